This design comes from an exercise in tuning for small area and a short achievable clock period on the open sky130 flow, not from production work. RTL that was checked went through simulation tests only; none was proved equivalent to the original. Order is by start time. A run may have started before the one above it ended, and the first run may already hold edits. The series may have gaps, and a smaller design here may also do less where the tests do not look. Function not checked in runs 3, 4 and 8: the RTL went through the layout flow alone. No activity file was given, so power comes from the tool's default toggle rates.

File: flow/design.v
`timescale 1ns / 1ps
module gen_clk #(
  parameter CNT_100HZ_MAX = 1_000_000,
  parameter CNT_1KHZ_MAX  = 100_000,
  parameter CNT_1US_MAX   = 100
) (
  input  iClk,
  input  iRst,
  output reg oClk100hz,
  output reg oClk1khz,
  output reg oTick1us
);
  reg [31:0] rCnt100hz;
  always @(posedge iClk or posedge iRst) begin
    if (iRst) begin
      rCnt100hz <= 0;
      oClk100hz <= 0;
    end
    else begin
      if (rCnt100hz >= CNT_100HZ_MAX - 1) begin
        rCnt100hz <= 0;
        oClk100hz <= 1'b1;
      end
      else begin
        rCnt100hz <= rCnt100hz + 1;
        oClk100hz <= 1'b0;
      end
    end
  end
  reg [31:0] rCnt1khz;
  always @(posedge iClk or posedge iRst) begin
    if (iRst) begin
      rCnt1khz <= 0;
      oClk1khz <= 0;
    end
    else begin
      if (rCnt1khz >= CNT_1KHZ_MAX - 1) begin
        rCnt1khz <= 0;
        oClk1khz <= 1'b1;
      end
      else begin
        rCnt1khz <= rCnt1khz + 1;
        oClk1khz <= 1'b0;
      end
    end
  end
  reg [31:0] rCnt1us;
  always @(posedge iClk or posedge iRst) begin
    if (iRst) begin
      rCnt1us <= 0;
      oTick1us <= 0;
    end
    else begin
      if (rCnt1us >= CNT_1US_MAX - 1) begin
        rCnt1us <= 0;
        oTick1us <= 1'b1;
      end
      else begin
        rCnt1us <= rCnt1us + 1;
        oTick1us <= 1'b0;
      end
    end
  end
endmodule
`timescale 1ns / 1ps
module baud_rate_gen #(
  parameter CLK_FREQ = 100_000_000,
  parameter BAUD_RATE = 9600
)(
  input  wire iClk,
  input  wire iRst,
  output wire oTick16x
);
  localparam CNT_MAX = CLK_FREQ / (BAUD_RATE * 16);
  localparam CNT_WIDTH = ($clog2(CNT_MAX) > 0) ? $clog2(CNT_MAX) : 1;
  reg [CNT_WIDTH-1:0] rCnt;
  reg rTick16x;
  always @(posedge iClk or posedge iRst) begin
    if (iRst) begin
      rCnt <= 0;
      rTick16x <= 0;
    end else begin
      if (rCnt >= (CNT_MAX - 1)) begin
        rCnt <= 0;
        rTick16x <= 1;
      end else begin
        rCnt <= rCnt + 1;
        rTick16x <= 0;
      end
    end
  end
  assign oTick16x = rTick16x;
endmodule
`timescale 1ns / 1ps
module uart_rx (
  input  wire       iClk,
  input  wire       iRst,  
  input  wire       iTick16x,  
  input  wire       iRx,
  output wire [7:0] oData,
  output wire       oValid
);
  localparam [1:0] IDLE  = 2'b00;
  localparam [1:0] START = 2'b01;
  localparam [1:0] DATA  = 2'b10;
  localparam [1:0] STOP  = 2'b11;
  reg [1:0] rCurState, rNxtState;
  reg [7:0] rData;
  reg [2:0] rBitCnt;
  reg [3:0] rTickCnt;
  reg       rValid;
  reg  rRxSync1, rRxSync2;
  wire wRxSynced;
  always @(posedge iClk or posedge iRst) begin
    if (iRst) begin
      rRxSync1 <= 1'b1;
      rRxSync2 <= 1'b1;
    end else begin
      rRxSync1 <= iRx;
      rRxSync2 <= rRxSync1;
    end
  end
  always @(posedge iClk or posedge iRst) begin
    if (iRst)   rCurState <= IDLE;
    else        rCurState <= rNxtState;
  end
  always @(*) begin
    rNxtState = rCurState;  
    case (rCurState)
      IDLE: begin
        if (wRxSynced == 1'b0) begin 
          rNxtState = START;
        end
      end
      START: begin
        if (iTick16x) begin
          if (rTickCnt == 7) begin
            if (wRxSynced == 1'b0) rNxtState = DATA;
            else                   rNxtState = IDLE;  
          end
        end
      end
      DATA: begin
        if (iTick16x && (rTickCnt == 15)) begin
          if (rBitCnt == 7) rNxtState = STOP;
        end
      end
      STOP: begin
        if (iTick16x && (rTickCnt == 15)) begin
          rNxtState = IDLE;
        end
      end
      default: rNxtState = IDLE;
    endcase
  end
  always @(posedge iClk or posedge iRst) begin
    if (iRst) begin
      rData    <= 0;
      rBitCnt  <= 0;
      rTickCnt <= 0;
      rValid   <= 1'b0;
    end 
    else begin
      rValid <= 1'b0; 
      case (rCurState)
        IDLE: begin
          rTickCnt <= 0;
          rBitCnt  <= 0;
        end
        START: begin
          if (iTick16x) begin
            if (rTickCnt == 7) begin
              rTickCnt <= 0;  
            end else begin
              rTickCnt <= rTickCnt + 1;
            end
          end
        end
        DATA: begin
          if (iTick16x) begin
            if (rTickCnt == 15) begin
              rTickCnt <= 0;
              rData    <= {wRxSynced, rData[7:1]};  
              if (rBitCnt != 7) begin
                rBitCnt <= rBitCnt + 1;
              end
            end else begin
              rTickCnt <= rTickCnt + 1;
            end
          end
        end
        STOP: begin
          if (iTick16x) begin
            if (rTickCnt == 15) begin
              rTickCnt <= 0;
              if (wRxSynced == 1'b1) begin
                rValid <= 1'b1;  
              end
            end else begin
              rTickCnt <= rTickCnt + 1;
            end
          end
        end
      endcase
    end
  end
  assign oData     = rData;
  assign oValid    = rValid;
  assign wRxSynced = rRxSync2;
endmodule
`timescale 1ns / 1ps
module uart_tx (
  input  wire       iClk,
  input  wire       iRst,  
  input  wire       iTick16x,  
  input  wire [7:0] iData,
  input  wire       iValid,
  output wire       oTx,
  output wire       oBusy
);
  localparam [1:0] IDLE  = 2'b00;
  localparam [1:0] START = 2'b01;
  localparam [1:0] DATA  = 2'b10;
  localparam [1:0] STOP  = 2'b11;
  reg [1:0] rCurState, rNxtState;
  reg [7:0] rShiftReg;  
  reg [2:0] rBitCnt;
  reg [3:0] rTickCnt;
  reg       rTx;
  always @(posedge iClk or posedge iRst) begin
    if (iRst)   rCurState <= IDLE;
    else        rCurState <= rNxtState;
  end
  always @(*) begin
    rNxtState = rCurState;  
    case (rCurState)
      IDLE: begin
        if (iValid) rNxtState = START;
      end
      START: begin
        if (iTick16x && (rTickCnt == 15)) begin
          rNxtState = DATA;
        end
      end
      DATA: begin
        if (iTick16x && (rTickCnt == 15)) begin
          if (rBitCnt == 7) rNxtState = STOP;
        end
      end
      STOP: begin
        if (iTick16x && (rTickCnt == 15)) begin
          rNxtState = IDLE;
        end
      end
      default: rNxtState = IDLE;
    endcase
  end
  always @(posedge iClk or posedge iRst) begin
    if (iRst) begin
      rShiftReg <= 0;
      rBitCnt   <= 0;
      rTickCnt  <= 0;
      rTx       <= 1'b1;  
    end else begin
      if (iTick16x) rTickCnt <= rTickCnt + 1;
      case (rCurState)
        IDLE: begin
          rTx <= 1'b1;
          rTickCnt <= 0;
          rBitCnt  <= 0;
          if (iValid) begin
            rShiftReg <= iData;  
          end
        end
        START: begin
          rTx <= 1'b0;  
          if (iTick16x && (rTickCnt == 15)) begin
             rTickCnt <= 0;  
          end
        end
        DATA: begin
          rTx <= rShiftReg[0]; 
          if (iTick16x && (rTickCnt == 15)) begin
            rTickCnt <= 0;
            rShiftReg <= {1'b0, rShiftReg[7:1]};
            if (rBitCnt != 7) begin
              rBitCnt <= rBitCnt + 1;
            end
          end
        end
        STOP: begin
          rTx <= 1'b1;  
          if (iTick16x && (rTickCnt == 15)) begin
             rTickCnt <= 0;
          end
        end
      endcase
    end
  end
  assign oTx   = rTx;
  assign oBusy = (rCurState != IDLE);
endmodule
`timescale 1ns / 1ps
module Fifo #(
  parameter integer P_DATA_WIDTH = 8,
  parameter integer P_FIFO_DEPTH = 16
)(
  input  wire                    iClk,
  input  wire                    iRst,
  input  wire                    iPush,
  input  wire [P_DATA_WIDTH-1:0] iPushData,
  output wire                    oFull,
  input  wire                    iPop,
  output wire [P_DATA_WIDTH-1:0] oPopData,
  output wire                    oEmpty
);
  localparam integer LP_ADDR_WIDTH = (P_FIFO_DEPTH <= 2) ? 1 : $clog2(P_FIFO_DEPTH);
  localparam integer LP_CNT_WIDTH  = $clog2(P_FIFO_DEPTH + 1);
  localparam [1:0] IDLE     = 2'd0;
  localparam [1:0] PUSH_ONLY = 2'd1;
  localparam [1:0] POP_ONLY  = 2'd2;
  localparam [1:0] PUSH_POP  = 2'd3;
  reg [1:0] rCurState;
  reg [1:0] rNxtState;
  reg [P_DATA_WIDTH-1:0] rMem [0:P_FIFO_DEPTH-1];
  reg [LP_ADDR_WIDTH-1:0] rWrPtr;
  reg [LP_ADDR_WIDTH-1:0] rRdPtr;
  reg [LP_CNT_WIDTH-1:0]  rCount;
  wire wPushReq;
  wire wPopReq;
  function [LP_ADDR_WIDTH-1:0] f_inc_ptr;
    input [LP_ADDR_WIDTH-1:0] ptr;
    begin
      if (ptr == (P_FIFO_DEPTH - 1)) f_inc_ptr = {LP_ADDR_WIDTH{1'b0}};
      else                           f_inc_ptr = ptr + 1'b1;
    end
  endfunction
  assign oEmpty   = (rCount == {LP_CNT_WIDTH{1'b0}});
  assign oFull    = (rCount == P_FIFO_DEPTH[LP_CNT_WIDTH-1:0]);
  assign wPushReq = iPush && !oFull;
  assign wPopReq  = iPop && !oEmpty;
  assign oPopData = rMem[rRdPtr];
  always @(*) begin
    rNxtState = IDLE;
    case (rCurState)
      IDLE, PUSH_ONLY, POP_ONLY, PUSH_POP: begin
        case ({wPushReq, wPopReq})
          2'b10: rNxtState = PUSH_ONLY;
          2'b01: rNxtState = POP_ONLY;
          2'b11: rNxtState = PUSH_POP;
          default: rNxtState = IDLE;
        endcase
      end
      default: rNxtState = IDLE;
    endcase
  end
  always @(posedge iClk or posedge iRst) begin
    if (iRst) begin
      rCurState <= IDLE;
      rWrPtr    <= {LP_ADDR_WIDTH{1'b0}};
      rRdPtr    <= {LP_ADDR_WIDTH{1'b0}};
      rCount    <= {LP_CNT_WIDTH{1'b0}};
    end else begin
      rCurState <= rNxtState;
      case (rNxtState)
        PUSH_ONLY: begin
          rMem[rWrPtr] <= iPushData;
          rWrPtr       <= f_inc_ptr(rWrPtr);
          rCount       <= rCount + 1'b1;
        end
        POP_ONLY: begin
          rRdPtr <= f_inc_ptr(rRdPtr);
          rCount <= rCount - 1'b1;
        end
        PUSH_POP: begin
          rMem[rWrPtr] <= iPushData;
          rWrPtr       <= f_inc_ptr(rWrPtr);
          rRdPtr       <= f_inc_ptr(rRdPtr);
        end
        default: begin
        end
      endcase
    end
  end
endmodule
`timescale 1ns / 1ps
module button_sync #(
  parameter P_BUTTON_WIDTH = 5
) (
  input wire                      iClk,
  input wire                      iRst,
  input wire [P_BUTTON_WIDTH-1:0] iButtonRaw,
  output wire [P_BUTTON_WIDTH-1:0] oButtonEdge
);
  reg [P_BUTTON_WIDTH-1:0] rSync1;
  reg [P_BUTTON_WIDTH-1:0] rSync2;
  reg [P_BUTTON_WIDTH-1:0] rPrev;
  always @(posedge iClk or posedge iRst) begin
    if (iRst) begin
      rSync1 <= {P_BUTTON_WIDTH{1'b0}};
      rSync2 <= {P_BUTTON_WIDTH{1'b0}};
      rPrev  <= {P_BUTTON_WIDTH{1'b0}};
    end else begin
      rSync1 <= iButtonRaw;
      rSync2 <= rSync1;
      rPrev  <= rSync2;
    end
  end
  assign oButtonEdge = rSync2 & ~rPrev;
endmodule
`timescale 1ns / 1ps
module uart_ascii_decoder (
  input  wire       iClk,
  input  wire       iRst,
  input  wire [7:0] iRxData,    
  input  wire       iRxValid,   
  output reg        oBtnC,      
  output reg        oBtnU,      
  output reg        oBtnD,      
  output reg        oBtnL,      
  output reg        oBtnR,      
  output reg        oTglSw0,    
  output reg        oTglSw1,    
  output reg        oTglSw2,    
  output reg        oTglSw3,    
  output reg        oClrSwTgl,  
  output reg        oReqWatchRpt,   
  output reg        oReqSr04Rpt,    
  output reg        oReqTempRpt,    
  output reg        oReqHumRpt,     
  output reg [7:0]  oLoopData,              
  output reg        oLoopValid              
);
  always @(posedge iClk or posedge iRst) begin
    if (iRst) begin
      oBtnC <= 1'b0;
      oBtnU <= 1'b0;
      oBtnD <= 1'b0;
      oBtnL <= 1'b0;
      oBtnR <= 1'b0;
      oTglSw0     <= 1'b0;
      oTglSw1     <= 1'b0;
      oTglSw2     <= 1'b0;
      oTglSw3     <= 1'b0;
      oClrSwTgl   <= 1'b0;
      oReqWatchRpt <= 1'b0;
      oReqSr04Rpt  <= 1'b0;
      oReqTempRpt  <= 1'b0;
      oReqHumRpt   <= 1'b0;
      oLoopData  <= 8'd0;
      oLoopValid <= 1'b0;
    end else begin
      oBtnC <= 1'b0;
      oBtnU <= 1'b0;
      oBtnD <= 1'b0;
      oBtnL <= 1'b0;
      oBtnR <= 1'b0;
      oTglSw0 <= 1'b0;
      oTglSw1 <= 1'b0;
      oTglSw2 <= 1'b0;
      oTglSw3 <= 1'b0;
      oClrSwTgl <= 1'b0;
      oReqWatchRpt <= 1'b0;
      oReqSr04Rpt  <= 1'b0;
      oReqTempRpt  <= 1'b0;
      oReqHumRpt   <= 1'b0;
      oLoopValid <= 1'b0;
      if (iRxValid) begin
        oLoopData  <= iRxData;
        oLoopValid <= 1'b1;
        case (iRxData)
          "c", "C": oBtnC <= 1'b1;
          "u", "U": oBtnU <= 1'b1;
          "d", "D": oBtnD <= 1'b1;
          "l", "L": oBtnL <= 1'b1;
          "r", "R": oBtnR <= 1'b1;
          "0", "1": oTglSw0 <= 1'b1;
          "2", "3": oTglSw1 <= 1'b1;
          "4", "5": oTglSw2 <= 1'b1;
          "6":      oTglSw3 <= 1'b1;
          "x", "X": oClrSwTgl <= 1'b1;
          "w", "W": oReqWatchRpt <= 1'b1;
          "s", "S": oReqSr04Rpt  <= 1'b1;
          "t", "T": oReqTempRpt  <= 1'b1;
          "h", "H": oReqHumRpt   <= 1'b1;
          default: ;
        endcase
      end
    end
  end
endmodule
`timescale 1ns / 1ps
module control_unit (
  input  wire      iClk,
  input  wire      iRst,
  input  wire      iSw0,
  input  wire      iSw1,
  input  wire      iSw2,
  input  wire      iSw3,
  input  wire      iPhysBtnC,
  input  wire      iPhysBtnU,
  input  wire      iPhysBtnD,
  input  wire      iPhysBtnL,
  input  wire      iPhysBtnR,
  input  wire      iDecBtnC,
  input  wire      iDecBtnU,
  input  wire      iDecBtnD,
  input  wire      iDecBtnL,
  input  wire      iDecBtnR,
  input  wire      iDecTglSw0,    
  input  wire      iDecTglSw1,    
  input  wire      iDecTglSw2,    
  input  wire      iDecTglSw3,    
  input  wire      iDecClrSwTgl,  
  input  wire      iDecReqWatchRpt,   
  input  wire      iDecReqSr04Rpt,    
  input  wire      iDecReqTempRpt,    
  input  wire      iDecReqHumRpt,     
  output wire      oWatchMode,                 
  output wire      oWatchDisplay,              
  output wire [1:0] oDisplaySelect,            
  output wire      oBtnC,
  output wire      oBtnU,
  output wire      oBtnD,
  output wire      oBtnL,
  output wire      oBtnR,
  output wire      oReqWatchRpt,               
  output wire      oReqSr04Rpt,                
  output wire      oReqTempRpt,                
  output wire      oReqHumRpt,                 
  output wire      oSr04Start,                 
  output wire      oDht11Start                 
);
  reg  [3:0] rSwTgl;
  wire [3:0] wSwEff;
  wire      wSw2Eff;
  wire      wSw3Eff;
  always @(posedge iClk or posedge iRst) begin
    if (iRst) begin
      rSwTgl <= 4'b0000;
    end else begin
      if (iDecClrSwTgl) rSwTgl <= 4'b0000;
      else begin
        if (iDecTglSw0) rSwTgl[0] <= ~rSwTgl[0];
        if (iDecTglSw1) rSwTgl[1] <= ~rSwTgl[1];
        if (iDecTglSw2) rSwTgl[2] <= ~rSwTgl[2];
        if (iDecTglSw3) rSwTgl[3] <= ~rSwTgl[3];
      end
    end
  end
  assign wSwEff = {iSw3, iSw2, iSw1, iSw0} ^ rSwTgl;
  assign oWatchMode    = wSwEff[0];
  assign oWatchDisplay = wSwEff[1];
  assign wSw2Eff       = wSwEff[2];
  assign wSw3Eff       = wSwEff[3];
  assign oDisplaySelect = (!wSw2Eff) ? 2'b00 :
                          (!wSw3Eff) ? 2'b01 : 2'b10;
  assign oBtnC = iPhysBtnC | iDecBtnC;
  assign oBtnU = iPhysBtnU | iDecBtnU;
  assign oBtnD = iPhysBtnD | iDecBtnD;
  assign oBtnL = iPhysBtnL | iDecBtnL;
  assign oBtnR = iPhysBtnR | iDecBtnR;
  assign oReqWatchRpt = iDecReqWatchRpt;
  assign oReqSr04Rpt  = iDecReqSr04Rpt;
  assign oReqTempRpt  = iDecReqTempRpt;
  assign oReqHumRpt   = iDecReqHumRpt;
  assign oSr04Start  = (iPhysBtnC | iDecBtnC) && (oDisplaySelect == 2'b01);
  assign oDht11Start = (iPhysBtnC | iDecBtnC) && (oDisplaySelect == 2'b10);
endmodule
`timescale 1ns / 1ps
module clock_core (
  input iClk,         
  input iRst,         
  input iTick,        
  input iBtnRunStop,  
  input iBtnInc,      
  input iBtnDec,      
  input iBtnLeft,     
  input iBtnRight,    
  output reg [6:0] oSec,
  output reg [6:0] oMin,
  output reg [6:0] oHour,
  output reg [6:0] oCentisec,
  output reg [1:0] oEditState  
);
  localparam RUN       = 2'd0;
  localparam EDIT_SEC  = 2'd1;
  localparam EDIT_MIN  = 2'd2;
  localparam EDIT_HOUR = 2'd3;
  always @(posedge iClk or posedge iRst) begin
    if (iRst) begin
      oCentisec  <= 0;
      oSec       <= 0;
      oMin       <= 0;
      oHour      <= 12;  
      oEditState <= RUN;
    end
    else begin
      if (iBtnRunStop) begin
        if (oEditState == RUN)
          oEditState <= EDIT_SEC;  
        else
          oEditState <= RUN;       
      end
      if (oEditState == RUN) begin
        if (iTick) begin
          if (oCentisec >= 99) begin
            oCentisec <= 0;
            if (oSec >= 59) begin
              oSec <= 0;
              if (oMin >= 59) begin
                oMin <= 0;
                if (oHour >= 12) oHour <= 1;
                else oHour <= oHour + 1;
              end
              else oMin <= oMin + 1;
            end
            else oSec <= oSec + 1;
          end
          else oCentisec <= oCentisec + 1;
        end
      end
      else begin
        if (iBtnLeft) begin
          case (oEditState)
            EDIT_SEC:  oEditState <= EDIT_MIN;
            EDIT_MIN:  oEditState <= EDIT_HOUR;
            EDIT_HOUR: oEditState <= EDIT_SEC;  
          endcase
        end
        else if (iBtnRight) begin
          case (oEditState)
            EDIT_SEC:  oEditState <= EDIT_HOUR;  
            EDIT_MIN:  oEditState <= EDIT_SEC;
            EDIT_HOUR: oEditState <= EDIT_MIN;
          endcase
        end
        if (iBtnInc) begin
          case (oEditState)
            EDIT_SEC: begin
              oCentisec <= 0;  
              if (oSec >= 59) oSec <= 0; else oSec <= oSec + 1;
            end
            EDIT_MIN: begin
              if (oMin >= 59) oMin <= 0; else oMin <= oMin + 1;
            end
            EDIT_HOUR: begin
              if (oHour >= 12) oHour <= 1; else oHour <= oHour + 1;
            end
          endcase
        end
        else if (iBtnDec) begin
          case (oEditState)
            EDIT_SEC: begin
              oCentisec <= 0;
              if (oSec == 0) oSec <= 59; else oSec <= oSec - 1;
            end
            EDIT_MIN: begin
              if (oMin == 0) oMin <= 59; else oMin <= oMin - 1;
            end
            EDIT_HOUR: begin
              if (oHour == 1) oHour <= 12; else oHour <= oHour - 1;
            end
          endcase
        end
      end
    end
  end
endmodule
`timescale 1ns / 1ps
module stopwatch (
  input        iClk,
  input        iClk100HzEn,
  input        iRst,
  input        iRunStop,
  input        iClear,
  input        iRecordNext,
  input        iRecordPrev,
  output reg [6:0] oHour,
  output reg [6:0] oMin,
  output reg [6:0] oSec,
  output reg [6:0] oCentisec,
  output            oMemWE,
  output [4:0]      oMemAddr,
  output [27:0]     oMemWData,
  input  [27:0]     iMemRData,
  output            oMemEn
);
  localparam [1:0] IDLE  = 2'b00;
  localparam [1:0] RUN   = 2'b01;
  localparam [1:0] STOP  = 2'b10;
  localparam [1:0] CLEAR = 2'b11;
  localparam integer LP_MEM_DEPTH = 30;
  reg [1:0] rCurState;
  reg [1:0] rNxtState;
  reg [6:0] rHour;
  reg [6:0] rMin;
  reg [6:0] rSec;
  reg [6:0] rCentisec;
  reg [27:0] rMemWData;
  reg        rMemWE;
  reg [4:0]  rMemAddr;
  reg [4:0] rRecordWrAddr;
  reg [4:0] rRecordRdAddr;
  reg [5:0] rRecordCount;  
  reg       rViewingRecord;
  reg [5:0] rClearCnt;
  always @(posedge iClk or posedge iRst) begin
    if (iRst) rCurState <= IDLE;
    else      rCurState <= rNxtState;
  end
  always @(*) begin
    case (rCurState)
      IDLE: begin
        if (iClear)         rNxtState = CLEAR;
        else if (iRunStop)  rNxtState = RUN;
        else                rNxtState = IDLE;
      end
      RUN: begin
        if (iClear)         rNxtState = CLEAR;
        else if (iRunStop)  rNxtState = STOP;
        else                rNxtState = RUN;
      end
      STOP: begin
        if (iClear)         rNxtState = CLEAR;
        else if (iRunStop)  rNxtState = RUN;
        else                rNxtState = STOP;
      end
      CLEAR: begin
        if (rClearCnt >= LP_MEM_DEPTH) rNxtState = IDLE;
        else                           rNxtState = CLEAR;
      end
      default: rNxtState = IDLE;
    endcase
  end
  always @(posedge iClk or posedge iRst) begin
    if (iRst) begin
      rHour     <= 7'd0;
      rMin      <= 7'd0;
      rSec      <= 7'd0;
      rCentisec <= 7'd0;
    end else if (iClk100HzEn) begin
      case (rCurState)
        IDLE: begin
          rHour     <= 7'd0;
          rMin      <= 7'd0;
          rSec      <= 7'd0;
          rCentisec <= 7'd0;
        end
        RUN: begin
          if (rCentisec >= 99) begin
            rCentisec <= 0;
            if (rSec >= 59) begin
              rSec <= 0;
              if (rMin >= 59) begin
                rMin <= 0;
                if (rHour >= 99) rHour <= 0;
                else             rHour <= rHour + 1'b1;
              end else begin
                rMin <= rMin + 1'b1;
              end
            end else begin
              rSec <= rSec + 1'b1;
            end
          end else begin
            rCentisec <= rCentisec + 1'b1;
          end
        end
        CLEAR: begin
          rHour     <= 7'd0;
          rMin      <= 7'd0;
          rSec      <= 7'd0;
          rCentisec <= 7'd0;
        end
        default: begin
          rHour     <= rHour;
          rMin      <= rMin;
          rSec      <= rSec;
          rCentisec <= rCentisec;
        end
      endcase
    end
  end
  always @(*) begin
    rMemWE    = 1'b0;
    rMemAddr  = rRecordRdAddr;
    rMemWData = 28'd0;
    if ((rCurState == RUN) && (rNxtState == STOP) && (rRecordCount < LP_MEM_DEPTH)) begin
      rMemWE    = 1'b1;
      rMemAddr  = rRecordWrAddr;
      rMemWData = {rHour, rMin, rSec, rCentisec};
    end
    else if ((rCurState == CLEAR) && (rClearCnt < LP_MEM_DEPTH)) begin
      rMemWE    = 1'b1;
      rMemAddr  = rClearCnt[4:0];
      rMemWData = 28'd0;
    end
  end
  always @(posedge iClk or posedge iRst) begin
    if (iRst) begin
      rRecordWrAddr <= 5'd0;
      rRecordCount  <= 6'd0;
    end else if ((rCurState == CLEAR) || iClear) begin
      rRecordWrAddr <= 5'd0;
      rRecordCount  <= 6'd0;
    end else if ((rCurState == RUN) && (rNxtState == STOP) && (rRecordCount < LP_MEM_DEPTH)) begin
      if (rRecordWrAddr < LP_MEM_DEPTH - 1) rRecordWrAddr <= rRecordWrAddr + 1'b1;
      else                                  rRecordWrAddr <= rRecordWrAddr;
      rRecordCount <= rRecordCount + 1'b1;
    end
  end
  always @(posedge iClk or posedge iRst) begin
    if (iRst) begin
      rRecordRdAddr  <= 5'd0;
      rViewingRecord <= 1'b0;
    end else if (rCurState == CLEAR) begin
      rRecordRdAddr  <= 5'd0;
      rViewingRecord <= 1'b0;
    end else if ((rCurState == RUN) || iRunStop) begin
      rViewingRecord <= 1'b0;
    end else if (rCurState == STOP) begin
      if (iRecordNext) begin
        if (!rViewingRecord && (rRecordCount > 0)) begin
          rRecordRdAddr  <= 5'd0;
          rViewingRecord <= 1'b1;
        end else if (rViewingRecord && (rRecordRdAddr + 1 < rRecordCount)) begin
          rRecordRdAddr <= rRecordRdAddr + 1'b1;
        end
      end else if (iRecordPrev && rViewingRecord) begin
        if (rRecordRdAddr > 0) rRecordRdAddr <= rRecordRdAddr - 1'b1;
        else                   rViewingRecord <= 1'b0;
      end
    end
  end
  always @(posedge iClk or posedge iRst) begin
    if (iRst) begin
      rClearCnt <= 6'd0;
    end else if (rCurState == CLEAR) begin
      if (rClearCnt < LP_MEM_DEPTH) rClearCnt <= rClearCnt + 1'b1;
      else                          rClearCnt <= rClearCnt;
    end else begin
      rClearCnt <= 6'd0;
    end
  end
  wire [27:0] wRecordData = iMemRData;
  always @(*) begin
    if (rCurState == CLEAR) begin
      oHour     = 7'd99;
      oMin      = 7'd99;
      oSec      = 7'd99;
      oCentisec = 7'd99;
    end else if (rViewingRecord && (rRecordCount > 0)) begin
      oHour     = wRecordData[27:21];
      oMin      = wRecordData[20:14];
      oSec      = wRecordData[13:7];
      oCentisec = wRecordData[6:0];
    end else begin
      oHour     = rHour;
      oMin      = rMin;
      oSec      = rSec;
      oCentisec = rCentisec;
    end
  end
  assign oMemWE    = rMemWE;
  assign oMemAddr  = rMemAddr;
  assign oMemWData = rMemWData;
  assign oMemEn    = (rCurState == RUN) || (rCurState == STOP) || (rCurState == CLEAR);
endmodule
`timescale 1ns / 1ps
module stopwatch_mem (
  input  wire        iClk,
  input  wire        iWE,       
  input  wire [4:0]  iAddr,     
  input  wire [27:0] iWData,    
  output wire [27:0] oRData
);
  reg [27:0] rMem [0:29];
  always @(posedge iClk) begin
    if (iWE) begin
      if (iAddr < 30) begin
        rMem[iAddr] <= iWData;
      end
    end
  end
  assign oRData = (iAddr < 30) ? rMem[iAddr] : 28'd0;
endmodule
`timescale 1ns / 1ps
module watch_top #(
  parameter integer BLINK_BIT = 25
) (
  input        iClk,
  input        iRst,
  input        iTick100Hz,
  input        iSw0,  
  input        iSw1,  
  input        iBtnCEdge,
  input        iBtnREdge,
  input        iBtnLEdge,
  input        iBtnUEdge,
  input        iBtnDEdge,
  output [13:0] oDispData,
  output [3:0]  oBlinkMask,
  output [6:0] oCurrentHour,
  output [6:0] oCurrentMin,
  output [6:0] oCurrentSec,
  output [6:0] oCurrentCenti
);
  wire [6:0] wClockHour;
  wire [6:0] wClockMin;
  wire [6:0] wClockSec;
  wire [6:0] wClockCenti;
  wire [6:0] wStopHour;
  wire [6:0] wStopMin;
  wire [6:0] wStopSec;
  wire [6:0] wStopCenti;
  wire [6:0] wDispHour;
  wire [6:0] wDispMin;
  wire [6:0] wDispSec;
  wire [6:0] wDispCenti;
  wire [1:0] wEditState;
  clock_core u_clock_core (
    .iClk(iClk),
    .iRst(iRst),
    .iTick(iTick100Hz),
    .iBtnRunStop(iSw0 ? iBtnCEdge : 1'b0),
    .iBtnInc(iSw0 ? iBtnUEdge : 1'b0),
    .iBtnDec(iSw0 ? iBtnDEdge : 1'b0),
    .iBtnLeft(iSw0 ? iBtnLEdge : 1'b0),
    .iBtnRight(iSw0 ? iBtnREdge : 1'b0),
    .oHour(wClockHour),
    .oMin(wClockMin),
    .oSec(wClockSec),
    .oCentisec(wClockCenti),
    .oEditState(wEditState)
  );
  wire        wMemWE;
  wire [4:0]  wMemAddr;
  wire [27:0] wMemWData;
  wire [27:0] wMemRData;
  wire        wStopwatchMemEn;
  stopwatch u_stopwatch (
    .iClk(iClk),
    .iClk100HzEn(iTick100Hz),
    .iRst(iRst),
    .iRunStop(!iSw0 ? iBtnCEdge : 1'b0),
    .iClear(!iSw0 ? iBtnUEdge : 1'b0),
    .iRecordNext(!iSw0 ? iBtnREdge : 1'b0),
    .iRecordPrev(!iSw0 ? iBtnLEdge : 1'b0),
    .oHour(wStopHour),
    .oMin(wStopMin),
    .oSec(wStopSec),
    .oCentisec(wStopCenti),
    .oMemWE(wMemWE),
    .oMemAddr(wMemAddr),
    .oMemWData(wMemWData),
    .iMemRData(wMemRData),
    .oMemEn(wStopwatchMemEn)
  );
  stopwatch_mem u_stopwatch_mem (
    .iClk(iClk),
    .iWE(wMemWE & wStopwatchMemEn),
    .iAddr(wMemAddr),
    .iWData(wMemWData),
    .oRData(wMemRData)
  );
  assign wDispHour  = iSw0 ? wClockHour  : wStopHour;
  assign wDispMin   = iSw0 ? wClockMin   : wStopMin;
  assign wDispSec   = iSw0 ? wClockSec   : wStopSec;
  assign wDispCenti = iSw0 ? wClockCenti : wStopCenti;
  assign oDispData = iSw1 ? {wDispHour, wDispMin} : {wDispSec, wDispCenti};
  reg [25:0] rBlinkCnt;
  wire wBlinkState = rBlinkCnt[BLINK_BIT];
  always @(posedge iClk or posedge iRst) begin
    if (iRst) rBlinkCnt <= 26'd0;
    else      rBlinkCnt <= rBlinkCnt + 1'b1;
  end
  reg [3:0] rBlinkMask;
  always @(*) begin
    rBlinkMask = 4'b0000;
    if (iSw0 && wBlinkState) begin
      case (wEditState)
        2'd1: if (!iSw1) rBlinkMask = 4'b1100;  
        2'd2: if ( iSw1) rBlinkMask = 4'b0011;  
        2'd3: if ( iSw1) rBlinkMask = 4'b1100;  
        default: rBlinkMask = 4'b0000;
      endcase
    end
  end
  assign oBlinkMask = rBlinkMask;
  assign oCurrentHour  = iSw0 ? wClockHour  : wStopHour;
  assign oCurrentMin   = iSw0 ? wClockMin   : wStopMin;
  assign oCurrentSec   = iSw0 ? wClockSec   : wStopSec;
  assign oCurrentCenti = iSw0 ? wClockCenti : wStopCenti;
endmodule
`timescale 1ns / 1ps
module sr04_controller #(
  parameter integer TRIG_US               = 10,
  parameter integer WAIT_ECHO_TIMEOUT_US  = 30_000, 
  parameter integer MEASURE_TIMEOUT_US    = 30_000
) (
  input  wire       iClk,
  input  wire       iRst,
  input  wire       iTickUs,
  input  wire       iEcho,
  input  wire       iStart,
  output reg        oTrig,
  output reg [9:0]  oDistanceCm,
  output reg        oDistanceValid
);
  localparam US_PER_CM       = 58;  
  localparam [2:0] IDLE      = 3'd0;
  localparam [2:0] START     = 3'd1;
  localparam [2:0] WAIT_ECHO = 3'd2;
  localparam [2:0] MEASURE   = 3'd3;
  localparam [2:0] DONE      = 3'd4;
  reg [2:0]  rCurState;
  reg [2:0]  rNxtState;
  reg [31:0] rTrigCnt;
  reg [31:0] rStepUsCnt;
  reg [31:0] rEchoUsCnt;
  reg [5:0]  rCnt58us;
  reg [9:0]  rDist;
  reg rEchoSync1;
  reg rEchoSync2;
  always @(posedge iClk or posedge iRst) begin
    if (iRst) begin
      rEchoSync1 <= 1'b0;
      rEchoSync2 <= 1'b0;
    end else begin
      rEchoSync1 <= iEcho;
      rEchoSync2 <= rEchoSync1;
    end
  end
  always @(*) begin
    rNxtState = rCurState;
    case (rCurState)
      IDLE: begin
        if (iStart) rNxtState = START;
        else        rNxtState = IDLE;
      end
      START: begin
        if (rTrigCnt > TRIG_US ) rNxtState = WAIT_ECHO;  
        else                           rNxtState = START;
      end
      WAIT_ECHO: begin
        if (rEchoSync2)                             rNxtState = MEASURE;
        else if (rStepUsCnt >= WAIT_ECHO_TIMEOUT_US) rNxtState = IDLE;  
        else                                        rNxtState = WAIT_ECHO;
      end
      MEASURE: begin
        if (!rEchoSync2)                          rNxtState = DONE;
        else if (rStepUsCnt >= MEASURE_TIMEOUT_US) rNxtState = IDLE;
        else                                      rNxtState = MEASURE;
      end
      DONE: rNxtState = IDLE;
      default: rNxtState = IDLE;
    endcase
  end
  always @(posedge iClk or posedge iRst) begin
    if (iRst) rCurState <= IDLE;
    else      rCurState <= rNxtState;
  end
  always @(posedge iClk or posedge iRst) begin
    if (iRst) begin
      rTrigCnt <= 32'd0;
      rStepUsCnt <= 32'd0;
      rEchoUsCnt <= 32'd0;
      rCnt58us <= 6'd0;
      rDist <= 10'd0;
      oTrig          <= 1'b0;
      oDistanceCm    <= 10'd0;
      oDistanceValid <= 1'b0;
    end else begin
      case (rCurState)
        IDLE: begin
          oTrig <= 1'b0;
          rStepUsCnt <= 32'd0;
          if (rNxtState == START) begin
            rTrigCnt <= 32'd0;
            oDistanceValid <= 1'b0;
          end
        end
        START: begin
          oTrig <= 1'b1;
          rStepUsCnt <= 32'd0;
          if (rNxtState == WAIT_ECHO) begin
            oTrig          <= 1'b0;
            rStepUsCnt <= 32'd0;
            rEchoUsCnt <= 32'd0;
            rCnt58us <= 6'd0;
            rDist <= 10'd0;
            rTrigCnt<=1'b0;
          end 
          else if (iTickUs) begin
            rTrigCnt <= rTrigCnt + 1'b1;
          end
        end
        WAIT_ECHO: begin
          oTrig <= 1'b0;
          if (rNxtState == MEASURE) begin
            rStepUsCnt <= 32'd0;
            rEchoUsCnt <= 32'd0;
            rCnt58us <= 6'd0;
            rDist <= 10'd0;
          end else if (rNxtState == WAIT_ECHO && iTickUs) begin
            rStepUsCnt <= rStepUsCnt + 1'b1;
          end
        end
        MEASURE: begin
          oTrig <= 1'b0;
          if ((rNxtState == MEASURE) && rEchoSync2 && iTickUs) begin
            rStepUsCnt <= rStepUsCnt + 1'b1;
            rEchoUsCnt <= rEchoUsCnt + 1'b1;
            if (rCnt58us == (US_PER_CM - 1)) begin
              rCnt58us <= 6'd0;
              rDist <= rDist + 1'b1;
            end 
            else begin
              rCnt58us <= rCnt58us + 1'b1;
            end
          end
        end
        DONE: begin
          oTrig <= 1'b0;
          if (rEchoUsCnt > 0) begin
            oDistanceCm    <= rDist;
            oDistanceValid <= 1'b1;
          end
        end
        default: begin
          oTrig <= 1'b0;
        end
      endcase
    end
  end
endmodule
`timescale 1ns / 1ps
module dht11_controller #(
  parameter integer START_LOW_MS      = 19,
  parameter integer START_RELEASE_US  = 30,
  parameter integer RESP_TIMEOUT_US   = 200,
  parameter integer BIT_TIMEOUT_US    = 120,
  parameter integer BIT_LOW_US        = 50,
  parameter integer BIT_HIGH_THRESHOLD_US = 40
)(
  input  wire      iClk,
  input  wire      iRst,
  input  wire      iTickUs,
  input  wire      iStart,
  input  wire      iData,
  output wire      oDataLow,
  output reg [7:0] oHumInt,
  output reg [7:0] oTempInt,
  output reg       oDataValid
);
  localparam integer START_LOW_US         = START_LOW_MS * 1000;
  localparam [3:0] IDLE       = 4'd0;
  localparam [3:0] START_LOW  = 4'd1;
  localparam [3:0] START_HIGH = 4'd2;
  localparam [3:0] WAIT_LOW   = 4'd3;
  localparam [3:0] WAIT_HIGH  = 4'd4;
  localparam [3:0] LOW_BIT    = 4'd5;
  localparam [3:0] HIGH_BIT   = 4'd6;
  localparam [3:0] DONE       = 4'd7;
  reg [3:0]  rCurState;       
  reg [3:0]  rNxtState;       
  reg [31:0] rStepUsCnt;      
  reg [31:0] rHighUsCnt;      
  reg [5:0]  rBitIdx;         
  reg [39:0] rDataShift;      
  reg        rHighSeen;       
  reg        rRespHighSeen;   
  reg rDataSync1;             
  reg rDataSync2;             
  wire wDataIn;               
  wire [7:0] wHumIntField;    
  wire [7:0] wHumDecField;    
  wire [7:0] wTempIntField;   
  wire [7:0] wTempDecField;   
  wire [7:0] wChecksumField;  
  wire [7:0] wChecksumCalc;   
  wire       wBitValue;       
  assign oDataLow = (rCurState == START_LOW);
  assign wDataIn = iData;
  assign wHumIntField   = rDataShift[39:32];
  assign wHumDecField   = rDataShift[31:24];
  assign wTempIntField  = rDataShift[23:16];
  assign wTempDecField  = rDataShift[15:8];
  assign wChecksumField = rDataShift[7:0];
  assign wChecksumCalc  = wHumIntField + wHumDecField + wTempIntField + wTempDecField;
  assign wBitValue = (rHighUsCnt >= BIT_HIGH_THRESHOLD_US);
  always @(posedge iClk or posedge iRst) begin
    if (iRst) begin
      rDataSync1 <= 1'b1;
      rDataSync2 <= 1'b1;
    end else begin
      rDataSync1 <= wDataIn;
      rDataSync2 <= rDataSync1;
    end
  end
  always @(*) begin
    rNxtState = rCurState;
    case (rCurState)
      IDLE: begin  
        if (iStart) rNxtState = START_LOW;
        else        rNxtState = IDLE;
      end
      START_LOW: begin  
        if (rStepUsCnt >= START_LOW_US) rNxtState = START_HIGH;
        else                            rNxtState = START_LOW;
      end
      START_HIGH: begin  
        if (rStepUsCnt >= START_RELEASE_US) rNxtState = WAIT_LOW;
        else                                rNxtState = START_HIGH;
      end
      WAIT_LOW: begin  
        if (!rDataSync2)                    rNxtState = WAIT_HIGH;
        else if (rStepUsCnt >= RESP_TIMEOUT_US) rNxtState = IDLE;
        else                                rNxtState = WAIT_LOW;
      end
      WAIT_HIGH: begin  
        if (!rRespHighSeen) begin
          if (rDataSync2)                      rNxtState = WAIT_HIGH;
          else if (rStepUsCnt >= RESP_TIMEOUT_US) rNxtState = IDLE;
          else                                 rNxtState = WAIT_HIGH;
        end else begin
          if (!rDataSync2)                     rNxtState = LOW_BIT;
          else if (rStepUsCnt >= RESP_TIMEOUT_US) rNxtState = IDLE;
          else                                 rNxtState = WAIT_HIGH;
        end
      end
      LOW_BIT: begin  
        if (rStepUsCnt >= BIT_LOW_US)       rNxtState = HIGH_BIT;
        else                                rNxtState = LOW_BIT;
      end
      HIGH_BIT: begin  
        if (rHighSeen && !rDataSync2) begin
          if (rBitIdx >= 39) rNxtState = DONE;
          else               rNxtState = LOW_BIT;
        end else if (rStepUsCnt >= BIT_TIMEOUT_US) begin
          rNxtState = IDLE;
        end else begin
          rNxtState = HIGH_BIT;
        end
      end
      DONE: rNxtState = IDLE;
      default: rNxtState = IDLE;
    endcase
  end
  always @(posedge iClk or posedge iRst) begin
    if (iRst) rCurState <= IDLE;
    else      rCurState <= rNxtState;
  end
  always @(posedge iClk or posedge iRst) begin
    if (iRst) begin
      rStepUsCnt   <= 32'd0;
      rHighUsCnt   <= 32'd0;
      rBitIdx      <= 6'd0;
      rDataShift   <= 40'd0;
      rHighSeen    <= 1'b0;
      rRespHighSeen <= 1'b0;
      oHumInt      <= 8'd0;
      oTempInt     <= 8'd0;
      oDataValid   <= 1'b0;
    end 
    else begin
      if (rNxtState != rCurState) rStepUsCnt <= 32'd0; 
      else if (iTickUs)           rStepUsCnt <= rStepUsCnt + 1'b1;
      if ((rCurState == WAIT_HIGH) && (rNxtState == LOW_BIT)) begin
        rBitIdx       <= 6'd0;
        rDataShift    <= 40'd0;
        rRespHighSeen <= 1'b0;
      end
      if ((rCurState == WAIT_LOW) && (rNxtState == WAIT_HIGH)) begin
        rRespHighSeen <= 1'b0;
      end
      if ((rCurState == WAIT_HIGH) && (rNxtState == WAIT_HIGH) && rDataSync2) begin
        rRespHighSeen <= 1'b1;
      end
      if ((rCurState == LOW_BIT) && (rNxtState == HIGH_BIT)) begin
        rHighUsCnt <= 32'd0;
        rHighSeen  <= 1'b0;
      end
      if ((rCurState == HIGH_BIT) && (rNxtState == HIGH_BIT)) begin
        if (rDataSync2) rHighSeen <= 1'b1;
        if (iTickUs && rDataSync2) rHighUsCnt <= rHighUsCnt + 1'b1;
      end
      if ((rCurState == HIGH_BIT) && ((rNxtState == LOW_BIT) || (rNxtState == DONE))) begin
        rDataShift <= {rDataShift[38:0], wBitValue};
      end
      if ((rCurState == HIGH_BIT) && (rNxtState == LOW_BIT)) begin
        rBitIdx <= rBitIdx + 1'b1;
      end
      if (rCurState == DONE) begin
        if (wChecksumCalc == wChecksumField) begin
          oHumInt    <= wHumIntField;
          oTempInt   <= wTempIntField;
          oDataValid <= 1'b1;
        end
      end
    end
  end
endmodule
`timescale 1ns / 1ps
module uart_ascii_sender (
  input  wire       iClk,
  input  wire       iRst,
  input  wire       iTxFifoFull,  
  output reg  [7:0] oTxData,
  output reg        oTxPushValid,
  input  wire [7:0] iLoopData,
  input  wire       iLoopValid,
  input  wire       iReqWatchReport,
  input  wire       iReqSr04Report,
  input  wire       iReqTempReport,
  input  wire       iReqHumReport,
  input  wire [6:0] iWatchHour,
  input  wire [6:0] iWatchMin,
  input  wire [6:0] iWatchSec,
  input  wire [9:0] iSr04DistanceCm,
  input  wire       iSr04DistanceValid,
  input  wire [7:0] iDhtHumInt,
  input  wire [7:0] iDhtTempInt,
  input  wire       iDhtDataValid
);
  localparam [2:0] ST_IDLE      = 3'd0;
  localparam [2:0] ST_LOAD_DATA = 3'd1;
  localparam [2:0] ST_ASSERT    = 3'd2;
  localparam [2:0] SRC_LOOP  = 3'd0;
  localparam [2:0] SRC_WATCH = 3'd1;
  localparam [2:0] SRC_SR04  = 3'd2;
  localparam [2:0] SRC_TEMP  = 3'd3;
  localparam [2:0] SRC_HUM   = 3'd4;
  reg [2:0] rCurState;
  reg [2:0] rNxtState;
  reg [2:0] rActiveSrc;
  reg [5:0] rCharIdx;
  reg [5:0] rLastIdx;
  reg       rLoopPending;
  reg [7:0] rLoopBuf;
  reg       rWatchPending;
  reg       rSr04Pending;
  reg       rTempPending;
  reg       rHumPending;
  reg [6:0] rSnapHour;
  reg [6:0] rSnapMin;
  reg [6:0] rSnapSec;
  reg [9:0] rSnapSr04Cm;
  reg       rSnapSr04Valid;
  reg [7:0] rSnapDhtHum;
  reg [7:0] rSnapDhtTemp;
  reg       rSnapDhtValid;
  function [7:0] f_ascii_digit; 
    input [3:0] val;
    begin
      f_ascii_digit = 8'h30 + val;
    end
  endfunction
  function [7:0] f_watch_char;
    input [5:0] idx;
    input [6:0] hh;
    input [6:0] mm;
    input [6:0] ss;
    begin
      case (idx)
        0:  f_watch_char = 8'h0D;
        1:  f_watch_char = 8'h0A;
        2:  f_watch_char = "W";
        3:  f_watch_char = "A";
        4:  f_watch_char = "T";
        5:  f_watch_char = "C";
        6:  f_watch_char = "H";
        7:  f_watch_char = " ";
        8:  f_watch_char = f_ascii_digit((hh / 10) % 10);
        9:  f_watch_char = f_ascii_digit(hh % 10);
        10: f_watch_char = ":";
        11: f_watch_char = f_ascii_digit((mm / 10) % 10);
        12: f_watch_char = f_ascii_digit(mm % 10);
        13: f_watch_char = ":";
        14: f_watch_char = f_ascii_digit((ss / 10) % 10);
        15: f_watch_char = f_ascii_digit(ss % 10);
        16: f_watch_char = 8'h0D;
        17: f_watch_char = 8'h0A;
        default: f_watch_char = " ";
      endcase
    end
  endfunction
  function [7:0] f_sr04_char;
    input [5:0] idx;
    input [9:0] cm;
    input       valid;
    reg [3:0] h;
    reg [3:0] t;
    reg [3:0] o;
    begin
      h = (cm / 100) % 10;
      t = (cm / 10) % 10;
      o = cm % 10;
      case (idx)
        0:  f_sr04_char = 8'h0D;
        1:  f_sr04_char = 8'h0A;
        2:  f_sr04_char = "S";
        3:  f_sr04_char = "R";
        4:  f_sr04_char = "0";
        5:  f_sr04_char = "4";
        6:  f_sr04_char = " ";
        7:  f_sr04_char = valid ? f_ascii_digit(h) : "-";
        8:  f_sr04_char = valid ? f_ascii_digit(t) : "-";
        9:  f_sr04_char = valid ? f_ascii_digit(o) : "-";
        10: f_sr04_char = "c";
        11: f_sr04_char = "m";
        12: f_sr04_char = 8'h0D;
        13: f_sr04_char = 8'h0A;
        default: f_sr04_char = " ";
      endcase
    end
  endfunction
  function [7:0] f_temp_char;
    input [5:0] idx;
    input [7:0] temp;
    input       valid;
    reg [3:0] t;
    reg [3:0] o;
    begin
      t = (temp / 10) % 10;
      o = temp % 10;
      case (idx)
        0:  f_temp_char = 8'h0D;
        1:  f_temp_char = 8'h0A;
        2:  f_temp_char = "T";
        3:  f_temp_char = "E";
        4:  f_temp_char = "M";
        5:  f_temp_char = "P";
        6:  f_temp_char = " ";
        7:  f_temp_char = valid ? f_ascii_digit(t) : "-";
        8:  f_temp_char = valid ? f_ascii_digit(o) : "-";
        9:  f_temp_char = "C";
        10: f_temp_char = 8'h0D;
        11: f_temp_char = 8'h0A;
        default: f_temp_char = " ";
      endcase
    end
  endfunction
  function [7:0] f_hum_char;
    input [5:0] idx;
    input [7:0] hum;
    input       valid;
    reg [3:0] t;
    reg [3:0] o;
    begin
      t = (hum / 10) % 10;
      o = hum % 10;
      case (idx)
        0:  f_hum_char = 8'h0D;
        1:  f_hum_char = 8'h0A;
        2:  f_hum_char = "H";
        3:  f_hum_char = "U";
        4:  f_hum_char = "M";
        5:  f_hum_char = " ";
        6:  f_hum_char = valid ? f_ascii_digit(t) : "-";
        7:  f_hum_char = valid ? f_ascii_digit(o) : "-";
        8:  f_hum_char = "%";
        9:  f_hum_char = 8'h0D;
        10: f_hum_char = 8'h0A;
        default: f_hum_char = " ";
      endcase
    end
  endfunction
  always @(*) begin
    rNxtState = rCurState;
    case (rCurState)
      ST_IDLE: begin
        if (rLoopPending || rWatchPending || rSr04Pending || rTempPending || rHumPending) rNxtState = ST_LOAD_DATA;
        else                                                                                rNxtState = ST_IDLE;
      end
      ST_LOAD_DATA: rNxtState = ST_ASSERT;
      ST_ASSERT: begin
        if (!iTxFifoFull) begin
          if (rCharIdx < rLastIdx) rNxtState = ST_LOAD_DATA;
          else                     rNxtState = ST_IDLE;
        end else begin
          rNxtState = ST_ASSERT;
        end
      end
      default: rNxtState = ST_IDLE;
    endcase
  end
  always @(posedge iClk or posedge iRst) begin
    if (iRst) rCurState <= ST_IDLE;
    else      rCurState <= rNxtState;
  end
  always @(posedge iClk or posedge iRst) begin
    if (iRst) begin
      rActiveSrc     <= SRC_LOOP;
      rCharIdx       <= 6'd0;
      rLastIdx       <= 6'd0;
      rLoopPending   <= 1'b0;
      rLoopBuf       <= 8'd0;
      rWatchPending  <= 1'b0;
      rSr04Pending   <= 1'b0;
      rTempPending   <= 1'b0;
      rHumPending    <= 1'b0;
      rSnapHour      <= 7'd0;
      rSnapMin       <= 7'd0;
      rSnapSec       <= 7'd0;
      rSnapSr04Cm    <= 10'd0;
      rSnapSr04Valid <= 1'b0;
      rSnapDhtHum    <= 8'd0;
      rSnapDhtTemp   <= 8'd0;
      rSnapDhtValid  <= 1'b0;
      oTxData        <= 8'd0;
      oTxPushValid   <= 1'b0;
    end else begin
      oTxPushValid <= 1'b0;
      if (iLoopValid) begin
        rLoopPending <= 1'b1;
        rLoopBuf     <= iLoopData;
      end
      if (iReqWatchReport) rWatchPending <= 1'b1;
      if (iReqSr04Report)  rSr04Pending  <= 1'b1;
      if (iReqTempReport)  rTempPending  <= 1'b1;
      if (iReqHumReport)   rHumPending   <= 1'b1;
      case (rCurState)
        ST_IDLE: begin
          if (rLoopPending) begin
            rActiveSrc   <= SRC_LOOP;
            rCharIdx     <= 6'd0;
            rLastIdx     <= 6'd0;
            rLoopPending <= 1'b0;
          end else if (rWatchPending) begin
            rActiveSrc    <= SRC_WATCH;
            rCharIdx      <= 6'd0;
            rLastIdx      <= 6'd17;
            rWatchPending <= 1'b0;
            rSnapHour     <= iWatchHour;
            rSnapMin      <= iWatchMin;
            rSnapSec      <= iWatchSec;
          end else if (rSr04Pending) begin
            rActiveSrc     <= SRC_SR04;
            rCharIdx       <= 6'd0;
            rLastIdx       <= 6'd13;
            rSr04Pending   <= 1'b0;
            rSnapSr04Cm    <= iSr04DistanceCm;
            rSnapSr04Valid <= iSr04DistanceValid;
          end else if (rTempPending) begin
            rActiveSrc    <= SRC_TEMP;
            rCharIdx      <= 6'd0;
            rLastIdx      <= 6'd11;
            rTempPending  <= 1'b0;
            rSnapDhtTemp  <= iDhtTempInt;
            rSnapDhtValid <= iDhtDataValid;
          end else if (rHumPending) begin
            rActiveSrc    <= SRC_HUM;
            rCharIdx      <= 6'd0;
            rLastIdx      <= 6'd10;
            rHumPending   <= 1'b0;
            rSnapDhtHum   <= iDhtHumInt;
            rSnapDhtValid <= iDhtDataValid;
          end
        end
        ST_LOAD_DATA: begin
          case (rActiveSrc)
            SRC_LOOP:  oTxData <= rLoopBuf;
            SRC_WATCH: oTxData <= f_watch_char(rCharIdx, rSnapHour, rSnapMin, rSnapSec);
            SRC_SR04:  oTxData <= f_sr04_char(rCharIdx, rSnapSr04Cm, rSnapSr04Valid);
            SRC_TEMP:  oTxData <= f_temp_char(rCharIdx, rSnapDhtTemp, rSnapDhtValid);
            default:   oTxData <= f_hum_char(rCharIdx, rSnapDhtHum, rSnapDhtValid);
          endcase
        end
        ST_ASSERT: begin
          if (!iTxFifoFull) begin
            oTxPushValid <= 1'b1;
          end
          if (!iTxFifoFull && (rCharIdx < rLastIdx)) begin
            rCharIdx <= rCharIdx + 1'b1;
          end
        end
        default: ;
      endcase
    end
  end
endmodule
`timescale 1ns / 1ps
module fnd_controller (
  input        iClk,
  input        iRst,
  input        iScanTick,
  input  [13:0] iDigit,
  output [ 7:0] oFndFont,
  output [ 3:0] oFndCom
);
reg  [1:0] rFndSel;
wire [3:0] wDigit1, wDigit10, wDigit100, wDigit1000;
wire [3:0] wSelectedDigit;
reg  [3:0] rFndCom;
reg  [3:0] rMuxOut;
reg  [7:0] rFndFont;
always @(posedge iClk, posedge iRst) begin
  if (iRst) begin
    rFndSel <= 2'b00;
  end
  else if (iScanTick) begin
    rFndSel <= rFndSel + 1;
  end
end
assign wDigit1    = iDigit[6:0] % 10;
assign wDigit10   = iDigit[6:0] / 10;
assign wDigit100  = iDigit[13:7] % 10;
assign wDigit1000 = iDigit[13:7] / 10;
always @(rFndSel) begin
  case (rFndSel)
    2'b00:
      rFndCom = 4'b1110;
    2'b01:
      rFndCom = 4'b1101;
    2'b10:
      rFndCom = 4'b1011;
    2'b11:
      rFndCom = 4'b0111;
    default:
      rFndCom = 4'b1111;
  endcase
end
always @(*) begin
  case (rFndSel)
    2'b00:
      rMuxOut <= wDigit1;
    2'b01:
      rMuxOut <= wDigit10;
    2'b10:
      rMuxOut <= wDigit100;
    2'b11:
      rMuxOut <= wDigit1000;
    default:
      rMuxOut <= wDigit1;
  endcase
end
assign wSelectedDigit = rMuxOut;
always @(wSelectedDigit) begin
  case (wSelectedDigit)
    4'd0:
      rFndFont = 8'hC0;
    4'd1:
      rFndFont = 8'hf9;
    4'd2:
      rFndFont = 8'ha4;
    4'd3:
      rFndFont = 8'hB0;
    4'd4:
      rFndFont = 8'h99;
    4'd5:
      rFndFont = 8'h92;
    4'd6:
      rFndFont = 8'h82;
    4'd7:
      rFndFont = 8'hf8;
    4'd8:
      rFndFont = 8'h80;
    4'd9:
      rFndFont = 8'h90;
    default:
      rFndFont = 8'hFF;
  endcase
end
assign oFndCom  = rFndCom;
assign oFndFont = (rFndSel == 2'b10) ? (rFndFont & 8'h7F) : rFndFont;
endmodule
`timescale 1ns / 1ps
module Top (
  input        iClk,
  input        iRst,
  input        iRx,
  output       oTx,
  input        iSw0,
  input        iSw1,
  input        iSw2,
  input        iSw3,
  input        iBtnC,
  input        iBtnU,
  input        iBtnD,
  input        iBtnL,
  input        iBtnR,
  input        iSr04Echo,
  output       oSr04Trig,
  input        iDht11Data,
  output       oDht11DataLow,
  output [3:0] oFndCom,
  output [7:0] oFndFont
);
  wire wTick100Hz;   
  wire wTick1kHz;    
  wire wTick1us;     
  wire wTick16x;     
  gen_clk #(
    .CNT_100HZ_MAX(10),
    .CNT_1KHZ_MAX(32),
    .CNT_1US_MAX(2)
  ) u_gen_clk (
    .iClk(iClk),
    .iRst(iRst),
    .oClk100hz(wTick100Hz),
    .oClk1khz(wTick1kHz),
    .oTick1us(wTick1us)
  );
  baud_rate_gen #(
    .CLK_FREQ(100_000_000),
    .BAUD_RATE(1_562_500)
  ) u_baud_gen (
    .iClk(iClk),
    .iRst(iRst),
    .oTick16x(wTick16x)
  );
  wire [7:0] wRxData;       
  wire       wRxValid;      
  wire [7:0] wRxFifoData;   
  wire       wRxFifoPop;    
  wire       wRxFifoEmpty;  
  wire       wRxFifoFull;   
  wire [7:0] wTxData;       
  wire       wTxPushValid;  
  wire       wTxBusy;       
  wire       wTxPathBusy;   
  wire [7:0] wTxFifoData;   
  wire       wTxFifoPop;    
  wire       wTxFifoEmpty;  
  wire       wTxFifoFull;   
  uart_rx u_uart_rx (
    .iClk(iClk),
    .iRst(iRst),
    .iTick16x(wTick16x),
    .iRx(iRx),
    .oData(wRxData),
    .oValid(wRxValid)
  );
  Fifo #(
    .P_DATA_WIDTH(8),
    .P_FIFO_DEPTH(16)
  ) u_uart_rx_fifo (
    .iClk(iClk),
    .iRst(iRst),
    .iPush(wRxValid && !wRxFifoFull),
    .iPushData(wRxData),
    .oFull(wRxFifoFull),
    .iPop(wRxFifoPop),
    .oPopData(wRxFifoData),
    .oEmpty(wRxFifoEmpty)
  );
  assign wRxFifoPop = !wRxFifoEmpty;
  Fifo #(
    .P_DATA_WIDTH(8),
    .P_FIFO_DEPTH(16)
  ) u_uart_tx_fifo (
    .iClk(iClk),
    .iRst(iRst),
    .iPush(wTxPushValid && !wTxFifoFull),
    .iPushData(wTxData),
    .oFull(wTxFifoFull),
    .iPop(wTxFifoPop),
    .oPopData(wTxFifoData),
    .oEmpty(wTxFifoEmpty)
  );
  assign wTxFifoPop = (!wTxFifoEmpty) && (!wTxBusy);
  uart_tx u_uart_tx (
    .iClk(iClk),
    .iRst(iRst),
    .iTick16x(wTick16x),
    .iData(wTxFifoData),
    .iValid(wTxFifoPop),
    .oTx(oTx),
    .oBusy(wTxBusy)
  );
  wire wPhysBtnC;  
  wire wPhysBtnU;  
  wire wPhysBtnD;  
  wire wPhysBtnL;  
  wire wPhysBtnR;  
  button_sync #(
    .P_BUTTON_WIDTH(5)
  ) u_button_sync (
    .iClk(iClk),
    .iRst(iRst),
    .iButtonRaw({iBtnC, iBtnU, iBtnD, iBtnL, iBtnR}),
    .oButtonEdge({wPhysBtnC, wPhysBtnU, wPhysBtnD, wPhysBtnL, wPhysBtnR})
  );
  wire wDecBtnC;                
  wire wDecBtnU;                
  wire wDecBtnD;                
  wire wDecBtnL;                
  wire wDecBtnR;                
  wire wDecTglSw0;              
  wire wDecTglSw1;              
  wire wDecTglSw2;              
  wire wDecTglSw3;              
  wire wDecClrSwTgl;            
  wire wDecReqWatchRpt;         
  wire wDecReqSr04Rpt;          
  wire wDecReqTempRpt;          
  wire wDecReqHumRpt;           
  wire [7:0] wDecLoopData;      
  wire wDecLoopValid;           
  uart_ascii_decoder u_uart_ascii_decoder (
    .iClk(iClk),
    .iRst(iRst),
    .iRxData(wRxFifoData),
    .iRxValid(wRxFifoPop),
    .oBtnC(wDecBtnC),
    .oBtnU(wDecBtnU),
    .oBtnD(wDecBtnD),
    .oBtnL(wDecBtnL),
    .oBtnR(wDecBtnR),
    .oTglSw0(wDecTglSw0),
    .oTglSw1(wDecTglSw1),
    .oTglSw2(wDecTglSw2),
    .oTglSw3(wDecTglSw3),
    .oClrSwTgl(wDecClrSwTgl),
    .oReqWatchRpt(wDecReqWatchRpt),
    .oReqSr04Rpt(wDecReqSr04Rpt),
    .oReqTempRpt(wDecReqTempRpt),
    .oReqHumRpt(wDecReqHumRpt),
    .oLoopData(wDecLoopData),
    .oLoopValid(wDecLoopValid)
  );
  wire wBtnC;                 
  wire wBtnU;                 
  wire wBtnD;                 
  wire wBtnL;                 
  wire wBtnR;                 
  wire wWatchMode;            
  wire wWatchDisplay;         
  wire [1:0] wDisplaySelect;  
  wire wReqWatchRpt;          
  wire wReqSr04Rpt;           
  wire wReqTempRpt;           
  wire wReqHumRpt;            
  wire wSr04Start;            
  wire wDht11Start;           
  control_unit u_control_unit (
    .iClk(iClk),
    .iRst(iRst),
    .iSw0(iSw0),
    .iSw1(iSw1),
    .iSw2(iSw2),
    .iSw3(iSw3),
    .iPhysBtnC(wPhysBtnC),
    .iPhysBtnU(wPhysBtnU),
    .iPhysBtnD(wPhysBtnD),
    .iPhysBtnL(wPhysBtnL),
    .iPhysBtnR(wPhysBtnR),
    .iDecBtnC(wDecBtnC),
    .iDecBtnU(wDecBtnU),
    .iDecBtnD(wDecBtnD),
    .iDecBtnL(wDecBtnL),
    .iDecBtnR(wDecBtnR),
    .iDecTglSw0(wDecTglSw0),
    .iDecTglSw1(wDecTglSw1),
    .iDecTglSw2(wDecTglSw2),
    .iDecTglSw3(wDecTglSw3),
    .iDecClrSwTgl(wDecClrSwTgl),
    .iDecReqWatchRpt(wDecReqWatchRpt),
    .iDecReqSr04Rpt(wDecReqSr04Rpt),
    .iDecReqTempRpt(wDecReqTempRpt),
    .iDecReqHumRpt(wDecReqHumRpt),
    .oWatchMode(wWatchMode),
    .oWatchDisplay(wWatchDisplay),
    .oDisplaySelect(wDisplaySelect),
    .oBtnC(wBtnC),
    .oBtnU(wBtnU),
    .oBtnD(wBtnD),
    .oBtnL(wBtnL),
    .oBtnR(wBtnR),
    .oReqWatchRpt(wReqWatchRpt),
    .oReqSr04Rpt(wReqSr04Rpt),
    .oReqTempRpt(wReqTempRpt),
    .oReqHumRpt(wReqHumRpt),
    .oSr04Start(wSr04Start),
    .oDht11Start(wDht11Start)
  );
  wire [13:0] wWatchDispData;    
  wire [3:0]  wWatchBlinkMask;   
  wire [6:0]  wWatchCurHour;     
  wire [6:0]  wWatchCurMin;      
  wire [6:0]  wWatchCurSec;      
  wire [6:0]  wWatchCurCenti;    
  watch_top #(
    .BLINK_BIT(9)
  ) u_watch_top (
    .iClk(iClk),
    .iRst(iRst),
    .iTick100Hz(wTick100Hz),
    .iSw0(wWatchMode),
    .iSw1(wWatchDisplay),
    .iBtnCEdge(wBtnC),
    .iBtnREdge(wBtnR),
    .iBtnLEdge(wBtnL),
    .iBtnUEdge(wBtnU),
    .iBtnDEdge(wBtnD),
    .oDispData(wWatchDispData),  
    .oBlinkMask(wWatchBlinkMask), 
    .oCurrentHour(wWatchCurHour),
    .oCurrentMin(wWatchCurMin),
    .oCurrentSec(wWatchCurSec),
    .oCurrentCenti(wWatchCurCenti)
  );
  wire [9:0] wSr04DistanceCm;    
  wire       wSr04DistanceValid; 
  sr04_controller u_sr04_controller (
    .iClk(iClk),
    .iRst(iRst),
    .iTickUs(wTick1us),
    .iEcho(iSr04Echo),
    .iStart(wSr04Start),
    .oTrig(oSr04Trig),
    .oDistanceCm(wSr04DistanceCm),
    .oDistanceValid(wSr04DistanceValid)
  );
  wire [7:0] wDhtHumInt;       
  wire [7:0] wDhtTempInt;      
  wire       wDhtDataValid;    
  dht11_controller #(
    .START_LOW_MS(1)
  ) u_dht11_controller (
    .iClk(iClk),
    .iRst(iRst),
    .iTickUs(wTick1us),
    .iStart(wDht11Start),
    .iData(iDht11Data),
    .oDataLow(oDht11DataLow),
    .oHumInt(wDhtHumInt),
    .oTempInt(wDhtTempInt),
    .oDataValid(wDhtDataValid)
  );
  assign wTxPathBusy = wTxFifoFull;
  uart_ascii_sender u_uart_ascii_sender (
    .iClk(iClk),
    .iRst(iRst),
    .iTxFifoFull(wTxPathBusy),
    .oTxData(wTxData),
    .oTxPushValid(wTxPushValid),
    .iLoopData(wDecLoopData),
    .iLoopValid(wDecLoopValid),
    .iReqWatchReport(wReqWatchRpt),
    .iReqSr04Report(wReqSr04Rpt),
    .iReqTempReport(wReqTempRpt),
    .iReqHumReport(wReqHumRpt),
    .iWatchHour(wWatchCurHour),
    .iWatchMin(wWatchCurMin),
    .iWatchSec(wWatchCurSec),
    .iSr04DistanceCm(wSr04DistanceCm),
    .iSr04DistanceValid(wSr04DistanceValid),
    .iDhtHumInt(wDhtHumInt),
    .iDhtTempInt(wDhtTempInt),
    .iDhtDataValid(wDhtDataValid)
  );
  wire [6:0] wSr04High = wSr04DistanceCm / 100; 
  wire [6:0] wSr04Low  = wSr04DistanceCm % 100; 
  wire [13:0] wSr04DispData = wSr04DistanceValid ? {wSr04High, wSr04Low} : 14'd0;
  wire [13:0] wDht11DispData = wDhtDataValid ? {wDhtTempInt[6:0], wDhtHumInt[6:0]} : 14'd0;
  reg [13:0] rSelectedDispData;  
  reg [3:0]  rSelectedBlinkMask;   
  always @(*) begin
    case (wDisplaySelect)
      2'b00: begin
        rSelectedDispData = wWatchDispData;
        rSelectedBlinkMask  = wWatchBlinkMask;
      end
      2'b01: begin
        rSelectedDispData = wSr04DispData;
        rSelectedBlinkMask  = 4'b0000;
      end
      2'b10: begin
        rSelectedDispData = wDht11DispData;
        rSelectedBlinkMask  = 4'b0000;
      end
      default: begin
        rSelectedDispData = 14'd0;
        rSelectedBlinkMask  = 4'b1111;
      end
    endcase
  end
  wire [3:0] wFndCom;   
  wire [7:0] wFndFont;  
  fnd_controller u_fnd_controller (
    .iClk(iClk),
    .iRst(iRst),
    .iScanTick(wTick1kHz),
    .iDigit(rSelectedDispData),
    .oFndFont(wFndFont),
    .oFndCom(wFndCom)
  );
  assign oFndCom  = wFndCom | rSelectedBlinkMask;
  assign oFndFont = wFndFont;
endmodule
File: flow/run.sh
#!/bin/bash
# synth_recipe.tcl (not shown) runs the flow's synth.tcl, then flattens the netlist and writes it again
# the make line also repeats each setting of config.mk as NAME=value (left out here)
make -C /OpenROAD-flow-scripts/flow DESIGN_CONFIG=/design/flow/config.mk WORK_HOME=/design/flow/orfs CLKGATE_MAP_FILE= SYNTH_SCRIPT=/design/flow/synth_recipe.tcl finish
File: flow/config.mk
export PLATFORM = sky130hd
export DESIGN_NAME = Top
export DESIGN_NICKNAME = Top
export VERILOG_FILES = /design/flow/design.v
export SDC_FILE = /design/flow/constraint.sdc
export NUM_CORES = 4
export LEC_CHECK = 0
export CAP_MARGIN = 20
export CORE_MARGIN = 2
export CORE_UTILIZATION = 40
export SLEW_MARGIN = 20
File: flow/constraint.sdc
create_clock -name core_clock -period 70.0 [get_ports {iClk}]
set_input_delay 14.0000 -clock core_clock [delete_from_list [all_inputs] [get_ports {iClk}]]
set_output_delay 14.0000 -clock core_clock [all_outputs]
set_load 0.01 [all_outputs]
==> results of run 1 <==
[cells in the final DEF (no fill, tap or decap), drive strengths merged, types with 124 or more instances in the layout]
master  Yosys  routed
ha        154     154
mux2i     167     167
clkbuf    248     241
nor2      538     538
and3      212     212
inv       191     197
nand3     240     240
nand2     761     761
o21ai     413     413
buf       128     146
a21oi     260     260
dfrtp     646     646
edfxtp   1096    1096
a31oi     124     124
[worst reg2reg max path: cells and delay by family (launching register included)]
family	cells	cell delay, ns
compound gates	17	5.13
simple gates	6	1.55
flops	1	0.84
fa+ha+maj	2	0.58
mux	1	0.38
buf+inv	2	0.28
[worst min-delay path by stage]
stage | slack, ns | to | depth (start not counted)
global route | 0.36 | u_button_sync.rSync2[2] | 0
detailed placement | 0.34 | u_button_sync.rSync2[1] | 0
floorplan | 0.33 | u_button_sync.rSync2[0] | 0
global placement | 0.34 | u_button_sync.rSync2[1] | 0
finish | 0.34 | u_button_sync.rSync2[1] | 0
CTS | 0.34 | u_button_sync.rSync2[1] | 0
[kinds of logic after synthesis]
kind of cell,count (synthesis),share of synthesized area (%)
simple gates,2343,13.7
flops,1749,60.3
compound gates,1682,14.2
buf+inv,570,2.92
mux,286,3.76
xor+xnor,199,2.14
fa+ha+maj,179,2.87
other cells,1,0.00459
[registers in the layout, summed over array words and instances (netlist names), 10 cells and up, named ones only]
name	cells
u_dht11_controller.rDataShift	40
u_dht11_controller.rHighUsCnt	32
u_dht11_controller.rStepUsCnt	32
u_gen_clk.rCnt100hz	32
u_gen_clk.rCnt1khz	32
u_gen_clk.rCnt1us	32
u_sr04_controller.oDistanceCm	10
u_sr04_controller.rDist	10
u_sr04_controller.rEchoUsCnt	32
u_sr04_controller.rStepUsCnt	32
u_sr04_controller.rTrigCnt	32
u_uart_ascii_sender.rSnapSr04Cm	10
u_uart_rx_fifo.rMem	128
u_uart_tx_fifo.rMem	128
u_watch_top.rBlinkCnt	10
u_watch_top.u_stopwatch_mem.rMem	840
[where the power goes]
group,internal (W),switching [W]
combinational,0.000172,0.000406
clock,0.000554,0.000425
sequential,0.00111,0.0000324
total,0.00184,0.000863
[metal layers]
layer / share of wire, % / vias up / track usage (%)
met4: 3.9 / 6 / 8.70
met2: 47 / 2372 / 35.9
met3: 7.7 / 486 / 4.02
met1: 42 / 29361 / 30.1
met5: 0.015 / - / 0
li1: - / 26517 / -
[final cells by class]
type | count | area share (%)
Timing Repair Buffer | 174 | 1.50
Multi-Input combinational cell | 4772 | 33.6
Clock inverter | 99 | 1.12
Antenna cell | 4 | 0.0109
Clock buffer | 241 | 5.50
Tap cell | 2672 | 3.65
Inverter | 194 | 0.804
Sequential cell | 1749 | 53.8
[through the flow]
step                      instance area, um2  worst slack [ns]  util [%]
after floorplan                        82000             36.11         -
after CTS                              91500             31.56      45.2
final                                  91500             31.47      45.2
after global routing                   91500             30.84      45.2
after detailed placement               85400             31.58      42.2
after global placement                 85400             31.79      42.2
==> impl_metrics.tcl, run 1 <==
set metrics [dict create \
    synth_seq_area_share_pct 60.3 \
    via_per_inst 5.93 \
    worst_pin_slew_ns 1.21 \
    grt_pass1_wl_um 358000 \
    io_buffers 28 \
    drive_gt1_share_pct 9.46 \
    period_share_pct 55.0 \
    fin_nets 7259 \
    ff2ff_setup_slack_ns 61.21 \
    yosys.area.top_type "edfxtp_1" \
    drv_cap 0 \
    cp_num_buf_inv 6 \
    reg2reg_to "u_uart_ascii_sender.oTxData[2]" \
    slowest_stage "mux2i_1" \
    clk_latency_ns 0.87 \
    cp-start-kind "primary input" \
    die-area_um2 208000 \
    hp-class "flip-flop to flip-flop" \
    worstHoldStart "u_button_sync.rSync1[1]" \
    hold_viol 0 \
    multi_input_area_um2 30700 \
    crit_arrival_ns 24.53 \
    drt_iter0_drc 6755 \
    cts_buffer_depth 3 \
    cts.sinks 1749 \
    setup.worst_path.end_class "primary output" \
    rsz0062_at_grt "false" \
    cts.reportedPaths.clkPinSlew_ns 0.06 \
    ir_worst_vdd_v 0.0000292 \
    cts_tree "built" \
    synth_top_cell_area_share_pct 40.3 \
    fillers 18320 \
    wirelength_um 238000 \
    routabilityCongestion 0.908 \
    drc 0 \
    power.density_nw_per_um2 29.5 \
    clock-root-buffer "clkbuf_16" \
    dp_cells 9561 \
    power.total_w 0.00270 \
    area_growth_pct 12.1 \
    synth.area.top_cells "edfxtp_1 40%, dfrtp_1 20%, nand2_1 3.5%" \
    cp-endpoint "oFndFont[5]" \
    design.core.area_um2 203000 \
    crit_start "iSw0" \
    grt_pass1_vias 55922 \
    postSynthAreaPerCell_um2 11.6 \
    antenna_found_initial 10 \
    period_needed_ns 38.53 \
    r2r-start "u_uart_ascii_sender.rSnapSr04Cm[8]" \
    holdWs_ns 0.342 \
    yosysMostFrequentCell "edfxtp_1" \
    syn_inst 7009 \
    numCtsBuffers 184 \
    yosysUniqueCellTypes 120 \
    initial_core_util_pct 40.3 \
    dr.pass1.iters 8 \
    finalNonFillerCells 9905 \
    yosys-top-cells-count "1096 x edfxtp_1, 760 x nand2_1, 646 x dfrtp_1, 533 x nor2_1, 386 x o21ai_0" \
    critPathMaxFanout 65 \
    leakagePower_nw 35.6 \
    yosys_warnings 18 \
    path_common_cell "buf_4" \
    htree_levels 4 \
    syn-cell-area_um2 81600 \
    synth_edf_count 1096 \
    grt_max_degree 132 \
    cts_hold_buf 0 \
    worst-path-stages 29 \
    die_w_um 456 \
    ant_nets 0 \
    post_cts_buffers 0 \
    fmax_ghz 0.0260 \
    rr_worst_depth 28 \
    outcome "timing/DRC/antenna clean" \
    slew_violations 0 \
    dominantRegCellSynth "edfxtp_1" \
    fin_skew_ns 0.0505 \
    path_class "primary input to primary output" \
    vias 58742 \
    worst_ep_required_time_ns 56.00 \
    rows 165 \
    grt_overflow 0 \
    synth-seq-cells 1749 \
    ctsResizeCount 0 \
    setup_viol 0 \
    fin_tns_setup_ns 0 \
    async_flop_share_pct 37.3 \
    seqCellArea_um2 49300 \
    place_hpwl_um 148000 \
    max_stage_delay_ns 0.91 \
    post_drt_wl_per_cell_um 24.0 \
    crit_family "buffers and inverters" \
    slew-limit-headroom_pct 18.7 \
    grt.total_usage_pct 22.4 \
    ios 29 \
    die_h_um 456 \
]
==> run 2, diff against run 1 <==
==> flow/design.v (replaced) <==
`timescale 1ns / 1ps
module gen_clk (
  input        iClk,
  input        iRst,
  output       oTick100Hz,
  output       oTick1us,
  output       oTick16x,
  output [1:0] oPhase,      
  output [1:0] oFndSel,     
  output       oBlink       
);
  reg [9:0] rCnt;       
  reg       rStarted;   
  reg [3:0] rCnt10;     
  wire wTick10 = rCnt10[3] & rCnt10[1];
  always @(posedge iClk or posedge iRst) begin
    if (iRst) begin
      rCnt     <= 10'd0;
      rStarted <= 1'b0;
      rCnt10   <= 4'd0;
    end else begin
      rCnt     <= rCnt + 1'b1;
      rStarted <= 1'b1;
      rCnt10   <= wTick10 ? 4'd1 : rCnt10 + 1'b1;
    end
  end
  assign oTick100Hz = wTick10;
  assign oTick1us   = rStarted & ~rCnt[0];
  assign oTick16x   = rStarted & (rCnt[1:0] == 2'd0);
  assign oPhase     = rCnt[1:0];
  assign oFndSel    = rStarted ? (rCnt[6:5] - {1'b0, (rCnt[4:0] == 5'd0)}) : 2'd0;
  assign oBlink     = rCnt[9];
endmodule
`timescale 1ns / 1ps
module baud_rate_gen (
  input  wire iClk,
  input  wire iRst,
  output wire oTick16x
);
  assign oTick16x = 1'b0;
endmodule
`timescale 1ns / 1ps
module uart_rx (
  input  wire       iClk,
  input  wire       iRst,
  input  wire       iTick16x,
  input  wire [1:0] iPhase,    
  input  wire       iRx,
  output wire [7:0] oData,
  output wire       oValid
);
  localparam [1:0] IDLE  = 2'b00;
  localparam [1:0] START = 2'b01;
  localparam [1:0] DATA  = 2'b10;
  localparam [1:0] STOP  = 2'b11;
  reg [1:0] rState;
  reg [7:0] rData;
  reg [6:0] rCnt;      
  reg       rPend;     
  reg       rRxSync1, rRxSync2;
  wire wRx = rRxSync2;
  always @(posedge iClk or posedge iRst) begin
    if (iRst) begin
      rRxSync1 <= 1'b1;
      rRxSync2 <= 1'b1;
    end else begin
      rRxSync1 <= iRx;
      rRxSync2 <= rRxSync1;
    end
  end
  always @(posedge iClk or posedge iRst) begin
    if (iRst) begin
      rState <= IDLE;
      rData  <= 8'd0;
      rCnt   <= 7'd0;
      rPend  <= 1'b0;
    end else begin
      if (iPhase == 2'd3) rPend <= 1'b0;
      case (rState)
        IDLE: begin
          rCnt <= 7'd0;
          if (!wRx) rState <= START;
        end
        START: begin
          if (iTick16x) begin
            if (rCnt[2:0] == 3'd7) begin
              rCnt   <= 7'd0;
              rState <= wRx ? IDLE : DATA;
            end else begin
              rCnt <= rCnt + 1'b1;
            end
          end
        end
        DATA: begin
          if (iTick16x) begin
            rCnt <= rCnt + 1'b1;
            if (rCnt[3:0] == 4'd15) begin
              rData <= {wRx, rData[7:1]};
              if (rCnt[6:4] == 3'd7) rState <= STOP;
            end
          end
        end
        STOP: begin
          if (iTick16x) begin
            rCnt <= rCnt + 1'b1;
            if (rCnt[3:0] == 4'd15) begin
              rState <= IDLE;
              if (wRx) rPend <= 1'b1;
            end
          end
        end
      endcase
    end
  end
  assign oData  = rData;
  assign oValid = rPend & (iPhase == 2'd3);
endmodule
`timescale 1ns / 1ps
module uart_tx (
  input  wire       iClk,
  input  wire       iRst,
  input  wire       iTick16x,
  input  wire [7:0] iData,
  input  wire       iValid,
  output wire       oTx,
  output wire       oBusy
);
  localparam [1:0] IDLE  = 2'b00;
  localparam [1:0] START = 2'b01;
  localparam [1:0] DATA  = 2'b10;
  localparam [1:0] STOP  = 2'b11;
  reg [1:0] rState;
  reg [7:0] rShift;
  reg [6:0] rCnt;    
  reg       rTx;
  wire wBitEnd = iTick16x & (rCnt[3:0] == 4'd15);
  always @(posedge iClk or posedge iRst) begin
    if (iRst) begin
      rState <= IDLE;
      rShift <= 8'd0;
      rCnt   <= 7'd0;
      rTx    <= 1'b1;
    end else begin
      if (iTick16x) rCnt <= rCnt + 1'b1;
      case (rState)
        IDLE: begin
          rTx  <= 1'b1;
          rCnt <= 7'd0;
          if (iValid) begin
            rShift <= iData;
            rState <= START;
          end
        end
        START: begin
          rTx <= 1'b0;
          if (wBitEnd) begin
            rCnt   <= 7'd0;
            rState <= DATA;
          end
        end
        DATA: begin
          rTx <= rShift[0];
          if (wBitEnd) begin
            rShift <= {1'b0, rShift[7:1]};
            if (rCnt[6:4] == 3'd7) rState <= STOP;
          end
        end
        STOP: begin
          rTx <= 1'b1;
          if (wBitEnd) rState <= IDLE;
        end
      endcase
    end
  end
  assign oTx   = rTx;
  assign oBusy = (rState != IDLE);
endmodule
`timescale 1ns / 1ps
module Fifo (
  input  wire       iClk,
  input  wire       iRst,
  input  wire       iPush,
  input  wire [7:0] iPushData,
  output wire       oFull,
  input  wire       iPop,
  output wire [7:0] oPopData,
  output wire       oEmpty
);
  reg [7:0] rMem [0:15];
  reg [4:0] rWrPtr;
  reg [4:0] rRdPtr;
  assign oEmpty   = (rWrPtr == rRdPtr);
  assign oFull    = (rWrPtr == {~rRdPtr[4], rRdPtr[3:0]});
  assign oPopData = rMem[rRdPtr[3:0]];
  wire wPush = iPush & ~oFull;
  wire wPop  = iPop & ~oEmpty;
  always @(posedge iClk) begin
    if (wPush) rMem[rWrPtr[3:0]] <= iPushData;
  end
  always @(posedge iClk or posedge iRst) begin
    if (iRst) begin
      rWrPtr <= 5'd0;
      rRdPtr <= 5'd0;
    end else begin
      if (wPush) rWrPtr <= rWrPtr + 1'b1;
      if (wPop)  rRdPtr <= rRdPtr + 1'b1;
    end
  end
endmodule
`timescale 1ns / 1ps
module button_sync #(
  parameter P_BUTTON_WIDTH = 5
) (
  input wire                       iClk,
  input wire                       iRst,
  input wire  [P_BUTTON_WIDTH-1:0] iButtonRaw,
  output wire [P_BUTTON_WIDTH-1:0] oButtonEdge
);
  reg [P_BUTTON_WIDTH-1:0] rSync1;
  reg [P_BUTTON_WIDTH-1:0] rSync2;
  reg [P_BUTTON_WIDTH-1:0] rPrev;
  always @(posedge iClk or posedge iRst) begin
    if (iRst) begin
      rSync1 <= {P_BUTTON_WIDTH{1'b0}};
      rSync2 <= {P_BUTTON_WIDTH{1'b0}};
      rPrev  <= {P_BUTTON_WIDTH{1'b0}};
    end else begin
      rSync1 <= iButtonRaw;
      rSync2 <= rSync1;
      rPrev  <= rSync2;
    end
  end
  assign oButtonEdge = rSync2 & ~rPrev;
endmodule
`timescale 1ns / 1ps
module uart_ascii_decoder (
  input  wire [7:0] iRxData,
  input  wire       iRxValid,
  output wire       oBtnC,
  output wire       oBtnU,
  output wire       oBtnD,
  output wire       oBtnL,
  output wire       oBtnR,
  output wire       oTglSw0,
  output wire       oTglSw1,
  output wire       oTglSw2,
  output wire       oTglSw3,
  output wire       oClrSwTgl,
  output wire       oReqWatchRpt,
  output wire       oReqSr04Rpt,
  output wire       oReqTempRpt,
  output wire       oReqHumRpt
);
  wire       wLetter = iRxValid & (iRxData[7:6] == 2'b01);
  wire [4:0] wL      = iRxData[4:0];
  wire       wDigit  = iRxValid & (iRxData[7:3] == 5'b00110);  
  wire [2:0] wD      = iRxData[2:0];
  assign oBtnC        = wLetter & (wL == 5'h03);   
  assign oBtnU        = wLetter & (wL == 5'h15);   
  assign oBtnD        = wLetter & (wL == 5'h04);   
  assign oBtnL        = wLetter & (wL == 5'h0C);   
  assign oBtnR        = wLetter & (wL == 5'h12);   
  assign oClrSwTgl    = wLetter & (wL == 5'h18);   
  assign oReqWatchRpt = wLetter & (wL == 5'h17);   
  assign oReqSr04Rpt  = wLetter & (wL == 5'h13);   
  assign oReqTempRpt  = wLetter & (wL == 5'h14);   
  assign oReqHumRpt   = wLetter & (wL == 5'h08);   
  assign oTglSw0 = wDigit & (wD[2:1] == 2'd0);     
  assign oTglSw1 = wDigit & (wD[2:1] == 2'd1);     
  assign oTglSw2 = wDigit & (wD[2:1] == 2'd2);     
  assign oTglSw3 = wDigit & (wD == 3'd6);          
endmodule
`timescale 1ns / 1ps
module control_unit (
  input  wire       iClk,
  input  wire       iRst,
  input  wire [3:0] iSw,           
  input  wire [4:0] iPhysBtn,      
  input  wire [4:0] iDecBtn,       
  input  wire [3:0] iDecTglSw,
  input  wire       iDecClrSwTgl,
  output wire [3:0] oSwTgl,        
  output wire [3:0] oSwEff,        
  output wire [4:0] oBtn           
);
  reg [3:0] rSwTgl;
  always @(posedge iClk or posedge iRst) begin
    if (iRst)              rSwTgl <= 4'b0000;
    else if (iDecClrSwTgl) rSwTgl <= 4'b0000;
    else                   rSwTgl <= rSwTgl ^ iDecTglSw;
  end
  assign oSwTgl = rSwTgl;
  assign oSwEff = iSw ^ rSwTgl;
  assign oBtn   = iPhysBtn | iDecBtn;
endmodule
`timescale 1ns / 1ps
module clock_core (
  input            iClk,
  input            iRst,
  input            iTick,
  input            iBtnRunStop,
  input            iBtnInc,
  input            iBtnDec,
  input            iBtnLeft,
  input            iBtnRight,
  output reg       oHourT,      
  output reg [3:0] oHourO,      
  output reg [2:0] oMinT,
  output reg [3:0] oMinO,
  output reg [2:0] oSecT,
  output reg [3:0] oSecO,
  output reg [3:0] oCentiT,
  output reg [3:0] oCentiO,
  output reg [1:0] oEditState   
);
  localparam RUN       = 2'd0;
  localparam EDIT_SEC  = 2'd1;
  localparam EDIT_MIN  = 2'd2;
  localparam EDIT_HOUR = 2'd3;
  wire wCentiMax = (oCentiT == 4'd9) & (oCentiO == 4'd9);
  wire wSecMax   = (oSecT == 3'd5) & (oSecO == 4'd9);
  wire wMinMax   = (oMinT == 3'd5) & (oMinO == 4'd9);
  wire wSecZero  = (oSecT == 3'd0) & (oSecO == 4'd0);
  wire wMinZero  = (oMinT == 3'd0) & (oMinO == 4'd0);
  wire wHour12   = oHourT & (oHourO == 4'd2);
  wire wHour1    = ~oHourT & (oHourO == 4'd1);
  always @(posedge iClk or posedge iRst) begin
    if (iRst) begin
      oCentiT    <= 4'd0;
      oCentiO    <= 4'd0;
      oSecT      <= 3'd0;
      oSecO      <= 4'd0;
      oMinT      <= 3'd0;
      oMinO      <= 4'd0;
      oHourT     <= 1'b1;    
      oHourO     <= 4'd2;
      oEditState <= RUN;
    end else begin
      if (iBtnRunStop) oEditState <= (oEditState == RUN) ? EDIT_SEC : RUN;
      if (oEditState == RUN) begin
        if (iTick) begin
          if (oCentiO == 4'd9) begin
            oCentiO <= 4'd0;
            oCentiT <= (oCentiT == 4'd9) ? 4'd0 : oCentiT + 1'b1;
          end else begin
            oCentiO <= oCentiO + 1'b1;
          end
          if (wCentiMax) begin
            if (oSecO == 4'd9) begin
              oSecO <= 4'd0;
              oSecT <= (oSecT == 3'd5) ? 3'd0 : oSecT + 1'b1;
            end else begin
              oSecO <= oSecO + 1'b1;
            end
            if (wSecMax) begin
              if (oMinO == 4'd9) begin
                oMinO <= 4'd0;
                oMinT <= (oMinT == 3'd5) ? 3'd0 : oMinT + 1'b1;
              end else begin
                oMinO <= oMinO + 1'b1;
              end
              if (wMinMax) begin
                if (wHour12)                begin oHourT <= 1'b0; oHourO <= 4'd1; end
                else if (oHourO == 4'd9)    begin oHourT <= 1'b1; oHourO <= 4'd0; end
                else                        oHourO <= oHourO + 1'b1;
              end
            end
          end
        end
      end else begin
        if (iBtnLeft) begin
          case (oEditState)
            EDIT_SEC:  oEditState <= EDIT_MIN;
            EDIT_MIN:  oEditState <= EDIT_HOUR;
            default:   oEditState <= EDIT_SEC;
          endcase
        end else if (iBtnRight) begin
          case (oEditState)
            EDIT_SEC:  oEditState <= EDIT_HOUR;
            EDIT_MIN:  oEditState <= EDIT_SEC;
            default:   oEditState <= EDIT_MIN;
          endcase
        end
        if (iBtnInc) begin
          case (oEditState)
            EDIT_SEC: begin
              oCentiT <= 4'd0;
              oCentiO <= 4'd0;
              if (oSecO == 4'd9) begin
                oSecO <= 4'd0;
                oSecT <= (oSecT == 3'd5) ? 3'd0 : oSecT + 1'b1;
              end else begin
                oSecO <= oSecO + 1'b1;
              end
            end
            EDIT_MIN: begin
              if (oMinO == 4'd9) begin
                oMinO <= 4'd0;
                oMinT <= (oMinT == 3'd5) ? 3'd0 : oMinT + 1'b1;
              end else begin
                oMinO <= oMinO + 1'b1;
              end
            end
            default: begin
              if (wHour12)             begin oHourT <= 1'b0; oHourO <= 4'd1; end
              else if (oHourO == 4'd9) begin oHourT <= 1'b1; oHourO <= 4'd0; end
              else                     oHourO <= oHourO + 1'b1;
            end
          endcase
        end else if (iBtnDec) begin
          case (oEditState)
            EDIT_SEC: begin
              oCentiT <= 4'd0;
              oCentiO <= 4'd0;
              if (wSecZero) begin
                oSecT <= 3'd5;
                oSecO <= 4'd9;
              end else if (oSecO == 4'd0) begin
                oSecT <= oSecT - 1'b1;
                oSecO <= 4'd9;
              end else begin
                oSecO <= oSecO - 1'b1;
              end
            end
            EDIT_MIN: begin
              if (wMinZero) begin
                oMinT <= 3'd5;
                oMinO <= 4'd9;
              end else if (oMinO == 4'd0) begin
                oMinT <= oMinT - 1'b1;
                oMinO <= 4'd9;
              end else begin
                oMinO <= oMinO - 1'b1;
              end
            end
            default: begin
              if (wHour1)              begin oHourT <= 1'b1; oHourO <= 4'd2; end
              else if (oHourO == 4'd0) begin oHourT <= 1'b0; oHourO <= 4'd9; end
              else                     oHourO <= oHourO - 1'b1;
            end
          endcase
        end
      end
    end
  end
endmodule
`timescale 1ns / 1ps
module stopwatch (
  input            iClk,
  input            iRst,
  input            iTick,
  input            iRunStop,
  input            iClear,
  input            iRecordNext,
  input            iRecordPrev,
  output reg [6:0] oHour,
  output reg [6:0] oMin,
  output reg [6:0] oSec,
  output reg [6:0] oCentisec
);
  localparam [1:0] IDLE  = 2'b00;
  localparam [1:0] RUN   = 2'b01;
  localparam [1:0] STOP  = 2'b10;
  localparam [1:0] CLEAR = 2'b11;
  reg [1:0] rState;
  reg [6:0] rHour;
  reg [5:0] rMin;
  reg [5:0] rSec;
  reg [6:0] rCentisec;
  reg [4:0] rCount;      
  reg [4:0] rRdAddr;     
  reg       rViewing;
  wire wInClear  = (rState == CLEAR);
  wire wClearEnd = (rRdAddr == 5'd30);
  wire wLapWrite = (rState == RUN) & iRunStop & ~iClear & (rCount != 5'd30);
  always @(posedge iClk or posedge iRst) begin
    if (iRst) rState <= IDLE;
    else if (wInClear) begin
      if (wClearEnd) rState <= IDLE;
    end
    else if (iClear)   rState <= CLEAR;
    else if (iRunStop) rState <= (rState == RUN) ? STOP : RUN;
  end
  always @(posedge iClk or posedge iRst) begin
    if (iRst) begin
      rHour     <= 7'd0;
      rMin      <= 6'd0;
      rSec      <= 6'd0;
      rCentisec <= 7'd0;
    end else if (iTick) begin
      if (rState == RUN) begin
        if (rCentisec == 7'd99) begin
          rCentisec <= 7'd0;
          if (rSec == 6'd59) begin
            rSec <= 6'd0;
            if (rMin == 6'd59) begin
              rMin  <= 6'd0;
              rHour <= (rHour == 7'd99) ? 7'd0 : rHour + 1'b1;
            end else begin
              rMin <= rMin + 1'b1;
            end
          end else begin
            rSec <= rSec + 1'b1;
          end
        end else begin
          rCentisec <= rCentisec + 1'b1;
        end
      end else if (rState != STOP) begin
        rHour     <= 7'd0;
        rMin      <= 6'd0;
        rSec      <= 6'd0;
        rCentisec <= 7'd0;
      end
    end
  end
  always @(posedge iClk or posedge iRst) begin
    if (iRst)                     rCount <= 5'd0;
    else if (wInClear || iClear)  rCount <= 5'd0;
    else if (wLapWrite)           rCount <= rCount + 1'b1;
  end
  always @(posedge iClk or posedge iRst) begin
    if (iRst) begin
      rRdAddr  <= 5'd0;
      rViewing <= 1'b0;
    end else if (wInClear) begin
      rRdAddr  <= rRdAddr + 1'b1;
      rViewing <= 1'b0;
    end else if (iClear) begin
      rRdAddr  <= 5'd0;
      rViewing <= 1'b0;
    end else if ((rState == RUN) || iRunStop) begin
      rViewing <= 1'b0;
    end else if (rState == STOP) begin
      if (iRecordNext) begin
        if (!rViewing && (rCount != 5'd0)) begin
          rRdAddr  <= 5'd0;
          rViewing <= 1'b1;
        end else if (rViewing && (rRdAddr + 1'b1 != rCount)) begin
          rRdAddr <= rRdAddr + 1'b1;
        end
      end else if (iRecordPrev && rViewing) begin
        if (rRdAddr != 5'd0) rRdAddr  <= rRdAddr - 1'b1;
        else                 rViewing <= 1'b0;
      end
    end
  end
  wire [25:0] wMemRData;
  stopwatch_mem u_mem (
    .iClk  (iClk),
    .iWE   (wLapWrite),
    .iWAddr(rCount),
    .iWData({rHour, rMin, rSec, rCentisec}),
    .iRAddr(rRdAddr),
    .oRData(wMemRData)
  );
  always @(*) begin
    if (wInClear) begin
      oHour     = 7'd99;
      oMin      = 7'd99;
      oSec      = 7'd99;
      oCentisec = 7'd99;
    end else if (rViewing) begin
      oHour     = wMemRData[25:19];
      oMin      = {1'b0, wMemRData[18:13]};
      oSec      = {1'b0, wMemRData[12:7]};
      oCentisec = wMemRData[6:0];
    end else begin
      oHour     = rHour;
      oMin      = {1'b0, rMin};
      oSec      = {1'b0, rSec};
      oCentisec = rCentisec;
    end
  end
endmodule
`timescale 1ns / 1ps
module stopwatch_mem (
  input  wire        iClk,
  input  wire        iWE,
  input  wire [4:0]  iWAddr,
  input  wire [25:0] iWData,
  input  wire [4:0]  iRAddr,
  output wire [25:0] oRData
);
  reg [25:0] rMem [0:29];
  always @(posedge iClk) begin
    if (iWE) rMem[iWAddr] <= iWData;
  end
  assign oRData = rMem[iRAddr];
endmodule
`timescale 1ns / 1ps
module watch_top (
  input        iClk,
  input        iRst,
  input        iTick100Hz,
  input        iSw0,        
  input        iBtnCEdge,
  input        iBtnREdge,
  input        iBtnLEdge,
  input        iBtnUEdge,
  input        iBtnDEdge,
  output       oClkHourT,
  output [3:0] oClkHourO,
  output [2:0] oClkMinT,
  output [3:0] oClkMinO,
  output [2:0] oClkSecT,
  output [3:0] oClkSecO,
  output [3:0] oClkCentiT,
  output [3:0] oClkCentiO,
  output [1:0] oEditState,
  output [6:0] oSwHour,
  output [6:0] oSwMin,
  output [6:0] oSwSec,
  output [6:0] oSwCenti
);
  clock_core u_clock_core (
    .iClk       (iClk),
    .iRst       (iRst),
    .iTick      (iTick100Hz),
    .iBtnRunStop(iSw0 & iBtnCEdge),
    .iBtnInc    (iSw0 & iBtnUEdge),
    .iBtnDec    (iSw0 & iBtnDEdge),
    .iBtnLeft   (iSw0 & iBtnLEdge),
    .iBtnRight  (iSw0 & iBtnREdge),
    .oHourT     (oClkHourT),
    .oHourO     (oClkHourO),
    .oMinT      (oClkMinT),
    .oMinO      (oClkMinO),
    .oSecT      (oClkSecT),
    .oSecO      (oClkSecO),
    .oCentiT    (oClkCentiT),
    .oCentiO    (oClkCentiO),
    .oEditState (oEditState)
  );
  stopwatch u_stopwatch (
    .iClk       (iClk),
    .iRst       (iRst),
    .iTick      (iTick100Hz),
    .iRunStop   (~iSw0 & iBtnCEdge),
    .iClear     (~iSw0 & iBtnUEdge),
    .iRecordNext(~iSw0 & iBtnREdge),
    .iRecordPrev(~iSw0 & iBtnLEdge),
    .oHour      (oSwHour),
    .oMin       (oSwMin),
    .oSec       (oSwSec),
    .oCentisec  (oSwCenti)
  );
endmodule
`timescale 1ns / 1ps
module sr04_controller (
  input  wire        iClk,
  input  wire        iRst,
  input  wire        iTickUs,
  input  wire        iEcho,
  input  wire        iStart,
  output reg         oTrig,
  output wire [10:0] oDistBcd,    
  output reg         oDistanceValid
);
  localparam [2:0] IDLE      = 3'd0;
  localparam [2:0] START     = 3'd1;
  localparam [2:0] WAIT_ECHO = 3'd2;
  localparam [2:0] MEASURE   = 3'd3;
  localparam [2:0] DONE      = 3'd4;
  reg [2:0] rState;
  reg [5:0] rCnt58;    
  reg [2:0] rDistH;
  reg [3:0] rDistT;
  reg [3:0] rDistO;
  reg       rEchoSync1, rEchoSync2;
  always @(posedge iClk or posedge iRst) begin
    if (iRst) begin
      rEchoSync1 <= 1'b0;
      rEchoSync2 <= 1'b0;
    end else begin
      rEchoSync1 <= iEcho;
      rEchoSync2 <= rEchoSync1;
    end
  end
  wire wTimeout = (rDistH == 3'd5) & (rDistT == 4'd1) & (rDistO == 4'd7) & (rCnt58 == 6'd14);
  wire wTrigEnd = (rCnt58 == 6'd11);
  wire wNonZero = (rCnt58 != 6'd0) | (rDistH != 3'd0) | (rDistT != 4'd0) | (rDistO != 4'd0);
  reg wCount;    
  reg wClear;    
  always @(*) begin
    wCount = 1'b0;
    wClear = 1'b0;
    case (rState)
      START:     begin wClear = wTrigEnd; wCount = iTickUs; end
      WAIT_ECHO: begin wClear = rEchoSync2; wCount = iTickUs & ~wTimeout; end
      MEASURE:   wCount = iTickUs & rEchoSync2 & ~wTimeout;
      default:   ;
    endcase
  end
  always @(posedge iClk or posedge iRst) begin
    if (iRst) begin
      rState         <= IDLE;
      rCnt58         <= 6'd0;
      rDistH         <= 3'd0;
      rDistT         <= 4'd0;
      rDistO         <= 4'd0;
      oTrig          <= 1'b0;
      oDistanceValid <= 1'b0;
    end else begin
      oTrig <= 1'b0;
      case (rState)
        IDLE: begin
          if (iStart) begin
            rState         <= START;
            rCnt58         <= 6'd0;
            oDistanceValid <= 1'b0;
          end
        end
        START: begin
          if (wTrigEnd) rState <= WAIT_ECHO;
          else          oTrig  <= 1'b1;
        end
        WAIT_ECHO: begin
          if (rEchoSync2)    rState <= MEASURE;
          else if (wTimeout) rState <= IDLE;
        end
        MEASURE: begin
          if (!rEchoSync2)   rState <= DONE;
          else if (wTimeout) rState <= IDLE;
        end
        DONE: begin
          rState <= IDLE;
          if (wNonZero) oDistanceValid <= 1'b1;
        end
        default: rState <= IDLE;
      endcase
      if (wClear) begin
        rCnt58 <= 6'd0;
        rDistH <= 3'd0;
        rDistT <= 4'd0;
        rDistO <= 4'd0;
      end else if (wCount) begin
        if ((rState != START) && (rCnt58 == 6'd57)) begin
          rCnt58 <= 6'd0;
          if (rDistO == 4'd9) begin
            rDistO <= 4'd0;
            if (rDistT == 4'd9) begin
              rDistT <= 4'd0;
              rDistH <= rDistH + 1'b1;
            end else begin
              rDistT <= rDistT + 1'b1;
            end
          end else begin
            rDistO <= rDistO + 1'b1;
          end
        end else begin
          rCnt58 <= rCnt58 + 1'b1;
        end
      end
    end
  end
  assign oDistBcd = {rDistH, rDistT, rDistO};
endmodule
`timescale 1ns / 1ps
module dht11_controller #(
  parameter integer START_LOW_US          = 1000,
  parameter integer START_RELEASE_US      = 30,
  parameter integer RESP_TIMEOUT_US       = 200,
  parameter integer BIT_TIMEOUT_US        = 120,
  parameter integer BIT_LOW_US            = 50,
  parameter integer BIT_HIGH_THRESHOLD_US = 40
)(
  input  wire      iClk,
  input  wire      iRst,
  input  wire      iTickUs,
  input  wire      iStart,
  input  wire      iData,
  output wire      oDataLow,
  output reg [7:0] oHumInt,
  output reg [7:0] oTempInt,
  output reg       oDataValid
);
  localparam [2:0] IDLE       = 3'd0;
  localparam [2:0] START_LOW  = 3'd1;
  localparam [2:0] START_HIGH = 3'd2;
  localparam [2:0] WAIT_LOW   = 3'd3;
  localparam [2:0] WAIT_HIGH  = 3'd4;
  localparam [2:0] LOW_BIT    = 3'd5;
  localparam [2:0] HIGH_BIT   = 3'd6;
  localparam [2:0] DONE       = 3'd7;
  reg [2:0] rState;
  reg [2:0] rNxt;
  reg [9:0] rStepUsCnt;
  reg [5:0] rHighUsCnt;     
  reg [5:0] rBitIdx;
  reg [7:0] rShift;         
  reg [7:0] rRxHum;
  reg [7:0] rRxTemp;
  reg [7:0] rSum;           
  reg       rHighSeen;
  reg       rRespHighSeen;
  reg       rDataSync1, rDataSync2;
  wire wD        = rDataSync2;
  wire wBitValue = (rHighUsCnt == BIT_HIGH_THRESHOLD_US);
  wire wRespTo   = (rStepUsCnt >= RESP_TIMEOUT_US);
  assign oDataLow = (rState == START_LOW);
  always @(posedge iClk or posedge iRst) begin
    if (iRst) begin
      rDataSync1 <= 1'b1;
      rDataSync2 <= 1'b1;
    end else begin
      rDataSync1 <= iData;
      rDataSync2 <= rDataSync1;
    end
  end
  always @(*) begin
    rNxt = rState;
    case (rState)
      IDLE:       if (iStart) rNxt = START_LOW;
      START_LOW:  if (rStepUsCnt >= START_LOW_US) rNxt = START_HIGH;
      START_HIGH: if (rStepUsCnt >= START_RELEASE_US) rNxt = WAIT_LOW;
      WAIT_LOW: begin
        if (!wD)          rNxt = WAIT_HIGH;
        else if (wRespTo) rNxt = IDLE;
      end
      WAIT_HIGH: begin
        if (!rRespHighSeen) begin
          if (!wD && wRespTo) rNxt = IDLE;
        end else begin
          if (!wD)          rNxt = LOW_BIT;
          else if (wRespTo) rNxt = IDLE;
        end
      end
      LOW_BIT:    if (rStepUsCnt >= BIT_LOW_US) rNxt = HIGH_BIT;
      HIGH_BIT: begin
        if (rHighSeen && !wD)                 rNxt = (rBitIdx == 6'd39) ? DONE : LOW_BIT;
        else if (rStepUsCnt >= BIT_TIMEOUT_US) rNxt = IDLE;
      end
      default:    rNxt = IDLE;
    endcase
  end
  wire wStay    = (rNxt == rState);
  wire wCapture = (rState == HIGH_BIT) & rHighSeen & ~wD;    
  wire [7:0] wByte = {rShift[6:0], wBitValue};
  always @(posedge iClk or posedge iRst) begin
    if (iRst) begin
      rState        <= IDLE;
      rStepUsCnt    <= 10'd0;
      rHighUsCnt    <= 6'd0;
      rBitIdx       <= 6'd0;
      rShift        <= 8'd0;
      rRxHum        <= 8'd0;
      rRxTemp       <= 8'd0;
      rSum          <= 8'd0;
      rHighSeen     <= 1'b0;
      rRespHighSeen <= 1'b0;
      oHumInt       <= 8'd0;
      oTempInt      <= 8'd0;
      oDataValid    <= 1'b0;
    end else begin
      rState <= rNxt;
      if (!wStay)       rStepUsCnt <= 10'd0;
      else if (iTickUs) rStepUsCnt <= rStepUsCnt + 1'b1;
      if (rState == WAIT_LOW)  rRespHighSeen <= 1'b0;
      if ((rState == WAIT_HIGH) && wStay && wD) rRespHighSeen <= 1'b1;
      if (rState == WAIT_HIGH) rBitIdx <= 6'd0;
      if (rState == LOW_BIT) begin
        rHighUsCnt <= 6'd0;
        rHighSeen  <= 1'b0;
      end
      if ((rState == HIGH_BIT) && wStay && wD) begin
        rHighSeen <= 1'b1;
        if (iTickUs && !wBitValue) rHighUsCnt <= rHighUsCnt + 1'b1;
      end
      if (wCapture) begin
        rShift  <= wByte;
        rBitIdx <= rBitIdx + 1'b1;
        if (rBitIdx[2:0] == 3'd7) begin
          case (rBitIdx[5:3])
            3'd0: begin rRxHum <= wByte; rSum <= wByte; end
            3'd2: begin rRxTemp <= wByte; rSum <= rSum + wByte; end
            3'd4: ;                               
            default: rSum <= rSum + wByte;
          endcase
        end
      end
      if (rState == DONE) begin
        if (rSum == rShift) begin
          oHumInt    <= rRxHum;
          oTempInt   <= rRxTemp;
          oDataValid <= 1'b1;
        end
      end
    end
  end
endmodule
`timescale 1ns / 1ps
module uart_ascii_sender (
  input  wire       iClk,
  input  wire       iRst,
  input  wire       iTxFifoFull,
  output wire [7:0] oTxData,
  output wire       oTxPushValid,
  input  wire [7:0] iLoopData,
  input  wire       iLoopValid,
  input  wire       iReqWatchReport,
  input  wire       iReqSr04Report,
  input  wire       iReqTempReport,
  input  wire       iReqHumReport,
  input  wire       iWatchBcd,       
  input  wire [6:0] iWatchHour,
  input  wire [6:0] iWatchMin,
  input  wire [6:0] iWatchSec,
  input  wire [10:0] iSr04Bcd,       
  input  wire       iSr04Valid,
  input  wire [7:0] iDhtHumInt,
  input  wire [7:0] iDhtTempInt,
  input  wire       iDhtDataValid
);
  localparam [1:0] ST_IDLE   = 2'd0;
  localparam [1:0] ST_LOAD   = 2'd1;
  localparam [1:0] ST_ASSERT = 2'd2;
  localparam [2:0] SRC_LOOP  = 3'd0;
  localparam [2:0] SRC_WATCH = 3'd1;
  localparam [2:0] SRC_SR04  = 3'd2;
  localparam [2:0] SRC_TEMP  = 3'd3;
  localparam [2:0] SRC_HUM   = 3'd4;
  reg [1:0]  rState;
  reg [2:0]  rSrc;
  reg [4:0]  rIdx;
  reg        rPush;
  reg        rLoopPending, rWatchPending, rSr04Pending, rTempPending, rHumPending;
  reg [7:0]  rLoopBuf;
  reg [21:0] rSnap;
  reg [4:0] wLast;
  always @(*) begin
    case (rSrc)
      SRC_WATCH: wLast = 5'd17;
      SRC_SR04:  wLast = 5'd13;
      SRC_TEMP:  wLast = 5'd11;
      SRC_HUM:   wLast = 5'd10;
      default:   wLast = 5'd0;
    endcase
  end
  wire wMore = (rIdx != wLast);
  wire wAnyPending = rLoopPending | rWatchPending | rSr04Pending | rTempPending | rHumPending;
  always @(posedge iClk or posedge iRst) begin
    if (iRst) begin
      rState        <= ST_IDLE;
      rSrc          <= SRC_LOOP;
      rIdx          <= 5'd0;
      rPush         <= 1'b0;
      rLoopPending  <= 1'b0;
      rWatchPending <= 1'b0;
      rSr04Pending  <= 1'b0;
      rTempPending  <= 1'b0;
      rHumPending   <= 1'b0;
      rLoopBuf      <= 8'd0;
      rSnap         <= 22'd0;
    end else begin
      rPush <= 1'b0;
      if (rPush && wMore) rIdx <= rIdx + 1'b1;
      if (iLoopValid) begin
        rLoopPending <= 1'b1;
        rLoopBuf     <= iLoopData;
      end
      if (iReqWatchReport) rWatchPending <= 1'b1;
      if (iReqSr04Report)  rSr04Pending  <= 1'b1;
      if (iReqTempReport)  rTempPending  <= 1'b1;
      if (iReqHumReport)   rHumPending   <= 1'b1;
      case (rState)
        ST_IDLE: begin
          if (wAnyPending) begin
            rState <= ST_LOAD;
            rIdx   <= 5'd0;
          end
          if (rLoopPending) begin
            rSrc         <= SRC_LOOP;
            rLoopPending <= 1'b0;
            rSnap[7:0]   <= iLoopValid ? iLoopData : rLoopBuf;
          end else if (rWatchPending) begin
            rSrc          <= SRC_WATCH;
            rWatchPending <= 1'b0;
            rSnap         <= {iWatchBcd, iWatchHour, iWatchMin, iWatchSec};
          end else if (rSr04Pending) begin
            rSrc          <= SRC_SR04;
            rSr04Pending  <= 1'b0;
            rSnap[11:0]   <= {iSr04Valid, iSr04Bcd};
          end else if (rTempPending) begin
            rSrc          <= SRC_TEMP;
            rTempPending  <= 1'b0;
            rSnap[8:0]    <= {iDhtDataValid, iDhtTempInt};
          end else if (rHumPending) begin
            rSrc          <= SRC_HUM;
            rHumPending   <= 1'b0;
            rSnap[8:0]    <= {iDhtDataValid, iDhtHumInt};
          end
        end
        ST_LOAD: rState <= ST_ASSERT;
        default: begin
          if (!iTxFifoFull) begin
            rPush  <= 1'b1;
            rState <= wMore ? ST_LOAD : ST_IDLE;
          end
        end
      endcase
    end
  end
  reg [6:0] wWatchField;
  always @(*) begin
    case (rIdx)
      5'd8, 5'd9:   wWatchField = rSnap[20:14];
      5'd11, 5'd12: wWatchField = rSnap[13:7];
      default:      wWatchField = rSnap[6:0];
    endcase
  end
  wire [7:0] wConvIn = (rSrc == SRC_WATCH) ? {1'b0, wWatchField} : rSnap[7:0];
  wire [3:0] wConvT  = (wConvIn / 8'd10) % 8'd10;
  wire [3:0] wConvO  = wConvIn % 8'd10;
  reg wTens;
  always @(*) begin
    case (rSrc)
      SRC_WATCH: wTens = (rIdx == 5'd8) | (rIdx == 5'd11) | (rIdx == 5'd14);
      SRC_TEMP:  wTens = (rIdx == 5'd7);
      default:   wTens = (rIdx == 5'd6);
    endcase
  end
  wire       wBcd   = (rSrc == SRC_WATCH) & rSnap[21];
  wire [3:0] wDigit = wBcd  ? (wTens ? {1'b0, wWatchField[6:4]} : wWatchField[3:0])
                            : (wTens ? wConvT : wConvO);
  wire [7:0] wAsc   = {4'h3, wDigit};
  reg [7:0] rChar;
  always @(*) begin
    rChar = " ";
    case (rSrc)
      SRC_LOOP: rChar = rSnap[7:0];
      SRC_WATCH: begin
        case (rIdx)
          5'd0:  rChar = 8'h0D;
          5'd1:  rChar = 8'h0A;
          5'd2:  rChar = "W";
          5'd3:  rChar = "A";
          5'd4:  rChar = "T";
          5'd5:  rChar = "C";
          5'd6:  rChar = "H";
          5'd7:  rChar = " ";
          5'd10: rChar = ":";
          5'd13: rChar = ":";
          5'd16: rChar = 8'h0D;
          5'd17: rChar = 8'h0A;
          5'd8, 5'd9, 5'd11, 5'd12, 5'd14, 5'd15: rChar = wAsc;
          default: rChar = " ";
        endcase
      end
      SRC_SR04: begin
        case (rIdx)
          5'd0:  rChar = 8'h0D;
          5'd1:  rChar = 8'h0A;
          5'd2:  rChar = "S";
          5'd3:  rChar = "R";
          5'd4:  rChar = "0";
          5'd5:  rChar = "4";
          5'd6:  rChar = " ";
          5'd7:  rChar = rSnap[11] ? {5'b00110, rSnap[10:8]} : "-";
          5'd8:  rChar = rSnap[11] ? {4'h3, rSnap[7:4]} : "-";
          5'd9:  rChar = rSnap[11] ? {4'h3, rSnap[3:0]} : "-";
          5'd10: rChar = "c";
          5'd11: rChar = "m";
          5'd12: rChar = 8'h0D;
          5'd13: rChar = 8'h0A;
          default: rChar = " ";
        endcase
      end
      SRC_TEMP: begin
        case (rIdx)
          5'd0:  rChar = 8'h0D;
          5'd1:  rChar = 8'h0A;
          5'd2:  rChar = "T";
          5'd3:  rChar = "E";
          5'd4:  rChar = "M";
          5'd5:  rChar = "P";
          5'd6:  rChar = " ";
          5'd7, 5'd8: rChar = rSnap[8] ? wAsc : "-";
          5'd9:  rChar = "C";
          5'd10: rChar = 8'h0D;
          5'd11: rChar = 8'h0A;
          default: rChar = " ";
        endcase
      end
      default: begin
        case (rIdx)
          5'd0:  rChar = 8'h0D;
          5'd1:  rChar = 8'h0A;
          5'd2:  rChar = "H";
          5'd3:  rChar = "U";
          5'd4:  rChar = "M";
          5'd5:  rChar = " ";
          5'd6, 5'd7: rChar = rSnap[8] ? wAsc : "-";
          5'd8:  rChar = "%";
          5'd9:  rChar = 8'h0D;
          5'd10: rChar = 8'h0A;
          default: rChar = " ";
        endcase
      end
    endcase
  end
  assign oTxData      = rChar;
  assign oTxPushValid = rPush;
endmodule
`timescale 1ns / 1ps
module fnd_controller (
  input  [1:0] iSel,
  input  [3:0] iSwEff,        
  input        iBlink,
  input  [1:0] iEditState,
  input        iClkHourT,
  input  [3:0] iClkHourO,
  input  [2:0] iClkMinT,
  input  [3:0] iClkMinO,
  input  [2:0] iClkSecT,
  input  [3:0] iClkSecO,
  input  [3:0] iClkCentiT,
  input  [3:0] iClkCentiO,
  input  [6:0] iSwHour,
  input  [6:0] iSwMin,
  input  [6:0] iSwSec,
  input  [6:0] iSwCenti,
  input        iSr04Valid,
  input [10:0] iSr04Bcd,
  input        iDhtValid,
  input  [6:0] iDhtTemp,
  input  [6:0] iDhtHum,
  output [7:0] oFndFont,
  output [3:0] oFndCom
);
  function [3:0] f_digit;    
    input [6:0] v;
    input       tens;
    begin
      f_digit = tens ? (v / 7'd10) : (v % 7'd10);
    end
  endfunction
  function [6:0] f_seg;      
    input [3:0] d;
    begin
      case (d)
        4'd0: f_seg = 7'h40;
        4'd1: f_seg = 7'h79;
        4'd2: f_seg = 7'h24;
        4'd3: f_seg = 7'h30;
        4'd4: f_seg = 7'h19;
        4'd5: f_seg = 7'h12;
        4'd6: f_seg = 7'h02;
        4'd7: f_seg = 7'h78;
        4'd8: f_seg = 7'h00;
        4'd9: f_seg = 7'h10;
        default: f_seg = 7'h7F;
      endcase
    end
  endfunction
  reg [3:0] wClkHm, wClkSc, wSr04;
  always @(*) begin
    case (iSel)
      2'd0: begin wClkHm = iClkMinO;            wClkSc = iClkCentiO;          wSr04 = iSr04Bcd[3:0]; end
      2'd1: begin wClkHm = {1'b0, iClkMinT};    wClkSc = iClkCentiT;          wSr04 = iSr04Bcd[7:4]; end
      2'd2: begin wClkHm = iClkHourO;           wClkSc = iClkSecO;            wSr04 = {1'b0, iSr04Bcd[10:8]}; end
      default: begin wClkHm = {3'b0, iClkHourT}; wClkSc = {1'b0, iClkSecT};   wSr04 = 4'd0; end
    endcase
  end
  wire [3:0] wSwHm = f_digit(iSel[1] ? iSwHour : iSwMin,   iSel[0]);
  wire [3:0] wSwSc = f_digit(iSel[1] ? iSwSec  : iSwCenti, iSel[0]);
  wire [3:0] wDht  = iDhtValid ? f_digit(iSel[1] ? iDhtTemp : iDhtHum, iSel[0]) : 4'd0;
  wire [3:0] wSr   = iSr04Valid ? wSr04 : 4'd0;
  wire [3:0] wWatch = iSwEff[0] ? (iSwEff[1] ? wClkHm : wClkSc)
                                : (iSwEff[1] ? wSwHm  : wSwSc);
  wire [3:0] wSens  = iSwEff[3] ? wDht : wSr;
  wire [3:0] wDigit = iSwEff[2] ? wSens : wWatch;
  assign oFndFont = {(iSel != 2'd2), f_seg(wDigit)};
  wire wBlinkOn = ~iSwEff[2] & iSwEff[0] & iBlink;
  wire wHi = wBlinkOn & (((iEditState == 2'd1) & ~iSwEff[1]) | ((iEditState == 2'd3) & iSwEff[1]));
  wire wLo = wBlinkOn & (iEditState == 2'd2) & iSwEff[1];
  wire [3:0] wCom = ~(4'b0001 << iSel);
  assign oFndCom = wCom | {wHi, wHi, wLo, wLo};
endmodule
`timescale 1ns / 1ps
module Top (
  input        iClk,
  input        iRst,
  input        iRx,
  output       oTx,
  input        iSw0,
  input        iSw1,
  input        iSw2,
  input        iSw3,
  input        iBtnC,
  input        iBtnU,
  input        iBtnD,
  input        iBtnL,
  input        iBtnR,
  input        iSr04Echo,
  output       oSr04Trig,
  input        iDht11Data,
  output       oDht11DataLow,
  output [3:0] oFndCom,
  output [7:0] oFndFont
);
  wire       wTick100Hz, wTick1us, wTick16x, wBlink;
  wire [1:0] wPhase, wFndSel;
  gen_clk u_gen_clk (
    .iClk      (iClk),
    .iRst      (iRst),
    .oTick100Hz(wTick100Hz),
    .oTick1us  (wTick1us),
    .oTick16x  (wTick16x),
    .oPhase    (wPhase),
    .oFndSel   (wFndSel),
    .oBlink    (wBlink)
  );
  wire [7:0] wRxData;
  wire       wRxValid;
  uart_rx u_uart_rx (
    .iClk    (iClk),
    .iRst    (iRst),
    .iTick16x(wTick16x),
    .iPhase  (wPhase),
    .iRx     (iRx),
    .oData   (wRxData),
    .oValid  (wRxValid)
  );
  wire [4:0] wDecBtn;
  wire [3:0] wDecTgl;
  wire       wDecClr, wReqW, wReqS, wReqT, wReqH;
  uart_ascii_decoder u_dec (
    .iRxData     (wRxData),
    .iRxValid    (wRxValid),
    .oBtnC       (wDecBtn[4]),
    .oBtnU       (wDecBtn[3]),
    .oBtnD       (wDecBtn[2]),
    .oBtnL       (wDecBtn[1]),
    .oBtnR       (wDecBtn[0]),
    .oTglSw0     (wDecTgl[0]),
    .oTglSw1     (wDecTgl[1]),
    .oTglSw2     (wDecTgl[2]),
    .oTglSw3     (wDecTgl[3]),
    .oClrSwTgl   (wDecClr),
    .oReqWatchRpt(wReqW),
    .oReqSr04Rpt (wReqS),
    .oReqTempRpt (wReqT),
    .oReqHumRpt  (wReqH)
  );
  wire [4:0] wPhysBtn;
  button_sync #(.P_BUTTON_WIDTH(5)) u_button_sync (
    .iClk       (iClk),
    .iRst       (iRst),
    .iButtonRaw ({iBtnC, iBtnU, iBtnD, iBtnL, iBtnR}),
    .oButtonEdge(wPhysBtn)
  );
  wire [3:0] wSwTgl, wSwEff;
  wire [4:0] wBtn;    
  control_unit u_control_unit (
    .iClk        (iClk),
    .iRst        (iRst),
    .iSw         ({iSw3, iSw2, iSw1, iSw0}),
    .iPhysBtn    (wPhysBtn),
    .iDecBtn     (wDecBtn),
    .iDecTglSw   (wDecTgl),
    .iDecClrSwTgl(wDecClr),
    .oSwTgl      (wSwTgl),
    .oSwEff      (wSwEff),
    .oBtn        (wBtn)
  );
  wire wSr04Start  = wBtn[4] &  wSwEff[2] & ~wSwEff[3];
  wire wDht11Start = wBtn[4] &  wSwEff[2] &  wSwEff[3];
  wire       wClkHourT;
  wire [3:0] wClkHourO, wClkMinO, wClkSecO, wClkCentiT, wClkCentiO;
  wire [2:0] wClkMinT, wClkSecT;
  wire [1:0] wEditState;
  wire [6:0] wSwHour, wSwMin, wSwSec, wSwCenti;
  watch_top u_watch_top (
    .iClk      (iClk),
    .iRst      (iRst),
    .iTick100Hz(wTick100Hz),
    .iSw0      (wSwEff[0]),
    .iBtnCEdge (wBtn[4]),
    .iBtnUEdge (wBtn[3]),
    .iBtnDEdge (wBtn[2]),
    .iBtnLEdge (wBtn[1]),
    .iBtnREdge (wBtn[0]),
    .oClkHourT (wClkHourT),
    .oClkHourO (wClkHourO),
    .oClkMinT  (wClkMinT),
    .oClkMinO  (wClkMinO),
    .oClkSecT  (wClkSecT),
    .oClkSecO  (wClkSecO),
    .oClkCentiT(wClkCentiT),
    .oClkCentiO(wClkCentiO),
    .oEditState(wEditState),
    .oSwHour   (wSwHour),
    .oSwMin    (wSwMin),
    .oSwSec    (wSwSec),
    .oSwCenti  (wSwCenti)
  );
  wire [10:0] wSr04Bcd;
  wire        wSr04Valid;
  sr04_controller u_sr04_controller (
    .iClk          (iClk),
    .iRst          (iRst),
    .iTickUs       (wTick1us),
    .iEcho         (iSr04Echo),
    .iStart        (wSr04Start),
    .oTrig         (oSr04Trig),
    .oDistBcd      (wSr04Bcd),
    .oDistanceValid(wSr04Valid)
  );
  wire [7:0] wDhtHumInt, wDhtTempInt;
  wire       wDhtDataValid;
  dht11_controller #(.START_LOW_US(1000)) u_dht11_controller (
    .iClk      (iClk),
    .iRst      (iRst),
    .iTickUs   (wTick1us),
    .iStart    (wDht11Start),
    .iData     (iDht11Data),
    .oDataLow  (oDht11DataLow),
    .oHumInt   (wDhtHumInt),
    .oTempInt  (wDhtTempInt),
    .oDataValid(wDhtDataValid)
  );
  wire [7:0] wTxData, wTxFifoData;
  wire       wTxPush, wTxFifoFull, wTxFifoEmpty, wTxBusy;
  wire       wTxFifoPop = ~wTxFifoEmpty & ~wTxBusy;
  uart_ascii_sender u_sender (
    .iClk           (iClk),
    .iRst           (iRst),
    .iTxFifoFull    (wTxFifoFull),
    .oTxData        (wTxData),
    .oTxPushValid   (wTxPush),
    .iLoopData      (wRxData),
    .iLoopValid     (wRxValid),
    .iReqWatchReport(wReqW),
    .iReqSr04Report (wReqS),
    .iReqTempReport (wReqT),
    .iReqHumReport  (wReqH),
    .iWatchBcd      (wSwEff[0]),
    .iWatchHour     (wSwEff[0] ? {2'b00, wClkHourT, wClkHourO} : wSwHour),
    .iWatchMin      (wSwEff[0] ? {wClkMinT, wClkMinO} : wSwMin),
    .iWatchSec      (wSwEff[0] ? {wClkSecT, wClkSecO} : wSwSec),
    .iSr04Bcd       (wSr04Bcd),
    .iSr04Valid     (wSr04Valid),
    .iDhtHumInt     (wDhtHumInt),
    .iDhtTempInt    (wDhtTempInt),
    .iDhtDataValid  (wDhtDataValid)
  );
  Fifo u_uart_tx_fifo (
    .iClk     (iClk),
    .iRst     (iRst),
    .iPush    (wTxPush),
    .iPushData(wTxData),
    .oFull    (wTxFifoFull),
    .iPop     (wTxFifoPop),
    .oPopData (wTxFifoData),
    .oEmpty   (wTxFifoEmpty)
  );
  uart_tx u_uart_tx (
    .iClk    (iClk),
    .iRst    (iRst),
    .iTick16x(wTick16x),
    .iData   (wTxFifoData),
    .iValid  (wTxFifoPop),
    .oTx     (oTx),
    .oBusy   (wTxBusy)
  );
  fnd_controller u_fnd_controller (
    .iSel      (wFndSel),
    .iSwEff    (wSwEff),
    .iBlink    (wBlink),
    .iEditState(wEditState),
    .iClkHourT (wClkHourT),
    .iClkHourO (wClkHourO),
    .iClkMinT  (wClkMinT),
    .iClkMinO  (wClkMinO),
    .iClkSecT  (wClkSecT),
    .iClkSecO  (wClkSecO),
    .iClkCentiT(wClkCentiT),
    .iClkCentiO(wClkCentiO),
    .iSwHour   (wSwHour),
    .iSwMin    (wSwMin),
    .iSwSec    (wSwSec),
    .iSwCenti  (wSwCenti),
    .iSr04Valid(wSr04Valid),
    .iSr04Bcd  (wSr04Bcd),
    .iDhtValid (wDhtDataValid),
    .iDhtTemp  (wDhtTempInt[6:0]),
    .iDhtHum   (wDhtHumInt[6:0]),
    .oFndFont  (oFndFont),
    .oFndCom   (oFndCom)
  );
endmodule
==> impl_metrics.tcl, run 2 <==
set metrics [dict create \
    fin_skew_ns 0.0428 \
    yosysUniqueCellTypes 111 \
    period_share_pct 45.6 \
    syn_inst 4128 \
    place_area_um2 58500 \
    fillers 12349 \
    setup_slack_ns 38.10 \
    path_class "primary input to primary output" \
    synth_seq_area_share_pct 62.2 \
    crit_arrival_ns 17.90 \
    period_needed_ns 31.90 \
    largest_reg_flops 780 \
    dominantRegCellSynth "edfxtp_1" \
    yosys-top-cells-count "908 x edfxtp_1, 358 x nand2_1, 293 x nor2_1, 291 x dfrtp_1, 226 x o21ai_0" \
    synth.area.top_cells "edfxtp_1 49%, dfrtp_1 13%, mux4_2 7.1%" \
    yosys_warnings 13 \
    die-area_um2 143000 \
    grt_overflow 0 \
    clock-root-buffer "clkbuf_16" \
    cts_buffer_depth 3 \
    rr_worst_depth 18 \
    vias 35506 \
    fin_nets 4285 \
    outcome "timing/DRC/antenna clean" \
    worst_pin_slew_ns 1.19 \
    cts_hold_buf 0 \
    rsz0062_at_grt "false" \
    design_area_um2 62800 \
    clk_latency_ns 0.77 \
    setup.worst_path.end_class "primary output" \
    hp-class "flip-flop to flip-flop" \
    power.density_nw_per_um2 30.7 \
    hold_depth 0 \
    ctsResizeCount 0 \
    postSynthAreaPerCell_um2 13.5 \
    cts.reportedPaths.clkPinSlew_ns 0.06 \
    slowest_stage "xor2_1" \
    synth-seq-cells 1206 \
    multi_input_area_um2 20000 \
    hold_viol 0 \
    rows 137 \
    cts_tree "built" \
    reg_top3 "u_watch_top.u_stopwatch.u_mem.rMem: 780 flops, u_uart_tx_fifo.rMem: 128 flops, u_sender.rSnap: 22 flops" \
    slew-limit-headroom_pct 19.9 \
    place_hpwl_um 93500 \
    final_util_pct 45.2 \
    die_w_um 378 \
    io_buffers 28 \
    dr.pass1.iters 8 \
    slew_violations 0 \
    path_common_cell "clkdlybuf4s50_1" \
    drc 0 \
    area_growth_pct 12.3 \
    post_drt_wl_per_cell_um 24.2 \
    grt_pass1_vias 34433 \
    grt.total_usage_pct 20.8 \
    drv_cap 0 \
    async_flop_share_pct 24.7 \
    ios 29 \
    die_h_um 378 \
    cts.sinks 1206 \
    antenna_found_initial 1 \
    leakagePower_nw 23.0 \
    worst_ep_required_time_ns 56.00 \
    post_cts_buffers 0 \
    final_common_cell "edfxtp_1" \
    cp-start-kind "primary input" \
    setup_viol 0 \
    drive_gt1_share_pct 15.4 \
    critPathMaxFanout 12 \
    yosys.area.top_type "edfxtp_1" \
    diodes 0 \
    via_per_inst 5.76 \
    initial_core_util_pct 40.2 \
    numCtsBuffers 120 \
    routabilityCongestion 0.905 \
    design.core.area_um2 139000 \
    yosysMostFrequentCell "edfxtp_1" \
    ant_nets 0 \
    grt_pass1_wl_um 223000 \
    htree_levels 3 \
    synth_top_cell_area_share_pct 48.8 \
    detailedPlace.worstSlack_ns 38.11 \
    seqCellArea_um2 34700 \
    drt_iter0_drc 3488 \
    wirelength_um 149000 \
    max_stage_delay_ns 0.77 \
    fmax_ghz 0.0314 \
    syn-cell-area_um2 55900 \
    synth_edf_count 908 \
    ir_worst_vdd_v 0.0000223 \
    grt_max_degree 86 \
    crit_chain "clkdlybuf4s50_1 -> xor2_1 -> o221ai_1 -> o311ai_0 -> nand3b_1 -> a211oi_1 -> inv_1 -> ha_1 -> nor2b_1 -> a21oi_1 -> clkdlybuf4s50_1" \
    fin_tns_setup_ns 0 \
    final_cell_mix "908 x edfxtp_1, 358 x nand2_1, 282 x dfrtp_1, 261 x nor2_1, 225 x o21ai_0" \
    top_register "u_watch_top.u_stopwatch.u_mem.rMem" \
]
==> run 2: cell types whose count changed in the layout (fill, tap and decap cells not counted), moves of 86 or more <==
cell / previous run / this run
a211oi_1: 119 / 33
inv_1: 186 / 98
edfxtp_1: 1096 / 908
nand3_1: 239 / 106
o21ai_0: 383 / 225
and3_1: 200 / 36
nor2_1: 501 / 261
nand2_1: 758 / 358
mux4_2: 5 / 177
dfrtp_1: 646 / 282
==> run 2: metal layers <==
metal	GRT usage (%)	up-vias	share of wire [%]
met5	0	-	0
met4	7.39	0	3.8
met3	4.28	277	7.0
met2	32.7	1185	46
met1	28.5	18068	43
li1	-	15976	-
==> run 2: worst paths after layout <==
path | from | to | slack (ns)
min in group asynchronous | iRst | u_dht11_controller.rStepUsCnt[7] | 13.73
max in group asynchronous | iRst | u_watch_top.u_stopwatch.rRdAddr[3] | 53.95
setup / recovery | iSw1 | oFndFont[1] | 38.10
hold reg to reg | u_button_sync.rSync1[0] | u_button_sync.rSync2[0] | 0.35
hold / removal | u_button_sync.rSync1[0] | u_button_sync.rSync2[0] | 0.35
setup reg to reg | u_sender.rIdx[4] | u_uart_tx_fifo.rMem[4][1] | 63.54
==> run 2: critical path: cells and delay by family <==
family	cells	cell delay, ns
AOI/OAI and AO/OA	4	1.21
xor gates and xnor gates	1	0.77
adders and majority gates	1	0.33
buffers and inverters	3	1.30
and+or+nand+nor	2	0.27
==> run 2: area by class of cell <==
cell class	count	share of cell area, %
sequential	1206	55.4
multi-input combinational	2615	31.9
clock inverter	76	1.26
tap	1876	3.74
clock buffer	153	5.24
timing repair buffer	132	1.90
inverter	105	0.644
==> run 2: kinds of logic after synthesis <==
kind of cell | Yosys count | synth area share (%)
compound gates | 870 | 10.4
flops | 1206 | 62.2
mux | 420 | 11.7
other cells | 1 | 0.00671
simple gates | 1132 | 9.59
xor+xnor | 98 | 1.55
buf+inv | 307 | 2.58
fa+ha+maj | 94 | 2.10
==> run 2: power by group <==
group          internal, W  switching [W]  total (W)
logic             0.000171       0.000270   0.000440
clock network     0.000381       0.000281   0.000662
registers         0.000788      0.0000377   0.000825
total              0.00134       0.000588    0.00193
==> run 2: stage by stage <==
step	power, W	hold slack, ns	cells
2_1_floorplan	0.00116	0.331	4128
3_3_place_gp	0.00128	0.338	5926
3_5_place_dp	0.00128	0.336	5929
4_1_cts	0.00194	0.353	6158
5_1_grt	0.00201	0.358	6163
6_report	0.00193	0.353	6163
==> run 3, diff against run 2 <==
--- a/flow/design.v
+++ b/flow/design.v
@@ -73,4 +73,2 @@
       rState <= IDLE;
-      rData  <= 8'd0;
-      rCnt   <= 7'd0;
       rPend  <= 1'b0;
@@ -79,32 +77,9 @@
       case (rState)
-        IDLE: begin
-          rCnt <= 7'd0;
-          if (!wRx) rState <= START;
-        end
-        START: begin
-          if (iTick16x) begin
-            if (rCnt[2:0] == 3'd7) begin
-              rCnt   <= 7'd0;
-              rState <= wRx ? IDLE : DATA;
-            end else begin
-              rCnt <= rCnt + 1'b1;
-            end
-          end
-        end
-        DATA: begin
-          if (iTick16x) begin
-            rCnt <= rCnt + 1'b1;
-            if (rCnt[3:0] == 4'd15) begin
-              rData <= {wRx, rData[7:1]};
-              if (rCnt[6:4] == 3'd7) rState <= STOP;
-            end
-          end
-        end
+        IDLE:  if (!wRx) rState <= START;
+        START: if (iTick16x && (rCnt[2:0] == 3'd7)) rState <= wRx ? IDLE : DATA;
+        DATA:  if (iTick16x && (rCnt == 7'd127)) rState <= STOP;
         STOP: begin
-          if (iTick16x) begin
-            rCnt <= rCnt + 1'b1;
-            if (rCnt[3:0] == 4'd15) begin
-              rState <= IDLE;
-              if (wRx) rPend <= 1'b1;
-            end
+          if (iTick16x && (rCnt[3:0] == 4'd15)) begin
+            rState <= IDLE;
+            if (wRx) rPend <= 1'b1;
           end
@@ -114,2 +89,19 @@
   end
+  always @(posedge iClk) begin
+    case (rState)
+      IDLE: rCnt <= 7'd0;
+      START: begin
+        if (iTick16x) begin
+          if (rCnt[2:0] == 3'd7) rCnt <= 7'd0;
+          else                   rCnt <= rCnt + 1'b1;
+        end
+      end
+      default: begin
+        if (iTick16x) begin
+          rCnt <= rCnt + 1'b1;
+          if ((rState == DATA) && (rCnt[3:0] == 4'd15)) rData <= {wRx, rData[7:1]};
+        end
+      end
+    endcase
+  end
   assign oData  = rData;
@@ -139,15 +131,8 @@
       rState <= IDLE;
-      rShift <= 8'd0;
-      rCnt   <= 7'd0;
       rTx    <= 1'b1;
     end else begin
-      if (iTick16x) rCnt <= rCnt + 1'b1;
       case (rState)
         IDLE: begin
-          rTx  <= 1'b1;
-          rCnt <= 7'd0;
-          if (iValid) begin
-            rShift <= iData;
-            rState <= START;
-          end
+          rTx <= 1'b1;
+          if (iValid) rState <= START;
         end
@@ -155,6 +140,3 @@
           rTx <= 1'b0;
-          if (wBitEnd) begin
-            rCnt   <= 7'd0;
-            rState <= DATA;
-          end
+          if (wBitEnd) rState <= DATA;
         end
@@ -162,6 +144,3 @@
           rTx <= rShift[0];
-          if (wBitEnd) begin
-            rShift <= {1'b0, rShift[7:1]};
-            if (rCnt[6:4] == 3'd7) rState <= STOP;
-          end
+          if (wBitEnd && (rCnt[6:4] == 3'd7)) rState <= STOP;
         end
@@ -174,2 +153,14 @@
   end
+  always @(posedge iClk) begin
+    if (iTick16x) rCnt <= rCnt + 1'b1;
+    case (rState)
+      IDLE: begin
+        rCnt <= 7'd0;
+        if (iValid) rShift <= iData;
+      end
+      START: if (wBitEnd) rCnt <= 7'd0;
+      DATA:  if (wBitEnd) rShift <= {1'b0, rShift[7:1]};
+      default: ;
+    endcase
+  end
   assign oTx   = rTx;
@@ -521,24 +512,22 @@
   always @(posedge iClk or posedge iRst) begin
-    if (iRst) begin
-      rRdAddr  <= 5'd0;
-      rViewing <= 1'b0;
-    end else if (wInClear) begin
-      rRdAddr  <= rRdAddr + 1'b1;
-      rViewing <= 1'b0;
-    end else if (iClear) begin
-      rRdAddr  <= 5'd0;
-      rViewing <= 1'b0;
-    end else if ((rState == RUN) || iRunStop) begin
-      rViewing <= 1'b0;
-    end else if (rState == STOP) begin
+    if (iRst)                               rViewing <= 1'b0;
+    else if (wInClear || iClear)            rViewing <= 1'b0;
+    else if ((rState == RUN) || iRunStop)   rViewing <= 1'b0;
+    else if (rState == STOP) begin
       if (iRecordNext) begin
-        if (!rViewing && (rCount != 5'd0)) begin
-          rRdAddr  <= 5'd0;
-          rViewing <= 1'b1;
-        end else if (rViewing && (rRdAddr + 1'b1 != rCount)) begin
-          rRdAddr <= rRdAddr + 1'b1;
-        end
-      end else if (iRecordPrev && rViewing) begin
-        if (rRdAddr != 5'd0) rRdAddr  <= rRdAddr - 1'b1;
-        else                 rViewing <= 1'b0;
+        if (!rViewing && (rCount != 5'd0)) rViewing <= 1'b1;
+      end else if (iRecordPrev && rViewing && (rRdAddr == 5'd0)) begin
+        rViewing <= 1'b0;
+      end
+    end
+  end
+  always @(posedge iClk) begin
+    if (wInClear)        rRdAddr <= rRdAddr + 1'b1;
+    else if (iClear)     rRdAddr <= 5'd0;
+    else if ((rState == STOP) && !iRunStop) begin
+      if (iRecordNext) begin
+        if (!rViewing)                             rRdAddr <= 5'd0;
+        else if (rRdAddr + 1'b1 != rCount)         rRdAddr <= rRdAddr + 1'b1;
+      end else if (iRecordPrev && rViewing && (rRdAddr != 5'd0)) begin
+        rRdAddr <= rRdAddr - 1'b1;
       end
@@ -581,3 +570,3 @@
   input  wire [4:0]  iRAddr,
-  output wire [25:0] oRData
+  output reg  [25:0] oRData
 );
@@ -587,3 +576,8 @@
   end
-  assign oRData = rMem[iRAddr];
+  integer i;
+  always @(*) begin
+    oRData = 26'd0;
+    for (i = 0; i < 30; i = i + 1)
+      oRData = oRData | (rMem[i] & {26{iRAddr == i}});
+  end
 endmodule
@@ -696,6 +690,2 @@
       rState         <= IDLE;
-      rCnt58         <= 6'd0;
-      rDistH         <= 3'd0;
-      rDistT         <= 4'd0;
-      rDistO         <= 4'd0;
       oTrig          <= 1'b0;
@@ -708,3 +698,2 @@
             rState         <= START;
-            rCnt58         <= 6'd0;
             oDistanceValid <= 1'b0;
@@ -730,4 +719,8 @@
       endcase
+    end
+  end
+  always @(posedge iClk) begin
+    if ((rState == IDLE) || wClear) begin
+      rCnt58 <= 6'd0;
       if (wClear) begin
-        rCnt58 <= 6'd0;
         rDistH <= 3'd0;
@@ -735,19 +728,19 @@
         rDistO <= 4'd0;
-      end else if (wCount) begin
-        if ((rState != START) && (rCnt58 == 6'd57)) begin
-          rCnt58 <= 6'd0;
-          if (rDistO == 4'd9) begin
-            rDistO <= 4'd0;
-            if (rDistT == 4'd9) begin
-              rDistT <= 4'd0;
-              rDistH <= rDistH + 1'b1;
-            end else begin
-              rDistT <= rDistT + 1'b1;
-            end
+      end
+    end else if (wCount) begin
+      if ((rState != START) && (rCnt58 == 6'd57)) begin
+        rCnt58 <= 6'd0;
+        if (rDistO == 4'd9) begin
+          rDistO <= 4'd0;
+          if (rDistT == 4'd9) begin
+            rDistT <= 4'd0;
+            rDistH <= rDistH + 1'b1;
           end else begin
-            rDistO <= rDistO + 1'b1;
+            rDistT <= rDistT + 1'b1;
           end
         end else begin
-          rCnt58 <= rCnt58 + 1'b1;
+          rDistO <= rDistO + 1'b1;
         end
+      end else begin
+        rCnt58 <= rCnt58 + 1'b1;
       end
@@ -840,50 +833,39 @@
     if (iRst) begin
-      rState        <= IDLE;
-      rStepUsCnt    <= 10'd0;
-      rHighUsCnt    <= 6'd0;
-      rBitIdx       <= 6'd0;
-      rShift        <= 8'd0;
-      rRxHum        <= 8'd0;
-      rRxTemp       <= 8'd0;
-      rSum          <= 8'd0;
-      rHighSeen     <= 1'b0;
-      rRespHighSeen <= 1'b0;
-      oHumInt       <= 8'd0;
-      oTempInt      <= 8'd0;
-      oDataValid    <= 1'b0;
+      rState     <= IDLE;
+      oDataValid <= 1'b0;
     end else begin
       rState <= rNxt;
-      if (!wStay)       rStepUsCnt <= 10'd0;
-      else if (iTickUs) rStepUsCnt <= rStepUsCnt + 1'b1;
-      if (rState == WAIT_LOW)  rRespHighSeen <= 1'b0;
-      if ((rState == WAIT_HIGH) && wStay && wD) rRespHighSeen <= 1'b1;
-      if (rState == WAIT_HIGH) rBitIdx <= 6'd0;
-      if (rState == LOW_BIT) begin
-        rHighUsCnt <= 6'd0;
-        rHighSeen  <= 1'b0;
-      end
-      if ((rState == HIGH_BIT) && wStay && wD) begin
-        rHighSeen <= 1'b1;
-        if (iTickUs && !wBitValue) rHighUsCnt <= rHighUsCnt + 1'b1;
-      end
-      if (wCapture) begin
-        rShift  <= wByte;
-        rBitIdx <= rBitIdx + 1'b1;
-        if (rBitIdx[2:0] == 3'd7) begin
-          case (rBitIdx[5:3])
-            3'd0: begin rRxHum <= wByte; rSum <= wByte; end
-            3'd2: begin rRxTemp <= wByte; rSum <= rSum + wByte; end
-            3'd4: ;                               
-            default: rSum <= rSum + wByte;
-          endcase
-        end
-      end
-      if (rState == DONE) begin
-        if (rSum == rShift) begin
-          oHumInt    <= rRxHum;
-          oTempInt   <= rRxTemp;
-          oDataValid <= 1'b1;
-        end
+      if ((rState == DONE) && (rSum == rShift)) oDataValid <= 1'b1;
+    end
+  end
+  always @(posedge iClk) begin
+    if (!wStay)       rStepUsCnt <= 10'd0;
+    else if (iTickUs) rStepUsCnt <= rStepUsCnt + 1'b1;
+    if (rState == WAIT_LOW)  rRespHighSeen <= 1'b0;
+    if ((rState == WAIT_HIGH) && wStay && wD) rRespHighSeen <= 1'b1;
+    if (rState == WAIT_HIGH) rBitIdx <= 6'd0;
+    if (rState == LOW_BIT) begin
+      rHighUsCnt <= 6'd0;
+      rHighSeen  <= 1'b0;
+    end
+    if ((rState == HIGH_BIT) && wStay && wD) begin
+      rHighSeen <= 1'b1;
+      if (iTickUs && !wBitValue) rHighUsCnt <= rHighUsCnt + 1'b1;
+    end
+    if (wCapture) begin
+      rShift  <= wByte;
+      rBitIdx <= rBitIdx + 1'b1;
+      if (rBitIdx[2:0] == 3'd7) begin
+        case (rBitIdx[5:3])
+          3'd0: begin rRxHum <= wByte; rSum <= wByte; end
+          3'd2: begin rRxTemp <= wByte; rSum <= rSum + wByte; end
+          3'd4: ;                               
+          default: rSum <= rSum + wByte;
+        endcase
       end
     end
+    if ((rState == DONE) && (rSum == rShift)) begin
+      oHumInt  <= rRxHum;
+      oTempInt <= rRxTemp;
+    end
   end
@@ -943,4 +925,2 @@
       rState        <= ST_IDLE;
-      rSrc          <= SRC_LOOP;
-      rIdx          <= 5'd0;
       rPush         <= 1'b0;
@@ -951,11 +931,5 @@
       rHumPending   <= 1'b0;
-      rLoopBuf      <= 8'd0;
-      rSnap         <= 22'd0;
     end else begin
       rPush <= 1'b0;
-      if (rPush && wMore) rIdx <= rIdx + 1'b1;
-      if (iLoopValid) begin
-        rLoopPending <= 1'b1;
-        rLoopBuf     <= iLoopData;
-      end
+      if (iLoopValid)      rLoopPending  <= 1'b1;
       if (iReqWatchReport) rWatchPending <= 1'b1;
@@ -966,27 +940,8 @@
         ST_IDLE: begin
-          if (wAnyPending) begin
-            rState <= ST_LOAD;
-            rIdx   <= 5'd0;
-          end
-          if (rLoopPending) begin
-            rSrc         <= SRC_LOOP;
-            rLoopPending <= 1'b0;
-            rSnap[7:0]   <= iLoopValid ? iLoopData : rLoopBuf;
-          end else if (rWatchPending) begin
-            rSrc          <= SRC_WATCH;
-            rWatchPending <= 1'b0;
-            rSnap         <= {iWatchBcd, iWatchHour, iWatchMin, iWatchSec};
-          end else if (rSr04Pending) begin
-            rSrc          <= SRC_SR04;
-            rSr04Pending  <= 1'b0;
-            rSnap[11:0]   <= {iSr04Valid, iSr04Bcd};
-          end else if (rTempPending) begin
-            rSrc          <= SRC_TEMP;
-            rTempPending  <= 1'b0;
-            rSnap[8:0]    <= {iDhtDataValid, iDhtTempInt};
-          end else if (rHumPending) begin
-            rSrc          <= SRC_HUM;
-            rHumPending   <= 1'b0;
-            rSnap[8:0]    <= {iDhtDataValid, iDhtHumInt};
-          end
+          if (wAnyPending) rState <= ST_LOAD;
+          if (rLoopPending)       rLoopPending  <= 1'b0;
+          else if (rWatchPending) rWatchPending <= 1'b0;
+          else if (rSr04Pending)  rSr04Pending  <= 1'b0;
+          else if (rTempPending)  rTempPending  <= 1'b0;
+          else if (rHumPending)   rHumPending   <= 1'b0;
         end
@@ -1002,2 +957,25 @@
   end
+  always @(posedge iClk) begin
+    if (iLoopValid) rLoopBuf <= iLoopData;
+    if (rPush && wMore) rIdx <= rIdx + 1'b1;
+    if (rState == ST_IDLE) begin
+      if (wAnyPending) rIdx <= 5'd0;
+      if (rLoopPending) begin
+        rSrc       <= SRC_LOOP;
+        rSnap[7:0] <= iLoopValid ? iLoopData : rLoopBuf;
+      end else if (rWatchPending) begin
+        rSrc  <= SRC_WATCH;
+        rSnap <= {iWatchBcd, iWatchHour, iWatchMin, iWatchSec};
+      end else if (rSr04Pending) begin
+        rSrc        <= SRC_SR04;
+        rSnap[11:0] <= {iSr04Valid, iSr04Bcd};
+      end else if (rTempPending) begin
+        rSrc       <= SRC_TEMP;
+        rSnap[8:0] <= {iDhtDataValid, iDhtTempInt};
+      end else if (rHumPending) begin
+        rSrc       <= SRC_HUM;
+        rSnap[8:0] <= {iDhtDataValid, iDhtHumInt};
+      end
+    end
+  end
   reg [6:0] wWatchField;
@@ -1167,7 +1145,13 @@
   wire [3:0] wSr   = iSr04Valid ? wSr04 : 4'd0;
-  wire [3:0] wWatch = iSwEff[0] ? (iSwEff[1] ? wClkHm : wClkSc)
-                                : (iSwEff[1] ? wSwHm  : wSwSc);
-  wire [3:0] wSens  = iSwEff[3] ? wDht : wSr;
-  wire [3:0] wDigit = iSwEff[2] ? wSens : wWatch;
-  assign oFndFont = {(iSel != 2'd2), f_seg(wDigit)};
+  wire [6:0] wSegClkHm = f_seg(wClkHm);
+  wire [6:0] wSegClkSc = f_seg(wClkSc);
+  wire [6:0] wSegSwHm  = f_seg(wSwHm);
+  wire [6:0] wSegSwSc  = f_seg(wSwSc);
+  wire [6:0] wSegDht   = f_seg(wDht);
+  wire [6:0] wSegSr    = f_seg(wSr);
+  wire [6:0] wSegClk   = iSwEff[1] ? wSegClkHm : wSegClkSc;
+  wire [6:0] wSegSw    = iSwEff[1] ? wSegSwHm  : wSegSwSc;
+  wire [6:0] wSegWatch = iSwEff[0] ? wSegClk   : wSegSw;
+  wire [6:0] wSegSens  = iSwEff[3] ? wSegDht   : wSegSr;
+  assign oFndFont = {(iSel != 2'd2), (iSwEff[2] ? wSegSens : wSegWatch)};
   wire wBlinkOn = ~iSwEff[2] & iSwEff[0] & iBlink;
--- a/flow/config.mk
+++ b/flow/config.mk
@@ -7,2 +7,3 @@
 export LEC_CHECK = 0
+export ABC_AREA = 1
 export CAP_MARGIN = 20
==> impl_metrics.tcl, run 3 <==
set metrics [dict create \
    drv_cap 0 \
    cp-start-kind "primary input" \
    area_growth_pct 12.6 \
    swShare_pct 35.3 \
    yosys-top-cells-count "1026 x edfxtp_1, 964 x nand2_1, 478 x nor2_1, 431 x inv_1, 272 x o21ai_0" \
    hp-class "flip-flop to flip-flop" \
    yosysUniqueCellTypes 75 \
    drt_iter0_drc 4381 \
    rsz0062_at_grt "false" \
    crit_chain "clkdlybuf4s50_1 -> xnor2_1 -> inv_1 -> nor3_1 -> o211ai_1 -> nand2_1 -> clkdlybuf4s50_1" \
    yosys_warnings 13 \
    ctsResizeCount 0 \
    post_drt_wl_per_cell_um 23.1 \
    synth_edf_count 1026 \
    path_class "primary input to primary output" \
    hold_viol 0 \
    ir_worst_vdd_v 0.0000256 \
    syn-cell-area_um2 54000 \
    die-area_um2 138000 \
    grt_pass1_wl_um 234000 \
    period_share_pct 44.2 \
    rr_worst_depth 33 \
    slew-limit-headroom_pct 27.5 \
    crit_arrival_ns 16.93 \
    clk_latency_ns 0.79 \
    worstHoldStart "u_button_sync.rSync1[3]" \
    synth_seq_area_share_pct 65.0 \
    pwr-share-seq_pct 41.0 \
    fillers 12121 \
    period_needed_ns 30.93 \
    cts_hold_buf 0 \
    fin_skew_ns 0.0874 \
    yosysMostFrequentCell "edfxtp_1" \
    reg_top3 "u_watch_top.u_stopwatch.u_mem.rMem: 780 flops, u_uart_tx_fifo.rMem: 128 flops, u_sender.rSnap: 22 flops" \
    ios 29 \
    power.internal_w 0.00139 \
    p_sw_w 0.000759 \
    synth_adder_area_share_pct 2.84 \
    routabilityCongestion 0.910 \
    cts.reportedPaths.clkPinSlew_ns 0.07 \
    p_comb_share_pct 28.8 \
    reg2reg_to "u_uart_tx_fifo.rMem[3][1]" \
    synth_compound_area_share_pct 10.5 \
    slowest_stage "xnor2_1" \
    r2r-start "u_sender.rSrc[2]" \
    drc 0 \
    largest_reg_flops 780 \
    vias 38263 \
    cts_buffer_depth 3 \
    grt_pass1_vias 36165 \
    async_flop_share_pct 11.3 \
    fmax_ghz 0.0323 \
    initial_core_util_pct 40.4 \
    rows 134 \
    via_per_inst 5.57 \
    synth_xor_area_share_pct 1.15 \
    setup_slack_ns 39.07 \
    syn_inst 4883 \
    ant_nets 0 \
    dr.pass1.iters 8 \
    cts_tree "built" \
    worst_pin_slew_ns 1.08 \
    max_stage_delay_ns 0.86 \
    critPathMaxFanout 10 \
    yosys.area.top_type "edfxtp_1" \
    slew_violations 0 \
    grt_max_degree 74 \
    synthSimpleGateAreaFrac_pct 15.8 \
    ff2ff_setup_slack_ns 64.46 \
    post_cts_buffers 0 \
    power.density_nw_per_um2 35.4 \
    drive_gt1_share_pct 8.75 \
    pwr-share-clk_pct 30.3 \
    design.core.area_um2 134000 \
    synth_top_family_by_area "simple AND/OR/NAND/NOR gates" \
    hold_depth 0 \
    numCtsBuffers 120 \
    grt.total_usage_pct 22.7 \
    diodes 0 \
    setup.worst_path.end_class "primary output" \
    synth-seq-cells 1206 \
    power.total_w 0.00215 \
    die_h_um 371 \
    postSynthAreaPerCell_um2 11.1 \
    cts.sinks 1206 \
    dominantRegCellSynth "edfxtp_1" \
    synth_top_cell_area_share_pct 57.1 \
    worst_ep_required_time_ns 56.00 \
    hold_path_end "u_button_sync.rSync2[3]" \
    detailedPlace.worstSlack_ns 39.11 \
    path_common_cell "clkdlybuf4s50_1" \
    top_register "u_watch_top.u_stopwatch.u_mem.rMem" \
    fin_nets 5129 \
    wirelength_um 158000 \
    final_cell_mix "1026 x edfxtp_1, 964 x nand2_1, 449 x nor2_1, 429 x inv_1, 272 x o21ai_0" \
    final_common_cell "edfxtp_1" \
    synthMuxAreaShare_pct 0.0927 \
    synth.area.top_cells "edfxtp_1 57%, nand2_1 6.7%, dfrtp_1 6.0%" \
    antenna_found_initial 0 \
    htree_levels 3 \
    setup_viol 0 \
    leakagePower_nw 22.6 \
    io_buffers 28 \
    outcome "timing/DRC/antenna clean" \
    grt_overflow 0 \
    die_w_um 371 \
    clock-root-buffer "clkbuf_16" \
    fin_tns_setup_ns 0 \
    place_hpwl_um 97500 \
]
-- run 3: changes by cell type after synthesis, moves of 46 or more --
cell      before   now
nand2_1      358   964
inv_1        100   431
nor2_1       293   478
mux4_2       177     0
dfrtp_1      291   129
mux2i_1      164     5
nand3_1      106   264
edfxtp_1     908  1026
clkbuf_1     134    63
mux2_2        67     0
nand4_1       37   102
a22o_1        20    77
a221oi_1      15    63
o21ai_0      226   272
-- run 3: power by group through the flow --
stage          registers, W  logic (W)  clock network, W
2_1_floorplan      0.000881   0.000420                 0
3_3_place_gp       0.000895   0.000607                 0
3_5_place_dp       0.000896   0.000611                 0
4_1_cts            0.000881   0.000614          0.000662
5_1_grt            0.000886   0.000693          0.000689
6_report           0.000882   0.000619          0.000651
-- run 3: cell families after synthesis --
kind of cell,count (synthesis)
AND/OR/NAND/NOR,1988
flip-flops,1206
AO/OA/AOI/OAI,876
buffers and inverters,614
adder cells (fa/ha/maj),122
XOR/XNOR,71
multiplexers,5
other,1
-- run 3: metal layers --
metal  global-route usage, %  share of wire (%)  up-vias
met4                    8.45                3.5        0
met1                    31.3                 42    18806
met5                       0                  0        -
met3                    3.33                8.4      273
met2                    36.5                 46     1612
li1                        -                  -    17572
-- run 3: how the worst max path moves through the flow --
stage	from	to	cells after the start
detailed placement	iSw2	oFndCom[2]	7
floorplan	iSw0	oFndFont[2]	6
global placement	iSw2	oFndCom[3]	7
finish	iSw2	oFndCom[2]	7
CTS	iSw2	oFndCom[2]	7
global route	iSw2	oFndCom[3]	7
-- run 3: through the flow --
stage	util, %	std cells	hold slack, ns	area, um2
after floorplan	-	4883	0.331	54000
after CTS	45.5	6866	0.309	60700
after global placement	42.4	6636	0.334	56700
after global routing	45.5	6868	0.333	60800
final	45.5	6868	0.306	60800
after detailed placement	42.5	6637	0.335	56800
-- run 3: area by class of cell --
class                      count  area, um2  area share (%)
tap                         1768       2210            3.64
inverter                     483       1830            3.00
clock inverter                87        872            1.43
clock buffer                 142       3130            5.14
sequential                  1206      35100            57.8
multi-input combinational   3063      16600            27.4
timing repair buffer         119        998            1.64
-- run 3: worst max-delay path: cells and delay by family --
family	cells	cell delay (ns)
xor+xnor	1	0.86
simple gates	2	0.46
buf+inv	3	1.34
compound gates	1	0.26
==> run 4, diff against run 3 <==
--- a/flow/config.mk
+++ b/flow/config.mk
@@ -11,2 +11,5 @@
 export CORE_UTILIZATION = 40
+export CTS_BUF_LIST = sky130_fd_sc_hd__clkbuf_16
+export CTS_CLUSTER_DIAMETER = 100
+export CTS_CLUSTER_SIZE = 30
 export SLEW_MARGIN = 20
==> impl_metrics.tcl, run 4 <==
set metrics [dict create \
    outcome "timing/DRC/antenna clean" \
    die_w_um 371 \
    async_flop_share_pct 11.3 \
    dr.max_layer_used "met4" \
    htree_levels 2 \
    grt_pass1_vias 35165 \
    antenna_found_initial 0 \
    routed-wl-met2_um 72500 \
    grt.total_usage_pct 22.3 \
    synth-seq-cells 1206 \
    grt_overflow 0 \
    hold_viol 0 \
    r2r-start "u_sender.rSrc[2]" \
    grt_max_degree 74 \
    holdWs_ns 0.321 \
    setup_viol 0 \
    ir_worst_vdd_v 0.0000222 \
    critPathMaxFanout 10 \
    fin_skew_ns 0.0717 \
    worst_ep_required_time_ns 56.00 \
    vias 37435 \
    final_cell_mix "1026 x edfxtp_1, 964 x nand2_1, 461 x inv_1, 449 x nor2_1, 272 x o21ai_0" \
    design.core.area_um2 134000 \
    largest_reg_flops 780 \
    cp-start-kind "primary input" \
    swShare_pct 37.6 \
    via_per_inst 5.56 \
    period_share_pct 44.1 \
    post_cts_buffers 0 \
    drv_cap 0 \
    ctsResizeCount 0 \
    yosysMostFrequentCell "edfxtp_1" \
    cts.sinks 1206 \
    routabilityCongestion 0.910 \
    cts_hold_buf 0 \
    synth.area.top_cells "edfxtp_1 57%, nand2_1 6.7%, dfrtp_1 6.0%" \
    cp-endpoint "oFndCom[2]" \
    fin_tns_setup_ns 0 \
    dr.pass1.iters 6 \
    reg2reg_to "u_uart_tx_fifo.rMem[6][2]" \
    power.internal_w 0.00116 \
    post_drt_wl_per_cell_um 23.2 \
    syn-cell-area_um2 54000 \
    rr_worst_depth 35 \
    numCtsBuffers 48 \
    clk_latency_ns 0.71 \
    ant_nets 0 \
    yosys_warnings 13 \
    slew_violations 0 \
    drt_iter0_drc 4577 \
    crit_arrival_ns 16.89 \
    synth_top_cell_area_share_pct 57.1 \
    setup_slack_ns 39.11 \
    design_area_um2 58300 \
    cts_tree "built" \
    postSynthAreaPerCell_um2 11.1 \
    place_hpwl_um 97500 \
    hp-class "flip-flop to flip-flop" \
    slew-limit-headroom_pct 24.9 \
    syn_inst 4883 \
    initial_core_util_pct 40.4 \
    p_comb_share_pct 33.1 \
    yosys-top-cells-count "1026 x edfxtp_1, 964 x nand2_1, 478 x nor2_1, 431 x inv_1, 272 x o21ai_0" \
    yosys.area.top_type "edfxtp_1" \
    drive_gt1_share_pct 6.39 \
    grt_pass1_wl_um 230000 \
    rows 134 \
    diodes 0 \
    ff2ff_setup_slack_ns 64.51 \
    pwr-share-seq_pct 47.3 \
    area_growth_pct 8.05 \
    cts.reportedPaths.clkPinSlew_ns 0.12 \
    final_common_cell "edfxtp_1" \
    reg_top3 "u_watch_top.u_stopwatch.u_mem.rMem: 780 flops, u_uart_tx_fifo.rMem: 128 flops, u_sender.rSnap: 22 flops" \
    wl_met3_um 12300 \
    worst_pin_slew_ns 1.13 \
    ios 29 \
    cts_buffer_depth 3 \
    crit_start "iSw2" \
    io_buffers 28 \
    synth_edf_count 1026 \
    pwr-share-clk_pct 19.6 \
    path_class "primary input to primary output" \
    power.density_nw_per_um2 32.0 \
    place_area_um2 56800 \
    detailedPlace.worstSlack_ns 39.11 \
    drc 0 \
    fmax_ghz 0.0324 \
    leakagePower_nw 21.5 \
    rsz0062_at_grt "false" \
    die_h_um 371 \
    p_sw_w 0.000700 \
    die-area_um2 138000 \
    clock-root-buffer "clkbuf_16" \
    period_needed_ns 30.89 \
    wirelength_um 156000 \
    setup.worst_path.end_class "primary output" \
    dominantRegCellSynth "edfxtp_1" \
    top_register "u_watch_top.u_stopwatch.u_mem.rMem" \
    fin_nets 5055 \
    yosysUniqueCellTypes 75 \
    synth_seq_area_share_pct 65.0 \
    route.layer.met1.wl_um 66800 \
]
-- run 4: changes by cell type in the layout (fill, tap and decap cells not counted), moves of 8 or more --
cell / delta
clkbuf_1: -18
clkinv_1: -26
clkinvlp_4: -8
clkinv_2: -27
clkbuf_16: -71
bufinv_16: -11
inv_1: +32
-- run 4: through the flow --
stage	total power [W]	std cells	util (%)
after floorplan	0.00130	4883	-
final	0.00186	6727	43.6
after detailed placement	0.00151	6637	42.5
after global routing	0.00197	6727	43.6
after CTS	0.00186	6727	43.6
after global placement	0.00150	6636	42.4
-- run 4: final cells by class --
| type | count | area [um2] |
|---|---|---|
| Multi-Input combinational cell | 3063 | 16600 |
| Sequential cell | 1206 | 35100 |
| Tap cell | 1768 | 2210 |
| Clock buffer | 49 | 1230 |
| Inverter | 483 | 1830 |
| Clock inverter | 41 | 325 |
| Timing Repair Buffer | 117 | 968 |
| Fill cell | 12371 | 75300 |
-- run 4: critical path, stage by stage --
cell	delay, ns
clkdlybuf4s50_1	0.42
xnor2_1	0.83
inv_1	0.37
nor3_1	0.33
o211ai_1	0.26
nand2_1	0.12
clkdlybuf4s50_1	0.54
-- run 4: cell families (layout without fill, tap and decap cells) --
logic type	after synthesis	after routing	synth area share, %
and+or+nand+nor	1988	1988	15.8
DFF	1206	1206	65.0
AOI/OAI and AO/OA	876	876	10.5
buffers and inverters	614	690	4.54
adders and majority gates	122	122	2.84
xor gates and xnor gates	71	71	1.15
muxes	5	5	0.0927
other	1	1	0.00695
-- run 4: how the worst min path moves through the flow --
| stage | startpoint | endpoint | slack [ns] | cells after the start |
|---|---|---|---|---|
| 2_1_floorplan | u_button_sync.rSync1[0] | u_button_sync.rSync2[0] | 0.33 | 0 |
| 3_3_place_gp | u_sr04_controller.rEchoSync1 | u_sr04_controller.rEchoSync2 | 0.33 | 0 |
| 3_5_place_dp | u_button_sync.rSync1[4] | u_button_sync.rSync2[4] | 0.33 | 0 |
| 4_1_cts | u_uart_rx.rRxSync1 | u_uart_rx.rRxSync2 | 0.32 | 0 |
| 5_1_grt | u_uart_rx.rRxSync1 | u_uart_rx.rRxSync2 | 0.34 | 0 |
| 6_report | u_uart_rx.rRxSync1 | u_uart_rx.rRxSync2 | 0.32 | 0 |
-- run 4: metal layers --
metal  vias up  global-route usage [%]
met5         -                       0
met4         0                    6.15
met3       191                    2.70
met2      1462                    36.3
met1     18438                    31.4
li1      17344                       -
-- run 4: power groups by stage --
stage | sequential, W | clock (W) | combinational [W]
3_3_place_gp | 0.000895 | 0 | 0.000607
4_1_cts | 0.000880 | 0.000371 | 0.000614
6_report | 0.000881 | 0.000365 | 0.000617
2_1_floorplan | 0.000881 | 0 | 0.000420
5_1_grt | 0.000886 | 0.000394 | 0.000690
3_5_place_dp | 0.000896 | 0 | 0.000611
==> run 5, diff against run 4 <==
--- a/flow/design.v
+++ b/flow/design.v
@@ -460,8 +460,15 @@
   reg [6:0] rCentisec;
-  reg [4:0] rCount;      
-  reg [4:0] rRdAddr;     
+  reg [5:0] rCntRow;
+  reg [5:0] rCntCol;
+  reg [4:0] rRdRow;
+  reg [5:0] rRdCol;
   reg       rViewing;
   wire wInClear  = (rState == CLEAR);
-  wire wClearEnd = (rRdAddr == 5'd30);
-  wire wLapWrite = (rState == RUN) & iRunStop & ~iClear & (rCount != 5'd30);
+  wire wCntFull  = rCntRow[5];                     
+  wire wCntZero  = rCntRow[0] & rCntCol[0];
+  wire wRdZero   = rRdRow[0] & rRdCol[0];
+  wire wLapWrite = (rState == RUN) & iRunStop & ~iClear & ~wCntFull;
+  wire [5:0] wRdIncCol = {rRdCol[4:0], rRdCol[5]};
+  wire [5:0] wRdIncRow = rRdCol[5] ? {rRdRow, 1'b0} : {1'b0, rRdRow};
+  wire       wRdLast   = (|(wRdIncRow & rCntRow)) & (|(wRdIncCol & rCntCol));
   always @(posedge iClk or posedge iRst) begin
@@ -469,3 +476,3 @@
     else if (wInClear) begin
-      if (wClearEnd) rState <= IDLE;
+      if (wCntFull) rState <= IDLE;
     end
@@ -507,5 +514,12 @@
   always @(posedge iClk or posedge iRst) begin
-    if (iRst)                     rCount <= 5'd0;
-    else if (wInClear || iClear)  rCount <= 5'd0;
-    else if (wLapWrite)           rCount <= rCount + 1'b1;
+    if (iRst) begin
+      rCntRow <= 6'b000001;
+      rCntCol <= 6'b000001;
+    end else if ((wInClear && wCntFull) || (!wInClear && iClear)) begin
+      rCntRow <= 6'b000001;
+      rCntCol <= 6'b000001;
+    end else if (wInClear || wLapWrite) begin
+      rCntCol <= {rCntCol[4:0], rCntCol[5]};
+      if (rCntCol[5]) rCntRow <= {rCntRow[4:0], 1'b0};
+    end
   end
@@ -517,4 +531,4 @@
       if (iRecordNext) begin
-        if (!rViewing && (rCount != 5'd0)) rViewing <= 1'b1;
-      end else if (iRecordPrev && rViewing && (rRdAddr == 5'd0)) begin
+        if (!rViewing && !wCntZero) rViewing <= 1'b1;
+      end else if (iRecordPrev && rViewing && wRdZero) begin
         rViewing <= 1'b0;
@@ -524,10 +538,14 @@
   always @(posedge iClk) begin
-    if (wInClear)        rRdAddr <= rRdAddr + 1'b1;
-    else if (iClear)     rRdAddr <= 5'd0;
-    else if ((rState == STOP) && !iRunStop) begin
+    if ((rState == STOP) && !iClear && !iRunStop) begin
       if (iRecordNext) begin
-        if (!rViewing)                             rRdAddr <= 5'd0;
-        else if (rRdAddr + 1'b1 != rCount)         rRdAddr <= rRdAddr + 1'b1;
-      end else if (iRecordPrev && rViewing && (rRdAddr != 5'd0)) begin
-        rRdAddr <= rRdAddr - 1'b1;
+        if (!rViewing) begin
+          rRdRow <= 5'b00001;
+          rRdCol <= 6'b000001;
+        end else if (!wRdLast) begin
+          rRdCol <= wRdIncCol;
+          rRdRow <= wRdIncRow[4:0];
+        end
+      end else if (iRecordPrev && rViewing && !wRdZero) begin
+        rRdCol <= {rRdCol[0], rRdCol[5:1]};
+        if (rRdCol[0]) rRdRow <= {1'b0, rRdRow[4:1]};
       end
@@ -539,5 +557,7 @@
     .iWE   (wLapWrite),
-    .iWAddr(rCount),
+    .iWRow (rCntRow[4:0]),
+    .iWCol (rCntCol),
     .iWData({rHour, rMin, rSec, rCentisec}),
-    .iRAddr(rRdAddr),
+    .iRRow (rRdRow),
+    .iRCol (rRdCol),
     .oRData(wMemRData)
@@ -567,5 +587,7 @@
   input  wire        iWE,
-  input  wire [4:0]  iWAddr,
+  input  wire [4:0]  iWRow,     
+  input  wire [5:0]  iWCol,     
   input  wire [25:0] iWData,
-  input  wire [4:0]  iRAddr,
+  input  wire [4:0]  iRRow,     
+  input  wire [5:0]  iRCol,     
   output reg  [25:0] oRData
@@ -573,10 +595,16 @@
   reg [25:0] rMem [0:29];
+  integer i, a, b;
   always @(posedge iClk) begin
-    if (iWE) rMem[iWAddr] <= iWData;
+    for (i = 0; i < 30; i = i + 1)
+      if (iWE && iWRow[i / 6] && iWCol[i % 6]) rMem[i] <= iWData;
   end
-  integer i;
+  reg [25:0] wRow;
   always @(*) begin
     oRData = 26'd0;
-    for (i = 0; i < 30; i = i + 1)
-      oRData = oRData | (rMem[i] & {26{iRAddr == i}});
+    for (a = 0; a < 5; a = a + 1) begin
+      wRow = 26'd0;
+      for (b = 0; b < 6; b = b + 1)
+        wRow = wRow | (rMem[a * 6 + b] & {26{iRCol[b]}});
+      oRData = oRData | (wRow & {26{iRRow[a]}});
+    end
   end
==> flow/flow/run.sh (new file) <==
#!/bin/bash
set -euo pipefail
bash standard.sh SETUP_SLACK_MARGIN=41 finish > standard.log 2>&1
==> flow/standard.sh (new file) <==
#!/bin/bash
# synth_recipe.tcl (not shown) runs the flow's synth.tcl, then flattens the netlist and writes it again
# the make line also repeats each setting of config.mk as NAME=value (left out here)
make -C /OpenROAD-flow-scripts/flow DESIGN_CONFIG=/design/flow/config.mk WORK_HOME=/design/flow/orfs CLKGATE_MAP_FILE= SYNTH_SCRIPT=/design/flow/synth_recipe.tcl "${@:-finish}"
--- a/flow/config.mk
+++ b/flow/config.mk
@@ -13,3 +13,3 @@
 export CTS_CLUSTER_DIAMETER = 100
-export CTS_CLUSTER_SIZE = 30
+export CTS_CLUSTER_SIZE = 25
 export SLEW_MARGIN = 20
removed: flow/run.sh
==> impl_metrics.tcl, run 5 <==
set metrics [dict create \
    setup_slack_ns 40.69 \
    power.density_nw_per_um2 27.7 \
    numCtsBuffers 56 \
    cts_tree "built" \
    worst_ep_required_time_ns 56.00 \
    clock-root-buffer "clkbuf_16" \
    clk_latency_ns 0.70 \
    place_area_um2 57000 \
    yosysMostFrequentCell "edfxtp_1" \
    fin_tns_setup_ns 0 \
    outcome "timing/DRC/antenna clean" \
    leakagePower_nw 21.8 \
    drv_cap 0 \
    fin_nets 4994 \
    detailedPlace.worstSlack_ns 39.18 \
    setup.worst_path.end_class "primary output" \
    postSynthAreaPerCell_um2 11.2 \
    crit_arrival_ns 15.31 \
    syn-cell-area_um2 54200 \
    path_class "primary input to primary output" \
    async_flop_share_pct 11.7 \
    antenna_found_initial 1 \
    die_w_um 372 \
    htree_levels 2 \
    fmax_ghz 0.0341 \
    period_share_pct 41.9 \
    via_per_inst 5.56 \
    critPathMaxFanout 6 \
    ir_worst_vdd_v 0.0000223 \
    rows 135 \
    synth.area.top_cells "edfxtp_1 57%, nand2_1 6.7%, dfrtp_1 6.2%" \
    worstHoldStart "u_button_sync.rSync1[3]" \
    post_drt_wl_per_cell_um 22.1 \
    design_area_um2 58900 \
    hold_depth 0 \
    synth_seq_area_share_pct 65.4 \
    slew-limit-headroom_pct 23.4 \
    cts.sinks 1219 \
    fillers 12419 \
    slew_violations 0 \
    drt_iter0_drc 4277 \
    routabilityCongestion 0.902 \
    rr_worst_depth 35 \
    power.total_w 0.00163 \
    cts_buffer_depth 3 \
    die-area_um2 138000 \
    syn_inst 4846 \
    die_h_um 372 \
    fin_skew_ns 0.0469 \
    wirelength_um 148000 \
    synth_edf_count 1032 \
    final_common_cell "edfxtp_1" \
    grt_pass1_vias 35023 \
    cp-start-kind "primary input" \
    design.core.area_um2 135000 \
    area_growth_pct 8.73 \
    synth_top_cell_area_share_pct 57.2 \
    ios 29 \
    final_cell_mix "1032 x edfxtp_1, 965 x nand2_1, 444 x inv_1, 372 x nor2_1, 302 x o21ai_0" \
    cts.reportedPaths.clkPinSlew_ns 0.10 \
    setup_viol 0 \
    rsz0062_at_grt "true" \
    drive_gt1_share_pct 7.02 \
    grt_pass1_wl_um 221000 \
    drc 0 \
    hold_path_end "u_button_sync.rSync2[3]" \
    yosys-top-cells-count "1032 x edfxtp_1, 967 x nand2_1, 411 x inv_1, 404 x nor2_1, 307 x o21ai_0" \
    io_buffers 28 \
    yosysUniqueCellTypes 80 \
    hold_viol 0 \
    r2r-start "u_sender.rIdx[1]" \
    vias 37208 \
    reg_top3 "u_watch_top.u_stopwatch.u_mem.rMem: 780 flops, u_uart_tx_fifo.rMem: 128 flops, u_sender.rSnap: 22 flops" \
    yosys.area.top_type "edfxtp_1" \
    ff2ff_setup_slack_ns 64.31 \
    yosys_warnings 14 \
    grt_max_degree 103 \
    hp-class "flip-flop to flip-flop" \
    place_hpwl_um 90600 \
    dr.pass1.iters 5 \
    top_register "u_watch_top.u_stopwatch.u_mem.rMem" \
    synth-seq-cells 1219 \
    grt_overflow 0 \
    dominantRegCellSynth "edfxtp_1" \
    largest_reg_flops 780 \
    grt.total_usage_pct 21.0 \
    worst_pin_slew_ns 1.14 \
    initial_core_util_pct 40.2 \
    period_needed_ns 29.31 \
    reg2reg_to "u_uart_tx_fifo.rMem[6][1]" \
    ant_nets 0 \
]
-- run 5: changes by cell type after synthesis, moves of 21 or more --
cell / before / now
inv_2: 40 / 19
a21oi_1: 172 / 194
o21ai_0: 272 / 307
a31oi_1: 23 / 58
nor2_1: 478 / 404
nand3_1: 264 / 235
a22oi_1: 61 / 12
-- run 5: timing repair --
action	in CTS	in global routing
resized for setup	86	16
pin swaps	16	16
setup endpoints to repair	11	11
setup buffers	10	1
cloned	3	0
hold buffers	0	0
-- run 5: per-layer routing --
metal / GRT usage (%) / wire length (um)
met2: 33.6 / 67900
met3: 2.33 / 10800
met5: 0 / 0
met1: 30.2 / 65000
met4: 6.20 / 4610
-- run 5: worst max path at each step --
stage / startpoint / to / depth (start not counted) / slack, ns
after floorplan: iSw0 / oFndFont[2] / 8 / 40.99
after global placement: iSw0 / oFndFont[2] / 9 / 39.17
after detailed placement: iSw0 / oFndFont[2] / 9 / 39.18
after CTS: iSw3 / oFndFont[1] / 9 / 40.72
after global routing: iSw1 / oFndFont[6] / 11 / 40.63
final: iSw1 / oFndFont[6] / 11 / 40.69
-- run 5: cell type report --
type / count / area [um2] / share of cell area [%]
Inverter: 437 / 1660 / 2.82
Timing Repair inverter: 1 / 5.00 / 0.00849
Antenna cell: 1 / 2.50 / 0.00425
Multi-Input combinational cell: 3029 / 16700 / 28.4
Tap cell: 1781 / 2230 / 3.78
Clock buffer: 56 / 1400 / 2.38
Timing Repair Buffer: 124 / 1140 / 1.93
Sequential cell: 1219 / 35500 / 60.2
Clock inverter: 50 / 283 / 0.480
-- run 5: kinds of logic (layout without fill, tap and decap cells) --
kind of cell             after synthesis  after routing  share of synthesized area (%)
AO/OA/AOI/OAI                        962            962                           11.4
XOR/XNOR                              67             67                           1.08
adder cells (fa/ha/maj)              112            112                           2.60
buffers and inverters                600            668                           4.46
flip-flops                          1219           1219                           65.4
multiplexers                           5              5                         0.0924
other                                  1              2                        0.00692
AND/OR/NAND/NOR                     1880           1882                           14.9
-- run 5: power breakdown --
group	total (W)	leakage (nW)	switching, W	internal [W]
Clock	0.000380	0.968	0.000230	0.000150
Combinational	0.000374	9.43	0.000260	0.000114
Sequential	0.000879	11.4	0.0000412	0.000838
-- run 5: per-stage QoR --
| step | hold slack, ns | std cells | utilization [%] |
|---|---|---|---|
| 6_report | 0.324 | 6698 | 43.7 |
| 4_1_cts | 0.310 | 6695 | 43.6 |
| 3_3_place_gp | 0.335 | 6572 | 42.1 |
| 5_1_grt | 0.329 | 6697 | 43.7 |
| 2_1_floorplan | 0.331 | 4846 | - |
| 3_5_place_dp | 0.338 | 6576 | 42.2 |
-- run 5: critical path, cell delays in order --
cell and delay (ns):
buf_8 0.10, xnor2_4 0.17, buf_12 0.15, clkinvlp_4 0.16, a21oi_4 0.20, nand2_1 0.09, nand3_1 0.08, nand2_1 0.06
nand2_1 0.07, nand2_1 0.06, buf_2 0.14
==> run 6, diff against run 5 <==
==> flow/flow/run.sh (replaced) <==
#!/bin/bash
# Layout flow:
#  1. the standard synthesis (standard.sh synth), unchanged.
#  2. Area re-mapping of the combinational logic only: the synthesized
#     netlist's flip-flops are kept as they are (same instances, names and
#     cell types); all other cells are flattened to their logic functions and
#     mapped again with ABC (flow/abc_resynth.script), avoiding the
#     platform's don't-use cells; then tie cells and pass-through buffers as
#     in ORFS synthesis.
set -euo pipefail
WD=$(pwd)
RES=$WD/orfs/results/$FLOW_PLATFORM/Top/base
LIB=$FLOW_HOME/platforms/$FLOW_PLATFORM/lib/sky130_fd_sc_hd__tt_025C_1v80.lib

bash standard.sh synth > standard_synth.log 2>&1

cp $RES/1_2_yosys.v $WD/standard_synth_netlist.v
DONT_USE=$(sed -n '/^export DONT_USE_CELLS += \\/,/^#/p' $FLOW_HOME/platforms/$FLOW_PLATFORM/config.mk \
  | grep -o 'sky130_fd_sc_hd__[a-z0-9_]*' | sed 's/^/-dont_use /' | tr '\n' ' ')
cat > $WD/resynth.ys <<EOT
read_liberty -ignore_miss_func $LIB
blackbox sky130_fd_sc_hd__df* sky130_fd_sc_hd__edf* sky130_fd_sc_hd__sdf* sky130_fd_sc_hd__sedf* sky130_fd_sc_hd__dl* sky130_fd_sc_hd__sdl*
read_verilog $WD/standard_synth_netlist.v
hierarchy -top $FLOW_TOP
flatten
opt_clean
abc -liberty $LIB -script $WD/flow/abc_resynth.script $DONT_USE
opt_clean -purge
setundef -zero
hilomap -singleton -hicell sky130_fd_sc_hd__conb_1 HI -locell sky130_fd_sc_hd__conb_1 LO
splitnets
opt_clean -purge
insbuf -buf sky130_fd_sc_hd__buf_4 A X
stat -liberty $LIB
write_verilog -noattr -noexpr -nohex -nodec $WD/resynth_netlist.v
EOT
yosys -l $WD/resynth.log -q $WD/resynth.ys > /dev/null 2>&1
cp $WD/resynth_netlist.v $RES/1_2_yosys.v
touch $RES/1_2_yosys.v

bash standard.sh SETUP_SLACK_MARGIN=41 finish > standard.log 2>&1
==> flow/flow/abc_resynth.script (new file) <==
strash
&get -n
&fraig -x
&put
scorr
dc2
strash
&get -n
&dch -f
&nf
&put
strash
&get -n
&dch -f
&nf
&put
==> impl_metrics.tcl, run 6 <==
set metrics [dict create \
    antenna_found_initial 2 \
    max_stage_delay_ns 0.34 \
    syn-cell-area_um2 49700 \
    io_buffers 28 \
    fillers 11075 \
    via_per_inst 6.09 \
    reg_top3 "u_watch_top.u_stopwatch.u_mem.rMem: 780 flops, u_uart_tx_fifo.rMem: 128 flops, u_sender.rSnap: 22 flops" \
    dr.pass1.iters 7 \
    wl_met3_um 12200 \
    drive_gt1_share_pct 7.30 \
    wirelength_um 138000 \
    numCtsBuffers 55 \
    drc 0 \
    dr.max_layer_used "met4" \
    htree_levels 2 \
    final_common_cell "edfxtp_1" \
    slowest_stage "o31a_1" \
    area_growth_pct 10.5 \
    drv_cap 0 \
    setup_viol 0 \
    cts.sinks 1219 \
    largest_reg_flops 780 \
    crit_chain "buf_8 -> xnor2_4 -> buf_12 -> clkinv_16 -> o31a_1 -> o22ai_4 -> buf_6" \
    ff2ff_setup_slack_ns 63.13 \
    slew-limit-headroom_pct 21.3 \
    r2r-start "u_sender.rIdx[2]" \
    clk_latency_ns 0.71 \
    postSynthAreaPerCell_um2 14.0 \
    period_share_pct 41.9 \
    place_area_um2 52700 \
    dp_cells 5275 \
    cts_buffer_depth 3 \
    worst_ep_required_time_ns 56.00 \
    period_needed_ns 29.34 \
    path_class "primary input to primary output" \
    holdWs_ns 0.360 \
    ios 29 \
    design_area_um2 54900 \
    hold_path_end "u_button_sync.rSync2[3]" \
    worstHoldStart "u_button_sync.rSync1[3]" \
    cts_hold_buf 0 \
    place_hpwl_um 79500 \
    reg2reg_to "u_uart_tx_fifo.rMem[12][2]" \
    grt_overflow 0 \
    setup.worst_path.end_class "primary output" \
    top_register "u_watch_top.u_stopwatch.u_mem.rMem" \
    crit_start "iSw0" \
    grt_pass1_vias 31426 \
    grt.total_usage_pct 21.4 \
    cp-start-kind "primary input" \
    worst_pin_slew_ns 1.18 \
    multi_input_area_um2 14400 \
    die-area_um2 127000 \
    final_cell_mix "1032 x edfxtp_1, 368 x nand2_1, 269 x nor2_1, 188 x a21oi_1, 163 x o21ai_0" \
    diodes 0 \
    design.core.area_um2 123000 \
    grt_pass1_wl_um 206000 \
    rsz0062_at_grt "true" \
    yosys_warnings 14 \
    post_drt_wl_per_cell_um 25.6 \
    die_h_um 357 \
    fin_tns_setup_ns 0 \
    vias 32923 \
    critPathMaxFanout 5 \
    hold_depth 0 \
    cp_num_buf_inv 4 \
    seqCellArea_um2 35500 \
    ant_nets 0 \
    fin_nets 3735 \
    cts.reportedPaths.clkPinSlew_ns 0.10 \
    fmax_ghz 0.0341 \
    route.layer.met1.wl_um 59600 \
    fin_skew_ns 0.0436 \
    cts_tree "built" \
    rows 129 \
    die_w_um 357 \
    slew_violations 0 \
    power.total_w 0.00161 \
    power.density_nw_per_um2 29.2 \
    clock-root-buffer "clkbuf_16" \
    routed-wl-met2_um 63400 \
    crit_arrival_ns 15.34 \
    syn_inst 3543 \
    finalNonFillerCells 5404 \
    hold_viol 0 \
    drt_iter0_drc 4658 \
    grt_max_degree 94 \
    ir_worst_vdd_v 0.0000219 \
    leakagePower_nw 17.6 \
    hp-class "flip-flop to flip-flop" \
    crit_family "compound AO/OA/AOI/OAI gates" \
    initial_core_util_pct 40.3 \
    rr_worst_depth 18 \
    outcome "timing/DRC/antenna clean" \
    routabilityCongestion 0.869 \
]
## run 6: worst max path at each step
stage,depth (start not counted),slack [ns],endpoint
finish,7,40.66,oFndFont[2]
global route,11,40.58,oFndFont[3]
CTS,7,40.64,oFndFont[2]
detailed placement,8,38.85,oFndFont[4]
global placement,8,38.90,oFndFont[4]
floorplan,8,40.50,oFndFont[3]
## run 6: area by class of cell
| type | count | area share (%) |
|---|---|---|
| sequential | 1219 | 64.6 |
| multi-input combinational | 2267 | 26.2 |
| tap | 1637 | 3.73 |
| clock buffer | 55 | 2.51 |
| timing repair buffer | 119 | 2.05 |
| clock inverter | 48 | 0.458 |
| inverter | 57 | 0.446 |
| timing repair inverter | 2 | 0.0592 |
## run 6: per-layer routing
layer,vias to the layer above,GRT usage [%]
li1,14709,-
met1,16526,31.5
met2,1498,33.8
met3,190,2.75
met4,0,5.13
met5,-,0
## run 6: stage by stage
stage / setup WS (ns) / utilization (%)
after floorplan: 40.50 / -
after global placement: 38.90 / 42.7
after detailed placement: 38.85 / 42.7
after CTS: 40.64 / 44.4
after global routing: 40.58 / 44.5
final: 40.66 / 44.5
## run 6: repair_timing
action,CTS,global route
gates resized for setup,107,15
endpoints found under the setup margin,11,11
cloned,4,0
buffers inserted,15,5
pin swaps,15,14
## run 6: power breakdown
group | internal, W | switching, W | total (W)
clock | 0.000147 | 0.000225 | 0.000372
combinational | 0.000117 | 0.000209 | 0.000325
sequential | 0.000856 | 0.0000531 | 0.000909
total | 0.00112 | 0.000487 | 0.00161
==> run 7, diff against run 6 <==
--- a/flow/config.mk
+++ b/flow/config.mk
@@ -8,3 +8,3 @@
 export ABC_AREA = 1
-export CAP_MARGIN = 20
+export CAP_MARGIN = 0
 export CORE_MARGIN = 2
@@ -14,2 +14,2 @@
 export CTS_CLUSTER_SIZE = 25
-export SLEW_MARGIN = 20
+export SLEW_MARGIN = 0
==> impl_metrics.tcl, run 7 <==
set metrics [dict create \
    postSynthAreaPerCell_um2 14.0 \
    numCtsBuffers 55 \
    slew_violations 0 \
    grt_pass1_vias 31340 \
    drv_cap 0 \
    grt_use_met1_pct 31.6 \
    fmax_ghz 0.0341 \
    ir_worst_vdd_v 0.0000243 \
    leakagePower_nw 17.6 \
    cp-start-kind "primary input" \
    outcome "timing/DRC/antenna clean" \
    die_w_um 357 \
    grt_pass1_wl_um 206000 \
    p_comb_share_pct 20.3 \
    hold_viol 0 \
    p_sw_w 0.000487 \
    final_cell_mix "1032 x edfxtp_1, 368 x nand2_1, 270 x nor2_1, 186 x a21oi_1, 165 x o21ai_0" \
    grtUsageMet3_pct 2.61 \
    dp_cells 5275 \
    multi_input_area_um2 14400 \
    worst_ep_required_time_ns 56.00 \
    drt_iter0_drc 4566 \
    hp-class "flip-flop to flip-flop" \
    setup_slack_ns 40.64 \
    worst_pin_slew_ns 1.27 \
    pwr-share-clk_pct 23.1 \
    critPathMaxFanout 5 \
    pwr-share-seq_pct 56.6 \
    holdWs_ns 0.360 \
    largest_reg_flops 780 \
    cts_hold_buf 0 \
    rsz0062_at_grt "true" \
    final_common_cell "edfxtp_1" \
    io_buffers 28 \
    finalNonFillerCells 5405 \
    design.core.area_um2 123000 \
    clock-root-buffer "clkbuf_16" \
    fin_skew_ns 0.0516 \
    grt_max_degree 94 \
    yosys_warnings 14 \
    grt_overflow 0 \
    power.density_nw_per_um2 29.3 \
    area_growth_pct 10.4 \
    detailedPlace.worstSlack_ns 38.86 \
    routabilityCongestion 0.869 \
    seqCellArea_um2 35500 \
    busiest_layer "met2" \
    dr.pass1.iters 8 \
    power.internal_w 0.00112 \
    ant_nets 0 \
    fin_tns_setup_ns 0 \
    syn-cell-area_um2 49700 \
    vias 32818 \
    cts_tree "built" \
    syn_inst 3543 \
    cts.reportedPaths.clkPinSlew_ns 0.09 \
    top_register "u_watch_top.u_stopwatch.u_mem.rMem" \
    period_needed_ns 29.36 \
    clk_latency_ns 0.69 \
    wirelength_um 138000 \
    setup_viol 0 \
    setup.worst_path.end_class "primary output" \
    swShare_pct 30.3 \
    met2_usage_pct 34.0 \
    post_drt_wl_per_cell_um 25.6 \
    rows 129 \
    reg_top3 "u_watch_top.u_stopwatch.u_mem.rMem: 780 flops, u_uart_tx_fifo.rMem: 128 flops, u_sender.rSnap: 22 flops" \
    ios 29 \
    place_hpwl_um 79600 \
    fillers 11116 \
    antenna_found_initial 2 \
    die-area_um2 127000 \
    path_class "primary input to primary output" \
    final_util_pct 44.5 \
    die_h_um 357 \
    via_per_inst 6.07 \
    period_share_pct 41.9 \
    crit_arrival_ns 15.36 \
    drive_gt1_share_pct 7.38 \
    initial_core_util_pct 40.3 \
    fin_nets 3735 \
    drc 0 \
    grt.total_usage_pct 21.4 \
    cts_buffer_depth 3 \
    htree_levels 2 \
    slew-limit-headroom_pct 15.0 \
    cts.sinks 1219 \
]
## run 7: worst paths after layout
| check | startpoint | end | slack, ns | cells after the start |
|---|---|---|---|---|
| max in group asynchronous | iRst | u_uart_tx_fifo.rRdPtr[1] | 54.70 | 3 |
| worst min register to register | u_button_sync.rSync1[3] | u_button_sync.rSync2[3] | 0.36 | 0 |
| min in group asynchronous | iRst | u_watch_top.u_stopwatch.rCentisec[6] | 13.88 | 2 |
| worst max register to register | u_sender.rIdx[2] | u_uart_tx_fifo.rMem[2][2] | 62.96 | 18 |
| worst max-delay path | iSw1 | oFndFont[2] | 40.64 | 7 |
| worst min-delay path | u_button_sync.rSync1[3] | u_button_sync.rSync2[3] | 0.36 | 0 |
## run 7: power by group through the flow
stage	combinational, W	clock (W)	sequential [W]
6_report	0.000326	0.000372	0.000909
5_1_grt	0.000360	0.000402	0.000916
4_1_cts	0.000322	0.000377	0.000908
3_5_place_dp	0.000317	0	0.000924
3_3_place_gp	0.000315	0	0.000923
2_1_floorplan	0.000205	0	0.000920
## run 7: repair_timing
action	in CTS	in global routing
setup endpoints to repair	11	11
pin swaps	15	14
setup buffers	17	6
resized for setup	103	25
gates cloned	3	0
## run 7: layout make-up
cell class,count,share of cell area [%]
Clock buffer,55,2.51
Antenna cell,1,0.00456
Clock inverter,48,0.458
Sequential cell,1219,64.6
Tap cell,1637,3.73
Inverter,57,0.447
Timing Repair inverter,1,0.0296
Multi-Input combinational cell,2267,26.2
Timing Repair Buffer,120,2.02
## run 7: worst max-delay path: stages
cell and delay (ns):
buf_12 0.11, xnor2_4 0.16, o21a_1 0.20, o31a_1 0.13
o31a_1 0.34, o22ai_4 0.25, buf_6 0.16
## run 7: metal layers
metal | share of wire, % | vias to the layer above
li1 | - | 14696
met1 | 44 | 16556
met2 | 46 | 1383
met3 | 7.7 | 183
met4 | 2.3 | 0
met5 | 0 | -
## run 7: metrics by stage
step	total power [W]	instance area, um2
after floorplan	0.00112	49800
after global placement	0.00124	52700
after global routing	0.00168	54900
after detailed placement	0.00124	52700
final	0.00161	54900
after CTS	0.00161	54800
==> run 8, diff against run 7 <==
--- a/flow/design.v
+++ b/flow/design.v
@@ -1173,13 +1173,6 @@
   wire [3:0] wSr   = iSr04Valid ? wSr04 : 4'd0;
-  wire [6:0] wSegClkHm = f_seg(wClkHm);
-  wire [6:0] wSegClkSc = f_seg(wClkSc);
-  wire [6:0] wSegSwHm  = f_seg(wSwHm);
-  wire [6:0] wSegSwSc  = f_seg(wSwSc);
-  wire [6:0] wSegDht   = f_seg(wDht);
-  wire [6:0] wSegSr    = f_seg(wSr);
-  wire [6:0] wSegClk   = iSwEff[1] ? wSegClkHm : wSegClkSc;
-  wire [6:0] wSegSw    = iSwEff[1] ? wSegSwHm  : wSegSwSc;
-  wire [6:0] wSegWatch = iSwEff[0] ? wSegClk   : wSegSw;
-  wire [6:0] wSegSens  = iSwEff[3] ? wSegDht   : wSegSr;
-  assign oFndFont = {(iSel != 2'd2), (iSwEff[2] ? wSegSens : wSegWatch)};
+  wire [3:0] wWatch = iSwEff[0] ? (iSwEff[1] ? wClkHm : wClkSc)
+                                : (iSwEff[1] ? wSwHm  : wSwSc);
+  wire [3:0] wSens  = iSwEff[3] ? wDht : wSr;
+  assign oFndFont = {(iSel != 2'd2), f_seg(iSwEff[2] ? wSens : wWatch)};
   wire wBlinkOn = ~iSwEff[2] & iSwEff[0] & iBlink;
--- a/flow/config.mk
+++ b/flow/config.mk
@@ -8,3 +8,3 @@
 export ABC_AREA = 1
-export CAP_MARGIN = 0
+export CAP_MARGIN = 20
 export CORE_MARGIN = 2
@@ -14,2 +14,2 @@
 export CTS_CLUSTER_SIZE = 25
-export SLEW_MARGIN = 0
+export SLEW_MARGIN = 20
==> impl_metrics.tcl, run 8 <==
set metrics [dict create \
    cts_buffer_depth 3 \
    period_needed_ns 29.94 \
    path_class "primary input to primary output" \
    ant_nets 0 \
    design.core.area_um2 122000 \
    cp_num_buf_inv 4 \
    power.density_nw_per_um2 29.4 \
    hold_viol 0 \
    crit_family "compound AO/OA/AOI/OAI gates" \
    outcome "timing/DRC/antenna clean" \
    rsz0062_at_grt "true" \
    slew_violations 0 \
    fin_skew_ns 0.0602 \
    crit_chain "buf_8 -> xnor2_4 -> buf_12 -> buf_8 -> a221o_1 -> a31o_4 -> o21ai_4 -> a21o_1 -> nand3_2 -> a31o_1 -> buf_2" \
    period_share_pct 42.8 \
    design_area_um2 54500 \
    grt_pass1_wl_um 203000 \
    die-area_um2 126000 \
    clk_latency_ns 0.72 \
    rr_worst_depth 19 \
    fin_nets 3644 \
    finalNonFillerCells 5302 \
    htree_levels 2 \
    slew-limit-headroom_pct 18.9 \
    cp-start-kind "primary input" \
    postSynthAreaPerCell_um2 14.3 \
    max_stage_delay_ns 0.33 \
    hp-class "flip-flop to flip-flop" \
    clock-root-buffer "clkbuf_16" \
    numCtsBuffers 55 \
    worst_ep_required_time_ns 56.00 \
    rows 128 \
    wirelength_um 137000 \
    via_per_inst 6.08 \
    slowest_stage "a221o_1" \
    cts_hold_buf 0 \
    area_growth_pct 10.7 \
    hold_depth 0 \
    drc 0 \
    final_cell_mix "1032 x edfxtp_1, 340 x nand2_1, 253 x nor2_1, 220 x a21oi_1, 147 x a222oi_1" \
    critPathMaxFanout 17 \
    cts.sinks 1219 \
    routabilityCongestion 0.884 \
    worst-path-stages 11 \
    cts.reportedPaths.clkPinSlew_ns 0.10 \
    die_w_um 355 \
    grt.total_usage_pct 21.3 \
    final_common_cell "edfxtp_1" \
    yosys_warnings 14 \
    ir_worst_vdd_v 0.0000194 \
    place_hpwl_um 78200 \
    place_area_um2 52300 \
    setup.worst_path.end_class "primary output" \
    drv_cap 0 \
    setup_viol 0 \
    cts_tree "built" \
    fin_tns_setup_ns 0 \
    initial_core_util_pct 40.3 \
    drive_gt1_share_pct 8.00 \
    antenna_found_initial 0 \
    post_drt_wl_per_cell_um 25.9 \
    syn-cell-area_um2 49200 \
    dr.pass1.iters 7 \
    syn_inst 3442 \
    diodes 0 \
    path_common_cell "buf_8" \
    ios 29 \
    leakagePower_nw 17.9 \
    power.total_w 0.00160 \
    grt_max_degree 108 \
    io_buffers 28 \
    dp_cells 5171 \
    grt_pass1_vias 30352 \
    largest_reg_flops 780 \
    die_h_um 355 \
    top_register "u_watch_top.u_stopwatch.u_mem.rMem" \
    crit_arrival_ns 15.94 \
    drt_iter0_drc 4111 \
    reg_top3 "u_watch_top.u_stopwatch.u_mem.rMem: 780 flops, u_uart_tx_fifo.rMem: 128 flops, u_sender.rSnap: 22 flops" \
    grt_overflow 0 \
    worst_pin_slew_ns 1.22 \
    vias 32232 \
    fmax_ghz 0.0334 \
]
## run 8: changes by cell type in the layout (fill, tap and decap cells not counted), moves of 10 or more
| cell | delta |
|---|---|
| nor2_1 | -17 |
| o21ai_0 | -28 |
| and2_0 | +10 |
| nand2_1 | -28 |
| o31ai_1 | -14 |
| nand3_1 | -20 |
| clkinv_1 | -17 |
| a21oi_1 | +34 |
## run 8: worst paths after layout
kind,start,slack (ns),to
worst min register to register,u_button_sync.rSync1[4],0.35,u_button_sync.rSync2[4]
worst min-delay path,u_button_sync.rSync1[4],0.35,u_button_sync.rSync2[4]
max in group asynchronous,iRst,54.76,u_uart_tx_fifo.rRdPtr[1]
worst max-delay path,iSw0,40.06,oFndFont[3]
min in group asynchronous,iRst,13.90,u_watch_top.u_clock_core.oCentiO[1]
worst max register to register,u_sender.rIdx[2],63.15,u_uart_tx_fifo.rMem[4][1]
## run 8: worst reg2reg max path, stage by stage, from the launching register on
cell and delay (ns):
dfxtp_1 0.77, nor4b_2 0.12, buf_4 0.21, a221oi_1 0.69, a221oi_1 0.32, a211o_1 0.42
a311o_1 0.36, a211o_1 0.33, a32o_1 0.31, a21boi_0 0.26, o22ai_1 0.18, o22ai_1 0.22
a21o_1 0.18, nor3b_1 0.28, o21ai_0 0.19, xnor2_1 0.17, a21oi_1 0.29, o22ai_1 0.14
o21ai_0 0.17, nand4_1 0.69
## run 8: metal layers
layer	wire, um	part of all wire [%]	track usage [%]
met3	10800	7.8	2.79
met1	59200	43	31.1
met4	4140	3.0	6.40
met2	63200	46	33.5
met5	0	0	0
## run 8: area by class of cell
type,instances,area [um2]
timing repair inverter,1,16.3
inverter,40,181
sequential,1219,35500
tap,1625,2030
timing repair buffer,130,1170
clock inverter,48,245
multi-input combinational,2183,14000
clock buffer,56,1400
fill,10884,67600
## run 8: power by group
| part | leakage (nW) | total [W] | internal, W | switching, W |
|---|---|---|---|---|
| clock network | 0.953 | 0.000375 | 0.000148 | 0.000226 |
| registers | 11.5 | 0.000912 | 0.000856 | 0.0000562 |
| logic | 5.46 | 0.000313 | 0.000115 | 0.000198 |
| total | 17.9 | 0.00160 | 0.00112 | 0.000481 |
## run 8: metrics by stage
stage	hold slack, ns	worst slack [ns]	utilization [%]
6_report	0.348	40.06	44.6
3_5_place_dp	0.335	38.55	42.9
3_3_place_gp	0.332	38.60	42.9
5_1_grt	0.352	40.01	44.6
2_1_floorplan	0.331	39.96	-
4_1_cts	0.339	39.98	44.5
## run 8: repair_timing
item,4_1_cts,5_1_grt
gates cloned,2,0
setup buffers,17,8
resized for setup,109,23
pin swaps,17,19
endpoints found under the setup margin,11,11
==> run 9, diff against run 8 <==
--- a/flow/design.v
+++ b/flow/design.v
@@ -1173,6 +1173,13 @@
   wire [3:0] wSr   = iSr04Valid ? wSr04 : 4'd0;
-  wire [3:0] wWatch = iSwEff[0] ? (iSwEff[1] ? wClkHm : wClkSc)
-                                : (iSwEff[1] ? wSwHm  : wSwSc);
-  wire [3:0] wSens  = iSwEff[3] ? wDht : wSr;
-  assign oFndFont = {(iSel != 2'd2), f_seg(iSwEff[2] ? wSens : wWatch)};
+  wire [6:0] wSegClkHm = f_seg(wClkHm);
+  wire [6:0] wSegClkSc = f_seg(wClkSc);
+  wire [6:0] wSegSwHm  = f_seg(wSwHm);
+  wire [6:0] wSegSwSc  = f_seg(wSwSc);
+  wire [6:0] wSegDht   = f_seg(wDht);
+  wire [6:0] wSegSr    = f_seg(wSr);
+  wire [6:0] wSegClk   = iSwEff[1] ? wSegClkHm : wSegClkSc;
+  wire [6:0] wSegSw    = iSwEff[1] ? wSegSwHm  : wSegSwSc;
+  wire [6:0] wSegWatch = iSwEff[0] ? wSegClk   : wSegSw;
+  wire [6:0] wSegSens  = iSwEff[3] ? wSegDht   : wSegSr;
+  assign oFndFont = {(iSel != 2'd2), (iSwEff[2] ? wSegSens : wSegWatch)};
   wire wBlinkOn = ~iSwEff[2] & iSwEff[0] & iBlink;
--- a/flow/flow/run.sh
+++ b/flow/flow/run.sh
@@ -40,2 +40,2 @@
 
-bash standard.sh SETUP_SLACK_MARGIN=41 finish > standard.log 2>&1
+bash standard.sh SETUP_SLACK_MARGIN=42 MATCH_CELL_FOOTPRINT=0 finish > standard.log 2>&1
==> impl_metrics.tcl, run 9 <==
set metrics [dict create \
    setup.worst_path.end_class "primary output" \
    place_hpwl_um 80300 \
    crit_family "buffers and inverters" \
    top_register "u_watch_top.u_stopwatch.u_mem.rMem" \
    diodes 0 \
    r2r-start "u_sender.rIdx[2]" \
    fillers 10970 \
    hold_path_end "u_uart_rx.rRxSync2" \
    yosys_warnings 14 \
    reg2reg_to "u_uart_tx_fifo.rMem[10][3]" \
    path_class "primary input to primary output" \
    clk_latency_ns 0.70 \
    drc 0 \
    die_h_um 357 \
    cts.sinks 1219 \
    max_stage_delay_ns 0.28 \
    hp-class "flip-flop to flip-flop" \
    die_w_um 357 \
    rr_worst_depth 18 \
    cp-start-kind "primary input" \
    postSynthAreaPerCell_um2 14.0 \
    fin_nets 3752 \
    setup_viol 0 \
    post_drt_wl_per_cell_um 25.9 \
    drt_iter0_drc 4960 \
    cts_tree "built" \
    design.core.area_um2 123000 \
    period_share_pct 42.1 \
    vias 33176 \
    rsz0062_at_grt "true" \
    drive_gt1_share_pct 7.72 \
    crit_start "iSw0" \
    path_common_cell "buf_6" \
    grt_max_degree 116 \
    numCtsBuffers 55 \
    cts_buffer_depth 3 \
    reg_top3 "u_watch_top.u_stopwatch.u_mem.rMem: 780 flops, u_uart_tx_fifo.rMem: 128 flops, u_sender.rSnap: 22 flops" \
    slew-limit-headroom_pct 21.7 \
    grt_pass1_vias 31663 \
    fin_skew_ns 0.0435 \
    slew_violations 0 \
    grt_overflow 0 \
    worst_ep_required_time_ns 56.00 \
    fmax_ghz 0.0339 \
    via_per_inst 6.12 \
    syn-cell-area_um2 49700 \
    final_cell_mix "1032 x edfxtp_1, 371 x nand2_1, 268 x nor2_1, 188 x a21oi_1, 167 x o21ai_0" \
    ff2ff_setup_slack_ns 62.97 \
    final_util_pct 44.5 \
    grt_pass1_wl_um 208000 \
    wirelength_um 140000 \
    io_buffers 28 \
    cts.reportedPaths.clkPinSlew_ns 0.10 \
    die-area_um2 127000 \
    largest_reg_flops 780 \
    rows 129 \
    fin_tns_setup_ns 0 \
    period_needed_ns 29.49 \
    grt.total_usage_pct 21.7 \
    worst_pin_slew_ns 1.18 \
    leakagePower_nw 17.6 \
    clock-root-buffer "clkbuf_16" \
    power.total_w 0.00162 \
    dr.pass1.iters 6 \
    final_common_cell "edfxtp_1" \
    routabilityCongestion 0.903 \
    outcome "timing/DRC/antenna clean" \
    worstHoldStart "u_uart_rx.rRxSync1" \
    hold_viol 0 \
    cp_num_buf_inv 5 \
    crit_arrival_ns 15.49 \
    area_growth_pct 10.5 \
    ir_worst_vdd_v 0.0000259 \
    initial_core_util_pct 40.3 \
    antenna_found_initial 1 \
    hold_depth 0 \
    syn_inst 3543 \
    ios 29 \
    crit_chain "buf_8 -> xnor2_4 -> buf_12 -> clkinvlp_4 -> buf_6 -> o31a_1 -> o22ai_4 -> buf_6" \
    slowest_stage "o31a_1" \
    power.density_nw_per_um2 29.4 \
    ant_nets 0 \
    drv_cap 0 \
    critPathMaxFanout 4 \
    htree_levels 2 \
]
-- run 9: worst max path at each step --
| stage | end | slack [ns] | cells after the start |
|---|---|---|---|
| floorplan | oFndFont[3] | 40.23 | 8 |
| global placement | oFndFont[4] | 38.57 | 8 |
| detailed placement | oFndFont[4] | 38.56 | 8 |
| CTS | oFndFont[4] | 40.51 | 9 |
| global route | oFndFont[2] | 40.48 | 8 |
| finish | oFndFont[2] | 40.51 | 8 |
-- run 9: cell type report --
| type | instances | area [um2] | share of cell area (%) |
|---|---|---|---|
| clock buffer | 56 | 1400 | 2.55 |
| timing repair inverter | 1 | 5.00 | 0.00911 |
| inverter | 57 | 223 | 0.405 |
| multi-input combinational | 2267 | 14400 | 26.2 |
| tap | 1637 | 2050 | 3.73 |
| clock inverter | 47 | 240 | 0.437 |
| timing repair buffer | 137 | 1210 | 2.20 |
| sequential | 1219 | 35500 | 64.5 |
-- run 9: power by group --
| group | leakage, nW | total [W] | internal, W | switching (W) |
|---|---|---|---|---|
| clock network | 0.954 | 0.000376 | 0.000149 | 0.000227 |
| logic | 5.84 | 0.000331 | 0.000118 | 0.000213 |
| registers | 10.8 | 0.000910 | 0.000856 | 0.0000537 |
-- run 9: repair_timing --
| item | 4_1_cts | 5_1_grt |
|---|---|---|
| resized for setup | 79 | 14 |
| endpoints found under the setup margin | 11 | 11 |
| hold buffers | 0 | 0 |
| cloned | 3 | 0 |
| buffers inserted | 21 | 2 |
| pin swaps | 13 | 7 |
-- run 9: worst reg2reg max path, delay by kind of cell, from the launching register on --
kind	cells	cell delay (ns)
AOI/OAI and AO/OA	14	4.44
and+or+nand+nor	4	1.30
DFF	1	0.74
-- run 9: routing by layer --
| metal | routed length (um) | part of all wire (%) | global-route usage, % | vias to the layer above |
|---|---|---|---|---|
| met5 | 0 | 0 | 0 | - |
| met4 | 3400 | 2.4 | 5.38 | 0 |
| met3 | 11300 | 8.0 | 2.94 | 198 |
| met2 | 64600 | 46 | 34.1 | 1453 |
| met1 | 61100 | 44 | 31.9 | 16796 |
| li1 | - | - | - | 14729 |
-- run 9: per-stage QoR --
step	area (um2)	hold WS (ns)	worst slack [ns]	std cells
after floorplan	49800	0.331	40.23	3543
after global placement	52800	0.333	38.57	5291
after detailed placement	52800	0.340	38.56	5291
after CTS	54800	0.326	40.51	5418
after global routing	55000	0.339	40.48	5421
final	55000	0.334	40.51	5421
==> run 10, diff against run 9 <==
--- a/flow/flow/run.sh
+++ b/flow/flow/run.sh
@@ -40,2 +40,2 @@
 
-bash standard.sh SETUP_SLACK_MARGIN=42 MATCH_CELL_FOOTPRINT=0 finish > standard.log 2>&1
+bash standard.sh SETUP_SLACK_MARGIN=41 finish > standard.log 2>&1
--- a/flow/config.mk
+++ b/flow/config.mk
@@ -10,3 +10,3 @@
 export CORE_MARGIN = 2
-export CORE_UTILIZATION = 40
+export CORE_UTILIZATION = 60
 export CTS_BUF_LIST = sky130_fd_sc_hd__clkbuf_16
@@ -14,2 +14,3 @@
 export CTS_CLUSTER_SIZE = 25
+export PLACE_DENSITY = 0.7
 export SLEW_MARGIN = 20
==> impl_metrics.tcl, run 10 <==
set metrics [dict create \
    initial_core_util_pct 60.6 \
    area_growth_pct 9.00 \
    ff2ff_setup_slack_ns 63.07 \
    slowest_stage "a221oi_2" \
    pwr-share-clk_pct 22.7 \
    via_per_inst 6.95 \
    ir_worst_vdd_v 0.0000267 \
    yosys_warnings 14 \
    worst_pin_slew_ns 1.21 \
    worst_ep_required_time_ns 56.00 \
    syn_inst 3543 \
    top_register "u_watch_top.u_stopwatch.u_mem.rMem" \
    setup_viol 0 \
    reg_top3 "u_watch_top.u_stopwatch.u_mem.rMem: 780 flops, u_uart_tx_fifo.rMem: 128 flops, u_sender.rSnap: 22 flops" \
    reg2reg_to "u_uart_tx_fifo.rMem[4][2]" \
    hold_viol 0 \
    path_class "primary input to primary output" \
    dr.pass1.iters 9 \
    max_stage_delay_ns 0.25 \
    slew_violations 0 \
    seqCellArea_um2 35500 \
    die_h_um 292 \
    fin_nets 3734 \
    outcome "timing/DRC/antenna clean" \
    cts.reportedPaths.clkPinSlew_ns 0.10 \
    cts.sinks 1219 \
    ios 29 \
    crit_arrival_ns 15.33 \
    period_needed_ns 29.33 \
    grt.total_usage_pct 32.2 \
    period_share_pct 41.9 \
    cts_hold_buf 0 \
    drv_cap 0 \
    drive_gt1_share_pct 7.70 \
    cts_buffer_depth 3 \
    rr_worst_depth 18 \
    fmax_ghz 0.0341 \
    final_cell_mix "1032 x edfxtp_1, 370 x nand2_1, 269 x nor2_1, 186 x a21oi_1, 158 x o21ai_0" \
    place_hpwl_um 81500 \
    p_sw_w 0.000487 \
    syn-cell-area_um2 49700 \
    p_comb_share_pct 20.7 \
    critPathMaxFanout 5 \
    fin_tns_setup_ns 0 \
    fin_skew_ns 0.0614 \
    clock-root-buffer "clkbuf_16" \
    grt_max_degree 105 \
    largest_reg_flops 780 \
    worstHoldStart "u_button_sync.rSync1[1]" \
    antenna_found_initial 4 \
    hold_depth 0 \
    ant_nets 0 \
    post_drt_wl_per_cell_um 28.6 \
    die_w_um 292 \
    multi_input_area_um2 14400 \
    power.internal_w 0.00112 \
    fillers 5776 \
    leakagePower_nw 17.5 \
    rsz0062_at_grt "true" \
    crit_chain "buf_8 -> xnor2_4 -> buf_12 -> clkinv_16 -> buf_6 -> buf_6 -> buf_6 -> a221oi_2 -> a21oi_1 -> buf_2" \
    htree_levels 2 \
    grt_pass1_wl_um 205000 \
    vias 33608 \
    rows 105 \
    drt_iter0_drc 4835 \
    postSynthAreaPerCell_um2 14.0 \
    grt_pass1_vias 32490 \
    power.density_nw_per_um2 29.6 \
    grt_overflow 0 \
    die-area_um2 85200 \
    cp-start-kind "primary input" \
    r2r-start "u_sender.rIdx[2]" \
    routabilityCongestion 0.921 \
    diodes 0 \
    swShare_pct 30.3 \
    pwr-share-seq_pct 56.6 \
    final_util_pct 66.0 \
    final_common_cell "edfxtp_1" \
    power.total_w 0.00161 \
    hp-class "flip-flop to flip-flop" \
    drc 0 \
    numCtsBuffers 55 \
    io_buffers 28 \
    path_common_cell "buf_6" \
    slew-limit-headroom_pct 19.5 \
    hold_path_end "u_button_sync.rSync2[1]" \
    clk_latency_ns 0.69 \
    setup.worst_path.end_class "primary output" \
    design.core.area_um2 82100 \
    cts_tree "built" \
    wirelength_um 138000 \
]
[run 10: worst max-delay path by stage]
stage	startpoint	end	slack, ns	depth (start not counted)
final	iSw0	oFndFont[4]	40.67	10
after global routing	iSw0	oFndFont[3]	40.63	11
after CTS	iSw0	oFndFont[3]	40.65	10
after detailed placement	iSw0	oFndFont[3]	39.26	11
after global placement	iSw0	oFndFont[3]	39.22	11
after floorplan	iSw0	oFndFont[3]	40.50	8
[run 10: final cells by class]
class | count | share of cell area (%)
inverters | 57 | 0.452
clock inverters | 48 | 0.487
flip-flops and latches | 1219 | 65.4
well taps | 1070 | 2.47
repair inverters | 1 | 0.0300
repair buffers | 118 | 1.97
clock buffers | 55 | 2.54
multi-input cells | 2268 | 26.6
[run 10: stage by stage]
step           cells  area, um2  hold WS, ns  setup slack [ns]
2_1_floorplan   3543      49800        0.331             40.50
3_3_place_gp    4701      52000        0.332             39.22
3_5_place_dp    4701      52000        0.336             39.26
4_1_cts         4828      54100        0.358             40.65
5_1_grt         4836      54200        0.372             40.63
6_report        4836      54200        0.360             40.67
[run 10: power groups by stage]
stage               logic [W]  registers, W  clock network (W)
floorplan            0.000205      0.000920                  0
global placement     0.000313      0.000921                  0
detailed placement   0.000319      0.000924                  0
CTS                  0.000325      0.000908           0.000366
global route         0.000363      0.000916           0.000392
finish               0.000332      0.000910           0.000365
[run 10: timing repair]
item,4_1_cts,5_1_grt
setup endpoints to repair,11,11
pin swaps,18,13
resized for setup,108,21
setup buffers,20,7
gates cloned,4,0
[run 10: worst max-delay path, delay by kind of cell]
family | cells | cell delay (ns)
buffers and inverters | 7 | 0.82
AO/OA/AOI/OAI | 2 | 0.31
XOR/XNOR | 1 | 0.20
[run 10: routing by layer]
layer | share of wire (%) | global-route usage (%) | vias up
li1 | - | - | 14677
met1 | 38 | 43.6 | 16688
met2 | 48 | 52.7 | 1850
met3 | 9.6 | 5.77 | 381
met4 | 4.3 | 12.1 | 12
met5 | 0.052 | 0 | -
==> run 11, diff against run 10 <==
--- a/flow/design.v
+++ b/flow/design.v
@@ -814,4 +814,3 @@
   reg [7:0] rSum;           
-  reg       rHighSeen;
-  reg       rRespHighSeen;
+  reg       rSeen;          
   reg       rDataSync1, rDataSync2;
@@ -841,3 +840,3 @@
       WAIT_HIGH: begin
-        if (!rRespHighSeen) begin
+        if (!rSeen) begin
           if (!wD && wRespTo) rNxt = IDLE;
@@ -850,3 +849,3 @@
       HIGH_BIT: begin
-        if (rHighSeen && !wD)                 rNxt = (rBitIdx == 6'd39) ? DONE : LOW_BIT;
+        if (rSeen && !wD)                 rNxt = (rBitIdx == 6'd39) ? DONE : LOW_BIT;
         else if (rStepUsCnt >= BIT_TIMEOUT_US) rNxt = IDLE;
@@ -857,3 +856,3 @@
   wire wStay    = (rNxt == rState);
-  wire wCapture = (rState == HIGH_BIT) & rHighSeen & ~wD;    
+  wire wCapture = (rState == HIGH_BIT) & rSeen & ~wD;    
   wire [7:0] wByte = {rShift[6:0], wBitValue};
@@ -871,13 +870,8 @@
     else if (iTickUs) rStepUsCnt <= rStepUsCnt + 1'b1;
-    if (rState == WAIT_LOW)  rRespHighSeen <= 1'b0;
-    if ((rState == WAIT_HIGH) && wStay && wD) rRespHighSeen <= 1'b1;
+    if ((rState == WAIT_LOW) || (rState == LOW_BIT)) rSeen <= 1'b0;
+    if (((rState == WAIT_HIGH) || (rState == HIGH_BIT)) && wStay && wD) rSeen <= 1'b1;
     if (rState == WAIT_HIGH) rBitIdx <= 6'd0;
-    if (rState == LOW_BIT) begin
-      rHighUsCnt <= 6'd0;
-      rHighSeen  <= 1'b0;
-    end
-    if ((rState == HIGH_BIT) && wStay && wD) begin
-      rHighSeen <= 1'b1;
-      if (iTickUs && !wBitValue) rHighUsCnt <= rHighUsCnt + 1'b1;
-    end
+    if (rState == LOW_BIT) rHighUsCnt <= 6'd0;
+    if ((rState == HIGH_BIT) && wStay && wD && iTickUs && !wBitValue)
+      rHighUsCnt <= rHighUsCnt + 1'b1;
     if (wCapture) begin
--- a/flow/config.mk
+++ b/flow/config.mk
@@ -10,7 +10,6 @@
 export CORE_MARGIN = 2
-export CORE_UTILIZATION = 60
-export CTS_BUF_LIST = sky130_fd_sc_hd__clkbuf_16
-export CTS_CLUSTER_DIAMETER = 100
-export CTS_CLUSTER_SIZE = 25
-export PLACE_DENSITY = 0.7
+export CORE_UTILIZATION = 40
+export CTS_BUF_LIST = sky130_fd_sc_hd__clkbuf_8
+export CTS_CLUSTER_DIAMETER = 80
+export CTS_CLUSTER_SIZE = 16
 export SLEW_MARGIN = 20
==> impl_metrics.tcl, run 11 <==
set metrics [dict create \
    outcome "timing/DRC/antenna clean" \
    ant_nets 0 \
    routabilityCongestion 0.901 \
    antenna_found_initial 2 \
    period_needed_ns 29.34 \
    drc 0 \
    fin_nets 3757 \
    final_common_cell "edfxtp_1" \
    syn_inst 3526 \
    wirelength_um 139000 \
    rr_worst_depth 19 \
    r2r-start "u_sender.rIdx[0]" \
    dp_cells 5263 \
    worst_pin_slew_ns 1.16 \
    die_w_um 357 \
    reg2reg_to "u_uart_tx_fifo.rMem[14][2]" \
    grt.total_usage_pct 21.5 \
    cts_buffer_depth 3 \
    rsz0062_at_grt "true" \
    setup_viol 0 \
    dr.pass1.iters 6 \
    numCtsBuffers 88 \
    rows 129 \
    fmax_ghz 0.0341 \
    multi_input_area_um2 14500 \
    clk_latency_ns 0.77 \
    largest_reg_flops 780 \
    vias 33046 \
    hp-class "flip-flop to flip-flop" \
    grt_overflow 0 \
    seqCellArea_um2 35500 \
    cts_hold_buf 0 \
    syn-cell-area_um2 49800 \
    grt_pass1_wl_um 207000 \
    htree_levels 3 \
    place_hpwl_um 79200 \
    hold_depth 0 \
    cp-endpoint "oFndFont[2]" \
    critPathMaxFanout 5 \
    fin_tns_setup_ns 0 \
    drive_gt1_share_pct 9.05 \
    finalNonFillerCells 5451 \
    design.core.area_um2 124000 \
    period_share_pct 41.9 \
    postSynthAreaPerCell_um2 14.1 \
    grt_pass1_vias 31483 \
    ff2ff_setup_slack_ns 62.90 \
    ios 29 \
    drt_iter0_drc 4105 \
    leakagePower_nw 18.2 \
    drv_cap 0 \
    clock-root-buffer "clkbuf_8" \
    fillers 11174 \
    ir_worst_vdd_v 0.0000149 \
    slew_violations 0 \
    die_h_um 357 \
    reg_top3 "u_watch_top.u_stopwatch.u_mem.rMem: 780 flops, u_uart_tx_fifo.rMem: 128 flops, u_sender.rSnap: 22 flops" \
    io_buffers 28 \
    hold_viol 0 \
    top_register "u_watch_top.u_stopwatch.u_mem.rMem" \
    final_cell_mix "1038 x edfxtp_1, 342 x nand2_1, 275 x nor2_1, 206 x a21oi_1, 154 x a222oi_1" \
    die-area_um2 127000 \
    grt_max_degree 100 \
    fin_skew_ns 0.0544 \
    cp-start-kind "primary input" \
    yosys_warnings 14 \
    cts.sinks 1218 \
    crit_start "iSw0" \
    path_class "primary input to primary output" \
    crit_arrival_ns 15.34 \
    slew-limit-headroom_pct 22.9 \
    cts_tree "built" \
    setup.worst_path.end_class "primary output" \
    initial_core_util_pct 40.3 \
    via_per_inst 6.06 \
    cts.reportedPaths.clkPinSlew_ns 0.08 \
    worst_ep_required_time_ns 56.00 \
    area_growth_pct 10.4 \
    power.density_nw_per_um2 28.5 \
    post_drt_wl_per_cell_um 25.5 \
]
## run 11: per-stage QoR
stage	area [um2]	util (%)	hold WS, ns	setup slack, ns	total power [W]
2_1_floorplan	49800	-	0.331	40.52	0.00110
3_3_place_gp	52800	42.7	0.333	39.05	0.00121
3_5_place_dp	52800	42.7	0.337	39.06	0.00121
4_1_cts	54800	44.3	0.357	40.60	0.00156
5_1_grt	55000	44.5	0.371	40.59	0.00163
6_report	55000	44.5	0.354	40.66	0.00157
## run 11: power breakdown
part           switching (W)  leakage [nW]  total, W  internal, W
logic               0.000200          5.70  0.000316     0.000116
clock network       0.000232          1.01  0.000354     0.000122
registers          0.0000539          11.5  0.000894     0.000841
## run 11: cell type report
class | instances | share of cell area [%]
clock inverters | 70 | 0.633
multi-input cells | 2252 | 26.3
flip-flops and latches | 1218 | 64.6
well taps | 1637 | 3.73
repair buffers | 126 | 2.03
clock buffers | 89 | 2.23
diodes | 2 | 0.00910
inverters | 56 | 0.442
repair inverters | 1 | 0.0296
## run 11: routing by layer
metal | vias to the layer above | GRT usage, % | part of all wire (%)
met2 | 1447 | 34.4 | 46
met1 | 16624 | 30.6 | 42
met5 | - | 0 | 0.0094
met3 | 220 | 3.34 | 8.3
met4 | 2 | 6.39 | 2.8
li1 | 14753 | - | -
## run 11: repair_timing
item                       in CTS  in global routing
pin swaps                      19                 10
setup endpoints to repair      11                 11
cloned                          2                  0
gates resized for setup       120                 12
setup buffers                  16                  3
## run 11: worst min-delay path by stage
stage | slack (ns) | startpoint | end
final | 0.35 | u_button_sync.rSync1[3] | u_button_sync.rSync2[3]
after global placement | 0.33 | u_button_sync.rSync1[3] | u_button_sync.rSync2[3]
after detailed placement | 0.34 | u_button_sync.rSync1[3] | u_button_sync.rSync2[3]
after global routing | 0.37 | u_dht11_controller.rDataSync1 | u_dht11_controller.rDataSync2
after floorplan | 0.33 | u_button_sync.rSync1[0] | u_button_sync.rSync2[0]
after CTS | 0.36 | u_button_sync.rSync1[3] | u_button_sync.rSync2[3]
## run 11: worst max-delay path, stage by stage
cell and delay (ns):
buf_8 0.10, xnor2_4 0.12, buf_12 0.16, clkinv_16 0.06, and2_4 0.16, nand3_2 0.07
a22oi_2 0.17, a21oi_2 0.07, o22ai_4 0.26, buf_6 0.15
==> run 12, diff against run 11 <==
--- a/flow/flow/run.sh
+++ b/flow/flow/run.sh
@@ -6,3 +6,4 @@
 #     cell types); all other cells are flattened to their logic functions and
-#     mapped again with ABC (flow/abc_resynth.script), avoiding the
+#     mapped again with ABC (flow/abc_resynth.script: AIG optimisation with
+#     a 60 s deepsyn run, then area-oriented mapping), avoiding the
 #     platform's don't-use cells; then tie cells and pass-through buffers as
==> flow/flow/abc_resynth.script (replaced) <==
strash
&get -n
&fraig -x
&put
scorr
dc2
strash
&get -n
&deepsyn -T 60
&put
strash
&get -n
&dch -f
&nf -R 1000
&put
strash
&get -n
&dch -f
&nf -R 1000
&put
--- a/flow/config.mk
+++ b/flow/config.mk
@@ -11,5 +11,5 @@
 export CORE_UTILIZATION = 40
-export CTS_BUF_LIST = sky130_fd_sc_hd__clkbuf_8
-export CTS_CLUSTER_DIAMETER = 80
-export CTS_CLUSTER_SIZE = 16
+export CTS_BUF_LIST = sky130_fd_sc_hd__clkbuf_16
+export CTS_CLUSTER_DIAMETER = 100
+export CTS_CLUSTER_SIZE = 25
 export SLEW_MARGIN = 20
==> impl_metrics.tcl, run 12 <==
set metrics [dict create \
    outcome "timing/DRC/antenna clean" \
    die-area_um2 124000 \
    yosys_warnings 14 \
    grt.total_usage_pct 24.3 \
    fin_tns_setup_ns 0 \
    fmax_ghz 0.0334 \
    leakagePower_nw 18.1 \
    rr_worst_depth 21 \
    cts.sinks 1218 \
    design.core.area_um2 120000 \
    post_drt_wl_per_cell_um 29.0 \
    drc 0 \
    syn-cell-area_um2 48600 \
    ff2ff_setup_slack_ns 63.94 \
    antenna_found_initial 3 \
    htree_levels 2 \
    clk_latency_ns 0.74 \
    initial_core_util_pct 40.4 \
    reg2reg_to "u_uart_tx_fifo.rMem[9][1]" \
    grt_pass1_wl_um 223000 \
    grt_overflow 0 \
    cts.reportedPaths.clkPinSlew_ns 0.09 \
    hold_viol 0 \
    vias 33333 \
    via_per_inst 6.26 \
    power.density_nw_per_um2 29.7 \
    reg_top3 "u_watch_top.u_stopwatch.u_mem.rMem: 780 flops, u_uart_tx_fifo.rMem: 128 flops, u_sender.rSnap: 22 flops" \
    hp-class "flip-flop to flip-flop" \
    setup.worst_path.end_class "primary output" \
    ir_worst_vdd_v 0.0000257 \
    cp-start-kind "primary input" \
    setup_viol 0 \
    place_hpwl_um 90600 \
    wirelength_um 155000 \
    slew-limit-headroom_pct 19.2 \
    fin_nets 3682 \
    ant_nets 0 \
    period_share_pct 42.8 \
    crit_arrival_ns 15.96 \
    io_buffers 28 \
    drive_gt1_share_pct 8.75 \
    fin_skew_ns 0.0768 \
    dr.pass1.iters 8 \
    postSynthAreaPerCell_um2 14.1 \
    grt_max_degree 75 \
    routabilityCongestion 0.871 \
    rsz0062_at_grt "true" \
    critPathMaxFanout 5 \
    final_common_cell "edfxtp_1" \
    drt_iter0_drc 4918 \
    die_w_um 352 \
    die_h_um 352 \
    worst_pin_slew_ns 1.21 \
    numCtsBuffers 55 \
    diodes 0 \
    cts_tree "built" \
    rows 127 \
    largest_reg_flops 780 \
    ios 29 \
    r2r-start "u_sender.rIdx[2]" \
    crit_start "iSw1" \
    clock-root-buffer "clkbuf_16" \
    period_needed_ns 29.96 \
    worst_ep_required_time_ns 56.00 \
    slew_violations 0 \
    power.total_w 0.00161 \
    cp-endpoint "oFndFont[3]" \
    area_growth_pct 11.6 \
    drv_cap 0 \
    grt_pass1_vias 31288 \
    path_class "primary input to primary output" \
    final_cell_mix "1038 x edfxtp_1, 349 x nand2_1, 279 x nor2_1, 188 x a21oi_1, 141 x a22oi_1" \
    cts_buffer_depth 3 \
    top_register "u_watch_top.u_stopwatch.u_mem.rMem" \
    syn_inst 3434 \
]
run 12: cell count changes in the layout (fill, tap and decap cells not counted), sizes merged, moves of 24 or more:
cell,before,now
o21ai,157,114
a221oi,13,62
mux4,35,0
nand4,12,78
and2,39,64
a31oi,137,26
a222oi,154,130
clkbuf,90,55
buf,111,159
a22o,18,45
run 12: final cells by class:
class | count | area, um2
flip-flops and latches | 1218 | 35500
multi-input cells | 2168 | 13300
well taps | 1612 | 2020
inverters | 48 | 211
repair buffers | 176 | 1480
clock inverters | 49 | 265
repair inverters | 1 | 16.3
fillers | 10829 | 65900
clock buffers | 55 | 1380
run 12: worst min path at each step:
| stage | startpoint | endpoint | slack (ns) | cells after the start |
|---|---|---|---|---|
| final | u_sr04_controller.rEchoSync1 | u_sr04_controller.rEchoSync2 | 0.36 | 0 |
| after global routing | u_button_sync.rSync1[3] | u_button_sync.rSync2[3] | 0.36 | 0 |
| after CTS | u_sr04_controller.rEchoSync1 | u_sr04_controller.rEchoSync2 | 0.36 | 0 |
| after detailed placement | u_button_sync.rSync1[0] | u_button_sync.rSync2[0] | 0.33 | 0 |
| after global placement | u_sr04_controller.rEchoSync1 | u_sr04_controller.rEchoSync2 | 0.33 | 0 |
| after floorplan | u_button_sync.rSync1[0] | u_button_sync.rSync2[0] | 0.33 | 0 |
run 12: critical path: stages:
cell	delay (ns)
buf_8	0.10
xor2_4	0.19
buf_12	0.17
nor3_4	0.26
buf_4	0.16
a21oi_2	0.05
and3_1	0.19
a21boi_2	0.16
a21oi_1	0.12
nor2_1	0.08
a211o_1	0.30
buf_2	0.16
run 12: repair_timing:
| action | 4_1_cts | 5_1_grt |
|---|---|---|
| resized for setup | 106 | 12 |
| hold endpoints to repair | 0 | 0 |
| setup buffers | 21 | 3 |
| cloned | 3 | 0 |
| endpoints found under the setup margin | 11 | 11 |
| hold buffers | 0 | 0 |
| pin swaps | 32 | 16 |
run 12: routing by layer:
layer	part of all wire [%]	vias up	wire length (um)	GRT usage, %
li1	-	14266	-	-
met1	40	16932	62100	34.6
met2	45	1819	70100	37.9
met3	10	314	16100	3.96
met4	4.0	2	6190	8.63
met5	0.0078	-	12	0
run 12: where the power goes:
group	total, W	internal (W)	switching [W]
logic	0.000362	0.000129	0.000232
registers	0.000873	0.000823	0.0000495
clock network	0.000377	0.000147	0.000230
total	0.00161	0.00110	0.000512
run 12: through the flow:
step                      utilization [%]  hold slack (ns)  worst slack, ns  cell area, um2  instances
after floorplan                         -            0.331            40.54           48700       3434
after global placement               43.3            0.333            38.87           52000       5194
after detailed placement             43.3            0.335            38.87           52000       5196
after CTS                            45.0            0.358            40.06           54100       5324
after global routing                 45.1            0.365            39.99           54200       5327
final                                45.1            0.356            40.04           54200       5327
==> run 13, diff against run 12 <==
--- a/flow/flow/run.sh
+++ b/flow/flow/run.sh
@@ -7,3 +7,3 @@
 #     mapped again with ABC (flow/abc_resynth.script: AIG optimisation with
-#     a 60 s deepsyn run, then area-oriented mapping), avoiding the
+#     a 240 s deepsyn run, then area-oriented mapping), avoiding the
 #     platform's don't-use cells; then tie cells and pass-through buffers as
--- a/flow/flow/abc_resynth.script
+++ b/flow/flow/abc_resynth.script
@@ -8,3 +8,3 @@
 &get -n
-&deepsyn -T 60
+&deepsyn -T 240
 &put
==> impl_metrics.tcl, run 13 <==
set metrics [dict create \
    ant_nets 0 \
    fmax_ghz 0.0332 \
    crit_arrival_ns 16.13 \
    power.internal_w 0.00110 \
    grt_overflow 0 \
    place_hpwl_um 87100 \
    yosys_warnings 14 \
    grt.total_usage_pct 24.0 \
    cts.reportedPaths.clkPinSlew_ns 0.10 \
    rsz0062_at_grt "true" \
    grt_pass1_wl_um 216000 \
    ir_worst_vdd_v 0.0000203 \
    hp-class "flip-flop to flip-flop" \
    fin_tns_setup_ns 0 \
    grt_max_degree 77 \
    setup_viol 0 \
    critPathMaxFanout 2 \
    period_share_pct 43.0 \
    syn-cell-area_um2 48400 \
    path_common_cell "buf_4" \
    leakagePower_nw 18.0 \
    slowest_stage "xnor2_1" \
    reg_top3 "u_watch_top.u_stopwatch.u_mem.rMem: 780 flops, u_uart_tx_fifo.rMem: 128 flops, u_sender.rSnap: 22 flops" \
    area_growth_pct 11.4 \
    rows 127 \
    antenna_found_initial 1 \
    drc 0 \
    cts_hold_buf 0 \
    postSynthAreaPerCell_um2 14.3 \
    routabilityCongestion 0.901 \
    hold_viol 0 \
    top_register "u_watch_top.u_stopwatch.u_mem.rMem" \
    cp-start-kind "primary input" \
    htree_levels 2 \
    largest_reg_flops 780 \
    cts.sinks 1218 \
    clock-root-buffer "clkbuf_16" \
    slew-limit-headroom_pct 15.8 \
    fin_nets 3627 \
    worst_pin_slew_ns 1.26 \
    slew_violations 0 \
    design.core.area_um2 120000 \
    drive_gt1_share_pct 9.27 \
    drv_cap 0 \
    die_h_um 352 \
    vias 32790 \
    period_needed_ns 30.13 \
    pwr-share-seq_pct 53.4 \
    ios 29 \
    via_per_inst 6.22 \
    path_class "primary input to primary output" \
    fin_skew_ns 0.0257 \
    final_cell_mix "1038 x edfxtp_1, 288 x nand2_1, 272 x nor2_1, 163 x a21oi_1, 145 x buf_4" \
    die-area_um2 124000 \
    worst_ep_required_time_ns 56.00 \
    outcome "timing/DRC/antenna clean" \
    cts_tree "built" \
    die_w_um 352 \
    wirelength_um 151000 \
    max_stage_delay_ns 0.33 \
    swShare_pct 32.2 \
    drt_iter0_drc 5207 \
    power.density_nw_per_um2 30.2 \
    p_sw_w 0.000524 \
    cts_buffer_depth 3 \
    grt_pass1_vias 30555 \
    clk_latency_ns 0.69 \
    dr.pass1.iters 6 \
    io_buffers 28 \
    initial_core_util_pct 40.3 \
    crit_chain "buf_12 -> buf_4 -> xnor2_1 -> a31oi_2 -> a22oi_2 -> nand2b_1 -> and3_1 -> o211ai_1 -> buf_4 -> nand4_1 -> buf_2" \
    setup.worst_path.end_class "primary output" \
    p_comb_share_pct 24.1 \
    post_drt_wl_per_cell_um 28.7 \
    final_common_cell "edfxtp_1" \
    pwr-share-clk_pct 22.5 \
    numCtsBuffers 54 \
    final_util_pct 44.9 \
    syn_inst 3374 \
]
run 13: metal layers:
layer  vias up  wire [um]  track usage (%)  part of all wire [%]
li1      14099          -                -                     -
met5         -         13                0                0.0086
met1     16607      61900             35.0                    41
met3       255      16500             3.99                    11
met4         2       5010             7.13                   3.3
met2      1827      67900             37.1                    45
run 13: path summary, 6_finish.rpt:
check / slack [ns] / end / from / cells past startpoint
max in group asynchronous: 54.68 / u_sr04_controller.rEchoSync2 / iRst / 3
worst min register to register: 0.36 / u_button_sync.rSync2[1] / u_button_sync.rSync1[1] / 0
worst min-delay path: 0.36 / u_button_sync.rSync2[1] / u_button_sync.rSync1[1] / 0
worst max-delay path: 39.87 / oFndFont[3] / iSw3 / 11
min in group asynchronous: 13.86 / u_watch_top.u_clock_core.oCentiT[2] / iRst / 2
worst max register to register: 62.85 / u_watch_top.u_clock_core.oHourO[2] / u_gen_clk.rCnt[0] / 27
run 13: stage by stage:
step                cells  setup WS (ns)  instance area (um2)  total power (W)  hold slack, ns
floorplan            3374          40.34                48500          0.00110           0.331
global placement     5131          38.73                51700          0.00124           0.335
detailed placement   5131          38.73                51700          0.00124           0.336
CTS                  5259          40.02                53700          0.00161           0.365
global route         5270          39.75                53900          0.00169           0.370
finish               5271          39.87                53900          0.00163           0.362
run 13: what timing repair did:
action,CTS,global route
resized for setup,109,25
buffers inserted,26,7
cloned,1,0
pin swaps,20,15
hold endpoints to repair,0,0
endpoints found under the setup margin,11,11
run 13: final cells by class:
class / count / area [um2]
diodes: 1 / 2.50
well taps: 1612 / 2020
clock buffers: 54 / 1350
fillers: 10666 / 66100
repair buffers: 183 / 1500
flip-flops and latches: 1218 / 35500
inverters: 47 / 184
multi-input cells: 2109 / 13100
clock inverters: 47 / 210
run 13: power groups by stage:
stage               registers [W]  clock network, W  logic, W
floorplan                0.000872                 0  0.000231
global placement         0.000883                 0  0.000355
detailed placement       0.000883                 0  0.000356
CTS                      0.000867          0.000369  0.000376
global route             0.000874          0.000392  0.000428
finish                   0.000869          0.000366  0.000393
run 13: critical path: cells and delay by family:
family	cells	cell delay (ns)
buf+inv	4	0.67
compound gates	3	0.55
xor+xnor	1	0.33
simple gates	3	0.57
==> run 14, diff against run 13 <==
--- a/flow/flow/run.sh
+++ b/flow/flow/run.sh
@@ -6,4 +6,4 @@
 #     cell types); all other cells are flattened to their logic functions and
-#     mapped again with ABC (flow/abc_resynth.script: AIG optimisation with
-#     a 240 s deepsyn run, then area-oriented mapping), avoiding the
+#     mapped again with ABC (flow/abc_resynth.script: AIG optimisation,
+#     then area-oriented mapping), avoiding the
 #     platform's don't-use cells; then tie cells and pass-through buffers as
==> flow/flow/abc_resynth.script (replaced) <==
strash
&get -n
&fraig -x
&put
scorr
dc2
strash
&get -n
&dch -f
&nf -R 1000
&put
strash
&get -n
&dch -f
&nf -R 1000
&put
==> impl_metrics.tcl, run 14 <==
set metrics [dict create \
    drive_gt1_share_pct 7.62 \
    slew_violations 0 \
    critPathMaxFanout 6 \
    setup_viol 0 \
    syn-cell-area_um2 49300 \
    final_common_cell "edfxtp_1" \
    drt_iter0_drc 4505 \
    design_area_um2 54500 \
    yosys_warnings 14 \
    via_per_inst 6.04 \
    io_buffers 28 \
    clock-root-buffer "clkbuf_16" \
    grt_pass1_wl_um 202000 \
    htree_levels 2 \
    power.internal_w 0.00110 \
    clk_latency_ns 0.72 \
    crit_arrival_ns 15.30 \
    cts.sinks 1218 \
    place_area_um2 52300 \
    worst_ep_required_time_ns 56.00 \
    max_stage_delay_ns 0.19 \
    drc 0 \
    dr.pass1.iters 9 \
    ir_worst_vdd_v 0.0000214 \
    die_w_um 355 \
    area_growth_pct 10.4 \
    rows 128 \
    power.total_w 0.00157 \
    path_class "primary input to primary output" \
    pwr-share-clk_pct 24.1 \
    path_common_cell "a21oi_2" \
    postSynthAreaPerCell_um2 14.4 \
    period_share_pct 41.9 \
    fmax_ghz 0.0341 \
    p_sw_w 0.000471 \
    grt_pass1_vias 30898 \
    leakagePower_nw 17.9 \
    slowest_stage "xnor2_4" \
    hold_viol 0 \
    cts_hold_buf 0 \
    design.core.area_um2 122000 \
    fillers 10915 \
    ant_nets 0 \
    worst_pin_slew_ns 1.18 \
    pwr-share-seq_pct 56.5 \
    numCtsBuffers 56 \
    cts_buffer_depth 3 \
    diodes 0 \
    cts_tree "built" \
    ios 29 \
    p_comb_share_pct 19.4 \
    setup.worst_path.end_class "primary output" \
    die_h_um 355 \
    cts.reportedPaths.clkPinSlew_ns 0.10 \
    initial_core_util_pct 40.4 \
    cp_num_buf_inv 4 \
    crit_family "buffers and inverters" \
    rsz0062_at_grt "true" \
    routabilityCongestion 0.897 \
    swShare_pct 30.0 \
    die-area_um2 126000 \
    wirelength_um 135000 \
    grt_max_degree 125 \
    grt_overflow 0 \
    top_register "u_watch_top.u_stopwatch.u_mem.rMem" \
    fin_nets 3617 \
    largest_reg_flops 780 \
    cp-start-kind "primary input" \
    grt.total_usage_pct 21.1 \
    final_cell_mix "1038 x edfxtp_1, 377 x nand2_1, 271 x nor2_1, 269 x a222oi_1, 231 x a21oi_1" \
    drv_cap 0 \
    outcome "timing/DRC/antenna clean" \
    post_drt_wl_per_cell_um 25.6 \
    place_hpwl_um 76500 \
    fin_skew_ns 0.0356 \
    antenna_found_initial 1 \
    reg_top3 "u_watch_top.u_stopwatch.u_mem.rMem: 780 flops, u_uart_tx_fifo.rMem: 128 flops, u_sender.rSnap: 22 flops" \
    syn_inst 3432 \
    fin_tns_setup_ns 0 \
    hp-class "flip-flop to flip-flop" \
    crit_chain "buf_8 -> xnor2_4 -> buf_12 -> clkinv_16 -> nand2_8 -> nor2_4 -> a21oi_2 -> a21oi_2 -> a31oi_2 -> o21ai_1 -> buf_2" \
    period_needed_ns 29.30 \
    slew-limit-headroom_pct 21.5 \
    vias 31874 \
    power.density_nw_per_um2 28.9 \
]
-- run 14: changes by cell type in the layout (fill, tap and decap cells not counted), sizes merged, moves of 35 or more --
cell | before | now
nand4 | 70 | 17
nand2 | 296 | 380
a22oi | 132 | 39
a222oi | 131 | 269
a21oi | 170 | 239
a221oi | 66 | 22
buf | 168 | 95
a22o | 56 | 14
mux4 | 0 | 35
-- run 14: power by group through the flow --
stage               registers (W)  clock network, W  logic, W
floorplan                0.000903                 0  0.000189
global placement         0.000902                 0  0.000294
detailed placement       0.000903                 0  0.000295
CTS                      0.000887          0.000386  0.000301
global route             0.000895          0.000409  0.000334
finish                   0.000888          0.000378  0.000306
-- run 14: area by class of cell --
type / count / area (um2) / share of cell area [%]
clock buffers: 56 / 1400 / 2.57
flip-flops and latches: 1218 / 35500 / 65.2
repair inverters: 1 / 16.3 / 0.0299
inverters: 54 / 236 / 0.434
clock inverters: 49 / 268 / 0.492
repair buffers: 112 / 1060 / 1.95
multi-input cells: 2160 / 13900 / 25.6
well taps: 1625 / 2030 / 3.73
-- run 14: timing repair --
action	CTS	global route
buffers inserted	18	2
resized for setup	114	18
cloned	3	0
pin swaps	18	17
endpoints found under the setup margin	11	11
-- run 14: worst reg2reg max path, delay by kind of cell, from the launching register on --
family,cells,cell delay [ns]
AO/OA/AOI/OAI,11,2.98
flip-flops,1,0.48
AND/OR/NAND/NOR,20,3.73
buffers and inverters,2,0.31
-- run 14: worst paths after layout --
check / slack (ns) / startpoint / to / cells after the start
min in group asynchronous: 13.80 / iRst / u_watch_top.u_stopwatch.rSec[1] / 2
max reg2reg: 62.04 / u_sender.rIdx[0] / u_uart_tx_fifo.rMem[7][2] / 33
min: 0.34 / u_button_sync.rSync1[0] / u_button_sync.rSync2[0] / 0
max in group asynchronous: 54.87 / iRst / u_uart_tx_fifo.rRdPtr[1] / 3
max: 40.70 / iSw0 / oFndFont[0] / 11
min reg2reg: 0.34 / u_button_sync.rSync1[0] / u_button_sync.rSync2[0] / 0
-- run 14: per-layer routing --
layer | track usage [%] | part of all wire, % | vias to the layer above
li1 | - | - | 14290
met1 | 30.1 | 43 | 16031
met2 | 33.5 | 46 | 1347
met3 | 2.91 | 7.5 | 204
met4 | 6.63 | 3.2 | 2
met5 | 0 | 0.0089 | -
-- run 14: through the flow --
| stage | std cells | util [%] | setup slack (ns) | hold slack [ns] |
|---|---|---|---|---|
| 3_5_place_dp | 5147 | 42.8 | 39.18 | 0.336 |
| 3_3_place_gp | 5147 | 42.8 | 39.16 | 0.332 |
| 2_1_floorplan | 3432 | - | 40.47 | 0.331 |
| 6_report | 5275 | 44.6 | 40.70 | 0.343 |
| 4_1_cts | 5273 | 44.5 | 40.72 | 0.358 |
| 5_1_grt | 5275 | 44.6 | 40.64 | 0.367 |
==> run 15, diff against run 14 <==
--- a/flow/flow/run.sh
+++ b/flow/flow/run.sh
@@ -3,7 +3,9 @@
 #  1. the standard synthesis (standard.sh synth), unchanged.
-#  2. Area re-mapping of the combinational logic only: the synthesized
-#     netlist's flip-flops are kept as they are (same instances, names and
-#     cell types); all other cells are flattened to their logic functions and
-#     mapped again with ABC (flow/abc_resynth.script: AIG optimisation,
-#     then area-oriented mapping), avoiding the
+#  2. Area re-mapping of the combinational logic: the synthesized netlist's
+#     flip-flops are kept as they are (same instances, names and cell types),
+#     and so are the cells on the combinational paths from the switch inputs
+#     (iSw0..3) to the display outputs (oFndFont, oFndCom), which set the
+#     achieved period. All other cells are flattened to their logic functions
+#     and mapped again with ABC (flow/abc_resynth.script: AIG optimisation
+#     with a 60 s deepsyn run, then area-oriented mapping), avoiding the
 #     platform's don't-use cells; then tie cells and pass-through buffers as
@@ -20,3 +22,4 @@
   | grep -o 'sky130_fd_sc_hd__[a-z0-9_]*' | sed 's/^/-dont_use /' | tr '\n' ' ')
-cat > $WD/resynth.ys <<EOT
+{
+cat <<EOT
 read_liberty -ignore_miss_func $LIB
@@ -25,5 +28,20 @@
 hierarchy -top $FLOW_TOP
+cd $FLOW_TOP
+select -set ff t:sky130_fd_sc_hd__df* t:sky130_fd_sc_hd__edf*
+select -set bwd w:oFndFont w:oFndCom
+select -set fwd w:iSw0 w:iSw1 w:iSw2 w:iSw3
+EOT
+# combinational cones, not crossing flip-flops
+for i in $(seq 1 100); do echo "select -set bwd @bwd %ci1 @ff %d"; done
+for i in $(seq 1 100); do echo "select -set fwd @fwd %co1 @ff %d"; done
+cat <<EOT
+select -set cone @fwd @bwd %i t:sky130_fd_sc_hd__* %i
+select -count @cone
+setattr -set keep_hierarchy 1 @cone
+cd
 flatten
 opt_clean
+cd $FLOW_TOP
 abc -liberty $LIB -script $WD/flow/abc_resynth.script $DONT_USE
+cd
 opt_clean -purge
@@ -35,4 +53,6 @@
 stat -liberty $LIB
+blackbox sky130_fd_sc_hd__*
 write_verilog -noattr -noexpr -nohex -nodec $WD/resynth_netlist.v
 EOT
+} > $WD/resynth.ys
 yosys -l $WD/resynth.log -q $WD/resynth.ys > /dev/null 2>&1
--- a/flow/flow/abc_resynth.script
+++ b/flow/flow/abc_resynth.script
@@ -6,2 +6,6 @@
 dc2
+strash
+&get -n
+&deepsyn -T 60
+&put
 strash
==> impl_metrics.tcl, run 15 <==
set metrics [dict create \
    slew_violations 0 \
    outcome "timing/DRC/antenna clean" \
    worst_pin_slew_ns 1.18 \
    drt_iter0_drc 5177 \
    clk_latency_ns 0.72 \
    grt_overflow 0 \
    clock-root-buffer "clkbuf_16" \
    swShare_pct 32.4 \
    reg_top3 "u_watch_top.u_stopwatch.u_mem.rMem: 780 flops, u_uart_tx_fifo.rMem: 128 flops, u_sender.rSnap: 22 flops" \
    leakagePower_nw 19.1 \
    final_common_cell "edfxtp_1" \
    cp-start-kind "primary input" \
    cts.reportedPaths.clkPinSlew_ns 0.09 \
    period_needed_ns 29.23 \
    post_drt_wl_per_cell_um 28.5 \
    final_cell_mix "1038 x edfxtp_1, 297 x nand2_1, 292 x nor2_1, 177 x a21oi_1, 166 x a22oi_1" \
    yosys_warnings 14 \
    setup.worst_path.end_class "primary output" \
    fin_skew_ns 0.0780 \
    postSynthAreaPerCell_um2 14.0 \
    slew-limit-headroom_pct 21.1 \
    die-area_um2 125000 \
    hold_viol 0 \
    fin_nets 3735 \
    cp_num_buf_inv 5 \
    vias 33201 \
    drc 0 \
    ir_worst_vdd_v 0.0000239 \
    crit_family "buffers and inverters" \
    die_w_um 354 \
    power.total_w 0.00162 \
    crit_arrival_ns 15.23 \
    syn_inst 3487 \
    grt.total_usage_pct 23.9 \
    worst_ep_required_time_ns 56.00 \
    rows 128 \
    rsz0062_at_grt "true" \
    p_sw_w 0.000526 \
    max_stage_delay_ns 0.21 \
    top_register "u_watch_top.u_stopwatch.u_mem.rMem" \
    cts_tree "built" \
    cts_buffer_depth 3 \
    power.internal_w 0.00110 \
    setup_viol 0 \
    via_per_inst 6.17 \
    path_class "primary input to primary output" \
    holdWs_ns 0.354 \
    pwr-share-seq_pct 53.1 \
    grt_pass1_wl_um 221000 \
    pwr-share-clk_pct 23.1 \
    design.core.area_um2 122000 \
    initial_core_util_pct 40.2 \
    cts.sinks 1218 \
    largest_reg_flops 780 \
    routabilityCongestion 0.875 \
    path_common_cell "buf_6" \
    antenna_found_initial 1 \
    drv_cap 0 \
    critPathMaxFanout 6 \
    fin_tns_setup_ns 0 \
    grt_pass1_vias 31327 \
    dr.pass1.iters 9 \
    die_h_um 354 \
    diodes 0 \
    grt_max_degree 99 \
    numCtsBuffers 55 \
    ios 29 \
    crit_chain "buf_6 -> xnor2_2 -> buf_6 -> buf_6 -> or2_4 -> o211ai_1 -> buf_4 -> nand2_2 -> buf_6" \
    wirelength_um 153000 \
    syn-cell-area_um2 48900 \
    io_buffers 28 \
    ant_nets 0 \
    slowest_stage "or2_4" \
    power.density_nw_per_um2 29.9 \
    period_share_pct 41.8 \
    hp-class "flip-flop to flip-flop" \
    p_comb_share_pct 23.8 \
    place_hpwl_um 88900 \
    htree_levels 2 \
    final_util_pct 44.7 \
    area_growth_pct 11.1 \
    fmax_ghz 0.0342 \
    drive_gt1_share_pct 8.44 \
]
## run 15: path summary, 6_finish.rpt
check                                              endpoint  slack, ns                     from  cells past startpoint
min                                 u_button_sync.rSync2[0]       0.35  u_button_sync.rSync1[0]                      0
max reg2reg                       u_uart_tx_fifo.rMem[8][1]      63.98         u_sender.rIdx[1]                     22
min reg2reg                         u_button_sync.rSync2[0]       0.35  u_button_sync.rSync1[0]                      0
max                                              oFndCom[3]      40.77                     iSw1                      9
max in group asynchronous  u_watch_top.u_stopwatch.rHour[5]      54.80                     iRst                      3
min in group asynchronous           u_button_sync.rSync1[2]      13.94                     iRst                      2
## run 15: power groups by stage
| stage | Clock [W] | Sequential (W) | Combinational [W] |
|---|---|---|---|
| floorplan | 0 | 0.000865 | 0.000257 |
| global placement | 0 | 0.000878 | 0.000369 |
| detailed placement | 0 | 0.000878 | 0.000370 |
| CTS | 0.000379 | 0.000862 | 0.000380 |
| global route | 0.000403 | 0.000869 | 0.000427 |
| finish | 0.000375 | 0.000863 | 0.000387 |
## run 15: per-layer routing
layer / share of wire [%] / GRT usage [%]
met3: 10 / 3.70
met2: 46 / 37.8
met4: 4.1 / 8.45
met5: 0.0078 / 0
met1: 40 / 33.7
## run 15: timing repair
action / CTS / global route
hold endpoints to repair: 0 / 0
hold buffers: 0 / 0
buffers inserted: 18 / 2
gates resized for setup: 128 / 9
pin swaps: 31 / 15
endpoints found under the setup margin: 11 / 10
cloned: 3 / 0
## run 15: final cells by class
| type | instances | area, um2 |
|---|---|---|
| Fill cell | 10711 | 67200 |
| Sequential cell | 1218 | 35500 |
| Tap cell | 1625 | 2030 |
| Clock buffer | 55 | 1380 |
| Clock inverter | 49 | 275 |
| Timing Repair Buffer | 170 | 1360 |
| Timing Repair inverter | 1 | 8.76 |
| Multi-Input combinational cell | 2172 | 13400 |
| Inverter | 93 | 383 |
## run 15: per-stage QoR
step,area [um2],setup slack (ns),cells
5_1_grt,54300,40.71,5383
3_3_place_gp,52200,39.37,5254
3_5_place_dp,52200,39.33,5255
2_1_floorplan,48900,41.00,3487
4_1_cts,54300,40.79,5380
6_report,54300,40.77,5383
==> run 16, diff against run 15 <==
--- a/flow/flow/run.sh
+++ b/flow/flow/run.sh
@@ -9,3 +9,3 @@
 #     and mapped again with ABC (flow/abc_resynth.script: AIG optimisation
-#     with a 60 s deepsyn run, then area-oriented mapping), avoiding the
+#     with a 150 s deepsyn run, then area-oriented mapping), avoiding the
 #     platform's don't-use cells; then tie cells and pass-through buffers as
--- a/flow/flow/abc_resynth.script
+++ b/flow/flow/abc_resynth.script
@@ -8,3 +8,3 @@
 &get -n
-&deepsyn -T 60
+&deepsyn -T 150
 &put
==> impl_metrics.tcl, run 16 <==
set metrics [dict create \
    outcome "timing/DRC/antenna clean" \
    final_common_cell "edfxtp_1" \
    setup_viol 0 \
    reg_top3 "u_watch_top.u_stopwatch.u_mem.rMem: 780 flops, u_uart_tx_fifo.rMem: 128 flops, u_sender.rSnap: 22 flops" \
    path_common_cell "buf_6" \
    route.layer.met1.wl_um 61500 \
    die_w_um 354 \
    dr.max_layer_used "met5" \
    post_drt_wl_per_cell_um 28.5 \
    crit_family "buffers and inverters" \
    fin_nets 3735 \
    diodes 0 \
    ant_nets 0 \
    hp-class "flip-flop to flip-flop" \
    routed-wl-met2_um 70200 \
    grt_max_degree 99 \
    rsz0062_at_grt "true" \
    hold_depth 0 \
    grt.total_usage_pct 23.9 \
    cts.reportedPaths.clkPinSlew_ns 0.09 \
    final_cell_mix "1038 x edfxtp_1, 297 x nand2_1, 292 x nor2_1, 177 x a21oi_1, 166 x a22oi_1" \
    slew-limit-headroom_pct 21.1 \
    yosys_warnings 14 \
    design.core.area_um2 122000 \
    syn_inst 3487 \
    cp_num_buf_inv 5 \
    clock-root-buffer "clkbuf_16" \
    fmax_ghz 0.0342 \
    postSynthAreaPerCell_um2 14.0 \
    power.density_nw_per_um2 29.9 \
    cts_hold_buf 0 \
    routabilityCongestion 0.875 \
    drv_cap 0 \
    area_growth_pct 11.1 \
    worst_pin_slew_ns 1.18 \
    worst_ep_required_time_ns 56.00 \
    fin_tns_setup_ns 0 \
    leakagePower_nw 19.1 \
    cp-start-kind "primary input" \
    setup.worst_path.end_class "primary output" \
    max_stage_delay_ns 0.21 \
    io_buffers 28 \
    drive_gt1_share_pct 8.44 \
    cts.sinks 1218 \
    rows 128 \
    period_share_pct 41.8 \
    syn-cell-area_um2 48900 \
    vias 33201 \
    hold_path_end "u_button_sync.rSync2[0]" \
    ios 29 \
    reg2reg_to "u_uart_tx_fifo.rMem[8][1]" \
    rr_worst_depth 22 \
    crit_start "iSw1" \
    antenna_found_initial 1 \
    worstHoldStart "u_button_sync.rSync1[0]" \
    path_class "primary input to primary output" \
    grt_overflow 0 \
    hold_viol 0 \
    slew_violations 0 \
    drt_iter0_drc 5177 \
    drc 0 \
    cts_buffer_depth 3 \
    place_hpwl_um 88900 \
    htree_levels 2 \
    largest_reg_flops 780 \
    initial_core_util_pct 40.2 \
    wirelength_um 153000 \
    period_needed_ns 29.23 \
    crit_chain "buf_6 -> xnor2_2 -> buf_6 -> buf_6 -> or2_4 -> o211ai_1 -> buf_4 -> nand2_2 -> buf_6" \
    slowest_stage "or2_4" \
    power.total_w 0.00162 \
    via_per_inst 6.17 \
    wl_met3_um 15400 \
    numCtsBuffers 55 \
    die-area_um2 125000 \
    ff2ff_setup_slack_ns 63.98 \
    top_register "u_watch_top.u_stopwatch.u_mem.rMem" \
    fin_skew_ns 0.0780 \
    cts_tree "built" \
    dr.pass1.iters 9 \
    r2r-start "u_sender.rIdx[1]" \
    die_h_um 354 \
    ir_worst_vdd_v 0.0000239 \
    grt_pass1_wl_um 221000 \
    clk_latency_ns 0.72 \
    crit_arrival_ns 15.23 \
    grt_pass1_vias 31327 \
    critPathMaxFanout 6 \
]
run 16: cell counts in the layout (fill, tap and decap cells not counted):
No cell type changed its count.
run 16: through the flow:
stage                     worst slack [ns]  util [%]  hold WS (ns)  cell area (um2)  std cells
final                                40.77      44.7         0.354            54300       5383
after global routing                 40.71      44.7         0.363            54300       5383
after CTS                            40.79      44.6         0.356            54300       5380
after detailed placement             39.33      43.0         0.336            52200       5255
after global placement               39.37      43.0         0.333            52200       5254
after floorplan                      41.00         -         0.331            48900       3487
run 16: area by class of cell:
| type | instances | area [um2] |
|---|---|---|
| Clock buffer | 55 | 1380 |
| Fill cell | 10711 | 67200 |
| Sequential cell | 1218 | 35500 |
| Timing Repair Buffer | 170 | 1360 |
| Tap cell | 1625 | 2030 |
| Clock inverter | 49 | 275 |
| Multi-Input combinational cell | 2172 | 13400 |
| Inverter | 93 | 383 |
| Timing Repair inverter | 1 | 8.76 |
run 16: what timing repair did:
item | 4_1_cts | 5_1_grt
setup buffers | 18 | 2
gates cloned | 3 | 0
resized for setup | 128 | 9
pin swaps | 31 | 15
setup endpoints to repair | 11 | 10
run 16: worst max-delay path by stage:
stage,cells after the start,slack (ns),to
6_report,9,40.77,oFndCom[3]
3_5_place_dp,8,39.33,oFndFont[5]
3_3_place_gp,8,39.37,oFndFont[5]
4_1_cts,9,40.79,oFndCom[3]
2_1_floorplan,8,41.00,oFndFont[4]
5_1_grt,11,40.71,oFndFont[5]
run 16: worst register-to-register path, stage by stage (launching register included):
cell,delay [ns]
dfxtp_1,0.72
nor2b_1,0.18
nor3_1,0.35
a21oi_1,0.17
nor2_1,0.20
o21ai_0,0.21
nand2b_1,0.30
nand2_1,0.16
o21ai_0,0.55
clkinv_1,0.24
o21ai_0,0.22
nand2_1,0.08
a21oi_1,0.25
or3_1,0.18
nand2_1,0.05
a31oi_1,0.27
mux2i_1,0.32
nor2b_1,0.08
a21oi_1,0.15
xor2_1,0.19
a211oi_1,0.13
nor3_1,0.26
nand2_1,0.38
run 16: report_power, final:
group / leakage (nW) / internal (W) / switching [W]
Sequential: 12.5 / 0.000820 / 0.0000433
Clock: 0.954 / 0.000147 / 0.000228
Combinational: 5.58 / 0.000132 / 0.000255
run 16: metal layers:
layer  vias up  GRT usage [%]
met5         -              0
met4         2           8.45
met3       303           3.70
met2      1843           37.8
met1     16690           33.7
li1      14363              -
==> run 17, diff against run 16 <==
--- a/flow/flow/run.sh
+++ b/flow/flow/run.sh
@@ -9,3 +9,3 @@
 #     and mapped again with ABC (flow/abc_resynth.script: AIG optimisation
-#     with a 150 s deepsyn run, then area-oriented mapping), avoiding the
+#     with a 300 s deepsyn run, then area-oriented mapping), avoiding the
 #     platform's don't-use cells; then tie cells and pass-through buffers as
--- a/flow/flow/abc_resynth.script
+++ b/flow/flow/abc_resynth.script
@@ -8,3 +8,3 @@
 &get -n
-&deepsyn -T 150
+&deepsyn -T 300
 &put
==> impl_metrics.tcl, run 17 <==
set metrics [dict create \
    swShare_pct 32.6 \
    path_class "primary input to primary output" \
    yosys_warnings 14 \
    worst_pin_slew_ns 1.09 \
    hp-class "flip-flop to flip-flop" \
    io_buffers 28 \
    initial_core_util_pct 40.2 \
    setup_viol 0 \
    r2r-start "u_sender.rSrc[0]" \
    worstHoldStart "u_button_sync.rSync1[2]" \
    htree_levels 2 \
    crit_arrival_ns 15.21 \
    drive_gt1_share_pct 8.74 \
    design_area_um2 54300 \
    largest_reg_flops 780 \
    area_growth_pct 11.0 \
    reg_top3 "u_watch_top.u_stopwatch.u_mem.rMem: 780 flops, u_uart_tx_fifo.rMem: 128 flops, u_sender.rSnap: 22 flops" \
    grt_max_degree 80 \
    die-area_um2 125000 \
    final_cell_mix "1038 x edfxtp_1, 297 x nand2_1, 279 x nor2_1, 180 x a21oi_1, 138 x a222oi_1" \
    p_sw_w 0.000539 \
    power.total_w 0.00165 \
    finalNonFillerCells 5365 \
    cp-start-kind "primary input" \
    grt_overflow 0 \
    top_register "u_watch_top.u_stopwatch.u_mem.rMem" \
    post_drt_wl_per_cell_um 28.7 \
    syn_inst 3481 \
    hold_depth 0 \
    multi_input_area_um2 13400 \
    cts.sinks 1218 \
    leakagePower_nw 18.0 \
    fin_nets 3716 \
    ff2ff_setup_slack_ns 64.40 \
    fin_skew_ns 0.0751 \
    antenna_found_initial 1 \
    postSynthAreaPerCell_um2 14.0 \
    grt_pass1_wl_um 221000 \
    vias 33225 \
    rr_worst_depth 21 \
    detailedPlace.worstSlack_ns 39.21 \
    setup_slack_ns 40.79 \
    grt.total_usage_pct 24.1 \
    pwr-share-clk_pct 23.1 \
    clock-root-buffer "clkbuf_16" \
    final_common_cell "edfxtp_1" \
    place_hpwl_um 87700 \
    die_w_um 354 \
    seqCellArea_um2 35500 \
    rows 128 \
    period_needed_ns 29.21 \
    pwr-share-seq_pct 53.4 \
    die_h_um 354 \
    power.density_nw_per_um2 30.4 \
    ant_nets 0 \
    setup.worst_path.end_class "primary output" \
    fmax_ghz 0.0342 \
    period_share_pct 41.7 \
    drv_cap 0 \
    hold_viol 0 \
    cts.reportedPaths.clkPinSlew_ns 0.10 \
    routabilityCongestion 0.884 \
    diodes 0 \
    numCtsBuffers 56 \
    rsz0062_at_grt "true" \
    dp_cells 5233 \
    hold_path_end "u_button_sync.rSync2[2]" \
    design.core.area_um2 122000 \
    place_area_um2 52100 \
    cts_buffer_depth 3 \
    power.internal_w 0.00111 \
    dr.pass1.iters 11 \
    drt_iter0_drc 4993 \
    drc 0 \
    p_comb_share_pct 23.5 \
    cts_tree "built" \
    slew-limit-headroom_pct 26.9 \
    fin_tns_setup_ns 0 \
    critPathMaxFanout 5 \
    ios 29 \
    grt_pass1_vias 31245 \
    syn-cell-area_um2 48900 \
    cts_hold_buf 0 \
    wirelength_um 154000 \
    fillers 10741 \
    slew_violations 0 \
    outcome "timing/DRC/antenna clean" \
    via_per_inst 6.19 \
    reg2reg_to "u_uart_tx_fifo.rMem[13][2]" \
    clk_latency_ns 0.74 \
    ir_worst_vdd_v 0.0000200 \
    worst_ep_required_time_ns 56.00 \
]
run 17: per-layer routing:
metal	track usage [%]	up-vias	part of all wire [%]
met5	0	-	0.0078
met2	39.0	1802	47
met3	3.34	280	10
li1	-	14333	-
met1	33.7	16808	40
met4	7.63	2	3.5
run 17: layout make-up:
class,count,area share (%)
flip-flops and latches,1218,65.4
multi-input cells,2155,24.7
well taps,1625,3.75
clock buffers,57,2.63
repair buffers,154,2.20
inverters,105,0.789
clock inverters,49,0.484
repair inverters,2,0.0323
run 17: worst max-delay path by stage:
stage,start,end,slack [ns],depth (start not counted)
2_1_floorplan,iSw0,oFndFont[5],41.00,7
3_3_place_gp,iSw0,oFndFont[5],39.26,8
3_5_place_dp,iSw0,oFndFont[5],39.21,8
4_1_cts,iSw1,oFndCom[3],40.78,9
5_1_grt,iSw1,oFndFont[0],40.72,12
6_report,iSw1,oFndCom[3],40.79,9
run 17: power groups by stage:
stage | logic [W] | clock network (W) | registers, W
3_5_place_dp | 0.000370 | 0 | 0.000898
2_1_floorplan | 0.000262 | 0 | 0.000878
6_report | 0.000387 | 0.000382 | 0.000882
4_1_cts | 0.000382 | 0.000385 | 0.000881
5_1_grt | 0.000428 | 0.000408 | 0.000889
3_3_place_gp | 0.000370 | 0 | 0.000897
run 17: worst max-delay path, stage by stage:
cell and delay [ns]:
buf_8 0.10, xnor2_4 0.11, buf_6 0.15, buf_6 0.13, or2_4 0.21, o211ai_1 0.09, buf_4 0.20, nand2_2 0.06
buf_6 0.14
run 17: what timing repair did:
item                       4_1_cts  5_1_grt
setup endpoints to repair       11       11
resized for setup              131       11
cloned                           5        0
pin swaps                       32       18
setup buffers                   16        3
run 17: metrics by stage:
step / util [%] / hold slack (ns)
2_1_floorplan: - / 0.331
3_3_place_gp: 42.9 / 0.332
3_5_place_dp: 42.9 / 0.337
4_1_cts: 44.6 / 0.318
5_1_grt: 44.6 / 0.321
6_report: 44.6 / 0.324

[separate check: timing with driven ports]
Ports are ideal in the flow. The routed layouts listed here were re-timed in OpenROAD. Step 1, drivers: a clkbuf_16 drives iClk and a buf_2 each remaining input, both assumed. Step 2 moves the port delays by t, midway between the first and last clock arrival at a register: inputs arrive t later, outputs are due t later. That takes back most of the time a late clock gives input paths. Slacks: ideal / step 1 / step 2; pairs: ideal / step 1.
| run | t, ns | setup WS [ns] | worst setup path at the end |
|---|---|---|---|
| run 1 | 0.923 | 31.468 / 31.438 / 31.438 | input to output |
| run 2 | 0.815 | 38.103 / 38.073 / 38.073 | input to output |
| run 3 | 0.815 | 39.070 / 39.048 / 39.048 | input to output |
| run 4 | 0.760 | 39.114 / 39.093 / 39.093 | input to output |
| run 5 | 0.744 | 40.694 / 40.651 / 40.651 | input to output |
| run 6 | 0.752 | 40.657 / 40.599 / 40.599 | input to output |
| run 7 | 0.735 | 40.641 / 40.593 / 40.593 | input to output |
| run 8 | 0.764 | 40.060 / 40.013 / 40.013 | input to output |
| run 9 | 0.748 | 40.506 / 40.457 / 40.457 | input to output |
| run 10 | 0.721 | 40.667 / 40.627 / 40.627 | input to output |
| run 11 | 0.811 | 40.664 / 40.625 / 40.625 | input to output |
| run 12 | 0.770 | 40.044 / 40.003 / 40.003 | input to output |
| run 13 | 0.744 | 39.870 / 39.820 / 39.820 | input to output |
| run 14 | 0.764 | 40.702 / 40.662 / 40.662 | input to output |
| run 15 | 0.750 | 40.773 / 40.742 / 40.742 | input to output |
| run 16 | 0.750 | 40.773 / 40.742 / 40.742 | input to output |
| run 17 | 0.768 | 40.794 / 40.755 / 40.755 | input to output |
After both steps setup and hold are still met in every run listed. The setup slack of run 6, which loses most, moves by -0.058 ns with the drivers and by -0.058 ns with both steps.
